This design comes from an exercise in tuning for small area, a short achievable clock period and few clock cycles per item on the open sky130 flow, not from production work. RTL that was checked went through simulation tests only; none was proved equivalent to the original. Order is by start time. A run may have started before the one above it ended, and the first run may already hold edits. Some runs may be left out. An edit can pass the tests and still lose a function that they never use. Only the layout flow was run in runs 2 to 9, 22 and 25; the RTL was not checked for function there.

==> design/flow/design.v <==
module SQRT(
	CLK, RST,
	START,
	DATA_IN,
	DATA_OUT,
	DONE
);
input			CLK, RST;
input			START;
input [15:0]	DATA_IN;
output [15:0]	DATA_OUT;
output			DONE;
wire			SEL_REG_0;
wire [1:0]		SEL_REG_1;
wire [1:0]		SEL_REG_2;
wire [1:0]		SEL_REG_3;
wire [1:0]		SEL_ADD_0;
wire [1:0]		SEL_ADD_1;
wire			CTRL;
DATAPATH DATAPATH(
	CLK, RST,
	DATA_IN,
	SEL_REG_0,
	SEL_REG_1,
	SEL_REG_2,
	SEL_REG_3,
	SEL_ADD_0,
	SEL_ADD_1,
	CTRL,
	DATA_OUT
);
CONTROLLER CONTROLLER(
	CLK, RST,
	START,
	CTRL,
	DONE,
	SEL_REG_0,
	SEL_REG_1,
	SEL_REG_2,
	SEL_REG_3,
	SEL_ADD_0,
	SEL_ADD_1
);
endmodule
module DATAPATH(
	CLK, RST,  
	DATA_IN,   
	IN_SEL_REG_0,   
	IN_SEL_REG_1,   
	IN_SEL_REG_2,   
	IN_SEL_REG_3,   
	IN_SEL_ADD_0,  
	IN_SEL_ADD_1,  
	CTRL,  
	DATA_OUT   
);
input			CLK, RST;
input [15:0]	DATA_IN;
input			IN_SEL_REG_0;
input [1:0]		IN_SEL_REG_1;
input [1:0]		IN_SEL_REG_2;
input [1:0]		IN_SEL_REG_3;
input [1:0]		IN_SEL_ADD_0;
input [1:0]		IN_SEL_ADD_1;
output			CTRL;
output [15:0]	DATA_OUT;
reg [15:0]		REG_0, REG_1, REG_2, REG_3;
wire [15:0]		DATA_IN_MUL_0, DATA_IN_MUL_1, DATA_OUT_MUL;
wire [15:0]		DATA_IN_DIV_0, DATA_IN_DIV_1, DATA_OUT_DIV;
wire [15:0]		DATA_IN_ADD_0, DATA_IN_ADD_1, DATA_OUT_ADD;
wire [15:0]		DATA_IN_CMP_0, DATA_IN_CMP_1;
wire [15:0]		DATA_IN_SHIFT, DATA_OUT_SHIFT;
always @(posedge CLK or posedge RST)
begin
	if(RST) begin
		REG_0 <= 16'd0;
		REG_1 <= 16'd0;
		REG_2 <= 16'd0;
		REG_3 <= 16'd0;
	end else begin
		REG_0 <= MUX_2_TO_1(DATA_IN, REG_0, IN_SEL_REG_0);
		REG_1 <= MUX_4_TO_1(REG_1, DATA_OUT_ADD, DATA_OUT_DIV, DATA_OUT_SHIFT, IN_SEL_REG_1);
		REG_2 <= MUX_3_TO_1(REG_1, DATA_OUT_MUL, DATA_OUT_ADD, IN_SEL_REG_2);
		REG_3 <= MUX_3_TO_1(16'b0000000000000000, REG_3, DATA_OUT_ADD, IN_SEL_REG_3);
	end
end
assign DATA_IN_MUL_0 = 16'b0000000011100011;  
assign DATA_IN_MUL_1 = REG_0;
assign DATA_IN_DIV_0 = REG_0;
assign DATA_IN_DIV_1 = REG_1;
assign DATA_IN_ADD_0 = MUX_3_TO_1(16'b0000000000111000, 16'b0000000100000000, REG_2, IN_SEL_ADD_0);  
assign DATA_IN_ADD_1 = MUX_3_TO_1(REG_1, REG_2, REG_3, IN_SEL_ADD_1);
assign DATA_IN_CMP_0 = REG_3;
assign DATA_IN_CMP_1 = 16'b0000010100000000;  
assign DATA_IN_SHIFT = REG_2;
function [15:0] MUX_2_TO_1;
input [15:0]    IN_0;
input [15:0]    IN_1;
input           IN_SEL;
reg [15:0]      ANSWER;
begin
	if(IN_SEL==0)
		ANSWER = IN_0;
	else if(IN_SEL==1)
		ANSWER = IN_1;
	else
		ANSWER = 16'b0000000000000000;
	MUX_2_TO_1 = ANSWER;
end
endfunction
function [15:0] MUX_3_TO_1;
input [15:0]    IN_0;
input [15:0]    IN_1;
input [15:0]    IN_2;
input [1:0]     IN_SEL;
reg [15:0]      ANSWER;
begin
	if(IN_SEL==0)
		ANSWER = IN_0;
	else if(IN_SEL==1)
		ANSWER = IN_1;
	else if(IN_SEL==2)
		ANSWER = IN_2;
	else
		ANSWER = 16'b0000000000000000;
	MUX_3_TO_1 = ANSWER;
end
endfunction
function [15:0] MUX_4_TO_1;
input [15:0]    IN_0;
input [15:0]    IN_1;
input [15:0]    IN_2;
input [15:0]    IN_3;
input [1:0]     IN_SEL;
reg [15:0]      ANSWER;
begin
	if(IN_SEL==0)
		ANSWER = IN_0;
	else if(IN_SEL==1)
		ANSWER = IN_1;
	else if(IN_SEL==2)
		ANSWER = IN_2;
	else if(IN_SEL==3)
		ANSWER = IN_3;
	else
		ANSWER = 16'b0000000000000000;
	MUX_4_TO_1 = ANSWER;
end
endfunction
ADDER ADDER(DATA_IN_ADD_0, DATA_IN_ADD_1, DATA_OUT_ADD);
MULTIPLIER MULTIPLIER(DATA_IN_MUL_0, DATA_IN_MUL_1, DATA_OUT_MUL);
DIVIDER DIVIDER(DATA_IN_DIV_0, DATA_IN_DIV_1, DATA_OUT_DIV);
COMPARATOR COMPARATOR(DATA_IN_CMP_0, DATA_IN_CMP_1, CTRL);
SHIFTER SHIFTER(DATA_IN_SHIFT, DATA_OUT_SHIFT);
assign DATA_OUT = REG_1;
endmodule
module ADDER(A, B, Y);
	input [15:0] A;
	input [15:0] B;
	output [15:0] Y;
	assign Y = A + B;
endmodule
module MULTIPLIER(A, B, Y);
	input [15:0] A;
	input [15:0] B;
	output [15:0] Y;
	assign Y = {4'b0000, A[15:4]} * {4'b0000, B[15:4]};
endmodule
module DIVIDER(A, B, Y);
	input [15:0] A;
	input [15:0] B;
	wire [23:0] T1, T2;
	output [15:0] Y;
	assign Y = (B[15:8] == 8'd0) ? 16'hFFFF : A / {8'b00000000, B[15:8]};
endmodule
module COMPARATOR(A, B, Y);
	input [15:0] A;
	input [15:0] B;
	output Y;
	assign Y = A < B;
endmodule
module SHIFTER(A, Y);
	input [15:0] A;
	output [15:0] Y;
	assign Y = {1'b0, A[15:1]};
endmodule
module CONTROLLER(
	CLK, RST,
	START,
	CTRL,
	OUT_DONE,
	OUT_SEL_REG_0,
	OUT_SEL_REG_1,
	OUT_SEL_REG_2,
	OUT_SEL_REG_3,
	OUT_SEL_ADD_0,
	OUT_SEL_ADD_1
);
input			CLK, RST;
input			START;
input			CTRL;
output			OUT_DONE;
output			OUT_SEL_REG_0;
output [1:0]	OUT_SEL_REG_1;
output [1:0]	OUT_SEL_REG_2;
output [1:0]	OUT_SEL_REG_3;
output [1:0]	OUT_SEL_ADD_0;
output [1:0]	OUT_SEL_ADD_1;
reg		S0, S1, S2, S3, S4, S5, S6;
always @( posedge CLK or posedge RST ) begin
	if( RST )
		{S0, S1, S2, S3, S4, S5, S6} <= 7'b0000001;
	else begin
		if(S0) begin
			S0 <= 1'b0; S1 <= 1'b1;
		end else if(S1) begin
			S1 <= 1'b0; S2 <= 1'b1;
		end else if(S2) begin
			S2 <= 1'b0; S3 <= 1'b1;
		end else if(S3) begin
			S3 <= 1'b0; S4 <= 1'b1;
		end else if(S4) begin
			S4 <= 1'b0; S5 <= 1'b1;
		end else if(S5) begin
			S5 <= 1'b0;
			if(CTRL)
				S3 <= 1'b1;
			else
				S6 <= 1'b1;
		end else if(S6) begin
			if(START) begin
				S6 <= 1'b0; S1 <= 1'b1;
			end
		end else begin
			{S0, S1, S2, S3, S4, S5, S6} <= 7'b0000001;
		end
	end
end
assign OUT_DONE = S6;
assign OUT_SEL_REG_0 = GET_SEL_REG_0(S0, S1, S2, S3, S4, S5, S6) & ~(S6 & START);
assign OUT_SEL_REG_1 = GET_SEL_REG_1(S0, S1, S2, S3, S4, S5, S6);
assign OUT_SEL_REG_2 = GET_SEL_REG_2(S0, S1, S2, S3, S4, S5, S6);
assign OUT_SEL_REG_3 = GET_SEL_REG_3(S0, S1, S2, S3, S4, S5, S6);
assign OUT_SEL_ADD_0 = GET_SEL_ADD_0(S0, S1, S2, S3, S4, S5, S6);
assign OUT_SEL_ADD_1 = GET_SEL_ADD_1(S0, S1, S2, S3, S4, S5, S6);
function GET_SEL_REG_0;
	input	S0, S1, S2, S3, S4, S5, S6;
	reg		ANSWER;
	begin
		if(S0)
			ANSWER = 1'b0;
		else if(S1)
			ANSWER = 1'b1;
		else if(S2)
			ANSWER = 1'b1;
		else if(S3)
			ANSWER = 1'b1;
		else if(S4)
			ANSWER = 1'b1;
		else if(S5)
			ANSWER = 1'b1;
		else if(S6)
			ANSWER = 1'b1;
		else
			ANSWER = 1'b1;
		GET_SEL_REG_0 = ANSWER;
	end
endfunction
function [1:0] GET_SEL_REG_1;
	input		S0, S1, S2, S3, S4, S5, S6;
	reg [1:0]	ANSWER;
	begin
		if(S0)
			ANSWER = 2'b00;
		else if(S1)
			ANSWER = 2'b00;
		else if(S2)
			ANSWER = 2'b01;
		else if(S3)
			ANSWER = 2'b10;
		else if(S4)
			ANSWER = 2'b00;
		else if(S5)
			ANSWER = 2'b11;
		else if(S6)
			ANSWER = 2'b00;
		else
			ANSWER = 2'b00;
		GET_SEL_REG_1 = ANSWER;
	end
endfunction
function [1:0] GET_SEL_REG_2;
	input		S0, S1, S2, S3, S4, S5, S6;
	reg [1:0]	ANSWER;
	begin
		if(S0)
			ANSWER = 2'b00;
		else if(S1)
			ANSWER = 2'b01;
		else if(S2)
			ANSWER = 2'b00;
		else if(S3)
			ANSWER = 2'b00;
		else if(S4)
			ANSWER = 2'b10;
		else if(S5)
			ANSWER = 2'b00;
		else if(S6)
			ANSWER = 2'b00;
		else
			ANSWER = 2'b00;
		GET_SEL_REG_2 = ANSWER;
	end
endfunction
function [1:0] GET_SEL_REG_3;
	input		S0, S1, S2, S3, S4, S5, S6;
	reg [1:0]	ANSWER;
	begin
		if(S0)
			ANSWER = 2'b00;
		else if(S1)
			ANSWER = 2'b00;
		else if(S2)
			ANSWER = 2'b00;
		else if(S3)
			ANSWER = 2'b10;
		else if(S4)
			ANSWER = 2'b01;
		else if(S5)
			ANSWER = 2'b01;
		else if(S6)
			ANSWER = 2'b00;
		else
			ANSWER = 2'b00;
		GET_SEL_REG_3 = ANSWER;
	end
endfunction
function [1:0] GET_SEL_ADD_0;
	input		S0, S1, S2, S3, S4, S5, S6;
	reg [1:0]	ANSWER;
	begin
		if(S0)
			ANSWER = 2'b00;
		else if(S1)
			ANSWER = 2'b00;
		else if(S2)
			ANSWER = 2'b00;
		else if(S3)
			ANSWER = 2'b01;
		else if(S4)
			ANSWER = 2'b10;
		else if(S5)
			ANSWER = 2'b00;
		else if(S6)
			ANSWER = 2'b00;
		else
			ANSWER = 2'b00;
		GET_SEL_ADD_0 = ANSWER;
	end
endfunction
function [1:0] GET_SEL_ADD_1;
	input		S0, S1, S2, S3, S4, S5, S6;
	reg [1:0]	ANSWER;
	begin
		if(S0)
			ANSWER = 2'b00;
		else if(S1)
			ANSWER = 2'b00;
		else if(S2)
			ANSWER = 2'b01;
		else if(S3)
			ANSWER = 2'b10;
		else if(S4)
			ANSWER = 2'b00;
		else if(S5)
			ANSWER = 2'b00;
		else if(S6)
			ANSWER = 2'b00;
		else
			ANSWER = 2'b00;
		GET_SEL_ADD_1 = ANSWER;
	end
endfunction
endmodule
==> design/flow/run.sh <==
#!/bin/bash
# synth_recipe.tcl (not shown) runs the flow's synth.tcl, then flattens the netlist and writes it again
# the make line also repeats each setting of config.mk as NAME=value (left out here)
make -C /OpenROAD-flow-scripts/flow DESIGN_CONFIG=/design/flow/config.mk WORK_HOME=/design/flow/orfs CLKGATE_MAP_FILE= SYNTH_SCRIPT=/design/flow/synth_recipe.tcl finish
==> design/flow/config.mk <==
export PLATFORM = sky130hd
export DESIGN_NAME = SQRT
export DESIGN_NICKNAME = SQRT
export VERILOG_FILES = /design/flow/design.v
export SDC_FILE = /design/flow/constraint.sdc
export NUM_CORES = 4
export LEC_CHECK = 0
export CAP_MARGIN = 20
export CORE_MARGIN = 2
export CORE_UTILIZATION = 40
export SLEW_MARGIN = 20
==> design/flow/constraint.sdc <==
create_clock -name core_clock -period 34.0 [get_ports {CLK}]
set_input_delay 6.8000 -clock core_clock [delete_from_list [all_inputs] [get_ports {CLK}]]
set_output_delay 6.8000 -clock core_clock [all_outputs]
set_load 0.01 [all_outputs]
==> results.sh, run 1 <==
export IMPL_antenna_violating_nets_post_route=0
export IMPL_crit_arrival_ns=31.94
export IMPL_register_area_share_after_synthesis_pct=16.09
export IMPL_synthXorXnorAreaFrac_pct=5.755
export IMPL_critPathKind="flip-flop to flip-flop"
export IMPL_final_layout_size_suffix_gt1_share_pct=11.18
export IMPL_slowest_delay_ns=0.59
export IMPL_final_max_slew_violation_count=0
export IMPL_dr_first_iter_drc_count=731
export IMPL_stdcell_area_um2=12100
export IMPL_worst_slew_margin_rel_pct=33.50
export IMPL_finalHoldViolCount=0
export IMPL_core_area_um2=26880
export IMPL_reg2reg_slack_ns=2.31
export IMPL_hold_path_end="DATAPATH.REG_3[1]$_DFFE_PP0P_"
export IMPL_hold_depth=2
export IMPL_hold_start="DATAPATH.REG_3[1]$_DFFE_PP0P_"
export IMPL_area_fraction_of_the_dominant_cell_type_after_synthesis_pct=16.89
export IMPL_status="finished clean"
export IMPL_clk_insertion_delay_late_ns=0.35
export IMPL_post_synthesis_instance_area_um2=10890
export IMPL_layout_cells_most_common_list="ha_1 (147), nor2_1 (108), nand2_1 (98)"
export IMPL_max_cap_violations=0
export IMPL_ys_warnings_count=2
export IMPL_clk_root_buffer_cell="clkbuf_16"
export IMPL_grt_pass1_vias=9809
export IMPL_num_nets_final=1543
export IMPL_yosys_mux_area_fraction_pct=6.307
export IMPL_timing_critical_path_to_type="flip-flop"
export IMPL_fp_dieArea_um2=28560
export IMPL_post_place_instance_area_um2=11580
export IMPL_wl_mm=32.47
export IMPL_critical_path_slowest_cell="or4_4"
export IMPL_drc=0
export IMPL_grt_start_max_net_pins=61
export IMPL_worst_ep_required_time_ns=34.25
export IMPL_synth_largest_area_cell="ha_1"
export IMPL_drtPass1Iterations=5
export IMPL_cts_tree="done"
export IMPL_ios=36
export IMPL_fin_worst_skew_ns=0.009616
export IMPL_antenna_violations_before_repair=0
export IMPL_critical_path_peak_fanout=14
export IMPL_cts_reportedPaths_clkPinSlew_ns=0.06
export IMPL_synth_adder_area_share_pct=19.28
export IMPL_clock_sinks=70
export IMPL_maxClockFrequency_mhz=31.55
export IMPL_layout_commonest_cell="ha_1"
export IMPL_post_synthesis_compound_gate_area_fraction_pct=29.02
export IMPL_synthToLayoutAreaGrowth_pct=11.07
export IMPL_main_combinational_cell_family_by_area_after_synthesis="compound AO/OA/AOI/OAI gates"
export IMPL_port_buffers=35
export IMPL_synthFlopType="dfrtp_1"
export IMPL_report_final_setup_viol=0
export IMPL_timing_critical_path_from_type="flip-flop"
export IMPL_n_antenna_cell=0
export IMPL_via_count=10370
export IMPL_synthSimpleGateAreaFrac_pct=19.66
export IMPL_avgSynthCellArea_um2=8.134
export IMPL_yosys_cell_types_count=109
export IMPL_timing_rr_start="DATAPATH.REG_0[0]$_DFFE_PP0P_"
export IMPL_async_reset_ff_share_pct=100.0
export IMPL_route_detailed_wl_per_inst_um=18.99
export IMPL_die_width_um=169.0
export IMPL_num_rows=60
export IMPL_start_util_pct=40.53
export IMPL_finalCritPeriodShare_pct=93.21
export IMPL_first_pass_grt_wire_length_mm=52.50
export IMPL_grt_ovfl_total=0
export IMPL_hold_path_class="flip-flop to flip-flop"
export IMPL_via_per_inst=6.062
export IMPL_layout_min_cycle_time_ns=31.69
export IMPL_ctsHtreeMaxLevel=3
export IMPL_worstMarginPinSlew_ns=0.9975
export IMPL_hpwl_mm=24.94
export IMPL_fp_dieH_um=169.0
export IMPL_post_cts_hold_buffer_count=0
export IMPL_numCtsBuffers=9
export IMPL_gp_congestion=0.9156
export IMPL_reg2regPathDepth=141
export IMPL_worstReg2RegEnd="DATAPATH.REG_1[0]$_DFFE_PP0P_"
export IMPL_cts_path_max_buffers=2
export IMPL_globalRouteTotalUtil_pct=22.71
export IMPL_critical_path_top_cell_by_count="o21a_1"
export IMPL_postSynthRegisterBits=70
export IMPL_synth_edff_count=0
export IMPL_synth_top_cells_by_area="ha_1 (17%), dfrtp_1 (16%), a21oi_1 (4.1%)"
export IMPL_synthesis_instances=1339
==> per-stage QoR <==
stage	hold WS, ns	std cells	setup WS (ns)	util [%]	setup TNS (ns)
floorplan	0.4213	1339	3.881	-	0
global placement	0.4713	1684	1.086	43.08	0
detailed placement	0.4804	1684	0.4352	43.08	0
CTS	0.4979	1700	0.3086	44.21	0
global route	0.5284	1710	-0.1263	45.01	-0.1263
finish	0.5015	1710	2.309	45.01	0
==> cells in the mapped netlist, drive strengths merged (5+ instances only) <==
| cell | instances |
|---|---|
| clkbuf | 34 |
| buf | 7 |
| o21a | 47 |
| a21boi | 13 |
| nand4 | 13 |
| fa | 13 |
| inv | 67 |
| nand2b | 20 |
| nor4 | 7 |
| nor3 | 54 |
| o31a | 5 |
| dfrtp | 69 |
| a222oi | 8 |
| nand2 | 101 |
| xor2 | 23 |
| a22oi | 24 |
| a22o | 14 |
| or2 | 11 |
| a21o | 24 |
| and2 | 11 |
| or4 | 7 |
| a211o | 5 |
| a21oi | 91 |
| a31oi | 10 |
| or3 | 13 |
| nand3 | 27 |
| o211ai | 18 |
| o31ai | 13 |
| o21ai | 88 |
| nor2 | 112 |
| nor2b | 14 |
| ha | 147 |
| mux2i | 15 |
| o22ai | 9 |
| xnor2 | 46 |
| mux2 | 45 |
| a211oi | 22 |
| o21bai | 15 |
| and3 | 15 |
==> timing repair <==
action	in CTS	in global routing
setup endpoints to repair	0	2
setup buffers	0	10
resized for setup	0	28
==> how the worst max path moves through the flow <==
stage | start | end | slack (ns) | depth (start not counted)
detailed placement | DATAPATH.REG_1[8]$_DFFE_PP0P_ | DATAPATH.REG_1[0]$_DFFE_PP0P_ | 0.44 | 142
finish | DATAPATH.REG_0[0]$_DFFE_PP0P_ | DATAPATH.REG_1[0]$_DFFE_PP0P_ | 2.31 | 141
floorplan | DATAPATH.REG_1[8]$_DFFE_PP0P_ | DATAPATH.REG_1[0]$_DFFE_PP0P_ | 3.88 | 149
global route | DATAPATH.REG_0[4]$_DFFE_PP0P_ | DATAPATH.REG_1[0]$_DFFE_PP0P_ | -0.13 | 143
global placement | DATAPATH.REG_1[8]$_DFFE_PP0P_ | DATAPATH.REG_1[0]$_DFFE_PP0P_ | 1.09 | 142
CTS | DATAPATH.REG_1[8]$_DFFE_PP0P_ | DATAPATH.REG_1[0]$_DFFE_PP0P_ | 0.31 | 142
==> sequential cells by signal, summed over array words and instances (netlist names) <==
signal and flops:
DATAPATH.REG_0 16, CONTROLLER.S3 1, DATAPATH.REG_1 16, CONTROLLER.S1 1, CONTROLLER.S5 1, DATAPATH.REG_3 16, CONTROLLER.S2 1, CONTROLLER.S4 1
DATAPATH.REG_2 16, CONTROLLER.S6 1
==> cells by family after synthesis <==
logic type / Yosys count
flip-flops: 70
adder cells (fa/ha/maj): 160
multiplexers: 60
XOR/XNOR: 70
AO/OA/AOI/OAI: 449
buffers and inverters: 108
AND/OR/NAND/NOR: 422
==> critical path: cells and delay by family (launching register included) <==
kind / cells / cell delay, ns
buffers and inverters: 5 / 0.57
and+or+nand+nor: 32 / 6.73
AOI/OAI and AO/OA: 85 / 18.49
muxes: 3 / 0.86
DFF: 1 / 0.42
adders and majority gates: 15 / 4.32
xor gates and xnor gates: 1 / 0.14
==> cell type report <==
type	count	area, um^2
multi-input combinational	1161	8841
tap	341	426.7
inverter	67	251.5
fill	2669	14780
timing repair buffer	55	513.0
clock inverter	7	80.08
sequential	70	1760
clock buffer	9	225.2
==> per-layer routing <==
layer	GRT usage, %	vias to the layer above	wire length (um)
met5	0	-	0
met2	35.46	294	14340
met3	2.899	45	1652
met4	6.689	0	748
met1	32.75	4947	15730
li1	-	5080	-
Testbench counts, summed over its fixed seeds: cycles 36,872, items 2,048.
Power of run 1 is not shown: default switching activity piles up to over one toggle a cycle in this logic, so the estimate is an artifact.
==> run 2, diff against run 1 <==
==> design/flow/design.v (replaced) <==
module SQRT(
	CLK, RST,
	START,
	DATA_IN,
	DATA_OUT,
	DONE
);
input			CLK, RST;
input			START;
input [15:0]	DATA_IN;
output [15:0]	DATA_OUT;
output			DONE;
reg			done_r;		 
reg			init_r;		 
reg [2:0]	iter;		 
reg [1:0]	cnt;		 
reg [15:0]	X;			 
reg [15:0]	G;			 
reg [11:0]	Q;			 
reg [7:0]	R;			 
wire [7:0]	gi    = G[15:8];
wire		first = (cnt == 2'd0);
wire		skip  = first & (|G[15:12]);
wire [1:0]	nib   = first ? {1'b0, skip} : cnt;
wire		last  = (nib == 2'd3);
reg [3:0]	xb;
always @(*) begin
	case (nib)
	2'd0: xb = X[15:12];
	2'd1: xb = X[11:8];
	2'd2: xb = X[7:4];
	default: xb = X[3:0];
	endcase
end
wire [7:0]	r0 = first ? (skip ? {4'b0000, X[15:12]} : 8'd0) : R;
function [8:0] DSTEP;
	input [7:0] r;
	input       b;
	input [7:0] d;
	reg   [9:0] t;
	begin
		t = {1'b0, r, b} - {2'b00, d};
		if (t[9])
			DSTEP = {1'b0, r[6:0], b};
		else
			DSTEP = {1'b1, t[7:0]};
	end
endfunction
wire [8:0]	s3 = DSTEP(r0,       xb[3], gi);
wire [8:0]	s2 = DSTEP(s3[7:0],  xb[2], gi);
wire [8:0]	s1 = DSTEP(s2[7:0],  xb[1], gi);
wire [8:0]	s0 = DSTEP(s1[7:0],  xb[0], gi);
wire [3:0]	qn = {s3[8], s2[8], s1[8], s0[8]};
wire [15:0]	sum = G + {Q, qn};
wire [15:0]	g0  = 16'h0038 + 16'd14 * {4'b0000, X[15:4]};
always @(posedge CLK or posedge RST) begin
	if (RST) begin
		done_r <= 1'b1;
		init_r <= 1'b0;
	end else if (done_r) begin
		if (START) begin
			done_r <= 1'b0;
			init_r <= 1'b1;
		end
	end else if (init_r) begin
		init_r <= 1'b0;
	end else if (last && iter == 3'd4) begin
		done_r <= 1'b1;
	end
end
always @(posedge CLK) begin
	if (done_r) begin
		if (START)
			X <= DATA_IN;
	end else if (init_r) begin
		G    <= g0;
		iter <= 3'd0;
		cnt  <= 2'd0;
	end else begin
		R   <= s0[7:0];
		Q   <= first ? {8'd0, qn} : {Q[7:0], qn};
		cnt <= nib + 2'd1;
		if (last) begin
			G    <= {1'b0, sum[15:1]};
			iter <= iter + 3'd1;
		end
	end
end
assign DONE     = done_r;
assign DATA_OUT = G;
endmodule
==> run 2 against run 1 <==
- still clean
- final cell count shrank 53%
- synthesized cell count shrank 57%
- maximum frequency grew to 2.6 times the previous value
- via count shrank 57%
- non-clock buffer count shrank 18
- die area shrank 48%
- first-iteration DRC count shrank 60%
- count of clock-buffer cells in the layout grew 3
- sequential share of layout area grew 13 points
- register-to-register slack gained 20 ns
- highest routed layer unchanged
==> results.sh, run 2 <==
export IMPL_reg2reg_slack_ns=21.95
export IMPL_timing_rr_start="G[13]$_DFFE_PP_"
export IMPL_num_rows=43
export IMPL_critical_path_top_cell_by_count="o21ai_0"
export IMPL_cts_reportedPaths_clkPinSlew_ns=0.06
export IMPL_via_per_inst=5.529
export IMPL_post_synth_top_count_cell="ha_1"
export IMPL_grt_ovfl_total=0
export IMPL_critical_path_peak_fanout=19
export IMPL_n_antenna_cell=0
export IMPL_layout_min_cycle_time_ns=12.05
export IMPL_setup_tns_final_ns=0
export IMPL_critical_path_slowest_cell="nor4_1"
export IMPL_synthesis_instances=578
export IMPL_worst_ep_required_time_ns=34.06
export IMPL_post_place_instance_area_um2=6152
export IMPL_stdcell_area_um2=6406
export IMPL_ys_warnings_count=1
export IMPL_final_layout_size_suffix_gt1_share_pct=7.246
export IMPL_dr_first_iter_drc_count=293
export IMPL_timing_critical_path_to_type="flip-flop"
export IMPL_finalCritPeriodShare_pct=35.44
export IMPL_post_place_cells=785
export IMPL_cts_path_max_buffers=2
export IMPL_globalRouteTotalUtil_pct=19.76
export IMPL_worst_slew_margin_rel_pct=36.57
export IMPL_clk_root_buffer_cell="clkbuf_16"
export IMPL_status="finished clean"
export IMPL_hold_path_class="flip-flop to flip-flop"
export IMPL_synthToLayoutAreaGrowth_pct=14.26
export IMPL_post_synthesis_instance_area_um2=5607
export IMPL_drtPass1Iterations=5
export IMPL_final_max_slew_violation_count=0
export IMPL_postSynthRegisterBits=59
export IMPL_nFillCells=1354
export IMPL_maxClockFrequency_mhz=82.98
export IMPL_wl_mm=13.82
export IMPL_clk_insertion_delay_late_ns=0.33
export IMPL_fin_worst_skew_ns=0.007950
export IMPL_core_area_um2=13770
export IMPL_synthFlopType="edfxtp_1"
export IMPL_crit_arrival_ns=12.11
export IMPL_drc=0
export IMPL_grt_pass1_vias=4462
export IMPL_synth_largest_area_cell="edfxtp_1"
export IMPL_die_width_um=122.4
export IMPL_layout_top_registers="G (16), X (16), Q (12)"
export IMPL_critPathKind="flip-flop to flip-flop"
export IMPL_hold_depth=1
export IMPL_antenna_violations_before_repair=0
export IMPL_hold_start="Q[5]$_SDFFCE_PN0P_"
export IMPL_timing_critical_path_from_type="flip-flop"
export IMPL_ctsHtreeMaxLevel=3
export IMPL_first_pass_grt_wire_length_mm=22.87
export IMPL_gp_congestion=0.8678
export IMPL_register_area_share_after_synthesis_pct=31.44
export IMPL_post_cts_hold_buffer_count=0
export IMPL_synth_top_cells_by_area="edfxtp_1 (31%), ha_1 (14%), fa_1 (6.1%)"
export IMPL_rsz0062_at_grt="no"
export IMPL_async_reset_ff_share_pct=3.390
export IMPL_layoutNonFillerInstCount=801
export IMPL_antenna_violating_nets_post_route=0
export IMPL_grt_start_max_net_pins=34
export IMPL_worstMarginPinSlew_ns=0.9428
export IMPL_worstReg2RegEnd="G[13]$_DFFE_PP_"
export IMPL_ios=36
export IMPL_cts_tree="done"
export IMPL_top_post_synthesis_cells_by_count="ha_1 (63), edfxtp_1 (57), nor2_1 (49)"
export IMPL_reg2regPathDepth=46
export IMPL_yosys_cell_types_count=67
export IMPL_layout_cells_most_common_list="ha_1 (63), edfxtp_1 (57), nor2_1 (48)"
export IMPL_route_met3_wl_um=601
export IMPL_start_util_pct=40.71
export IMPL_routedLengthMet1_mm=6.588
export IMPL_numCtsBuffers=9
export IMPL_ctsResizeCount=0
export IMPL_port_buffers=35
export IMPL_hpwl_mm=10.89
export IMPL_fp_dieArea_um2=14980
export IMPL_route_detailed_wl_per_inst_um=17.25
export IMPL_area_fraction_of_the_dominant_cell_type_after_synthesis_pct=30.53
export IMPL_hold_path_end="Q[9]$_SDFFCE_PN0P_"
export IMPL_dr_max_layer_used="met4"
export IMPL_via_count=4429
export IMPL_synth_edff_count=57
export IMPL_post_cts_setup_buffers=0
export IMPL_hold_ws_ns=0.5679
export IMPL_slowest_delay_ns=0.85
export IMPL_avgSynthCellArea_um2=9.700
export IMPL_report_final_setup_viol=0
export IMPL_max_cap_violations=0
export IMPL_fp_dieH_um=122.4
export IMPL_met2WireLength_mm=6.403
export IMPL_finalHoldViolCount=0
export IMPL_num_nets_final=715
export IMPL_clock_sinks=59
export IMPL_layout_commonest_cell="ha_1"
==> run 2: cell families after synthesis <==
kind of cell,Yosys count,share of synthesized area (%)
xor+xnor,50,7.811
buf+inv,53,3.883
flops,59,31.44
mux,19,3.838
simple gates,168,14.86
compound gates,149,18.03
fa+ha+maj,80,20.13
==> run 2: area by class of cell <==
type | count | area (um^2) | share of cell area (%)
clock buffer | 12 | 236.5 | 3.691
sequential | 59 | 1763 | 27.52
inverter | 43 | 161.4 | 2.520
clock inverter | 4 | 17.52 | 0.2734
multi-input combinational | 466 | 3637 | 56.78
timing repair buffer | 37 | 365.4 | 5.703
tap | 180 | 225.2 | 3.516
==> run 2: stage by stage <==
step	util (%)	setup slack (ns)
5_1_grt	46.51	20.97
6_report	46.51	21.95
3_5_place_dp	44.67	22.17
4_1_cts	46.51	22.11
3_3_place_gp	44.63	22.47
2_1_floorplan	-	24.12
==> run 2: critical path: cells and delay by family, from the launching register on <==
family | cells | cell delay [ns]
simple gates | 11 | 2.62
compound gates | 24 | 5.51
xor+xnor | 1 | 0.14
mux | 3 | 1.16
buf+inv | 2 | 0.24
fa+ha+maj | 5 | 1.63
flops | 1 | 0.46
==> run 2: how the worst max path moves through the flow <==
stage | endpoint | slack (ns) | depth (start not counted) | startpoint
floorplan | G[13]$_DFFE_PP_ | 24.12 | 49 | G[15]$_SDFFCE_PN0P_
global placement | G[13]$_DFFE_PP_ | 22.47 | 46 | G[13]$_DFFE_PP_
detailed placement | G[13]$_DFFE_PP_ | 22.17 | 46 | G[13]$_DFFE_PP_
CTS | G[13]$_DFFE_PP_ | 22.11 | 46 | G[13]$_DFFE_PP_
global route | G[11]$_DFFE_PP_ | 20.97 | 46 | G[13]$_DFFE_PP_
finish | G[13]$_DFFE_PP_ | 21.95 | 46 | G[13]$_DFFE_PP_
==> run 2: per-layer routing <==
layer,up-vias,track usage (%)
met5,-,0
met4,0,5.819
met3,20,3.346
met2,111,32.29
met1,2113,26.91
li1,2185,-
Power of run 2 is left out for the same reason.
==> run 3, diff against run 2 <==
==> design/flow/design.v (replaced) <==
module SQRT(
	CLK, RST,
	START,
	DATA_IN,
	DATA_OUT,
	DONE
);
input			CLK, RST;
input			START;
input [15:0]	DATA_IN;
output [15:0]	DATA_OUT;
output			DONE;
reg			done_r;		 
reg [2:0]	iter;		 
reg [15:0]	X;			 
reg [15:0]	G;			 
function [8:0] DSTEP;
	input [7:0] r;
	input       b;
	input [7:0] d;
	reg   [9:0] t;
	begin
		t = {1'b0, r, b} - {2'b00, d};
		if (t[9])
			DSTEP = {1'b0, r[6:0], b};
		else
			DSTEP = {1'b1, t[7:0]};
	end
endfunction
function [15:0] DIV;
	input [15:0] x;
	input [7:0]  d;
	reg   [7:0]  r;
	reg   [8:0]  s;
	integer      i;
	begin
		r = 8'd0;
		for (i = 15; i >= 0; i = i - 1) begin
			s = DSTEP(r, x[i], d);
			DIV[i] = s[8];
			r = s[7:0];
		end
	end
endfunction
wire [15:0]	quo  = DIV(X, G[15:8]);
wire [15:0]	sum  = G + quo;
wire [15:0]	g0   = 16'h0038 + 16'd14 * {4'b0000, DATA_IN[15:4]};
always @(posedge CLK or posedge RST) begin
	if (RST)
		done_r <= 1'b1;
	else if (done_r)
		done_r <= ~START;
	else if (iter == 3'd4)
		done_r <= 1'b1;
end
always @(posedge CLK) begin
	if (done_r) begin
		if (START) begin
			X    <= DATA_IN;
			G    <= g0;
			iter <= 3'd0;
		end
	end else begin
		G    <= {1'b0, sum[15:1]};
		iter <= iter + 3'd1;
	end
end
assign DONE     = done_r;
assign DATA_OUT = G;
endmodule
--- a/design/flow/config.mk
+++ b/design/flow/config.mk
@@ -5,6 +5,7 @@
 export SDC_FILE = /design/flow/constraint.sdc
 export NUM_CORES = 4
 export LEC_CHECK = 0
+export ABC_AREA = 1
 export CAP_MARGIN = 20
 export CORE_MARGIN = 2
 export CORE_UTILIZATION = 40
==> run 3 against run 2 <==
- non-clock buffer count increased by 6
- sequential share of layout area is 17 points lower
- critical path type unchanged
- worst setup slack worse by 18 ns
- first-iteration DRC count up 30%
- global-route usage shrank 0.68 points
- critical endpoint unchanged
- hold slack lost 0.0042 ns
- area after synthesis is 63% higher
- still clean on timing, DRC and antenna
- routed wire length rose by 61%
- clock skew hardly changed
==> results.sh, run 3 <==
export IMPL_start_util_pct=40.53
export IMPL_clk_root_buffer_cell="clkbuf_16"
export IMPL_final_max_slew_violation_count=0
export IMPL_postSynthRegisterBits=36
export IMPL_critical_path_depth=222
export IMPL_top_post_synthesis_cells_by_count="nand2_1 (332), inv_1 (224), ha_1 (152)"
export IMPL_synthToLayoutAreaGrowth_pct=9.725
export IMPL_register_area_share_after_synthesis_pct=11.70
export IMPL_crit_family="compound AO/OA/AOI/OAI gates"
export IMPL_synth_edff_count=34
export IMPL_critical_path_peak_fanout=17
export IMPL_core_area_um2=22500
export IMPL_critical_path_top_cell_by_count="nand2_1"
export IMPL_fin_worst_skew_ns=0.007767
export IMPL_timing_critical_path_from="G[10]$_DFFE_PP_"
export IMPL_maxClockFrequency_mhz=32.99
export IMPL_nFillCells=2317
export IMPL_register_area_um2=1067
export IMPL_hold_path_class="flip-flop to flip-flop"
export IMPL_worstMarginPinSlew_ns=0.9551
export IMPL_avgSynthCellArea_um2=6.921
export IMPL_cts_reportedPaths_clkPinSlew_ns=0.06
export IMPL_fp_dieH_um=155.0
export IMPL_setup_tns_final_ns=0
export IMPL_critPathKind="flip-flop to flip-flop"
export IMPL_worst_slew_margin_rel_pct=36.25
export IMPL_clk_insertion_delay_late_ns=0.29
export IMPL_clock_sinks=36
export IMPL_finalHoldViolCount=0
export IMPL_yosys_cell_types_count=46
export IMPL_ys_warnings_count=1
export IMPL_layout_min_cycle_time_ns=30.31
export IMPL_grt_ovfl_total=0
export IMPL_async_reset_ff_share_pct=2.778
export IMPL_wl_mm=22.25
export IMPL_post_place_cells=1636
export IMPL_antenna_violations_before_repair=0
export IMPL_n_antenna_cell=0
export IMPL_status="finished clean"
export IMPL_finish_utilization_pct=44.48
export IMPL_num_rows=55
export IMPL_grt_start_max_net_pins=23
export IMPL_reg2regPathDepth=222
export IMPL_finalCritPeriodShare_pct=89.14
export IMPL_synthesis_instances=1318
export IMPL_port_buffers=35
export IMPL_route_detailed_wl_per_inst_um=13.50
export IMPL_ctsHtreeMaxLevel=2
export IMPL_reg2reg_slack_ns=3.69
export IMPL_post_synthesis_instance_area_um2=9121
export IMPL_cts_path_max_buffers=2
export IMPL_num_nets_final=1560
export IMPL_synth_largest_area_cell="ha_1"
export IMPL_ios=36
export IMPL_drtPass1Iterations=5
export IMPL_layout_commonest_cell="nand2_1"
export IMPL_timing_critical_path_from_type="flip-flop"
export IMPL_footprint_of_the_multi_input_gates_um2=7156
export IMPL_timing_critical_path_to_type="flip-flop"
export IMPL_antenna_violating_nets_post_route=0
export IMPL_cts_tree="done"
export IMPL_via_per_inst=4.968
export IMPL_critical_path_slowest_cell="edfxtp_1"
export IMPL_synthFlopType="edfxtp_1"
export IMPL_worst_path_buffer_plus_inverter_count=25
export IMPL_slowest_delay_ns=0.54
export IMPL_via_count=8187
export IMPL_synth_top_cells_by_area="ha_1 (21%), nand2_1 (14%), edfxtp_1 (11%)"
export IMPL_grt_pass1_vias=7832
export IMPL_post_synth_top_count_cell="nand2_1"
export IMPL_layoutNonFillerInstCount=1648
export IMPL_final_layout_size_suffix_gt1_share_pct=6.897
export IMPL_drc=0
export IMPL_worstReg2RegEnd="G[13]$_DFFE_PP_"
export IMPL_gp_congestion=0.8432
export IMPL_timing_rr_start="G[10]$_DFFE_PP_"
export IMPL_fp_dieArea_um2=24030
export IMPL_globalRouteTotalUtil_pct=19.09
export IMPL_critPathCapture="G[13]$_DFFE_PP_"
export IMPL_layout_top_registers="G (16), X (16), iter (3)"
export IMPL_numCtsBuffers=5
export IMPL_max_cap_violations=0
export IMPL_dr_first_iter_drc_count=380
export IMPL_area_fraction_of_the_dominant_cell_type_after_synthesis_pct=20.85
export IMPL_hpwl_mm=17.88
export IMPL_die_width_um=155.0
export IMPL_layout_cells_most_common_list="nand2_1 (331), inv_1 (222), ha_1 (152)"
export IMPL_worst_ep_required_time_ns=34.01
export IMPL_crit_arrival_ns=30.32
export IMPL_report_final_setup_viol=0
export IMPL_hold_ws_ns=0.5637
export IMPL_first_pass_grt_wire_length_mm=38.00
## run 3: changes by cell type after synthesis, sizes merged, moves of 11 or more
cell    change
a21oi      +68
and2       -15
edfxtp     -23
ha         +89
inv       +188
mux2       -14
nand2     +322
nand3     +108
nor2       +11
o21ai      +41
o21bai     +12
xnor2      +19
xor2       +18
## run 3: final cells by class
class	count	area share (%)
Timing Repair Buffer	43	4.101
Tap cell	285	3.563
Multi-Input combinational cell	1047	71.50
Sequential cell	36	10.66
Inverter	229	8.764
Clock inverter	2	0.1250
Clock buffer	6	1.288
## run 3: worst min path at each step
stage	startpoint	end	slack [ns]	cells past startpoint
detailed placement	iter[2]$_SDFFCE_PP0P_	done_r$_DFF_PP1_	0.55	2
floorplan	iter[2]$_SDFFCE_PP0P_	done_r$_DFF_PP1_	0.50	2
CTS	iter[2]$_SDFFCE_PP0P_	done_r$_DFF_PP1_	0.57	2
finish	iter[2]$_SDFFCE_PP0P_	done_r$_DFF_PP1_	0.56	2
global placement	iter[2]$_SDFFCE_PP0P_	done_r$_DFF_PP1_	0.55	2
global route	iter[0]$_SDFFCE_PP0P_	iter[0]$_SDFFCE_PP0P_	0.63	1
## run 3: cells by family (layout without fill, tap and decap cells)
| group | after synthesis | after routing | share of synthesized area, % |
|---|---|---|---|
| compound gates | 222 | 222 | 14.14 |
| buf+inv | 237 | 280 | 10.08 |
| other cells | 1 | 3 | 0.04111 |
| xor+xnor | 87 | 87 | 8.354 |
| fa+ha+maj | 179 | 179 | 26.78 |
| simple gates | 556 | 556 | 28.90 |
| flops | 36 | 36 | 11.70 |
## run 3: worst min-delay path: stages (launching register included)
cell and delay, ns:
edfxtp_1 0.36, nand3_1 0.10, nand2_1 0.07
## run 3: stage by stage
| step | instance area [um^2] | setup slack [ns] |
|---|---|---|
| floorplan | 9129 | 5.904 |
| global placement | 9806 | 2.525 |
| detailed placement | 9806 | 1.786 |
| CTS | 9947 | 1.640 |
| global route | 10010 | -0.01571 |
| finish | 10010 | 3.691 |
## run 3: repair_timing
| action | in CTS | in global routing |
|---|---|---|
| setup buffers | 0 | 4 |
| setup endpoints to repair | 0 | 15 |
| hold buffers | 0 | 0 |
| gates resized for setup | 0 | 29 |
## run 3: per-layer routing
metal  vias to the layer above  routed length [um]  global-route usage [%]
met5                         -                   0                       0
met1                      3670               11660                   27.71
met3                        15                 550                   1.337
met2                       102                9789                   31.81
met4                         0                 250                   2.690
li1                       4400                   -                       -
Power of run 3 is left out for the same reason.
==> run 4, diff against run 3 <==
--- a/design/flow/config.mk
+++ b/design/flow/config.mk
@@ -5,7 +5,6 @@
 export SDC_FILE = /design/flow/constraint.sdc
 export NUM_CORES = 4
 export LEC_CHECK = 0
-export ABC_AREA = 1
 export CAP_MARGIN = 20
 export CORE_MARGIN = 2
 export CORE_UTILIZATION = 40
==> run 4 against run 3 <==
- global-route usage up 2.8 points
- via count up 9.1%
- critical path type unchanged
- critical path depth down 30
- cell area up 22%
- area after synthesis up 1.8%
- highest routed layer unchanged
==> results.sh, run 4 <==
export IMPL_cts_path_max_buffers=2
export IMPL_cts_reportedPaths_clkPinSlew_ns=0.06
export IMPL_post_synthesis_instance_area_um2=9283
export IMPL_synthXorXnorAreaFrac_pct=9.152
export IMPL_port_buffers=35
export IMPL_timing_critical_path_to_type="flip-flop"
export IMPL_async_reset_ff_share_pct=2.778
export IMPL_fp_dieArea_um2=24440
export IMPL_synthSimpleGateAreaFrac_pct=16.67
export IMPL_routedLengthMet1_mm=13.39
export IMPL_start_util_pct=40.88
export IMPL_postSynthRegisterBits=36
export IMPL_reg2reg_slack_ns=0.82
export IMPL_status="finished clean"
export IMPL_critical_path_top_cell_by_count="a21o_1"
export IMPL_gp_congestion=0.8890
export IMPL_antenna_violating_nets_post_route=0
export IMPL_globalRouteTotalUtil_pct=21.92
export IMPL_layout_cells_most_common_list="buf_4 (168), ha_1 (140), nand2_1 (98)"
export IMPL_crit_family="compound AO/OA/AOI/OAI gates"
export IMPL_synth_top_cells_by_area="ha_1 (20%), edfxtp_1 (11%), xnor2_1 (6.0%)"
export IMPL_met2WireLength_mm=12.11
export IMPL_synthFlopType="edfxtp_1"
export IMPL_clk_root_buffer_cell="clkbuf_16"
export IMPL_route_detailed_wl_per_inst_um=16.68
export IMPL_n_antenna_cell=0
export IMPL_maxClockFrequency_mhz=30.14
export IMPL_main_combinational_cell_family_by_area_after_synthesis="adder cells"
export IMPL_footprint_of_the_multi_input_gates_um2=8581
export IMPL_nFillCells=2125
export IMPL_final_max_slew_violation_count=0
export IMPL_dr_max_layer_used="met4"
export IMPL_drtPass1Iterations=5
export IMPL_die_width_um=156.3
export IMPL_via_per_inst=5.490
export IMPL_synth_edff_count=34
export IMPL_synth_adder_area_share_pct=26.31
export IMPL_register_area_share_after_synthesis_pct=11.50
export IMPL_layout_top_registers="G (16), X (16), iter (3)"
export IMPL_num_nets_final=1539
export IMPL_post_place_cells=1546
export IMPL_numCtsBuffers=5
export IMPL_fp_dieH_um=156.3
export IMPL_layout_min_cycle_time_ns=33.18
export IMPL_first_pass_grt_wire_length_mm=43.33
export IMPL_cts_tree="done"
export IMPL_timing_critical_path_from_type="flip-flop"
export IMPL_max_cap_violations=0
export IMPL_dr_first_iter_drc_count=498
export IMPL_final_layout_size_suffix_gt1_share_pct=27.50
export IMPL_slowest_delay_ns=0.57
export IMPL_critical_path_peak_fanout=9
export IMPL_hold_path_class="flip-flop to flip-flop"
export IMPL_finalCritPeriodShare_pct=97.58
export IMPL_clk_insertion_delay_late_ns=0.28
export IMPL_ys_warnings_count=1
export IMPL_yosys_mux_area_fraction_pct=6.942
export IMPL_layoutNonFillerInstCount=1627
export IMPL_ctsHtreeMaxLevel=2
export IMPL_yosys_cell_types_count=90
export IMPL_worst_slew_margin_rel_pct=34.91
export IMPL_top_post_synthesis_cells_by_count="ha_1 (152), nand2_1 (101), inv_1 (95)"
export IMPL_synthToLayoutAreaGrowth_pct=31.92
export IMPL_ios=36
export IMPL_clock_sinks=36
export IMPL_worst_path_buffer_plus_inverter_count=17
export IMPL_grt_pass1_vias=8492
export IMPL_report_final_setup_viol=0
export IMPL_wl_mm=27.14
export IMPL_finalHoldViolCount=0
export IMPL_register_area_um2=1067
export IMPL_rsz0062_at_grt="yes"
export IMPL_antenna_violations_before_repair=0
export IMPL_worst_ep_required_time_ns=34.01
export IMPL_post_place_instance_area_um2=11110
export IMPL_post_synthesis_compound_gate_area_fraction_pct=24.45
export IMPL_setup_tns_final_ns=0
export IMPL_grt_ovfl_total=0
export IMPL_core_area_um2=22710
export IMPL_critPathKind="flip-flop to flip-flop"
export IMPL_via_count=8932
export IMPL_critical_path_slowest_cell="or4_4"
export IMPL_synthesis_instances=1142
export IMPL_avgSynthCellArea_um2=8.128
export IMPL_num_rows=55
export IMPL_post_synth_top_count_cell="ha_1"
export IMPL_layout_commonest_cell="buf_4"
export IMPL_post_cts_hold_buffer_count=0
export IMPL_route_met3_wl_mm=1.052
export IMPL_hpwl_mm=21.13
export IMPL_stdcell_area_um2=12250
export IMPL_worstMarginPinSlew_ns=0.9763
export IMPL_crit_arrival_ns=33.18
export IMPL_drc=0
export IMPL_area_fraction_of_the_dominant_cell_type_after_synthesis_pct=20.49
export IMPL_grt_start_max_net_pins=37
export IMPL_synth_largest_area_cell="ha_1"
export IMPL_fin_worst_skew_ns=0.007357
-- run 4: cell families after synthesis --
logic type / count (synthesis)
compound gates: 334
simple gates: 317
flops: 36
other cells: 1
buf+inv: 118
mux: 60
xor+xnor: 97
fa+ha+maj: 179
-- run 4: through the flow --
step,util (%),worst slack [ns],hold slack (ns)
floorplan,-,-0.02204,0.5002
finish,53.92,0.8231,0.5372
global placement,48.93,0.1843,0.5355
global route,53.92,-0.9367,0.5573
CTS,50.57,0.00007816,0.5332
detailed placement,48.93,-0.5539,0.5194
-- run 4: layer usage --
metal | vias up | global-route usage, %
li1 | 4517 | -
met1 | 4169 | 31.33
met2 | 203 | 35.91
met3 | 43 | 1.662
met4 | 0 | 5.286
met5 | - | 0
-- run 4: final timing paths --
check | from | to | cells after the start
setup / recovery | G[8]$_DFFE_PP_ | G[13]$_DFFE_PP_ | 192
hold / removal | iter[2]$_SDFFCE_PP0P_ | done_r$_DFF_PP1_ | 2
setup reg to reg | G[8]$_DFFE_PP_ | G[13]$_DFFE_PP_ | 192
hold reg to reg | iter[2]$_SDFFCE_PP0P_ | done_r$_DFF_PP1_ | 2
max in group asynchronous | RST | done_r$_DFF_PP1_ | 2
min in group asynchronous | RST | done_r$_DFF_PP1_ | 2
-- run 4: area by class of cell --
type | count | share of cell area [%]
Clock inverter | 3 | 0.3474
Multi-Input combinational cell | 990 | 70.07
Clock buffer | 5 | 1.022
Tap cell | 285 | 2.912
Inverter | 100 | 3.239
Timing Repair Buffer | 208 | 13.69
Sequential cell | 36 | 8.716
-- run 4: tightest hold or removal path, cell delays in order, from the launching register on --
cell      delay, ns
edfxtp_1       0.36
nand3b_1       0.08
nand2_1        0.06
-- run 4: timing repair --
item                       in CTS  in global routing
pin swaps                       4                 74
setup endpoints to repair       3                 15
buffers inserted               23                 50
gates resized for setup         8                 86
Power of run 4 is left out for the same reason.
==> run 5, diff against run 4 <==
==> design/flow/design.v (replaced) <==
module SQRT(
	CLK, RST,
	START,
	DATA_IN,
	DATA_OUT,
	DONE
);
input			CLK, RST;
input			START;
input [15:0]	DATA_IN;
output [15:0]	DATA_OUT;
output			DONE;
reg			done_r;		 
reg			init_r;		 
reg [2:0]	iter;		 
reg [1:0]	cnt;		 
reg [15:0]	X;			 
reg [15:0]	G;			 
reg [11:0]	Q;			 
reg [7:0]	R;			 
wire [7:0]	gi    = G[15:8];
wire		first = (cnt == 2'd0);
wire		skip  = first & (|G[15:12]);
wire [1:0]	nib   = first ? {1'b0, skip} : cnt;
wire		last  = (nib == 2'd3);
reg [3:0]	xb;
always @(*) begin
	case (nib)
	2'd0: xb = X[15:12];
	2'd1: xb = X[11:8];
	2'd2: xb = X[7:4];
	default: xb = X[3:0];
	endcase
end
wire [7:0]	r0 = first ? (skip ? {4'b0000, X[15:12]} : 8'd0) : R;
function [8:0] DSTEP;
	input [7:0] r;
	input       b;
	input [7:0] d;
	reg   [9:0] t;
	begin
		t = {1'b0, r, b} - {2'b00, d};
		if (t[9])
			DSTEP = {1'b0, r[6:0], b};
		else
			DSTEP = {1'b1, t[7:0]};
	end
endfunction
wire [8:0]	s3 = DSTEP(r0,       xb[3], gi);
wire [8:0]	s2 = DSTEP(s3[7:0],  xb[2], gi);
wire [8:0]	s1 = DSTEP(s2[7:0],  xb[1], gi);
wire [8:0]	s0 = DSTEP(s1[7:0],  xb[0], gi);
wire [3:0]	qn = {s3[8], s2[8], s1[8], s0[8]};
wire [11:0]	hi0 = G[15:4] + Q;
wire [11:0]	hi1 = G[15:4] + Q + 12'd1;
wire [4:0]	lo  = {1'b0, G[3:0]} + {1'b0, qn};
wire [15:0]	sum = {lo[4] ? hi1 : hi0, lo[3:0]};
wire [15:0]	g0  = 16'h0038 + 16'd14 * {4'b0000, X[15:4]};
always @(posedge CLK or posedge RST) begin
	if (RST) begin
		done_r <= 1'b1;
		init_r <= 1'b0;
	end else if (done_r) begin
		if (START) begin
			done_r <= 1'b0;
			init_r <= 1'b1;
		end
	end else if (init_r) begin
		init_r <= 1'b0;
	end else if (last && iter == 3'd4) begin
		done_r <= 1'b1;
	end
end
always @(posedge CLK) begin
	if (done_r) begin
		if (START)
			X <= DATA_IN;
	end else if (init_r) begin
		G    <= g0;
		iter <= 3'd0;
		cnt  <= 2'd0;
	end else begin
		R   <= s0[7:0];
		Q   <= first ? {8'd0, qn} : {Q[7:0], qn};
		cnt <= nib + 2'd1;
		if (last) begin
			G    <= {1'b0, sum[15:1]};
			iter <= iter + 3'd1;
		end
	end
end
assign DONE     = done_r;
assign DATA_OUT = G;
endmodule
--- a/design/flow/config.mk
+++ b/design/flow/config.mk
@@ -5,6 +5,7 @@
 export SDC_FILE = /design/flow/constraint.sdc
 export NUM_CORES = 4
 export LEC_CHECK = 0
+export ABC_AREA = 1
 export CAP_MARGIN = 20
 export CORE_MARGIN = 2
 export CORE_UTILIZATION = 40
==> run 5 against run 4 <==
- die area down 37%
- routed wire length fell by 47%
- critical endpoint is now G[14]$_DFFE_PP_
- register-to-register slack improved by 23 ns
- maximum frequency grew to 3.3 times the previous value
- highest routed layer unchanged
==> results.sh, run 5 <==
export IMPL_clk_insertion_delay_late_ns=0.34
export IMPL_synthFlopType="edfxtp_1"
export IMPL_timing_critical_path_from="cnt[0]$_SDFFCE_PP0N_"
export IMPL_first_pass_grt_wire_length_mm=23.60
export IMPL_crit_arrival_ns=10.11
export IMPL_start_util_pct=41.17
export IMPL_status="finished clean"
export IMPL_grt_ovfl_total=0
export IMPL_die_width_um=124.0
export IMPL_route_detailed_wl_per_inst_um=15.22
export IMPL_synth_largest_area_cell="edfxtp_1"
export IMPL_reg2reg_slack_ns=23.98
export IMPL_hpwl_mm=11.45
export IMPL_rsz0062_at_grt="no"
export IMPL_post_cts_setup_buffers=0
export IMPL_clock_sinks=59
export IMPL_finalCritPeriodShare_pct=29.47
export IMPL_nFillCells=1343
export IMPL_reg2regPathDepth=57
export IMPL_worstReg2RegEnd="G[14]$_DFFE_PP_"
export IMPL_worstMarginPinSlew_ns=0.8302
export IMPL_wl_mm=14.43
export IMPL_timing_rr_start="cnt[0]$_SDFFCE_PP0N_"
export IMPL_layout_cells_most_common_list="nand2_1 (155), inv_1 (117), ha_1 (64)"
export IMPL_worst_path_buffer_plus_inverter_count=8
export IMPL_max_cap_violations=0
export IMPL_synthesis_instances=723
export IMPL_port_buffers=35
export IMPL_ios=36
export IMPL_globalRouteTotalUtil_pct=20.24
export IMPL_crit_family="compound AO/OA/AOI/OAI gates"
export IMPL_finalHoldViolCount=0
export IMPL_ctsHtreeMaxLevel=3
export IMPL_drc=0
export IMPL_final_max_slew_violation_count=0
export IMPL_fp_dieH_um=124.0
export IMPL_core_area_um2=13990
export IMPL_ctsResizeCount=0
export IMPL_drtPass1Iterations=6
export IMPL_async_reset_ff_share_pct=3.390
export IMPL_critical_path_peak_fanout=16
export IMPL_hold_start="iter[2]$_SDFFCE_PP0P_"
export IMPL_worst_slew_margin_rel_pct=44.66
export IMPL_hold_path_class="flip-flop to flip-flop"
export IMPL_postSynthRegisterBits=59
export IMPL_antenna_violating_nets_post_route=0
export IMPL_num_nets_final=864
export IMPL_layout_min_cycle_time_ns=10.02
export IMPL_layout_top_registers="G (16), X (16), Q (12)"
export IMPL_dr_first_iter_drc_count=367
export IMPL_area_fraction_of_the_dominant_cell_type_after_synthesis_pct=29.72
export IMPL_post_synthesis_instance_area_um2=5759
export IMPL_antenna_violations_before_repair=0
export IMPL_avgSynthCellArea_um2=7.966
export IMPL_synthToLayoutAreaGrowth_pct=15.29
export IMPL_via_per_inst=5.170
export IMPL_critPathKind="flip-flop to flip-flop"
export IMPL_final_layout_size_suffix_gt1_share_pct=6.380
export IMPL_critical_path_top_cell_by_count="nand2_1"
export IMPL_grt_pass1_vias=4790
export IMPL_num_rows=43
export IMPL_via_count=4901
export IMPL_cts_tree="done"
export IMPL_worst_ep_required_time_ns=34.09
export IMPL_fin_worst_skew_ns=0.009938
export IMPL_gp_congestion=0.9399
export IMPL_register_area_um2=1763
export IMPL_critical_path_slowest_cell="edfxtp_1"
export IMPL_post_cts_hold_buffer_count=0
export IMPL_slowest_delay_ns=0.46
export IMPL_hold_depth=2
export IMPL_synth_edff_count=57
export IMPL_register_area_share_after_synthesis_pct=30.61
export IMPL_n_antenna_cell=0
export IMPL_cts_path_max_buffers=2
export IMPL_fp_dieArea_um2=15370
export IMPL_footprint_of_the_multi_input_gates_um2=3501
export IMPL_grt_start_max_net_pins=25
export IMPL_hold_path_end="done_r$_DFF_PP1_"
export IMPL_report_final_setup_viol=0
export IMPL_setup_tns_final_ns=0
export IMPL_maxClockFrequency_mhz=99.81
export IMPL_ys_warnings_count=1
export IMPL_clk_root_buffer_cell="clkbuf_16"
export IMPL_yosys_cell_types_count=46
export IMPL_post_synth_top_count_cell="nand2_1"
export IMPL_synth_top_cells_by_area="edfxtp_1 (30%), ha_1 (14%), nand2_1 (10%)"
export IMPL_timing_critical_path_from_type="flip-flop"
export IMPL_timing_critical_path_to_type="flip-flop"
export IMPL_layout_commonest_cell="nand2_1"
export IMPL_numCtsBuffers=9
export IMPL_top_post_synthesis_cells_by_count="nand2_1 (155), inv_1 (117), ha_1 (64)"
export IMPL_cts_reportedPaths_clkPinSlew_ns=0.06
[run 5: cell count changes after synthesis, moves of 28 or more]
cell,delta
a21o_1,-34
a21oi_1,-40
xnor2_1,-52
mux2i_1,-30
nor2_1,-31
nor2b_1,-28
nand2_1,+54
ha_1,-88
[run 5: routing by layer]
metal / wire length, um / vias up / track usage (%)
met5: 0 / - / 0
li1: - / 2462 / -
met1: 6732 / 2270 / 26.89
met2: 6714 / 145 / 33.38
met3: 692 / 24 / 3.480
met4: 291 / 0 / 7.022
[run 5: metrics by stage]
step	util [%]	instances	instance area [um^2]	hold slack (ns)	setup WS, ns
after floorplan	-	723	5759	0.5223	25.83
after global placement	45.09	932	6307	0.5694	24.35
after detailed placement	45.09	932	6307	0.5730	24.09
after CTS	47.42	948	6633	0.5884	24.08
after global routing	47.47	948	6640	0.6015	23.07
final	47.47	948	6640	0.5814	23.98
[run 5: kinds of logic after synthesis]
logic type,Yosys count,synth area share [%]
and+or+nand+nor,273,20.29
AOI/OAI and AO/OA,134,13.43
buffers and inverters,131,8.799
adders and majority gates,82,20.16
DFF,59,30.61
xor gates and xnor gates,43,6.539
muxes,1,0.1738
[run 5: how the worst max path moves through the flow]
stage	to	slack (ns)	depth (start not counted)
after floorplan	G[14]$_DFFE_PP_	25.83	61
after global placement	G[14]$_DFFE_PP_	24.35	57
after detailed placement	G[14]$_DFFE_PP_	24.09	57
after CTS	G[14]$_DFFE_PP_	24.08	57
after global routing	G[14]$_DFFE_PP_	23.07	57
final	G[14]$_DFFE_PP_	23.98	57
[run 5: final cells by class]
class                           instances  area share [%]
Multi-Input combinational cell        533           52.72
Sequential cell                        59           26.55
Clock inverter                          7           1.507
Tap cell                              180           3.392
Timing Repair Buffer                   36           5.389
Inverter                              124           7.047
Clock buffer                            9           3.392
[run 5: worst min-delay path, cell delays in order, from the launching register on]
cell and delay (ns):
edfxtp_1 0.37, nand4_1 0.10, o21ai_0 0.08
Power of run 5 is left out for the same reason.
==> run 6, diff against run 5 <==
==> design/flow/design.v (replaced) <==
module SQRT(
	CLK, RST,
	START,
	DATA_IN,
	DATA_OUT,
	DONE
);
input			CLK, RST;
input			START;
input [15:0]	DATA_IN;
output [15:0]	DATA_OUT;
output			DONE;
reg			done_r;		 
reg [2:0]	iter;		 
reg			first;		 
reg [1:0]	nib;		 
reg [15:0]	X;			 
reg [15:0]	G;			 
reg [11:0]	Q;			 
reg [7:0]	R;			 
function [8:0] DSTEP;
	input [7:0] r;
	input       b;
	input [7:0] d;
	reg   [7:0] t, g, p, gn, pn;
	reg         q;
	integer     i, k;
	begin
		t = {r[6:0], b};
		for (i = 0; i < 8; i = i + 1) begin
			g[i] = ~t[i] & d[i];
			p[i] = ~(t[i] ^ d[i]);
		end
		for (k = 1; k < 8; k = k * 2) begin
			gn = g; pn = p;
			for (i = k; i < 8; i = i + 1) begin
				gn[i] = g[i] | (p[i] & g[i-k]);
				pn[i] = p[i] & p[i-k];
			end
			g = gn; p = pn;
		end
		q = r[7] | ~g[7];
		DSTEP[8] = q;
		DSTEP[0] = q ? (t[0] ^ d[0]) : t[0];
		for (i = 1; i < 8; i = i + 1)
			DSTEP[i] = q ? (t[i] ^ d[i] ^ g[i-1]) : t[i];
	end
endfunction
wire [7:0]	gi    = G[15:8];
wire		last  = (nib == 2'd3);
reg [3:0]	xb;
always @(*) begin
	case (nib)
	2'd0: xb = X[15:12];
	2'd1: xb = X[11:8];
	2'd2: xb = X[7:4];
	default: xb = X[3:0];
	endcase
end
wire [7:0]	r0 = first ? (nib[0] ? {4'b0000, X[15:12]} : 8'd0) : R;
wire [8:0]	s3 = DSTEP(r0,       xb[3], gi);
wire [8:0]	s2 = DSTEP(s3[7:0],  xb[2], gi);
wire [8:0]	s1 = DSTEP(s2[7:0],  xb[1], gi);
wire [8:0]	s0 = DSTEP(s1[7:0],  xb[0], gi);
wire [3:0]	qn = {s3[8], s2[8], s1[8], s0[8]};
wire [11:0]	hi0 = G[15:4] + Q;
wire [11:0]	hi1 = G[15:4] + Q + 12'd1;
wire [4:0]	lo  = {1'b0, G[3:0]} + {1'b0, qn};
wire [15:0]	sum = {lo[4] ? hi1 : hi0, lo[3:0]};
function SKIPS;
	input [11:0] h;		 
	input [3:0]  xt;	 
	begin
		SKIPS = (|h[11:9]) | (xt < h[8:5]);
	end
endfunction
wire		sk0 = SKIPS(hi0, X[15:12]);
wire		sk1 = SKIPS(hi1, X[15:12]);
wire		skn = lo[4] ? sk1 : sk0;
wire [15:0]	ea  = {DATA_IN[15:4], 4'b0000};
wire [15:0]	eb  = ~{3'b000, DATA_IN[15:4], 1'b0};
wire [15:0]	ek  = 16'h0038;
wire [15:0]	ex  = ea ^ eb ^ ek;
wire [15:0]	ec  = (ea & eb) | (ek & (ea ^ eb));
wire [15:0]	g0  = ex + {ec[14:0], 1'b1};
wire		take = done_r & START;
wire		sk_in = |DATA_IN[15:8] | (&DATA_IN[7:4]);
always @(posedge CLK or posedge RST) begin
	if (RST)
		done_r <= 1'b1;
	else if (done_r)
		done_r <= ~START;
	else if (last && iter == 3'd4)
		done_r <= 1'b1;
end
always @(posedge CLK) begin
	R   <= s0[7:0];
	Q   <= first ? {8'd0, qn} : {Q[7:0], qn};
end
always @(posedge CLK) begin
	if (take) begin
		X     <= DATA_IN;
		G     <= g0;
		iter  <= 3'd0;
		first <= 1'b1;
		nib   <= {1'b0, sk_in};
	end else if (!done_r) begin
		if (last) begin
			G     <= {1'b0, sum[15:1]};
			iter  <= iter + 3'd1;
			first <= 1'b1;
			nib   <= {1'b0, skn};
		end else begin
			first <= 1'b0;
			nib   <= nib + 2'd1;
		end
	end
end
assign DONE     = done_r;
assign DATA_OUT = G;
endmodule
==> run 6 against run 5 <==
- still clean on timing, DRC and antenna
- register-to-register slack improved by 0.24 ns
- area after synthesis increased by 1.3%
- hold slack got worse by 0.16 ns
- global-route usage decreased by 0.83 points
- via count increased by 5.8%
- sequential share of layout area decreased by 3.8 points
- first-iteration DRC count decreased by 7.4%
- non-clock buffer count unchanged
- maximum frequency increased by 2.5%
- clock skew about the same
- routed wire length increased by 2.2%
- critical path type unchanged
- critical endpoint is now nib[0]$_DFFE_PP_
==> results.sh, run 6 <==
export IMPL_ys_warnings_count=1
export IMPL_via_per_inst=5.018
export IMPL_hold_path_class="flip-flop to flip-flop"
export IMPL_hold_depth=2
export IMPL_worst_ep_required_time_ns=34.07
export IMPL_ctsResizeCount=0
export IMPL_final_max_slew_violation_count=0
export IMPL_num_rows=44
export IMPL_layout_cells_most_common_list="nand2_1 (210), inv_1 (122), ha_1 (83)"
export IMPL_avgSynthCellArea_um2=7.248
export IMPL_first_pass_grt_wire_length_mm=24.58
export IMPL_synth_edff_count=33
export IMPL_yosys_cell_types_count=47
export IMPL_postSynthRegisterBits=59
export IMPL_globalRouteTotalUtil_pct=19.41
export IMPL_rsz0062_at_grt="no"
export IMPL_core_area_um2=14370
export IMPL_crit_arrival_ns=9.84
export IMPL_critical_path_peak_fanout=18
export IMPL_drtPass1Iterations=5
export IMPL_register_area_share_after_synthesis_pct=26.01
export IMPL_fp_dieArea_um2=15570
export IMPL_critical_path_top_cell_by_count="nand2_1"
export IMPL_async_reset_ff_share_pct=1.695
export IMPL_cts_path_max_buffers=2
export IMPL_post_cts_hold_buffer_count=0
export IMPL_reg2reg_slack_ns=24.23
export IMPL_grt_ovfl_total=0
export IMPL_layout_top_registers="G (16), X (16), Q (12)"
export IMPL_top_post_synthesis_cells_by_count="nand2_1 (210), inv_1 (122), ha_1 (83)"
export IMPL_cts_tree="done"
export IMPL_clock_sinks=59
export IMPL_synthToLayoutAreaGrowth_pct=14.52
export IMPL_synthesis_instances=805
export IMPL_timing_critical_path_from_type="flip-flop"
export IMPL_synthFlopType="edfxtp_1"
export IMPL_dr_first_iter_drc_count=340
export IMPL_numCtsBuffers=9
export IMPL_critPathKind="flip-flop to flip-flop"
export IMPL_post_cts_setup_buffers=0
export IMPL_status="finished clean"
export IMPL_finalHoldViolCount=0
export IMPL_gp_congestion=0.8335
export IMPL_ctsHtreeMaxLevel=3
export IMPL_clk_insertion_delay_late_ns=0.33
export IMPL_report_final_setup_viol=0
export IMPL_layout_commonest_cell="nand2_1"
export IMPL_ios=36
export IMPL_layout_min_cycle_time_ns=9.775
export IMPL_drc=0
export IMPL_synth_largest_area_cell="ha_1"
export IMPL_finalCritPeriodShare_pct=28.75
export IMPL_fp_dieH_um=124.8
export IMPL_wl_mm=14.75
export IMPL_die_width_um=124.8
export IMPL_final_layout_size_suffix_gt1_share_pct=5.771
export IMPL_post_synth_top_count_cell="nand2_1"
export IMPL_timing_critical_path_to_type="flip-flop"
export IMPL_num_nets_final=952
export IMPL_max_cap_violations=0
export IMPL_area_fraction_of_the_dominant_cell_type_after_synthesis_pct=17.80
export IMPL_setup_tns_final_ns=0
export IMPL_fin_worst_skew_ns=0.009996
export IMPL_synth_top_cells_by_area="ha_1 (18%), edfxtp_1 (17%), nand2_1 (14%)"
export IMPL_slowest_delay_ns=0.53
export IMPL_cts_reportedPaths_clkPinSlew_ns=0.06
export IMPL_critical_path_slowest_cell="a31oi_1"
export IMPL_antenna_violating_nets_post_route=0
export IMPL_worstMarginPinSlew_ns=0.8431
export IMPL_antenna_violations_before_repair=0
export IMPL_maxClockFrequency_mhz=102.3
export IMPL_via_count=5184
export IMPL_hpwl_mm=11.96
export IMPL_route_detailed_wl_per_inst_um=14.27
export IMPL_port_buffers=35
export IMPL_grt_start_max_net_pins=22
export IMPL_clk_root_buffer_cell="clkbuf_16"
export IMPL_post_synthesis_instance_area_um2=5834
export IMPL_reg2regPathDepth=54
export IMPL_n_antenna_cell=0
export IMPL_worst_slew_margin_rel_pct=43.66
export IMPL_grt_pass1_vias=4917
export IMPL_start_util_pct=40.60
run 6: final cells by class:
cell class,count,area (um^2)
well taps,184,230.2
repair buffers,36,357.8
clock buffers,9,225.2
inverters,130,488.0
multi-input cells,608,3779
fillers,1441,7687
flip-flops and latches,59,1518
clock inverters,7,83.83
run 6: worst max-delay path: cells and delay by family, from the launching register on:
family                   cells  cell delay, ns
buffers and inverters        9            1.36
AO/OA/AOI/OAI               12            2.31
adder cells (fa/ha/maj)      7            2.49
AND/OR/NAND/NOR             26            2.91
flip-flops                   1            0.44
run 6: metal layers:
layer,global-route usage [%],part of all wire [%]
met2,32.47,46
met1,26.98,50
met3,2.534,3.3
met5,0,0
met4,3.767,0.80
run 6: worst paths after layout:
| check | from | endpoint |
|---|---|---|
| max reg2reg | nib[0]$_DFFE_PP_ | nib[0]$_DFFE_PP_ |
| max | nib[0]$_DFFE_PP_ | nib[0]$_DFFE_PP_ |
| min in group asynchronous | RST | done_r$_DFF_PP1_ |
| min reg2reg | Q[6]$_SDFF_PP0_ | Q[10]$_SDFF_PP0_ |
| min | Q[6]$_SDFF_PP0_ | Q[10]$_SDFF_PP0_ |
| max in group asynchronous | RST | done_r$_DFF_PP1_ |
run 6: kinds of logic after synthesis:
kind of cell               count (synthesis)  synth area share, %
and+or+nand+nor                          354                27.00
AOI/OAI and AO/OA                        135                13.38
xor gates and xnor gates                  29                4.353
DFF                                       59                26.01
buffers and inverters                    138                9.221
adders and majority gates                 89                19.86
muxes                                      1               0.1716
run 6: stage by stage:
| stage | hold WS, ns | setup slack, ns | cell area [um^2] | instances | util [%] |
|---|---|---|---|---|---|
| after floorplan | 0.4074 | 25.14 | 5834 | 805 | - |
| final | 0.4239 | 24.23 | 6681 | 1033 | 46.50 |
| after CTS | 0.4259 | 24.22 | 6681 | 1033 | 46.50 |
| after detailed placement | 0.4183 | 24.23 | 6372 | 1017 | 44.35 |
| after global placement | 0.4189 | 24.19 | 6372 | 1017 | 44.35 |
| after global routing | 0.4403 | 23.11 | 6681 | 1033 | 46.50 |
Power of run 6 is left out for the same reason.
==> run 7, diff against run 6 <==
--- a/design/flow/design.v
+++ b/design/flow/design.v
@@ -12,8 +12,7 @@
 output			DONE;
 reg			done_r;		 
 reg [2:0]	iter;		 
-reg			first;		 
-reg [1:0]	nib;		 
+reg [1:0]	cnt;		 
 reg [15:0]	X;			 
 reg [15:0]	G;			 
 reg [11:0]	Q;			 
@@ -47,6 +46,9 @@
 	end
 endfunction
 wire [7:0]	gi    = G[15:8];
+wire		first = (cnt == 2'd0);
+wire		skip  = first & ((|gi[7:4]) | (X[15:12] < gi[3:0]));
+wire [1:0]	nib   = first ? {1'b0, skip} : cnt;
 wire		last  = (nib == 2'd3);
 reg [3:0]	xb;
 always @(*) begin
@@ -57,7 +59,7 @@
 	default: xb = X[3:0];
 	endcase
 end
-wire [7:0]	r0 = first ? (nib[0] ? {4'b0000, X[15:12]} : 8'd0) : R;
+wire [7:0]	r0 = first ? (skip ? {4'b0000, X[15:12]} : 8'd0) : R;
 wire [8:0]	s3 = DSTEP(r0,       xb[3], gi);
 wire [8:0]	s2 = DSTEP(s3[7:0],  xb[2], gi);
 wire [8:0]	s1 = DSTEP(s2[7:0],  xb[1], gi);
@@ -67,16 +69,6 @@
 wire [11:0]	hi1 = G[15:4] + Q + 12'd1;
 wire [4:0]	lo  = {1'b0, G[3:0]} + {1'b0, qn};
 wire [15:0]	sum = {lo[4] ? hi1 : hi0, lo[3:0]};
-function SKIPS;
-	input [11:0] h;		 
-	input [3:0]  xt;	 
-	begin
-		SKIPS = (|h[11:9]) | (xt < h[8:5]);
-	end
-endfunction
-wire		sk0 = SKIPS(hi0, X[15:12]);
-wire		sk1 = SKIPS(hi1, X[15:12]);
-wire		skn = lo[4] ? sk1 : sk0;
 wire [15:0]	ea  = {DATA_IN[15:4], 4'b0000};
 wire [15:0]	eb  = ~{3'b000, DATA_IN[15:4], 1'b0};
 wire [15:0]	ek  = 16'h0038;
@@ -84,7 +76,6 @@
 wire [15:0]	ec  = (ea & eb) | (ek & (ea ^ eb));
 wire [15:0]	g0  = ex + {ec[14:0], 1'b1};
 wire		take = done_r & START;
-wire		sk_in = |DATA_IN[15:8] | (&DATA_IN[7:4]);
 always @(posedge CLK or posedge RST) begin
 	if (RST)
 		done_r <= 1'b1;
@@ -96,24 +87,16 @@
 always @(posedge CLK) begin
 	R   <= s0[7:0];
 	Q   <= first ? {8'd0, qn} : {Q[7:0], qn};
+	cnt <= (done_r | last) ? 2'd0 : nib + 2'd1;
 end
 always @(posedge CLK) begin
 	if (take) begin
-		X     <= DATA_IN;
-		G     <= g0;
-		iter  <= 3'd0;
-		first <= 1'b1;
-		nib   <= {1'b0, sk_in};
-	end else if (!done_r) begin
-		if (last) begin
-			G     <= {1'b0, sum[15:1]};
-			iter  <= iter + 3'd1;
-			first <= 1'b1;
-			nib   <= {1'b0, skn};
-		end else begin
-			first <= 1'b0;
-			nib   <= nib + 2'd1;
-		end
+		X    <= DATA_IN;
+		G    <= g0;
+		iter <= 3'd0;
+	end else if (!done_r && last) begin
+		G    <= {1'b0, sum[15:1]};
+		iter <= iter + 3'd1;
 	end
 end
 assign DONE     = done_r;
==> run 7 against run 6 <==
- still clean
- sequential cell count decreased by 1
- core utilization increased by 1.2 points
- routed wire length decreased by 4.5%
- sequential share of layout area increased by 0.75 points
- non-clock buffer count increased by 1
- final cell count decreased by 8.0%
- maximum frequency decreased by 5.3%
- area after synthesis decreased by 6.4%
- largest cell class unchanged
==> results.sh, run 7 <==
export IMPL_status="finished clean"
export IMPL_post_cts_setup_buffers=0
export IMPL_top_post_synthesis_cells_by_count="nand2_1 (169), inv_1 (121), ha_1 (74)"
export IMPL_synthFlopType="edfxtp_1"
export IMPL_fin_worst_skew_ns=0.006075
export IMPL_avgSynthCellArea_um2=7.514
export IMPL_via_count=4845
export IMPL_finalCritPeriodShare_pct=30.37
export IMPL_setup_tns_final_ns=0
export IMPL_num_rows=42
export IMPL_hpwl_mm=11.02
export IMPL_register_area_share_after_synthesis_pct=27.23
export IMPL_first_pass_grt_wire_length_mm=23.47
export IMPL_grt_start_max_net_pins=34
export IMPL_layoutNonFillerInstCount=950
export IMPL_synth_edff_count=32
export IMPL_register_area_um2=1488
export IMPL_slowest_delay_ns=0.71
export IMPL_final_max_slew_violation_count=0
export IMPL_start_util_pct=41.09
export IMPL_timing_critical_path_from_type="flip-flop"
export IMPL_synthToLayoutAreaGrowth_pct=16.08
export IMPL_layout_commonest_cell="nand2_1"
export IMPL_finalHoldViolCount=0
export IMPL_die_width_um=120.9
export IMPL_layout_top_registers="G (16), X (16), Q (12)"
export IMPL_hold_path_class="flip-flop to flip-flop"
export IMPL_yosys_cell_types_count=46
export IMPL_ctsResizeCount=0
export IMPL_antenna_violating_nets_post_route=0
export IMPL_wl_mm=14.08
export IMPL_globalRouteTotalUtil_pct=20.55
export IMPL_async_reset_ff_share_pct=1.724
export IMPL_core_area_um2=13300
export IMPL_synth_largest_area_cell="edfxtp_1"
export IMPL_post_place_cells=933
export IMPL_port_buffers=35
export IMPL_fp_dieH_um=120.9
export IMPL_postSynthRegisterBits=58
export IMPL_ys_warnings_count=1
export IMPL_ios=36
export IMPL_worst_slew_margin_rel_pct=48.90
export IMPL_drc=0
export IMPL_report_final_setup_viol=0
export IMPL_synthesis_instances=727
export IMPL_gp_congestion=0.9186
export IMPL_synth_top_cells_by_area="edfxtp_1 (18%), ha_1 (17%), nand2_1 (12%)"
export IMPL_timing_critical_path_to_type="flip-flop"
export IMPL_cts_path_max_buffers=2
export IMPL_critical_path_peak_fanout=14
export IMPL_clk_root_buffer_cell="clkbuf_16"
export IMPL_crit_arrival_ns=10.41
export IMPL_clk_insertion_delay_late_ns=0.33
export IMPL_via_per_inst=5.100
export IMPL_critPathKind="flip-flop to flip-flop"
export IMPL_ctsHtreeMaxLevel=3
export IMPL_final_layout_size_suffix_gt1_share_pct=7.364
export IMPL_critical_path_top_cell_by_count="nand2_1"
export IMPL_numCtsBuffers=9
export IMPL_post_cts_hold_buffer_count=0
export IMPL_footprint_of_the_multi_input_gates_um2=3445
export IMPL_max_cap_violations=0
export IMPL_critical_path_slowest_cell="edfxtp_1"
export IMPL_worstMarginPinSlew_ns=0.7647
export IMPL_fp_dieArea_um2=14610
export IMPL_clock_sinks=58
export IMPL_layout_min_cycle_time_ns=10.33
export IMPL_nFillCells=1329
export IMPL_cts_tree="done"
export IMPL_grt_pass1_vias=4896
export IMPL_area_fraction_of_the_dominant_cell_type_after_synthesis_pct=17.59
export IMPL_n_antenna_cell=0
export IMPL_post_synthesis_instance_area_um2=5463
export IMPL_layout_cells_most_common_list="nand2_1 (169), inv_1 (121), ha_1 (74)"
export IMPL_cts_reportedPaths_clkPinSlew_ns=0.06
export IMPL_rsz0062_at_grt="no"
export IMPL_route_detailed_wl_per_inst_um=14.82
export IMPL_grt_ovfl_total=0
export IMPL_worst_ep_required_time_ns=34.09
export IMPL_antenna_violations_before_repair=0
export IMPL_post_synth_top_count_cell="nand2_1"
export IMPL_dr_first_iter_drc_count=248
export IMPL_maxClockFrequency_mhz=96.83
export IMPL_drtPass1Iterations=5
export IMPL_num_nets_final=868
==> run 7: cell count changes after synthesis, moves of 9 or more <==
cell	before	now
o21ai_1	17	3
nand4_1	19	7
o21ai_0	32	47
ha_1	83	74
nor2_1	50	35
nand2_1	210	169
==> run 7: final cells by class <==
class | count | area share (%)
Multi-Input combinational cell | 535 | 54.32
Sequential cell | 58 | 23.46
Inverter | 128 | 7.577
Timing Repair Buffer | 37 | 6.077
Clock buffer | 10 | 3.946
Tap cell | 176 | 3.473
Clock inverter | 6 | 1.144
==> run 7: logic make-up after synthesis <==
| family | synth area share [%] |
|---|---|
| flops | 27.23 |
| mux | 0.3665 |
| buf+inv | 9.711 |
| xor+xnor | 5.772 |
| compound gates | 14.45 |
| fa+ha+maj | 19.15 |
| simple gates | 23.32 |
==> run 7: worst paths after layout <==
check,startpoint,slack [ns],to,cells after the start
worst max-delay path,G[9]$_DFFE_PP_,23.67,G[14]$_DFFE_PP_,62
worst min-delay path,Q[7]$_SDFF_PP0_,0.43,Q[11]$_SDFF_PP0_,2
worst max register to register,G[9]$_DFFE_PP_,23.67,G[14]$_DFFE_PP_,62
worst min register to register,Q[7]$_SDFF_PP0_,0.43,Q[11]$_SDFF_PP0_,2
max in group asynchronous,RST,27.21,done_r$_DFF_PP1_,2
min in group asynchronous,RST,6.77,done_r$_DFF_PP1_,2
==> run 7: routing by layer <==
layer	global-route usage, %	part of all wire [%]	routed length [um]
met1	26.40	47	6652
met2	34.83	47	6590
met3	3.242	3.3	464
met4	7.413	2.6	372
met5	0	0	0
==> run 7: critical path, delay by kind of cell (launching register included) <==
family	cells	cell delay [ns]
buf+inv	9	0.94
flops	1	0.71
mux	1	0.21
fa+ha+maj	7	2.55
compound gates	9	1.37
simple gates	36	4.30
==> run 7: metrics by stage <==
step                area [um^2]  utilization, %  hold slack [ns]  setup WS, ns
detailed placement         5991           45.06           0.4243         23.69
global placement           5991           45.06           0.4276         23.98
global route               6341           47.69           0.4488         22.65
finish                     6341           47.69           0.4312         23.67
floorplan                  5463               -           0.4127         24.91
CTS                        6314           47.49           0.4336         23.64
Power of run 7 is left out for the same reason.
==> run 8, diff against run 7 <==
--- a/design/flow/design.v
+++ b/design/flow/design.v
@@ -12,7 +12,8 @@
 output			DONE;
 reg			done_r;		 
 reg [2:0]	iter;		 
-reg [1:0]	cnt;		 
+reg			first;		 
+reg [1:0]	nib;		 
 reg [15:0]	X;			 
 reg [15:0]	G;			 
 reg [11:0]	Q;			 
@@ -46,9 +47,6 @@
 	end
 endfunction
 wire [7:0]	gi    = G[15:8];
-wire		first = (cnt == 2'd0);
-wire		skip  = first & ((|gi[7:4]) | (X[15:12] < gi[3:0]));
-wire [1:0]	nib   = first ? {1'b0, skip} : cnt;
 wire		last  = (nib == 2'd3);
 reg [3:0]	xb;
 always @(*) begin
@@ -59,7 +57,7 @@
 	default: xb = X[3:0];
 	endcase
 end
-wire [7:0]	r0 = first ? (skip ? {4'b0000, X[15:12]} : 8'd0) : R;
+wire [7:0]	r0 = first ? (nib[0] ? {4'b0000, X[15:12]} : 8'd0) : R;
 wire [8:0]	s3 = DSTEP(r0,       xb[3], gi);
 wire [8:0]	s2 = DSTEP(s3[7:0],  xb[2], gi);
 wire [8:0]	s1 = DSTEP(s2[7:0],  xb[1], gi);
@@ -69,6 +67,16 @@
 wire [11:0]	hi1 = G[15:4] + Q + 12'd1;
 wire [4:0]	lo  = {1'b0, G[3:0]} + {1'b0, qn};
 wire [15:0]	sum = {lo[4] ? hi1 : hi0, lo[3:0]};
+function SKIPS;
+	input [11:0] h;		 
+	input [3:0]  xt;	 
+	begin
+		SKIPS = (|h[11:9]) | (xt < h[8:5]);
+	end
+endfunction
+wire		sk0 = SKIPS(hi0, X[15:12]);
+wire		sk1 = SKIPS(hi1, X[15:12]);
+wire		skn = lo[4] ? sk1 : sk0;
 wire [15:0]	ea  = {DATA_IN[15:4], 4'b0000};
 wire [15:0]	eb  = ~{3'b000, DATA_IN[15:4], 1'b0};
 wire [15:0]	ek  = 16'h0038;
@@ -76,6 +84,7 @@
 wire [15:0]	ec  = (ea & eb) | (ek & (ea ^ eb));
 wire [15:0]	g0  = ex + {ec[14:0], 1'b1};
 wire		take = done_r & START;
+wire		sk_in = |DATA_IN[15:8] | (&DATA_IN[7:4]);
 always @(posedge CLK or posedge RST) begin
 	if (RST)
 		done_r <= 1'b1;
@@ -87,16 +96,24 @@
 always @(posedge CLK) begin
 	R   <= s0[7:0];
 	Q   <= first ? {8'd0, qn} : {Q[7:0], qn};
-	cnt <= (done_r | last) ? 2'd0 : nib + 2'd1;
 end
 always @(posedge CLK) begin
 	if (take) begin
-		X    <= DATA_IN;
-		G    <= g0;
-		iter <= 3'd0;
-	end else if (!done_r && last) begin
-		G    <= {1'b0, sum[15:1]};
-		iter <= iter + 3'd1;
+		X     <= DATA_IN;
+		G     <= g0;
+		iter  <= 3'd0;
+		first <= 1'b1;
+		nib   <= {1'b0, sk_in};
+	end else if (!done_r) begin
+		if (last) begin
+			G     <= {1'b0, sum[15:1]};
+			iter  <= iter + 3'd1;
+			first <= 1'b1;
+			nib   <= {1'b0, skn};
+		end else begin
+			first <= 1'b0;
+			nib   <= nib + 2'd1;
+		end
 	end
 end
 assign DONE     = done_r;
==> design/flow/flow/run.sh (new file) <==
#!/bin/bash
# Standard layout, with repair_timing aiming for 25 ns of setup slack
# (the clock period and constraints are the design's own).
set -euo pipefail
bash standard.sh SETUP_SLACK_MARGIN=25 finish > make_finish.log 2>&1
==> design/flow/standard.sh (new file) <==
#!/bin/bash
# synth_recipe.tcl (not shown) runs the flow's synth.tcl, then flattens the netlist and writes it again
# the make line also repeats each setting of config.mk as NAME=value (left out here)
make -C /OpenROAD-flow-scripts/flow DESIGN_CONFIG=/design/flow/config.mk WORK_HOME=/design/flow/orfs CLKGATE_MAP_FILE= SYNTH_SCRIPT=/design/flow/synth_recipe.tcl "${@:-finish}"
removed: design/flow/run.sh
==> run 8 against run 7 <==
- clock skew increased by 0.0018 ns
- non-clock buffer count increased by 15
- routed wire length increased by 7.0%
- first-iteration DRC count increased by 37%
- final cell count increased by 10%
- critical endpoint unchanged
- cell area increased by 9.2%
- synthesized cell count increased by 11%
- core utilization increased by 0.49 points
- count of clock-buffer cells in the layout decreased by 1
- sequential share of layout area decreased by 1.5 points
==> results.sh, run 8 <==
export IMPL_wl_mm=15.07
export IMPL_hold_ws_ns=0.4239
export IMPL_avgSynthCellArea_um2=7.248
export IMPL_async_reset_ff_share_pct=1.695
export IMPL_worst_slew_margin_rel_pct=44.44
export IMPL_layout_commonest_cell="nand2_1"
export IMPL_ios=36
export IMPL_dr_first_iter_drc_count=340
export IMPL_status="finished clean"
export IMPL_fp_dieArea_um2=15570
export IMPL_ys_warnings_count=1
export IMPL_worst_ep_required_time_ns=34.07
export IMPL_drc=0
export IMPL_cts_tree="done"
export IMPL_gp_congestion=0.8335
export IMPL_final_layout_size_suffix_gt1_share_pct=11.68
export IMPL_fp_dieH_um=124.8
export IMPL_top_post_synthesis_cells_by_count="nand2_1 (210), inv_1 (122), ha_1 (83)"
export IMPL_cts_path_max_buffers=2
export IMPL_yosys_cell_types_count=47
export IMPL_dp_slack_ns=24.23
export IMPL_post_cts_hold_buffer_count=0
export IMPL_timing_critical_path_from_type="input pin"
export IMPL_ctsHtreeMaxLevel=3
export IMPL_postSynthRegisterBits=59
export IMPL_n_antenna_cell=0
export IMPL_port_buffers=35
export IMPL_hold_depth=2
export IMPL_core_area_um2=14370
export IMPL_via_per_inst=5.106
export IMPL_numCtsBuffers=9
export IMPL_report_final_setup_viol=0
export IMPL_via_count=5356
export IMPL_synth_top_cells_by_area="ha_1 (18%), edfxtp_1 (17%), nand2_1 (14%)"
export IMPL_globalRouteTotalUtil_pct=19.47
export IMPL_fin_worst_skew_ns=0.007836
export IMPL_antenna_violating_nets_post_route=0
export IMPL_synthesis_instances=805
export IMPL_grt_start_max_net_pins=22
export IMPL_num_nets_final=968
export IMPL_synthFlopType="edfxtp_1"
export IMPL_finalHoldViolCount=0
export IMPL_timing_final_ws_setup_ns=25.14
export IMPL_synth_largest_area_cell="ha_1"
export IMPL_first_pass_grt_wire_length_mm=24.65
export IMPL_maxClockFrequency_mhz=112.9
export IMPL_clk_insertion_delay_late_ns=0.33
export IMPL_hold_path_class="flip-flop to flip-flop"
export IMPL_antenna_violations_before_repair=0
export IMPL_finalCritPeriodShare_pct=26.05
export IMPL_layout_cells_most_common_list="nand2_1 (209), inv_1 (117), ha_1 (79)"
export IMPL_critical_path_peak_fanout=4
export IMPL_register_area_share_after_synthesis_pct=26.01
export IMPL_timing_critical_path_to_type="flip-flop"
export IMPL_post_synthesis_instance_area_um2=5834
export IMPL_cts_reportedPaths_clkPinSlew_ns=0.05
export IMPL_drtPass1Iterations=4
export IMPL_post_synth_top_count_cell="nand2_1"
export IMPL_layout_top_registers="G (16), X (16), Q (12)"
export IMPL_clock_sinks=59
export IMPL_final_max_slew_violation_count=0
export IMPL_rsz0062_at_grt="yes"
export IMPL_num_rows=44
export IMPL_critPathKind="input pin to flip-flop"
export IMPL_reg2regPathDepth=53
export IMPL_die_width_um=124.8
export IMPL_area_fraction_of_the_dominant_cell_type_after_synthesis_pct=17.80
export IMPL_setup_tns_final_ns=0
export IMPL_grt_pass1_vias=4954
export IMPL_crit_arrival_ns=8.93
export IMPL_start_util_pct=40.60
export IMPL_synthToLayoutAreaGrowth_pct=18.68
export IMPL_grt_ovfl_total=0
export IMPL_clk_root_buffer_cell="clkbuf_16"
export IMPL_hpwl_mm=11.96
export IMPL_synth_edff_count=33
export IMPL_max_cap_violations=0
export IMPL_layout_min_cycle_time_ns=8.858
export IMPL_route_detailed_wl_per_inst_um=14.36
export IMPL_worstMarginPinSlew_ns=0.8314
[run 8: cell types whose count changed after synthesis, moves of 5 or more]
cell / delta
nand4_1: +12
xor2_1: -5
o21ai_0: -15
nand2_1: +41
o21ai_1: +14
ha_1: +9
o21ai_2: -6
o22ai_1: +6
nor2_1: +15
[run 8: cell families (layout without fill, tap and decap cells)]
family | Yosys count | in the layout | synth area share, %
simple gates | 354 | 354 | 27.00
mux | 1 | 1 | 0.1716
compound gates | 135 | 135 | 13.38
flops | 59 | 59 | 26.01
buf+inv | 138 | 198 | 9.221
xor+xnor | 29 | 29 | 4.353
fa+ha+maj | 89 | 89 | 19.86
[run 8: what timing repair did]
| item | CTS | global route |
|---|---|---|
| resized for setup | 22 | 45 |
| setup buffers | 0 | 16 |
| pin swaps | 0 | 18 |
| endpoints found under the setup margin | 14 | 15 |
[run 8: worst max-delay path, stage by stage]
cell and delay [ns]:
clkdlybuf4s50_1 0.56, inv_1 0.07, ha_1 0.27, ha_1 0.32, nand2_1 0.11, nand2_1 0.07
a21oi_2 0.19, o21ai_2 0.08, nand2_1 0.11, a21oi_2 0.07, nor2_1 0.08, nand2_1 0.06
nand3_1 0.07, nand2_1 0.06
[run 8: routing by layer]
layer	GRT usage (%)	up-vias	wire, um
li1	-	2811	-
met1	26.87	2431	7505
met2	32.47	99	6885
met3	2.706	15	460
met4	4.164	0	214
met5	0	-	0
[run 8: cell type report]
class                           count  area (um^2)
Clock buffer                        9        225.2
Clock inverter                      7        83.83
Fill cell                        1428         7445
Inverter                          130        509.2
Multi-Input combinational cell    608         3910
Sequential cell                    59         1518
Tap cell                          184        230.2
Timing Repair Buffer               52        447.9
[run 8: path summary, 6_finish.rpt]
path / from / endpoint / slack, ns
max in group asynchronous: RST / done_r$_DFF_PP1_ / 27.22
worst min register to register: Q[6]$_SDFF_PP0_ / Q[10]$_SDFF_PP0_ / 0.42
worst max register to register: nib[0]$_DFFE_PP_ / nib[0]$_DFFE_PP_ / 25.68
min in group asynchronous: RST / done_r$_DFF_PP1_ / 6.76
worst max-delay path: DATA_IN[11] / G[14]$_DFFE_PP_ / 25.14
worst min-delay path: Q[6]$_SDFF_PP0_ / Q[10]$_SDFF_PP0_ / 0.42
[run 8: metrics by stage]
stage / util (%) / cell area [um^2] / std cells
2_1_floorplan: - / 5834 / 805
3_3_place_gp: 44.35 / 6372 / 1017
3_5_place_dp: 44.35 / 6372 / 1017
4_1_cts: 46.66 / 6705 / 1033
5_1_grt: 48.19 / 6924 / 1049
6_report: 48.19 / 6924 / 1049
Power of run 8 is left out for the same reason.
==> run 9, diff against run 8 <==
==> design/flow/flow/run.sh (replaced) <==
#!/bin/bash
# Standard layout, with repair_timing aiming for 26 ns of setup slack
# (the clock period and constraints are the design's own).
set -euo pipefail
bash standard.sh SETUP_SLACK_MARGIN=26 finish > make_finish.log 2>&1
==> run 9 against run 8 <==
- critical path depth is 4 lower
- die area stayed put
- still clean on timing, DRC and antenna
- via count is 7.2% higher
- sequential share of layout area is 2.9 points lower
- synthesized cell count stayed put
- final cell count is 6.5% higher
- sequential cell count stayed put
- non-clock buffer count is 65 higher
- core utilization is 7.5 points higher
==> results.sh, run 9 <==
export IMPL_via_per_inst=5.138
export IMPL_drtPass1Iterations=5
export IMPL_postSynthRegisterBits=59
export IMPL_synth_largest_area_cell="ha_1"
export IMPL_ctsHtreeMaxLevel=3
export IMPL_synthesis_instances=805
export IMPL_cts_tree="done"
export IMPL_layout_commonest_cell="nand2_1"
export IMPL_antenna_violating_nets_post_route=0
export IMPL_num_rows=44
export IMPL_register_area_share_after_synthesis_pct=26.01
export IMPL_clk_root_buffer_cell="clkbuf_16"
export IMPL_numCtsBuffers=9
export IMPL_core_area_um2=14370
export IMPL_globalRouteTotalUtil_pct=20.89
export IMPL_ys_warnings_count=1
export IMPL_timing_critical_path_to_type="flip-flop"
export IMPL_setup_tns_final_ns=0
export IMPL_post_synth_top_count_cell="nand2_1"
export IMPL_cts_path_max_buffers=2
export IMPL_crit_arrival_ns=8.69
export IMPL_fp_dieArea_um2=15570
export IMPL_grt_pass1_vias=5295
export IMPL_post_place_instance_area_um2=6496
export IMPL_layout_top_registers="G (16), X (16), Q (12)"
export IMPL_n_antenna_cell=0
export IMPL_grt_start_max_net_pins=29
export IMPL_grt_ovfl_total=0
export IMPL_gp_congestion=0.8521
export IMPL_die_width_um=124.8
export IMPL_stdcell_area_um2=7998
export IMPL_top_post_synthesis_cells_by_count="nand2_1 (210), inv_1 (122), ha_1 (83)"
export IMPL_dr_first_iter_drc_count=349
export IMPL_finalHoldViolCount=0
export IMPL_worst_slew_margin_rel_pct=63.74
export IMPL_synthToLayoutAreaGrowth_pct=37.08
export IMPL_finalCritPeriodShare_pct=25.33
export IMPL_worst_ep_required_time_ns=34.08
export IMPL_synth_top_cells_by_area="ha_1 (18%), edfxtp_1 (17%), nand2_1 (14%)"
export IMPL_critical_path_peak_fanout=4
export IMPL_worstMarginPinSlew_ns=0.5421
export IMPL_critPathKind="input pin to flip-flop"
export IMPL_final_layout_size_suffix_gt1_share_pct=25.62
export IMPL_report_final_setup_viol=0
export IMPL_area_fraction_of_the_dominant_cell_type_after_synthesis_pct=17.80
export IMPL_rsz0062_at_grt="yes"
export IMPL_wl_mm=17.04
export IMPL_start_util_pct=40.60
export IMPL_hold_path_class="flip-flop to flip-flop"
export IMPL_via_count=5739
export IMPL_avgSynthCellArea_um2=7.248
export IMPL_fin_worst_skew_ns=0.008051
export IMPL_hpwl_mm=12.06
export IMPL_cts_reportedPaths_clkPinSlew_ns=0.05
export IMPL_clock_sinks=59
export IMPL_route_detailed_wl_per_inst_um=15.26
export IMPL_synthFlopType="edfxtp_1"
export IMPL_num_nets_final=1036
export IMPL_fp_dieH_um=124.8
export IMPL_drc=0
export IMPL_antenna_violations_before_repair=0
export IMPL_async_reset_ff_share_pct=1.695
export IMPL_port_buffers=35
export IMPL_final_max_slew_violation_count=0
export IMPL_first_pass_grt_wire_length_mm=26.28
export IMPL_layout_cells_most_common_list="nand2_1 (194), inv_1 (108), buf_4 (73)"
export IMPL_timing_critical_path_from_type="input pin"
export IMPL_synth_edff_count=33
export IMPL_yosys_cell_types_count=47
export IMPL_layout_min_cycle_time_ns=8.612
export IMPL_maxClockFrequency_mhz=116.1
export IMPL_status="finished clean"
export IMPL_post_synthesis_instance_area_um2=5834
export IMPL_clk_insertion_delay_late_ns=0.33
export IMPL_ios=36
export IMPL_max_cap_violations=0
==> run 9: per-stage QoR <==
stage	hold slack, ns	utilization, %	instances	setup slack [ns]
final	0.4224	55.66	1117	25.39
after global routing	0.4466	55.66	1117	25.22
after CTS	0.4241	50.95	1076	25.35
after detailed placement	0.4166	45.21	1017	24.28
after global placement	0.4157	45.21	1017	24.27
after floorplan	0.4074	-	805	25.28
==> run 9: worst max-delay path, cell delays in order <==
cell	delay, ns
clkdlybuf4s50_1	0.50
inv_1	0.07
ha_1	0.28
ha_1	0.33
a21oi_1	0.22
nor2_1	0.07
a211oi_2	0.19
nand3_1	0.12
nand2_1	0.07
nor2_1	0.05
==> run 9: metal layers <==
layer  GRT usage [%]  routed length (um)
met1           27.17                7734
met2           36.52                8173
met3           2.663                 693
met4           5.486                 439
met5               0                   0
==> run 9: what timing repair did <==
item | 4_1_cts | 5_1_grt
hold buffers | 0 | 0
pin swaps | 35 | 68
gates cloned | 1 | 2
setup buffers | 42 | 39
resized for setup | 114 | 90
endpoints found under the setup margin | 68 | 14
==> run 9: layout make-up <==
type,instances,area (um^2)
multi-input cells,610,4362
clock buffers,9,225.2
inverters,130,534.3
clock inverters,7,83.83
repair buffers,117,1037
flip-flops and latches,59,1520
repair inverters,1,5.005
fillers,1303,6371
well taps,184,230.2
==> run 9: cells by family after synthesis <==
group	after synthesis	share of synthesized area [%]
fa+ha+maj	89	19.86
xor+xnor	29	4.353
mux	1	0.1716
compound gates	135	13.38
buf+inv	138	9.221
flops	59	26.01
simple gates	354	27.00
==> run 9: final timing paths <==
| path | start | endpoint | slack, ns | cells after the start |
|---|---|---|---|---|
| max | DATA_IN[15] | G[15]$_SDFFCE_PN0P_ | 25.39 | 10 |
| min | Q[7]$_SDFF_PP0_ | Q[11]$_SDFF_PP0_ | 0.42 | 2 |
| max reg2reg | nib[0]$_DFFE_PP_ | G[12]$_DFFE_PP_ | 26.07 | 49 |
| min reg2reg | Q[7]$_SDFF_PP0_ | Q[11]$_SDFF_PP0_ | 0.42 | 2 |
| max in group asynchronous | RST | done_r$_DFF_PP1_ | 27.22 | 2 |
| min in group asynchronous | RST | done_r$_DFF_PP1_ | 6.76 | 2 |
Power of run 9 is left out for the same reason.
==> run 10, diff against run 9 <==
--- a/design/flow/design.v
+++ b/design/flow/design.v
@@ -16,7 +16,7 @@
 reg [1:0]	nib;		 
 reg [15:0]	X;			 
 reg [15:0]	G;			 
-reg [11:0]	Q;			 
+reg [11:0]	A;			 
 reg [7:0]	R;			 
 function [8:0] DSTEP;
 	input [7:0] r;
@@ -63,9 +63,19 @@
 wire [8:0]	s1 = DSTEP(s2[7:0],  xb[1], gi);
 wire [8:0]	s0 = DSTEP(s1[7:0],  xb[0], gi);
 wire [3:0]	qn = {s3[8], s2[8], s1[8], s0[8]};
-wire [11:0]	hi0 = G[15:4] + Q;
-wire [11:0]	hi1 = G[15:4] + Q + 12'd1;
-wire [4:0]	lo  = {1'b0, G[3:0]} + {1'b0, qn};
+reg [3:0]	gb;
+always @(*) begin
+	case (nib)
+	2'd0: gb = G[15:12];
+	2'd1: gb = G[11:8];
+	2'd2: gb = G[7:4];
+	default: gb = G[3:0];
+	endcase
+end
+wire [11:0]	ain = first ? {8'd0, nib[0] ? G[15:12] : 4'd0} : A;
+wire [11:0]	hi0 = ain;
+wire [11:0]	hi1 = ain + 12'd1;
+wire [4:0]	lo  = {1'b0, gb} + {1'b0, qn};
 wire [15:0]	sum = {lo[4] ? hi1 : hi0, lo[3:0]};
 function SKIPS;
 	input [11:0] h;		 
@@ -95,7 +105,7 @@
 end
 always @(posedge CLK) begin
 	R   <= s0[7:0];
-	Q   <= first ? {8'd0, qn} : {Q[7:0], qn};
+	A   <= sum[11:0];
 end
 always @(posedge CLK) begin
 	if (take) begin
==> design/flow/flow/run.sh (replaced) <==
#!/bin/bash
# Standard layout, with repair_timing aiming for 25.5 ns of setup slack
# (the clock period and constraints are the design's own).
set -euo pipefail
bash standard.sh SETUP_SLACK_MARGIN=25.5 finish > make_finish.log 2>&1
==> run 10 against run 9 <==
- critical path depth down 9
- register-to-register slack about the same
- critical endpoint is now DATA_OUT[15]
- synthesized cell count up 0.99%
- worst setup slack better by 0.097 ns
- die area down 0.87%
- sequential share of layout area up 1.8 points
- critical path type is now flip-flop to output pin
- sequential cell count unchanged
- final cell count down 4.4%
- via count down 4.1%
==> results.sh, run 10 <==
export IMPL_maxClockFrequency_mhz=117.4
export IMPL_layout_min_cycle_time_ns=8.515
export IMPL_post_synth_top_count_cell="nand2_1"
export IMPL_critPathCapture="DATA_OUT[15]"
export IMPL_status="finished clean"
export IMPL_layout_commonest_cell="nand2_1"
export IMPL_grt_ovfl_total=0
export IMPL_worst_path_buffer_plus_inverter_count=1
export IMPL_start_util_pct=41.33
export IMPL_drc=0
export IMPL_grt_start_max_net_pins=30
export IMPL_port_buffers=35
export IMPL_first_pass_grt_wire_length_mm=26.57
export IMPL_rsz0062_at_grt="yes"
export IMPL_cts_reportedPaths_clkPinSlew_ns=0.05
export IMPL_fp_dieArea_um2=15430
export IMPL_via_count=5505
export IMPL_core_area_um2=13990
export IMPL_ys_warnings_count=1
export IMPL_avgSynthCellArea_um2=7.112
export IMPL_clock_sinks=59
export IMPL_num_nets_final=980
export IMPL_crit_family="flip-flops"
export IMPL_ctsHtreeMaxLevel=3
export IMPL_wl_mm=17.10
export IMPL_timing_rr_start="first$_SDFFE_PP1N_"
export IMPL_hold_path_class="flip-flop to flip-flop"
export IMPL_finalHoldViolCount=0
export IMPL_register_area_share_after_synthesis_pct=26.25
export IMPL_finalCritPeriodShare_pct=25.05
export IMPL_synth_top_cells_by_area="edfxtp_1 (17%), ha_1 (16%), nand2_1 (15%)"
export IMPL_slowest_delay_ns=0.73
export IMPL_yosys_cell_types_count=46
export IMPL_timing_critical_path_to_type="output pin"
export IMPL_synthFlopType="edfxtp_1"
export IMPL_synthesis_instances=813
export IMPL_worstMarginPinSlew_ns=0.7450
export IMPL_timing_critical_path_from="G[15]$_SDFFCE_PN0P_"
export IMPL_worst_ep_required_time_ns=27.20
export IMPL_crit_arrival_ns=1.72
export IMPL_layout_top_registers="G (16), X (16), A (12)"
export IMPL_grt_pass1_vias=5165
export IMPL_hpwl_mm=12.65
export IMPL_reg2reg_slack_ns=26.08
export IMPL_worstReg2RegEnd="G[6]$_DFFE_PP_"
export IMPL_reg2regPathDepth=51
export IMPL_fin_worst_skew_ns=0.006180
export IMPL_clk_root_buffer_cell="clkbuf_16"
export IMPL_critical_path_slowest_cell="edfxtp_1"
export IMPL_timing_critical_path_from_type="flip-flop"
export IMPL_post_synthesis_instance_area_um2=5782
export IMPL_hold_ws_ns=0.4453
export IMPL_die_width_um=124.2
export IMPL_cts_tree="done"
export IMPL_globalRouteTotalUtil_pct=21.49
export IMPL_n_antenna_cell=0
export IMPL_top_post_synthesis_cells_by_count="nand2_1 (236), inv_1 (134), ha_1 (73)"
export IMPL_route_detailed_wl_per_inst_um=16.01
export IMPL_max_cap_violations=0
export IMPL_gp_congestion=0.9089
export IMPL_cp_cell_sequence="clkdlybuf4s50_1"
export IMPL_layoutNonFillerInstCount=1068
export IMPL_ios=36
export IMPL_antenna_violations_before_repair=0
export IMPL_synth_largest_area_cell="edfxtp_1"
export IMPL_dr_first_iter_drc_count=355
export IMPL_num_rows=43
export IMPL_numCtsBuffers=9
export IMPL_stdcell_area_um2=7313
export IMPL_nFillCells=1374
export IMPL_clk_insertion_delay_late_ns=0.33
export IMPL_fp_dieH_um=124.2
export IMPL_async_reset_ff_share_pct=1.695
export IMPL_final_max_slew_violation_count=0
export IMPL_hold_start="iter[2]$_SDFFE_PP0P_"
export IMPL_worst_slew_margin_rel_pct=50.21
export IMPL_setup_tns_final_ns=0
export IMPL_post_place_cells=1015
export IMPL_area_fraction_of_the_dominant_cell_type_after_synthesis_pct=17.14
export IMPL_report_final_setup_viol=0
export IMPL_antenna_violating_nets_post_route=0
export IMPL_final_layout_size_suffix_gt1_share_pct=19.03
export IMPL_post_place_instance_area_um2=6400
export IMPL_drtPass1Iterations=5
export IMPL_via_per_inst=5.154
export IMPL_cts_path_max_buffers=2
export IMPL_layout_cells_most_common_list="nand2_1 (229), inv_1 (123), nand3_1 (66)"
export IMPL_critical_path_depth=1
export IMPL_critical_path_peak_fanout=7
export IMPL_critPathKind="flip-flop to output pin"
export IMPL_synth_edff_count=33
export IMPL_synthToLayoutAreaGrowth_pct=26.49
export IMPL_postSynthRegisterBits=59
run 10: cell count changes after synthesis, moves of 5 or more:
cell	delta
nor2_1	-17
nand4_1	-8
o21ai_1	-13
o21ai_0	-9
a21oi_1	-6
nand3_1	+23
xor2_1	+5
ha_1	-10
nand2_1	+26
inv_1	+12
run 10: worst register-to-register path, delay by kind of cell (launching register included):
family          cells  cell delay (ns)
compound gates      8             1.28
xor+xnor            1             0.18
fa+ha+maj           6             1.93
buf+inv             8             0.96
flops               1             0.66
simple gates       28             2.65
run 10: metal layers:
layer / wire length (um) / vias to the layer above / GRT usage [%]
li1: - / 2794 / -
met4: 544 / 0 / 7.997
met3: 785 / 34 / 3.442
met1: 7575 / 2509 / 27.32
met5: 0 / - / 0
met2: 8194 / 168 / 36.68
run 10: worst min-delay path by stage:
| stage | end | slack, ns | cells past startpoint |
|---|---|---|---|
| floorplan | done_r$_DFF_PP1_ | 0.42 | 2 |
| global placement | iter[2]$_SDFFE_PP0P_ | 0.45 | 2 |
| detailed placement | done_r$_DFF_PP1_ | 0.44 | 2 |
| CTS | done_r$_DFF_PP1_ | 0.45 | 2 |
| global route | done_r$_DFF_PP1_ | 0.50 | 2 |
| finish | done_r$_DFF_PP1_ | 0.45 | 2 |
run 10: what timing repair did:
item	4_1_cts	5_1_grt
gates cloned	0	4
setup buffers	3	30
hold buffers	0	0
pin swaps	4	21
setup endpoints to repair	40	27
gates resized for setup	65	59
run 10: cell type report:
cell class	instances	area (um^2)	share of cell area, %
clock buffers	10	229.0	3.131
clock inverters	6	80.08	1.095
inverters	139	539.3	7.374
multi-input cells	604	4123	56.37
flip-flops and latches	59	1519	20.77
well taps	180	225.2	3.080
repair buffers	69	593.1	8.110
repair inverters	1	5.005	0.06843
run 10: cells by family (layout without fill, tap and decap cells):
group,Yosys count,after routing,share of synthesized area [%]
AO/OA/AOI/OAI,99,99,9.976
adder cells (fa/ha/maj),78,78,17.53
flip-flops,59,59,26.25
buffers and inverters,153,225,10.63
AND/OR/NAND/NOR,388,391,30.17
XOR/XNOR,36,36,5.453
run 10: per-stage QoR:
step | utilization (%) | setup slack (ns)
after floorplan | - | 25.48
after CTS | 48.73 | 25.50
after detailed placement | 45.75 | 24.60
after global routing | 52.28 | 25.42
final | 52.28 | 25.48
after global placement | 45.75 | 24.63
Testbench counts for the RTL of run 10, summed over its fixed seeds: cycles 32,821, items 2,048.
Power of run 10 is left out for the same reason.
==> run 11, diff against run 10 <==
==> design/flow/flow/run.sh (replaced) <==
#!/bin/bash
# Standard layout, with repair_timing aiming for 25 ns of setup slack
# (the clock period and constraints are the design's own).
set -euo pipefail
bash standard.sh SETUP_SLACK_MARGIN=25 finish > make_finish.log 2>&1
==> run 11 against run 10 <==
- final cell count shrank 1.6%
- synthesized cell count is the same
- clock skew shrank 0.0014 ns
- count of clock-buffer cells in the layout shrank 1
- maximum frequency shrank 3.4%
- critical path depth grew 10
- non-clock buffer count shrank 17
- largest cell class unchanged
- first-iteration DRC count grew 17%
- critical path type is now input pin to flip-flop
- still clean
- register-to-register slack lost 0.46 ns
- worst setup slack lost 0.30 ns
- die area is the same
==> results.sh, run 11 <==
export IMPL_status="finished clean"
export IMPL_synthToLayoutAreaGrowth_pct=19.00
export IMPL_ctsHtreeMaxLevel=3
export IMPL_fin_worst_skew_ns=0.004813
export IMPL_via_per_inst=5.163
export IMPL_ys_warnings_count=1
export IMPL_worstMarginPinSlew_ns=0.7495
export IMPL_grt_start_max_net_pins=30
export IMPL_numCtsBuffers=9
export IMPL_drc=0
export IMPL_drtPass1Iterations=5
export IMPL_main_combinational_cell_family_by_area_after_synthesis="simple AND/OR/NAND/NOR gates"
export IMPL_die_width_um=124.2
export IMPL_postSynthRegisterBits=59
export IMPL_critical_path_slowest_cell="clkdlybuf4s50_1"
export IMPL_yosys_cell_types_count=46
export IMPL_layout_top_registers="G (16), X (16), A (12)"
export IMPL_dr_first_iter_drc_count=414
export IMPL_maxClockFrequency_mhz=113.4
export IMPL_clk_insertion_delay_late_ns=0.33
export IMPL_layout_commonest_cell="nand2_1"
export IMPL_final_max_slew_violation_count=0
export IMPL_num_rows=43
export IMPL_n_antenna_cell=0
export IMPL_fp_dieArea_um2=15430
export IMPL_critical_path_peak_fanout=6
export IMPL_cts_path_max_buffers=2
export IMPL_rsz0062_at_grt="no"
export IMPL_layout_min_cycle_time_ns=8.816
export IMPL_globalRouteTotalUtil_pct=20.29
export IMPL_clk_root_buffer_cell="clkbuf_16"
export IMPL_async_reset_ff_share_pct=1.695
export IMPL_crit_arrival_ns=8.89
export IMPL_slowest_delay_ns=0.48
export IMPL_critPathKind="input pin to flip-flop"
export IMPL_top_post_synthesis_cells_by_count="nand2_1 (236), inv_1 (134), ha_1 (73)"
export IMPL_clock_sinks=59
export IMPL_worst_slew_margin_rel_pct=49.92
export IMPL_critical_path_top_cell_by_count="nand3_1"
export IMPL_fp_dieH_um=124.2
export IMPL_max_cap_violations=0
export IMPL_final_layout_size_suffix_gt1_share_pct=11.25
export IMPL_area_fraction_of_the_dominant_cell_type_after_synthesis_pct=17.14
export IMPL_synthesis_instances=813
export IMPL_cts_reportedPaths_clkPinSlew_ns=0.05
export IMPL_post_synth_top_count_cell="nand2_1"
export IMPL_port_buffers=35
export IMPL_grt_ovfl_total=0
export IMPL_synth_adder_area_share_pct=17.53
export IMPL_synthSimpleGateAreaFrac_pct=30.17
export IMPL_via_count=5426
export IMPL_synth_largest_area_cell="edfxtp_1"
export IMPL_worst_ep_required_time_ns=34.07
export IMPL_start_util_pct=41.33
export IMPL_avgSynthCellArea_um2=7.112
export IMPL_finalCritPeriodShare_pct=25.93
export IMPL_post_synthesis_instance_area_um2=5782
export IMPL_layout_cells_most_common_list="nand2_1 (233), inv_1 (132), nand3_1 (67)"
export IMPL_num_nets_final=963
export IMPL_timing_critical_path_from_type="input pin"
export IMPL_report_final_setup_viol=0
export IMPL_cts_tree="done"
export IMPL_first_pass_grt_wire_length_mm=25.23
export IMPL_reg2regPathDepth=49
export IMPL_gp_congestion=0.9063
export IMPL_grt_pass1_vias=5002
export IMPL_wl_mm=16.42
export IMPL_antenna_violating_nets_post_route=0
export IMPL_register_area_share_after_synthesis_pct=26.25
export IMPL_setup_tns_final_ns=0
export IMPL_core_area_um2=13990
export IMPL_post_synthesis_compound_gate_area_fraction_pct=9.976
export IMPL_cp_cell_sequence="clkdlybuf4s50_1 -> inv_1 -> ha_1 -> ha_2 -> nand2_1 -> a21oi_1 -> a211oi_2 -> nand3_1 -> or2_2 -> nand3_1 -> o21ai_0"
export IMPL_hold_path_class="flip-flop to flip-flop"
export IMPL_antenna_violations_before_repair=0
export IMPL_hold_depth=2
export IMPL_timing_critical_path_to_type="flip-flop"
export IMPL_ios=36
export IMPL_synthFlopType="edfxtp_1"
export IMPL_synth_edff_count=33
export IMPL_hpwl_mm=12.33
export IMPL_finalHoldViolCount=0
export IMPL_synth_top_cells_by_area="edfxtp_1 (17%), ha_1 (16%), nand2_1 (15%)"
export IMPL_route_detailed_wl_per_inst_um=15.62
export IMPL_synthXorXnorAreaFrac_pct=5.453
export IMPL_post_cts_hold_buffer_count=0
export IMPL_yosys_mux_area_fraction_pct=0
## run 11: final cells by class
class / count / area (um^2)
clock inverter: 7 / 76.32
timing repair buffer: 52 / 489.2
inverter: 139 / 535.5
multi-input combinational: 604 / 3806
timing repair inverter: 1 / 5.005
clock buffer: 9 / 225.2
fill: 1413 / 7108
sequential: 59 / 1518
tap: 180 / 225.2
## run 11: logic make-up after synthesis
| logic type | after synthesis |
|---|---|
| AOI/OAI and AO/OA | 99 |
| and+or+nand+nor | 388 |
| buffers and inverters | 153 |
| adders and majority gates | 78 |
| xor gates and xnor gates | 36 |
| DFF | 59 |
## run 11: final timing paths
path,from,to,slack [ns]
setup / recovery,DATA_IN[15],G[13]$_DFFE_PP_,25.18
hold / removal,iter[2]$_SDFFE_PP0P_,done_r$_DFF_PP1_,0.46
setup reg to reg,first$_SDFFE_PP1N_,nib[0]$_DFFE_PP_,25.62
hold reg to reg,iter[2]$_SDFFE_PP0P_,done_r$_DFF_PP1_,0.46
max in group asynchronous,RST,done_r$_DFF_PP1_,27.22
min in group asynchronous,RST,done_r$_DFF_PP1_,6.76
## run 11: worst max-delay path, delay by kind of cell
kind,cells,cell delay (ns)
adder cells (fa/ha/maj),2,0.58
AO/OA/AOI/OAI,3,0.32
AND/OR/NAND/NOR,4,0.63
buffers and inverters,2,0.54
## run 11: what timing repair did
item | in CTS | in global routing
buffers inserted | 1 | 16
endpoints found under the setup margin | 29 | 26
pin swaps | 1 | 4
gates resized for setup | 9 | 35
gates cloned | 0 | 4
## run 11: through the flow
| step | cells | area, um^2 | utilization (%) | hold WS, ns | setup slack, ns |
|---|---|---|---|---|---|
| floorplan | 813 | 5782 | - | 0.4184 | 25.28 |
| global placement | 1014 | 6267 | 44.80 | 0.4465 | 24.38 |
| detailed placement | 1014 | 6267 | 44.80 | 0.4454 | 24.37 |
| CTS | 1031 | 6584 | 47.07 | 0.4605 | 24.96 |
| global route | 1051 | 6880 | 49.19 | 0.4848 | 24.88 |
| finish | 1051 | 6880 | 49.19 | 0.4585 | 25.18 |
## run 11: layer usage
layer	vias to the layer above	part of all wire, %	global-route usage (%)
met5	-	0	0
li1	2759	-	-
met2	154	47	33.94
met4	0	3.7	9.253
met1	2470	44	26.33
met3	43	4.7	2.194
Power of run 11 is left out for the same reason.
==> run 12, diff against run 11 <==
==> design/flow/flow/run.sh (replaced) <==
#!/bin/bash
set -euo pipefail
bash standard.sh SETUP_SLACK_MARGIN=25 "BUFFER_PORTS_ARGS=-buffer_cell sky130_fd_sc_hd__buf_2" finish > make_finish.log 2>&1
==> run 12 against run 11 <==
- global-route usage up 0.15 points
- register-to-register slack better by 0.06 ns
- clock skew grew 0.0045 ns
- critical path depth increased by 4
- critical endpoint is now G[12]$_DFFE_PP_
==> results.sh, run 12 <==
export IMPL_max_cap_violations=0
export IMPL_register_area_um2=1518
export IMPL_fin_worst_skew_ns=0.009285
export IMPL_synthToLayoutAreaGrowth_pct=13.81
export IMPL_reg2reg_slack_ns=25.68
export IMPL_cts_reportedPaths_clkPinSlew_ns=0.05
export IMPL_area_fraction_of_the_dominant_cell_type_after_synthesis_pct=17.14
export IMPL_worst_ep_required_time_ns=34.06
export IMPL_route_detailed_wl_per_inst_um=15.13
export IMPL_via_count=5306
export IMPL_critical_path_slowest_cell="ha_1"
export IMPL_cts_tree="done"
export IMPL_gp_congestion=0.8676
export IMPL_timing_rr_start="nib[0]$_DFFE_PP_"
export IMPL_globalRouteTotalUtil_pct=20.44
export IMPL_clock_sinks=59
export IMPL_first_pass_grt_wire_length_mm=25.47
export IMPL_post_synthesis_compound_gate_area_fraction_pct=9.976
export IMPL_finalCritPeriodShare_pct=25.64
export IMPL_rsz0062_at_grt="no"
export IMPL_clk_root_buffer_cell="clkbuf_16"
export IMPL_postSynthRegisterBits=59
export IMPL_dr_first_iter_drc_count=394
export IMPL_post_synth_top_count_cell="nand2_1"
export IMPL_timing_critical_path_to_type="flip-flop"
export IMPL_layout_top_registers="G (16), X (16), A (12)"
export IMPL_synthFlopType="edfxtp_1"
export IMPL_worstMarginPinSlew_ns=0.8335
export IMPL_yosys_cell_types_count=46
export IMPL_setup_tns_final_ns=0
export IMPL_drc=0
export IMPL_critical_path_peak_fanout=5
export IMPL_ios=36
export IMPL_hold_path_class="flip-flop to flip-flop"
export IMPL_fp_dieH_um=124.2
export IMPL_synth_largest_area_cell="edfxtp_1"
export IMPL_post_synthesis_instance_area_um2=5782
export IMPL_slowest_delay_ns=0.36
export IMPL_grt_ovfl_total=0
export IMPL_fp_dieArea_um2=15430
export IMPL_final_layout_size_suffix_gt1_share_pct=13.03
export IMPL_status="finished clean"
export IMPL_grt_pass1_vias=4991
export IMPL_crit_arrival_ns=8.78
export IMPL_cts_path_max_buffers=2
export IMPL_grt_start_max_net_pins=30
export IMPL_top_post_synthesis_cells_by_count="nand2_1 (236), inv_1 (134), ha_1 (73)"
export IMPL_post_cts_hold_buffer_count=0
export IMPL_critical_path_top_cell_by_count="nand2_1"
export IMPL_synth_top_cells_by_area="edfxtp_1 (17%), ha_1 (16%), nand2_1 (15%)"
export IMPL_layout_min_cycle_time_ns=8.718
export IMPL_register_area_share_after_synthesis_pct=26.25
export IMPL_ys_warnings_count=1
export IMPL_reg2regPathDepth=58
export IMPL_finalHoldViolCount=0
export IMPL_start_util_pct=41.33
export IMPL_critPathKind="input pin to flip-flop"
export IMPL_die_width_um=124.2
export IMPL_num_nets_final=959
export IMPL_core_area_um2=13990
export IMPL_maxClockFrequency_mhz=114.7
export IMPL_report_final_setup_viol=0
export IMPL_synth_edff_count=33
export IMPL_footprint_of_the_multi_input_gates_um2=3740
export IMPL_cp_cell_sequence="buf_2 -> inv_1 -> ha_1 -> inv_1 -> ha_1 -> nand4_1 -> o21ai_1 -> nand3_1 -> nand2_1 -> nand2_1 -> nand2_1 -> a21o_1 -> nand2_1 -> nand2_1 -> o21ai_0"
export IMPL_antenna_violating_nets_post_route=0
export IMPL_nFillCells=1476
export IMPL_hpwl_mm=12.29
export IMPL_synthesis_instances=813
export IMPL_drtPass1Iterations=6
export IMPL_hold_path_end="done_r$_DFF_PP1_"
export IMPL_synthSimpleGateAreaFrac_pct=30.17
export IMPL_yosys_mux_area_fraction_pct=0
export IMPL_avgSynthCellArea_um2=7.112
export IMPL_n_antenna_cell=0
export IMPL_synth_adder_area_share_pct=17.53
export IMPL_clk_insertion_delay_late_ns=0.33
export IMPL_layout_cells_most_common_list="nand2_1 (235), inv_1 (132), ha_1 (69)"
export IMPL_worst_slew_margin_rel_pct=44.09
export IMPL_async_reset_ff_share_pct=1.695
export IMPL_hold_depth=2
export IMPL_wl_mm=15.84
export IMPL_port_buffers=35
export IMPL_ctsHtreeMaxLevel=3
export IMPL_via_per_inst=5.068
export IMPL_num_rows=43
export IMPL_main_combinational_cell_family_by_area_after_synthesis="simple AND/OR/NAND/NOR gates"
export IMPL_antenna_violations_before_repair=0
export IMPL_final_max_slew_violation_count=0
export IMPL_timing_critical_path_from_type="input pin"
export IMPL_hold_start="iter[2]$_SDFFE_PP0P_"
export IMPL_numCtsBuffers=9
export IMPL_synthXorXnorAreaFrac_pct=5.453
export IMPL_layout_commonest_cell="nand2_1"
export IMPL_worstReg2RegEnd="G[6]$_DFFE_PP_"
==> run 12: layer usage <==
layer,vias up,track usage (%),share of wire (%)
met5,-,0,0
met4,0,6.213,2.4
met3,32,2.883,5.0
met2,125,34.75,48
met1,2398,26.91,45
li1,2751,-,-
==> run 12: layout make-up <==
type | instances | share of cell area, %
multi-input combinational | 602 | 56.84
sequential | 59 | 23.07
inverter | 139 | 8.081
timing repair buffer | 50 | 4.373
clock buffer | 10 | 3.480
tap | 180 | 3.423
clock inverter | 6 | 0.6655
timing repair inverter | 1 | 0.07606
==> run 12: per-stage QoR <==
stage / hold slack, ns / instance area, um^2 / instances / util, % / setup slack [ns]
3_3_place_gp: 0.4450 / 6100 / 1015 / 43.60 / 24.84
4_1_cts: 0.4553 / 6379 / 1031 / 45.60 / 25.07
5_1_grt: 0.4715 / 6580 / 1047 / 47.04 / 25.01
6_report: 0.4488 / 6580 / 1047 / 47.04 / 25.28
3_5_place_dp: 0.4438 / 6100 / 1015 / 43.60 / 24.82
2_1_floorplan: 0.4184 / 5782 / 813 / - / 25.28
==> run 12: critical path, delay by kind of cell <==
| family | cells | cell delay [ns] |
|---|---|---|
| fa+ha+maj | 2 | 0.64 |
| simple gates | 7 | 0.58 |
| buf+inv | 3 | 0.25 |
| compound gates | 3 | 0.52 |
==> run 12: kinds of logic after synthesis <==
family / after synthesis
buffers and inverters: 153
XOR/XNOR: 36
AO/OA/AOI/OAI: 99
adder cells (fa/ha/maj): 78
AND/OR/NAND/NOR: 388
flip-flops: 59
==> run 12: worst max-delay path by stage <==
stage | depth (start not counted) | from | to
after floorplan | 14 | DATA_IN[5] | G[12]$_DFFE_PP_
after global placement | 15 | DATA_IN[5] | G[12]$_DFFE_PP_
after detailed placement | 15 | DATA_IN[5] | G[12]$_DFFE_PP_
after CTS | 58 | nib[0]$_DFFE_PP_ | G[7]$_DFFE_PP_
after global routing | 15 | DATA_IN[5] | G[12]$_DFFE_PP_
final | 15 | DATA_IN[5] | G[12]$_DFFE_PP_
==> run 12: timing repair <==
item	CTS	global route
pin swaps	0	3
gates cloned	0	2
setup endpoints to repair	6	21
setup buffers	0	14
resized for setup	2	18
Power of run 12 is left out for the same reason.
==> run 13, diff against run 12 <==
==> design/flow/flow/run.sh (replaced) <==
#!/bin/bash
set -euo pipefail
bash standard.sh SETUP_SLACK_MARGIN=25.5 "BUFFER_PORTS_ARGS=-buffer_cell sky130_fd_sc_hd__buf_2" finish > make_finish.log 2>&1
==> run 13 against run 12 <==
- cell area is 8.6% higher
- hold slack worse by 0.0044 ns
- sequential cell count stayed put
- core utilization is 4.1 points higher
- count of clock-buffer cells in the layout is 1 lower
- global-route usage is 0.30 points higher
- first-iteration DRC count is 8.4% higher
- critical path depth is 5 lower
- critical path type unchanged
- largest cell class unchanged
- highest routed layer unchanged
==> results.sh, run 13 <==
export IMPL_critical_path_slowest_cell="ha_1"
export IMPL_crit_family="adder cells"
export IMPL_cp_cell_sequence="clkbuf_4 -> ha_1 -> ha_4 -> nand2_1 -> a21oi_1 -> a211oi_2 -> nand3_2 -> or2_2 -> nand3_1 -> o21ai_1"
export IMPL_ios=36
export IMPL_post_synthesis_compound_gate_area_fraction_pct=9.976
export IMPL_drtPass1Iterations=5
export IMPL_synthXorXnorAreaFrac_pct=5.453
export IMPL_globalRouteTotalUtil_pct=20.74
export IMPL_synthFlopType="edfxtp_1"
export IMPL_cts_tree="done"
export IMPL_post_synthesis_instance_area_um2=5782
export IMPL_worst_ep_required_time_ns=34.07
export IMPL_synthSimpleGateAreaFrac_pct=30.17
export IMPL_timing_rr_start="nib[0]$_DFFE_PP_"
export IMPL_worst_path_buffer_plus_inverter_count=1
export IMPL_slowest_delay_ns=0.33
export IMPL_top_post_synthesis_cells_by_count="nand2_1 (236), inv_1 (134), ha_1 (73)"
export IMPL_finalCritPeriodShare_pct=24.76
export IMPL_cts_reportedPaths_clkPinSlew_ns=0.06
export IMPL_layout_min_cycle_time_ns=8.418
export IMPL_main_combinational_cell_family_by_area_after_synthesis="simple AND/OR/NAND/NOR gates"
export IMPL_antenna_violating_nets_post_route=0
export IMPL_wl_mm=16.66
export IMPL_met2WireLength_mm=8.150
export IMPL_async_reset_ff_share_pct=1.695
export IMPL_worstMarginPinSlew_ns=0.8069
export IMPL_ctsHtreeMaxLevel=3
export IMPL_critPathKind="input pin to flip-flop"
export IMPL_clk_root_buffer_cell="clkbuf_16"
export IMPL_post_synth_top_count_cell="nand2_1"
export IMPL_timing_critical_path_to_type="flip-flop"
export IMPL_routedLengthMet1_mm=7.303
export IMPL_route_met3_wl_um=800
export IMPL_rsz0062_at_grt="no"
export IMPL_final_layout_size_suffix_gt1_share_pct=20.25
export IMPL_via_per_inst=5.203
export IMPL_layout_commonest_cell="nand2_1"
export IMPL_antenna_violations_before_repair=0
export IMPL_area_fraction_of_the_dominant_cell_type_after_synthesis_pct=17.14
export IMPL_layout_top_registers="G (16), X (16), A (12)"
export IMPL_port_buffers=35
export IMPL_fp_dieH_um=124.2
export IMPL_finalHoldViolCount=0
export IMPL_yosys_cell_types_count=46
export IMPL_synth_adder_area_share_pct=17.53
export IMPL_num_rows=43
export IMPL_first_pass_grt_wire_length_mm=25.74
export IMPL_numCtsBuffers=9
export IMPL_clock_sinks=59
export IMPL_report_final_setup_viol=0
export IMPL_die_width_um=124.2
export IMPL_ys_warnings_count=1
export IMPL_crit_arrival_ns=8.49
export IMPL_core_area_um2=13990
export IMPL_route_detailed_wl_per_inst_um=15.66
export IMPL_postSynthRegisterBits=59
export IMPL_hold_start="iter[2]$_SDFFE_PP0P_"
export IMPL_drc=0
export IMPL_hpwl_mm=12.57
export IMPL_setup_tns_final_ns=0
export IMPL_stdcell_area_um2=7147
export IMPL_fin_worst_skew_ns=0.007255
export IMPL_critical_path_peak_fanout=4
export IMPL_status="finished clean"
export IMPL_finish_utilization_pct=51.09
export IMPL_cts_path_max_buffers=2
export IMPL_synth_largest_area_cell="edfxtp_1"
export IMPL_maxClockFrequency_mhz=118.8
export IMPL_fp_dieArea_um2=15430
export IMPL_synth_top_cells_by_area="edfxtp_1 (17%), ha_1 (16%), nand2_1 (15%)"
export IMPL_gp_congestion=0.8757
export IMPL_post_place_instance_area_um2=6225
export IMPL_timing_critical_path_from="DATA_IN[11]"
export IMPL_grt_ovfl_total=0
export IMPL_avgSynthCellArea_um2=7.112
export IMPL_register_area_share_after_synthesis_pct=26.25
export IMPL_synth_edff_count=33
export IMPL_n_antenna_cell=0
export IMPL_synthToLayoutAreaGrowth_pct=23.61
export IMPL_synthesis_instances=813
export IMPL_nFillCells=1422
export IMPL_start_util_pct=41.33
export IMPL_hold_path_class="flip-flop to flip-flop"
export IMPL_final_max_slew_violation_count=0
export IMPL_timing_critical_path_from_type="input pin"
export IMPL_grt_start_max_net_pins=30
export IMPL_clk_insertion_delay_late_ns=0.33
export IMPL_max_cap_violations=0
export IMPL_via_count=5536
export IMPL_dr_max_layer_used="met4"
export IMPL_num_nets_final=976
export IMPL_layout_cells_most_common_list="nand2_1 (230), inv_1 (128), nand3_1 (66)"
export IMPL_dr_first_iter_drc_count=427
export IMPL_post_cts_hold_buffer_count=0
export IMPL_grt_pass1_vias=5101
export IMPL_yosys_mux_area_fraction_pct=0
export IMPL_worst_slew_margin_rel_pct=46.08
run 13: cell counts after synthesis:
Identical to the previous run, type by type.
run 13: logic make-up (layout without fill, tap and decap cells):
| kind of cell | Yosys count | after routing |
|---|---|---|
| compound gates | 99 | 99 |
| flops | 59 | 59 |
| buf+inv | 153 | 222 |
| simple gates | 388 | 390 |
| xor+xnor | 36 | 36 |
| fa+ha+maj | 78 | 78 |
run 13: routing by layer:
metal | up-vias | track usage, %
li1 | 2784 | -
met1 | 2559 | 26.73
met2 | 163 | 36.55
met3 | 30 | 2.324
met4 | 0 | 6.015
met5 | - | 0
run 13: path summary, 6_finish.rpt:
path	slack, ns	cells past startpoint	end
hold reg to reg	0.44	2	done_r$_DFF_PP1_
setup reg to reg	25.95	58	nib[0]$_DFFE_PP_
hold / removal	0.44	2	done_r$_DFF_PP1_
min in group asynchronous	6.45	2	done_r$_DFF_PP1_
max in group asynchronous	27.53	2	done_r$_DFF_PP1_
setup / recovery	25.58	10	G[13]$_DFFE_PP_
run 13: stage by stage:
step / hold WS, ns / cells / setup WS (ns)
floorplan: 0.4184 / 813 / 25.48
global placement: 0.4391 / 1015 / 25.10
detailed placement: 0.4446 / 1015 / 24.84
CTS: 0.4489 / 1034 / 25.50
global route: 0.4965 / 1064 / 25.36
finish: 0.4444 / 1064 / 25.58
run 13: cell type report:
class | count | area, um^2 | area share (%)
Clock buffer | 9 | 225.2 | 3.151
Clock inverter | 7 | 98.84 | 1.383
Inverter | 139 | 538.0 | 7.528
Multi-Input combinational cell | 603 | 4100 | 57.37
Sequential cell | 59 | 1519 | 21.25
Tap cell | 180 | 225.2 | 3.151
Timing Repair Buffer | 67 | 440.4 | 6.162
run 13: worst register-to-register path: cells and delay by family, from the launching register on:
kind | cells | cell delay [ns]
AND/OR/NAND/NOR | 32 | 3.40
AO/OA/AOI/OAI | 5 | 0.55
flip-flops | 1 | 0.42
buffers and inverters | 13 | 1.17
adder cells (fa/ha/maj) | 8 | 2.28
run 13: timing repair:
action                     CTS  global route
setup endpoints to repair   21            27
buffers inserted             3            28
cloned                       0             2
pin swaps                    2            13
gates resized for setup     10            60
Power of run 13 is left out for the same reason.
==> run 14, diff against run 13 <==
==> design/flow/flow/run.sh (replaced) <==
#!/bin/bash
set -euo pipefail
bash standard.sh SETUP_SLACK_MARGIN=25 "BUFFER_PORTS_ARGS=-buffer_cell sky130_fd_sc_hd__buf_2" finish > make_finish.log 2>&1
--- a/design/flow/config.mk
+++ b/design/flow/config.mk
@@ -9,4 +9,6 @@
 export CAP_MARGIN = 20
 export CORE_MARGIN = 2
 export CORE_UTILIZATION = 40
+export CTS_BUF_LIST = sky130_fd_sc_hd__clkbuf_4 sky130_fd_sc_hd__clkbuf_8
+export CTS_CLUSTER_SIZE = 30
 export SLEW_MARGIN = 20
==> run 14 against run 13 <==
- sequential share of layout area grew 2.2 points
- final cell count shrank 1.6%
- non-clock buffer count shrank 17
- count of clock-buffer cells in the layout grew 1
- synthesized cell count is the same
- cell area shrank 9.3%
- clock skew grew 0.0072 ns
- critical path type unchanged
==> results.sh, run 14 <==
export IMPL_status="finished clean"
export IMPL_post_cts_hold_buffer_count=0
export IMPL_dp_slack_ns=24.82
export IMPL_setup_tns_final_ns=0
export IMPL_synthesis_instances=813
export IMPL_port_buffers=35
export IMPL_drtPass1Iterations=5
export IMPL_synthXorXnorAreaFrac_pct=5.453
export IMPL_grt_pass1_vias=4968
export IMPL_finalCritPeriodShare_pct=25.61
export IMPL_post_synthesis_instance_area_um2=5782
export IMPL_synthSimpleGateAreaFrac_pct=30.17
export IMPL_dr_first_iter_drc_count=446
export IMPL_maxClockFrequency_mhz=114.8
export IMPL_ctsHtreeMaxLevel=3
export IMPL_critPathKind="input pin to flip-flop"
export IMPL_synthToLayoutAreaGrowth_pct=12.12
export IMPL_hold_start="iter[2]$_SDFFE_PP0P_"
export IMPL_layoutNonFillerInstCount=1047
export IMPL_register_area_share_after_synthesis_pct=26.25
export IMPL_drc=0
export IMPL_timing_rr_start="nib[0]$_DFFE_PP_"
export IMPL_ys_warnings_count=1
export IMPL_antenna_violations_before_repair=0
export IMPL_antenna_violating_nets_post_route=0
export IMPL_final_layout_size_suffix_gt1_share_pct=13.15
export IMPL_max_cap_violations=0
export IMPL_die_width_um=124.2
export IMPL_grt_ovfl_total=0
export IMPL_globalRouteTotalUtil_pct=20.27
export IMPL_ios=36
export IMPL_via_per_inst=5.070
export IMPL_area_fraction_of_the_dominant_cell_type_after_synthesis_pct=17.14
export IMPL_worst_slew_margin_rel_pct=44.98
export IMPL_hpwl_mm=12.29
export IMPL_synth_adder_area_share_pct=17.53
export IMPL_synth_edff_count=33
export IMPL_yosys_mux_area_fraction_pct=0
export IMPL_synthFlopType="edfxtp_1"
export IMPL_worst_ep_required_time_ns=34.08
export IMPL_layout_top_registers="G (16), X (16), A (12)"
export IMPL_fin_worst_skew_ns=0.01446
export IMPL_num_nets_final=959
export IMPL_gp_congestion=0.8676
export IMPL_crit_arrival_ns=8.79
export IMPL_yosys_cell_types_count=46
export IMPL_fp_dieArea_um2=15430
export IMPL_timing_critical_path_from_type="input pin"
export IMPL_num_rows=43
export IMPL_synth_largest_area_cell="edfxtp_1"
export IMPL_async_reset_ff_share_pct=1.695
export IMPL_finalHoldViolCount=0
export IMPL_synth_top_cells_by_area="edfxtp_1 (17%), ha_1 (16%), nand2_1 (15%)"
export IMPL_timing_critical_path_to_type="flip-flop"
export IMPL_grt_start_max_net_pins=30
export IMPL_first_pass_grt_wire_length_mm=25.38
export IMPL_final_max_slew_violation_count=0
export IMPL_fp_dieH_um=124.2
export IMPL_worstMarginPinSlew_ns=0.8202
export IMPL_post_synthesis_compound_gate_area_fraction_pct=9.976
export IMPL_hold_path_class="flip-flop to flip-flop"
export IMPL_n_antenna_cell=0
export IMPL_via_count=5308
export IMPL_critical_path_peak_fanout=5
export IMPL_post_synth_top_count_cell="nand2_1"
export IMPL_start_util_pct=41.33
export IMPL_main_combinational_cell_family_by_area_after_synthesis="simple AND/OR/NAND/NOR gates"
export IMPL_timing_final_ws_setup_ns=25.29
export IMPL_core_area_um2=13990
export IMPL_layout_commonest_cell="nand2_1"
export IMPL_layout_min_cycle_time_ns=8.708
export IMPL_avgSynthCellArea_um2=7.112
export IMPL_report_final_setup_viol=0
export IMPL_clock_sinks=59
export IMPL_nFillCells=1481
export IMPL_numCtsBuffers=9
export IMPL_route_detailed_wl_per_inst_um=15.11
export IMPL_clk_root_buffer_cell="clkbuf_8"
export IMPL_cts_reportedPaths_clkPinSlew_ns=0.07
export IMPL_cts_tree="done"
export IMPL_timing_critical_path_from="DATA_IN[5]"
export IMPL_wl_mm=15.82
export IMPL_top_post_synthesis_cells_by_count="nand2_1 (236), inv_1 (134), ha_1 (73)"
export IMPL_clk_insertion_delay_late_ns=0.35
export IMPL_cts_path_max_buffers=2
export IMPL_layout_cells_most_common_list="nand2_1 (235), inv_1 (132), ha_1 (69)"
export IMPL_post_place_cells=1015
export IMPL_rsz0062_at_grt="no"
export IMPL_postSynthRegisterBits=59
==> run 14: cell types whose count changed in the layout (fill, tap and decap cells not counted), sizes merged <==
cell      change
bufinv        -2
clkinv        +2
clkinvlp      +3
clkbuf        -1
nand2         -1
buf          -15
inv           -3
==> run 14: final cells by class <==
cell class / instances / area [um^2] / share of cell area [%]
inverters: 139 / 531.8 / 8.203
clock buffers: 10 / 131.4 / 2.027
clock inverters: 6 / 43.79 / 0.6755
repair inverters: 1 / 5.005 / 0.07721
repair buffers: 50 / 287.8 / 4.439
multi-input cells: 602 / 3740 / 57.69
flip-flops and latches: 59 / 1518 / 23.41
well taps: 180 / 225.2 / 3.474
==> run 14: final timing paths <==
| check | end | cells past startpoint | slack, ns |
|---|---|---|---|
| setup / recovery | G[12]$_DFFE_PP_ | 15 | 25.29 |
| min in group asynchronous | done_r$_DFF_PP1_ | 2 | 6.43 |
| hold reg to reg | done_r$_DFF_PP1_ | 2 | 0.45 |
| hold / removal | done_r$_DFF_PP1_ | 2 | 0.45 |
| setup reg to reg | G[6]$_DFFE_PP_ | 59 | 25.67 |
| max in group asynchronous | done_r$_DFF_PP1_ | 2 | 27.55 |
==> run 14: kinds of logic (layout without fill, tap and decap cells) <==
kind of cell / after synthesis / count (layout)
flip-flops: 59 / 59
AND/OR/NAND/NOR: 388 / 389
adder cells (fa/ha/maj): 78 / 78
XOR/XNOR: 36 / 36
AO/OA/AOI/OAI: 99 / 99
buffers and inverters: 153 / 206
==> run 14: timing repair <==
action / 4_1_cts / 5_1_grt
gates resized for setup: 2 / 18
cloned: 0 / 2
endpoints found under the hold margin: 0 / 0
setup buffers: 0 / 14
endpoints found under the setup margin: 6 / 21
pin swaps: 0 / 3
==> run 14: routing by layer <==
layer / part of all wire [%] / track usage [%] / vias to the layer above
li1: - / - / 2745
met1: 46 / 26.86 / 2402
met2: 48 / 34.59 / 134
met3: 3.8 / 2.582 / 27
met4: 2.6 / 5.882 / 0
met5: 0 / 0 / -
==> run 14: metrics by stage <==
step	utilization [%]	instance area (um^2)	hold slack, ns
floorplan	-	5782	0.4184
global placement	43.60	6100	0.4450
detailed placement	43.60	6100	0.4438
CTS	44.90	6281	0.4582
global route	46.34	6482	0.4744
finish	46.34	6482	0.4512
==> run 14: critical path, cell delays in order <==
cell     delay, ns
buf_2         0.12
inv_1         0.09
ha_1          0.28
inv_1         0.04
ha_1          0.36
nand4_1       0.11
o21ai_1       0.29
nand3_1       0.11
nand2_1       0.11
nand2_1       0.06
nand2_1       0.09
a21o_1        0.14
nand2_1       0.05
nand2_1       0.05
o21ai_0       0.10
Power of run 14 is left out for the same reason.
==> run 15, diff against run 14 <==
--- a/design/flow/config.mk
+++ b/design/flow/config.mk
@@ -5,7 +5,7 @@
 export SDC_FILE = /design/flow/constraint.sdc
 export NUM_CORES = 4
 export LEC_CHECK = 0
-export ABC_AREA = 1
+export ABC_AREA = 0
 export CAP_MARGIN = 20
 export CORE_MARGIN = 2
 export CORE_UTILIZATION = 40
==> run 15 against run 14 <==
- maximum frequency decreased by 6.9%
- count of clock-buffer cells in the layout up 1
- synthesized cell count shrank 28%
- register-to-register slack got worse by 1.0 ns
- non-clock buffer count increased by 66
- core utilization increased by 7.7 points
- largest cell class unchanged
- first-iteration DRC count shrank 38%
- worst setup slack got worse by 0.65 ns
- via count fell by 7.3%
- hold slack improved by 0.018 ns
- highest routed layer unchanged
- cell area increased by 9.0%
==> results.sh, run 15 <==
export IMPL_synth_top_cells_by_area="edfxtp_1 (19%), ha_1 (17%), dfxtp_1 (9.4%)"
export IMPL_finalCritPeriodShare_pct=27.52
export IMPL_hpwl_mm=11.58
export IMPL_crit_arrival_ns=9.43
export IMPL_via_per_inst=5.572
export IMPL_route_detailed_wl_per_inst_um=18.48
export IMPL_cts_path_max_buffers=2
export IMPL_async_reset_ff_share_pct=1.695
export IMPL_ctsHtreeMaxLevel=3
export IMPL_critical_path_depth=52
export IMPL_fp_dieArea_um2=14190
export IMPL_synth_adder_area_share_pct=19.12
export IMPL_num_rows=42
export IMPL_rsz0062_at_grt="yes"
export IMPL_register_area_share_after_synthesis_pct=28.64
export IMPL_main_combinational_cell_family_by_area_after_synthesis="compound AO/OA/AOI/OAI gates"
export IMPL_synth_largest_area_cell="edfxtp_1"
export IMPL_report_final_setup_viol=0
export IMPL_fp_dieH_um=119.1
export IMPL_reg2reg_slack_ns=24.64
export IMPL_ios=36
export IMPL_yosys_cell_types_count=62
export IMPL_drtPass1Iterations=5
export IMPL_footprint_of_the_multi_input_gates_um2=4065
export IMPL_max_cap_violations=0
export IMPL_post_synthesis_instance_area_um2=5300
export IMPL_clk_insertion_delay_late_ns=0.35
export IMPL_yosys_mux_area_fraction_pct=3.824
export IMPL_cts_tree="done"
export IMPL_grt_ovfl_total=0
export IMPL_nFillCells=1143
export IMPL_drc=0
export IMPL_num_nets_final=799
export IMPL_hold_path_class="flip-flop to flip-flop"
export IMPL_timing_critical_path_from="nib[0]$_DFFE_PP_"
export IMPL_antenna_violations_before_repair=0
export IMPL_worst_path_buffer_plus_inverter_count=7
export IMPL_critPathKind="flip-flop to flip-flop"
export IMPL_final_max_slew_violation_count=0
export IMPL_first_pass_grt_wire_length_mm=25.71
export IMPL_layout_top_registers="G (16), X (16), A (12)"
export IMPL_antenna_violating_nets_post_route=0
export IMPL_clk_root_buffer_cell="clkbuf_8"
export IMPL_via_count=4920
export IMPL_synth_edff_count=33
export IMPL_grt_start_max_net_pins=31
export IMPL_finish_utilization_pct=54.01
export IMPL_critical_path_top_cell_by_count="fa_2"
export IMPL_area_fraction_of_the_dominant_cell_type_after_synthesis_pct=18.70
export IMPL_synthFlopType="edfxtp_1"
export IMPL_timing_rr_start="nib[0]$_DFFE_PP_"
export IMPL_post_synth_top_count_cell="ha_1"
export IMPL_timing_critical_path_from_type="flip-flop"
export IMPL_dr_first_iter_drc_count=277
export IMPL_fin_worst_skew_ns=0.01473
export IMPL_postSynthRegisterBits=59
export IMPL_critical_path_peak_fanout=17
export IMPL_top_post_synthesis_cells_by_count="ha_1 (73), nand2_1 (63), inv_1 (42)"
export IMPL_hold_start="iter[2]$_SDFFE_PP0P_"
export IMPL_layout_min_cycle_time_ns=9.358
export IMPL_n_antenna_cell=0
export IMPL_finalHoldViolCount=0
export IMPL_layout_cells_most_common_list="buf_4 (79), ha_1 (60), nand2_1 (57)"
export IMPL_gp_congestion=0.9293
export IMPL_grt_pass1_vias=5122
export IMPL_worst_ep_required_time_ns=34.07
export IMPL_synthToLayoutAreaGrowth_pct=33.33
export IMPL_ys_warnings_count=1
export IMPL_die_width_um=119.1
export IMPL_synthSimpleGateAreaFrac_pct=14.49
export IMPL_register_area_um2=1523
export IMPL_synthXorXnorAreaFrac_pct=7.602
export IMPL_clock_sinks=59
export IMPL_synthesis_instances=588
export IMPL_hold_ws_ns=0.4693
export IMPL_slowest_delay_ns=0.48
export IMPL_worst_slew_margin_rel_pct=41.55
export IMPL_cts_reportedPaths_clkPinSlew_ns=0.07
export IMPL_dp_slack_ns=23.58
export IMPL_post_synthesis_compound_gate_area_fraction_pct=21.58
export IMPL_port_buffers=35
export IMPL_layout_commonest_cell="buf_4"
export IMPL_status="finished clean"
export IMPL_avgSynthCellArea_um2=9.014
export IMPL_final_layout_size_suffix_gt1_share_pct=35.36
export IMPL_start_util_pct=40.50
export IMPL_setup_tns_final_ns=0
export IMPL_timing_critical_path_to_type="flip-flop"
export IMPL_core_area_um2=13090
export IMPL_critical_path_slowest_cell="edfxtp_1"
export IMPL_wl_mm=16.32
export IMPL_hold_depth=2
export IMPL_globalRouteTotalUtil_pct=23.22
export IMPL_crit_family="compound AO/OA/AOI/OAI gates"
export IMPL_reg2regPathDepth=52
export IMPL_maxClockFrequency_mhz=106.9
export IMPL_worstMarginPinSlew_ns=0.8747
export IMPL_timing_final_ws_setup_ns=24.64
export IMPL_numCtsBuffers=9
==> run 15: routing by layer <==
layer,up-vias,global-route usage (%),part of all wire (%)
li1,2372,-,-
met1,2339,27.07,41
met2,162,40.88,50
met3,47,2.969,4.1
met4,0,13.24,4.7
met5,-,0,0
==> run 15: through the flow <==
stage	cell area [um^2]	std cells
after floorplan	5479	588
after global placement	5786	785
after detailed placement	5786	785
after CTS	6838	870
after global routing	7067	883
final	7067	883
==> run 15: path summary, 6_finish.rpt <==
kind,to
max in group asynchronous,done_r$_DFF_PP1_
hold / removal,done_r$_DFF_PP1_
min in group asynchronous,done_r$_DFF_PP1_
hold reg to reg,done_r$_DFF_PP1_
setup / recovery,G[14]$_DFFE_PP_
setup reg to reg,G[14]$_DFFE_PP_
==> run 15: cells by family after synthesis <==
| logic type | count (synthesis) |
|---|---|
| and+or+nand+nor | 164 |
| AOI/OAI and AO/OA | 161 |
| DFF | 59 |
| xor gates and xnor gates | 46 |
| buffers and inverters | 61 |
| adders and majority gates | 78 |
| muxes | 19 |
==> run 15: final cells by class <==
type	count	share of cell area, %
Clock buffer	11	2.054
Sequential cell	59	21.55
Timing Repair Buffer	116	11.51
Inverter	47	2.815
Multi-Input combinational cell	469	57.52
Clock inverter	5	1.434
Tap cell	176	3.116
==> run 15: repair_timing <==
| action | 4_1_cts | 5_1_grt |
|---|---|---|
| pin swaps | 38 | 20 |
| buffers inserted | 68 | 12 |
| gates cloned | 1 | 0 |
| resized for setup | 57 | 23 |
| hold buffers | 0 | 0 |
| endpoints found under the setup margin | 28 | 29 |
==> run 15: tightest hold or removal path, cell delays in order, from the launching register on <==
cell and delay [ns]:
dfxtp_1 0.33, nand2_1 0.06, o21ai_0 0.07
Power of run 15 is left out for the same reason.
==> run 16, diff against run 15 <==
==> design/flow/flow/run.sh (replaced) <==
#!/bin/bash
set -euo pipefail
bash standard.sh SETUP_SLACK_MARGIN=24.5 "BUFFER_PORTS_ARGS=-buffer_cell sky130_fd_sc_hd__buf_2" finish > make_finish.log 2>&1
--- a/design/flow/config.mk
+++ b/design/flow/config.mk
@@ -5,7 +5,7 @@
 export SDC_FILE = /design/flow/constraint.sdc
 export NUM_CORES = 4
 export LEC_CHECK = 0
-export ABC_AREA = 0
+export ABC_AREA = 1
 export CAP_MARGIN = 20
 export CORE_MARGIN = 2
 export CORE_UTILIZATION = 40
==> run 16 against run 15 <==
- die area up 8.8%
- maximum frequency up 5.8%
- hold slack worse by 0.018 ns
- global-route usage down 3.0 points
- area after synthesis up 9.1%
- worst setup slack better by 0.52 ns
- synthesized cell count up 38%
- core utilization down 8.6 points
- critical path depth down 37
- clock skew up 0.00076 ns
- sequential share of layout area up 2.4 points
- critical endpoint is now G[12]$_DFFE_PP_
- highest routed layer unchanged
==> results.sh, run 16 <==
export IMPL_num_rows=43
export IMPL_wl_mm=15.56
export IMPL_gp_congestion=0.8676
export IMPL_core_area_um2=13990
export IMPL_reg2reg_slack_ns=25.33
export IMPL_die_width_um=124.2
export IMPL_area_fraction_of_the_dominant_cell_type_after_synthesis_pct=17.14
export IMPL_layout_cells_most_common_list="nand2_1 (235), inv_1 (133), ha_1 (71)"
export IMPL_synthToLayoutAreaGrowth_pct=9.738
export IMPL_report_final_setup_viol=0
export IMPL_async_reset_ff_share_pct=1.695
export IMPL_num_nets_final=949
export IMPL_crit_family="adder cells"
export IMPL_ctsHtreeMaxLevel=3
export IMPL_yosys_cell_types_count=46
export IMPL_status="finished clean"
export IMPL_worst_ep_required_time_ns=34.08
export IMPL_reg2regPathDepth=59
export IMPL_avgSynthCellArea_um2=7.112
export IMPL_post_synthesis_instance_area_um2=5782
export IMPL_hold_path_end="done_r$_DFF_PP1_"
export IMPL_nFillCells=1497
export IMPL_antenna_violating_nets_post_route=0
export IMPL_first_pass_grt_wire_length_mm=25.37
export IMPL_post_synth_top_count_cell="nand2_1"
export IMPL_clk_insertion_delay_late_ns=0.35
export IMPL_hold_ws_ns=0.4513
export IMPL_setup_tns_final_ns=0
export IMPL_critical_path_top_cell_by_count="nand2_1"
export IMPL_cts_path_max_buffers=2
export IMPL_crit_arrival_ns=8.92
export IMPL_footprint_of_the_multi_input_gates_um2=3667
export IMPL_via_count=5242
export IMPL_slowest_delay_ns=0.40
export IMPL_critical_path_peak_fanout=5
export IMPL_final_layout_size_suffix_gt1_share_pct=11.55
export IMPL_yosys_mux_area_fraction_pct=0
export IMPL_cts_reportedPaths_clkPinSlew_ns=0.07
export IMPL_numCtsBuffers=9
export IMPL_timing_rr_start="nib[0]$_DFFE_PP_"
export IMPL_hold_path_class="flip-flop to flip-flop"
export IMPL_register_area_um2=1518
export IMPL_synthXorXnorAreaFrac_pct=5.453
export IMPL_cp_cell_sequence="buf_2 -> inv_1 -> ha_1 -> inv_1 -> ha_1 -> nand4_1 -> o21ai_0 -> nand3_1 -> nand2_1 -> nand2_1 -> nand2_1 -> a21o_1 -> nand2_1 -> nand2_1 -> o21ai_0"
export IMPL_worstReg2RegEnd="G[7]$_DFFE_PP_"
export IMPL_worstMarginPinSlew_ns=0.8427
export IMPL_worst_slew_margin_rel_pct=43.47
export IMPL_hpwl_mm=12.29
export IMPL_finalHoldViolCount=0
export IMPL_top_post_synthesis_cells_by_count="nand2_1 (236), inv_1 (134), ha_1 (73)"
export IMPL_synth_edff_count=33
export IMPL_grt_start_max_net_pins=30
export IMPL_start_util_pct=41.33
export IMPL_synthesis_instances=813
export IMPL_clk_root_buffer_cell="clkbuf_8"
export IMPL_dr_first_iter_drc_count=348
export IMPL_critical_path_slowest_cell="o21ai_0"
export IMPL_drc=0
export IMPL_layout_commonest_cell="nand2_1"
export IMPL_final_max_slew_violation_count=0
export IMPL_via_per_inst=5.055
export IMPL_finalCritPeriodShare_pct=26.01
export IMPL_critPathKind="input pin to flip-flop"
export IMPL_hold_start="iter[2]$_SDFFE_PP0P_"
export IMPL_ios=36
export IMPL_synth_top_cells_by_area="edfxtp_1 (17%), ha_1 (16%), nand2_1 (15%)"
export IMPL_fp_dieArea_um2=15430
export IMPL_drtPass1Iterations=6
export IMPL_grt_ovfl_total=0
export IMPL_clock_sinks=59
export IMPL_maxClockFrequency_mhz=113.1
export IMPL_timing_critical_path_from_type="input pin"
export IMPL_n_antenna_cell=0
export IMPL_fp_dieH_um=124.2
export IMPL_main_combinational_cell_family_by_area_after_synthesis="simple AND/OR/NAND/NOR gates"
export IMPL_post_synthesis_compound_gate_area_fraction_pct=9.976
export IMPL_fin_worst_skew_ns=0.01549
export IMPL_ys_warnings_count=1
export IMPL_globalRouteTotalUtil_pct=20.26
export IMPL_rsz0062_at_grt="no"
export IMPL_layout_min_cycle_time_ns=8.842
export IMPL_synth_adder_area_share_pct=17.53
export IMPL_register_area_share_after_synthesis_pct=26.25
export IMPL_synthFlopType="edfxtp_1"
export IMPL_synth_largest_area_cell="edfxtp_1"
export IMPL_postSynthRegisterBits=59
export IMPL_worst_path_buffer_plus_inverter_count=3
export IMPL_port_buffers=35
export IMPL_max_cap_violations=0
export IMPL_route_detailed_wl_per_inst_um=15.00
export IMPL_timing_critical_path_to_type="flip-flop"
export IMPL_synthSimpleGateAreaFrac_pct=30.17
export IMPL_layout_top_registers="G (16), X (16), A (12)"
export IMPL_antenna_violations_before_repair=0
export IMPL_grt_pass1_vias=4961
export IMPL_hold_depth=2
export IMPL_cts_tree="done"
## run 16: cell types whose count changed after synthesis, moves of 8 or more
cell / before / now
o21a_1: 8 / 0
inv_1: 42 / 134
mux2_2: 10 / 0
xnor2_1: 29 / 14
a21o_1: 15 / 3
nand2b_1: 11 / 0
nand2_2: 0 / 9
o21ai_0: 37 / 23
nand3_1: 12 / 68
mux2i_1: 9 / 0
a211oi_1: 9 / 1
nand2_1: 63 / 236
nor2b_1: 12 / 0
## run 16: final cells by class
class / count / area share [%]
clock buffer: 10 / 2.071
multi-input combinational: 601 / 57.80
tap: 180 / 3.550
timing repair buffer: 42 / 3.589
clock inverter: 6 / 0.6902
sequential: 59 / 23.92
inverter: 139 / 8.381
## run 16: kinds of logic (layout without fill, tap and decap cells)
kind of cell	after synthesis	count (layout)
flip-flops	59	59
buffers and inverters	153	197
XOR/XNOR	36	36
adder cells (fa/ha/maj)	78	78
AO/OA/AOI/OAI	99	99
AND/OR/NAND/NOR	388	388
## run 16: worst min-delay path, delay by kind of cell, from the launching register on
kind	cells	cell delay, ns
flops	1	0.32
simple gates	2	0.13
## run 16: worst max-delay path by stage
stage / start / endpoint / depth (start not counted)
after floorplan: DATA_IN[5] / G[12]$_DFFE_PP_ / 14
after global placement: DATA_IN[5] / G[12]$_DFFE_PP_ / 15
after detailed placement: DATA_IN[5] / G[12]$_DFFE_PP_ / 15
after CTS: nib[0]$_DFFE_PP_ / G[7]$_DFFE_PP_ / 57
after global routing: nib[0]$_DFFE_PP_ / G[7]$_DFFE_PP_ / 59
final: DATA_IN[5] / G[12]$_DFFE_PP_ / 15
## run 16: through the flow
stage	cell area [um^2]	cells	utilization, %	setup slack (ns)
finish	6345	1037	45.36	25.16
CTS	6275	1031	44.86	24.80
global placement	6100	1015	43.60	24.84
floorplan	5782	813	-	25.28
global route	6345	1037	45.36	24.50
detailed placement	6100	1015	43.60	24.82
## run 16: routing by layer
| layer | up-vias | track usage, % | share of wire (%) |
|---|---|---|---|
| li1 | 2726 | - | - |
| met5 | - | 0 | 0 |
| met4 | 0 | 5.882 | 2.6 |
| met1 | 2376 | 26.78 | 46 |
| met3 | 27 | 2.582 | 4.4 |
| met2 | 113 | 34.65 | 47 |
## run 16: what timing repair did
| item | in CTS | in global routing |
|---|---|---|
| hold endpoints to repair | 0 | 0 |
| endpoints found under the setup margin | 0 | 20 |
| hold buffers | 0 | 0 |
| setup buffers | 0 | 6 |
| resized for setup | 0 | 8 |
Power of run 16 is left out for the same reason.
==> run 17, diff against run 16 <==
--- a/design/flow/design.v
+++ b/design/flow/design.v
@@ -11,6 +11,7 @@
 output [15:0]	DATA_OUT;
 output			DONE;
 reg			done_r;		 
+reg			init_r;		 
 reg [2:0]	iter;		 
 reg			first;		 
 reg [1:0]	nib;		 
@@ -22,28 +23,13 @@
 	input [7:0] r;
 	input       b;
 	input [7:0] d;
-	reg   [7:0] t, g, p, gn, pn;
-	reg         q;
-	integer     i, k;
+	reg   [9:0] t;
 	begin
-		t = {r[6:0], b};
-		for (i = 0; i < 8; i = i + 1) begin
-			g[i] = ~t[i] & d[i];
-			p[i] = ~(t[i] ^ d[i]);
-		end
-		for (k = 1; k < 8; k = k * 2) begin
-			gn = g; pn = p;
-			for (i = k; i < 8; i = i + 1) begin
-				gn[i] = g[i] | (p[i] & g[i-k]);
-				pn[i] = p[i] & p[i-k];
-			end
-			g = gn; p = pn;
-		end
-		q = r[7] | ~g[7];
-		DSTEP[8] = q;
-		DSTEP[0] = q ? (t[0] ^ d[0]) : t[0];
-		for (i = 1; i < 8; i = i + 1)
-			DSTEP[i] = q ? (t[i] ^ d[i] ^ g[i-1]) : t[i];
+		t = {1'b0, r, b} - {2'b00, d};
+		if (t[9])
+			DSTEP = {1'b0, r[6:0], b};
+		else
+			DSTEP = {1'b1, t[7:0]};
 	end
 endfunction
 wire [7:0]	gi    = G[15:8];
@@ -87,20 +73,36 @@
 wire		sk0 = SKIPS(hi0, X[15:12]);
 wire		sk1 = SKIPS(hi1, X[15:12]);
 wire		skn = lo[4] ? sk1 : sk0;
-wire [15:0]	ea  = {DATA_IN[15:4], 4'b0000};
-wire [15:0]	eb  = ~{3'b000, DATA_IN[15:4], 1'b0};
+wire [15:0]	ea  = {X[15:4], 4'b0000};
+wire [15:0]	eb  = ~{3'b000, X[15:4], 1'b0};
 wire [15:0]	ek  = 16'h0038;
 wire [15:0]	ex  = ea ^ eb ^ ek;
 wire [15:0]	ec  = (ea & eb) | (ek & (ea ^ eb));
-wire [15:0]	g0  = ex + {ec[14:0], 1'b1};
+wire [15:0]	ey  = {ec[14:0], 1'b1};
+reg  [15:0]	g0;
+reg  [16:0]	gc;
+integer		j;
+always @(*) begin
+	gc[0] = 1'b0;
+	for (j = 0; j < 16; j = j + 1) begin
+		g0[j]   = ex[j] ^ ey[j] ^ gc[j];
+		gc[j+1] = (ex[j] & ey[j]) | (gc[j] & (ex[j] ^ ey[j]));
+	end
+end
 wire		take = done_r & START;
-wire		sk_in = |DATA_IN[15:8] | (&DATA_IN[7:4]);
+wire		sk_in = |X[15:8] | (&X[7:4]);
+always @(posedge CLK or posedge RST) begin
+	if (RST)
+		init_r <= 1'b0;
+	else
+		init_r <= take;
+end
 always @(posedge CLK or posedge RST) begin
 	if (RST)
 		done_r <= 1'b1;
 	else if (done_r)
 		done_r <= ~START;
-	else if (last && iter == 3'd4)
+	else if (!init_r && last && iter == 3'd4)
 		done_r <= 1'b1;
 end
 always @(posedge CLK) begin
@@ -108,8 +110,9 @@
 	A   <= sum[11:0];
 end
 always @(posedge CLK) begin
-	if (take) begin
+	if (take)
 		X     <= DATA_IN;
+	if (init_r) begin
 		G     <= g0;
 		iter  <= 3'd0;
 		first <= 1'b1;
==> design/flow/flow/run.sh (replaced) <==
#!/bin/bash
set -euo pipefail
bash standard.sh SETUP_SLACK_MARGIN=25 "BUFFER_PORTS_ARGS=-buffer_cell sky130_fd_sc_hd__buf_2" finish > make_finish.log 2>&1
==> run 17 against run 16 <==
- still clean
- count of clock-buffer cells in the layout is 1 higher
- routed wire length shrank 7.6%
- register-to-register slack better by 0.33 ns
- critical path type is now flip-flop to flip-flop
- sequential cell count up 1
- global-route usage up 0.21 points
- sequential share of layout area rose by 2.1 points
- critical path depth rose by 31
- area after synthesis fell by 7.9%
- worst setup slack improved by 0.50 ns
- via count fell by 11%
==> results.sh, run 17 <==
export IMPL_top_post_synthesis_cells_by_count="nand2_1 (179), inv_1 (112), ha_1 (62)"
export IMPL_routedLengthMet1_mm=6.354
export IMPL_hpwl_mm=11.64
export IMPL_postSynthRegisterBits=60
export IMPL_antenna_violations_before_repair=0
export IMPL_synthToLayoutAreaGrowth_pct=11.16
export IMPL_critPathKind="flip-flop to flip-flop"
export IMPL_ios=36
export IMPL_fp_dieArea_um2=14250
export IMPL_cts_path_max_buffers=2
export IMPL_met2WireLength_mm=6.920
export IMPL_port_buffers=35
export IMPL_die_width_um=119.4
export IMPL_numCtsBuffers=9
export IMPL_via_per_inst=5.137
export IMPL_layout_top_registers="G (16), X (16), A (12)"
export IMPL_wl_mm=14.38
export IMPL_post_synth_top_count_cell="nand2_1"
export IMPL_synth_top_cells_by_area="edfxtp_1 (19%), ha_1 (15%), nand2_1 (13%)"
export IMPL_globalRouteTotalUtil_pct=20.47
export IMPL_ctsHtreeMaxLevel=3
export IMPL_num_nets_final=827
export IMPL_route_detailed_wl_per_inst_um=15.79
export IMPL_max_cap_violations=0
export IMPL_post_cts_hold_buffer_count=0
export IMPL_status="finished clean"
export IMPL_crit_family="adder cells"
export IMPL_via_count=4680
export IMPL_finalHoldViolCount=0
export IMPL_route_met3_wl_um=500
export IMPL_start_util_pct=40.53
export IMPL_clk_root_buffer_cell="clkbuf_8"
export IMPL_timing_critical_path_to_type="flip-flop"
export IMPL_dr_max_layer_used="met4"
export IMPL_async_reset_ff_share_pct=3.333
export IMPL_layout_cells_most_common_list="nand2_1 (178), inv_1 (111), ha_1 (62)"
export IMPL_clk_insertion_delay_late_ns=0.35
export IMPL_hold_path_class="flip-flop to flip-flop"
export IMPL_critical_path_top_cell_by_count="nand2_1"
export IMPL_synth_edff_count=33
export IMPL_report_final_setup_viol=0
export IMPL_critical_path_peak_fanout=13
export IMPL_worst_path_buffer_plus_inverter_count=4
export IMPL_n_antenna_cell=0
export IMPL_drc=0
export IMPL_synth_largest_area_cell="edfxtp_1"
export IMPL_antenna_violating_nets_post_route=0
export IMPL_worst_ep_required_time_ns=34.06
export IMPL_post_synthesis_instance_area_um2=5325
export IMPL_fp_dieH_um=119.4
export IMPL_fin_worst_skew_ns=0.01038
export IMPL_grt_ovfl_total=0
export IMPL_num_rows=42
export IMPL_rsz0062_at_grt="yes"
export IMPL_register_area_share_after_synthesis_pct=28.97
export IMPL_worstMarginPinSlew_ns=0.8893
export IMPL_first_pass_grt_wire_length_mm=22.75
export IMPL_maxClockFrequency_mhz=119.9
export IMPL_area_fraction_of_the_dominant_cell_type_after_synthesis_pct=18.61
export IMPL_timing_critical_path_from_type="flip-flop"
export IMPL_synthesis_instances=689
export IMPL_core_area_um2=13140
export IMPL_finalCritPeriodShare_pct=24.53
export IMPL_grt_pass1_vias=4591
export IMPL_critical_path_slowest_cell="edfxtp_1"
export IMPL_yosys_cell_types_count=45
export IMPL_layout_min_cycle_time_ns=8.341
export IMPL_cts_reportedPaths_clkPinSlew_ns=0.07
export IMPL_gp_congestion=0.9384
export IMPL_setup_tns_final_ns=0
export IMPL_clock_sinks=60
export IMPL_slowest_delay_ns=0.49
export IMPL_grt_start_max_net_pins=36
export IMPL_cts_tree="done"
export IMPL_final_max_slew_violation_count=0
export IMPL_synthFlopType="edfxtp_1"
export IMPL_ys_warnings_count=1
export IMPL_dr_first_iter_drc_count=324
export IMPL_crit_arrival_ns=8.40
export IMPL_worst_slew_margin_rel_pct=40.35
export IMPL_final_layout_size_suffix_gt1_share_pct=12.38
export IMPL_drtPass1Iterations=5
export IMPL_avgSynthCellArea_um2=7.729
export IMPL_layout_commonest_cell="nand2_1"
==> run 17: cell families (layout without fill, tap and decap cells) <==
| logic type | count (synthesis) | after routing | synth area share (%) |
|---|---|---|---|
| AO/OA/AOI/OAI | 100 | 100 | 10.67 |
| XOR/XNOR | 32 | 32 | 5.263 |
| adder cells (fa/ha/maj) | 78 | 78 | 20.58 |
| buffers and inverters | 130 | 176 | 9.492 |
| flip-flops | 60 | 60 | 28.97 |
| AND/OR/NAND/NOR | 289 | 289 | 25.02 |
==> run 17: area by class of cell <==
cell class	count	area, um^2
repair buffers	39	205.2
clock buffers	11	145.1
fillers	1330	7218
well taps	176	220.2
inverters	121	466.7
clock inverters	5	51.30
multi-input cells	499	3288
flip-flops and latches	60	1543
==> run 17: path summary, 6_finish.rpt <==
path / from / endpoint / slack (ns) / cells past startpoint
max: nib[0]$_DFFE_PP_ / G[9]$_DFFE_PP_ / 25.66 / 46
min: iter[2]$_SDFFE_PP0P_ / iter[2]$_SDFFE_PP0P_ / 0.47 / 2
max reg2reg: nib[0]$_DFFE_PP_ / G[9]$_DFFE_PP_ / 25.66 / 46
min reg2reg: iter[2]$_SDFFE_PP0P_ / iter[2]$_SDFFE_PP0P_ / 0.47 / 2
max in group asynchronous: RST / done_r$_DFF_PP1_ / 27.52 / 2
min in group asynchronous: RST / init_r$_DFF_PP0_ / 6.29 / 2
==> run 17: what timing repair did <==
item,CTS,global route
endpoints found under the setup margin,0,21
endpoints found under the hold margin,0,0
buffers inserted,0,4
resized for setup,0,5
==> run 17: metrics by stage <==
stage	cells	setup WS, ns	area [um^2]	hold WS [ns]	util [%]
final	911	25.66	5919	0.4705	45.06
after floorplan	689	26.45	5325	0.4351	-
after global routing	911	24.94	5919	0.4918	45.06
after global placement	891	25.31	5674	0.4434	43.19
after CTS	907	25.03	5871	0.4741	44.69
after detailed placement	891	25.08	5674	0.4639	43.19
==> run 17: metal layers <==
| metal | vias up | GRT usage (%) |
|---|---|---|
| li1 | 2335 | - |
| met1 | 2167 | 25.65 |
| met2 | 135 | 34.84 |
| met3 | 43 | 3.305 |
| met4 | 0 | 8.897 |
| met5 | - | 0 |
==> run 17: tightest hold or removal path, stage by stage, from the launching register on <==
cell	delay, ns
dfxtp_1	0.33
inv_1	0.05
a21oi_1	0.05
Testbench counts for the RTL of run 17, summed over its fixed seeds: cycles 34,869, items 2,048.
Power of run 17 is left out for the same reason.
==> run 18, diff against run 17 <==
==> design/flow/flow/run.sh (replaced) <==
#!/bin/bash
set -euo pipefail
bash standard.sh SETUP_SLACK_MARGIN=25.5 "BUFFER_PORTS_ARGS=-buffer_cell sky130_fd_sc_hd__buf_2" finish > make_finish.log 2>&1
--- a/design/flow/config.mk
+++ b/design/flow/config.mk
@@ -9,6 +9,5 @@
 export CAP_MARGIN = 20
 export CORE_MARGIN = 2
 export CORE_UTILIZATION = 40
-export CTS_BUF_LIST = sky130_fd_sc_hd__clkbuf_4 sky130_fd_sc_hd__clkbuf_8
-export CTS_CLUSTER_SIZE = 30
+export CTS_BUF_LIST = sky130_fd_sc_hd__clkbuf_4
 export SLEW_MARGIN = 20
==> run 18 against run 17 <==
- still clean
- cell area is 0.27% lower
- non-clock buffer count did not move
- count of clock-buffer cells in the layout decreased by 1
- final cell count increased by 0.11%
- critical path type is now flip-flop to output pin
==> results.sh, run 18 <==
export IMPL_status="finished clean"
export IMPL_final_layout_size_suffix_gt1_share_pct=13.45
export IMPL_hpwl_mm=11.64
export IMPL_clk_root_buffer_cell="clkbuf_4"
export IMPL_synthToLayoutAreaGrowth_pct=10.86
export IMPL_fp_dieArea_um2=14250
export IMPL_critical_path_peak_fanout=7
export IMPL_rsz0062_at_grt="no"
export IMPL_clock_sinks=60
export IMPL_avgSynthCellArea_um2=7.729
export IMPL_critPathKind="flip-flop to output pin"
export IMPL_port_buffers=35
export IMPL_register_area_um2=1544
export IMPL_wl_mm=14.46
export IMPL_worst_ep_required_time_ns=27.20
export IMPL_crit_family="flip-flops"
export IMPL_post_synthesis_instance_area_um2=5325
export IMPL_slowest_delay_ns=0.62
export IMPL_worstMarginPinSlew_ns=0.8891
export IMPL_globalRouteTotalUtil_pct=20.53
export IMPL_nFillCells=1333
export IMPL_timing_critical_path_to_type="output pin"
export IMPL_cts_tree="done"
export IMPL_antenna_violations_before_repair=0
export IMPL_cts_reportedPaths_clkPinSlew_ns=0.11
export IMPL_ios=36
export IMPL_timing_critical_path_from_type="flip-flop"
export IMPL_cts_path_max_buffers=2
export IMPL_synthesis_instances=689
export IMPL_synth_largest_area_cell="edfxtp_1"
export IMPL_ctsHtreeMaxLevel=3
export IMPL_finalHoldViolCount=0
export IMPL_via_count=4685
export IMPL_antenna_violating_nets_post_route=0
export IMPL_finalCritPeriodShare_pct=23.47
export IMPL_core_area_um2=13140
export IMPL_post_cts_hold_buffer_count=0
export IMPL_gp_congestion=0.9384
export IMPL_numCtsBuffers=9
export IMPL_clk_insertion_delay_late_ns=0.41
export IMPL_top_post_synthesis_cells_by_count="nand2_1 (179), inv_1 (112), ha_1 (62)"
export IMPL_hold_ws_ns=0.4770
export IMPL_fin_worst_skew_ns=0.02083
export IMPL_fp_dieH_um=119.4
export IMPL_drtPass1Iterations=5
export IMPL_setup_tns_final_ns=0
export IMPL_layout_min_cycle_time_ns=7.979
export IMPL_register_area_share_after_synthesis_pct=28.97
export IMPL_synth_edff_count=33
export IMPL_max_cap_violations=0
export IMPL_critical_path_slowest_cell="dfstp_2"
export IMPL_post_synth_top_count_cell="nand2_1"
export IMPL_synth_top_cells_by_area="edfxtp_1 (19%), ha_1 (15%), nand2_1 (13%)"
export IMPL_n_antenna_cell=0
export IMPL_maxClockFrequency_mhz=125.3
export IMPL_dr_first_iter_drc_count=334
export IMPL_synthFlopType="edfxtp_1"
export IMPL_grt_ovfl_total=0
export IMPL_drc=0
export IMPL_report_final_setup_viol=0
export IMPL_cp_cell_sequence="buf_2"
export IMPL_start_util_pct=40.53
export IMPL_route_detailed_wl_per_inst_um=15.85
export IMPL_async_reset_ff_share_pct=3.333
export IMPL_layout_cells_most_common_list="nand2_1 (178), inv_1 (111), ha_1 (59)"
export IMPL_grt_pass1_vias=4621
export IMPL_via_per_inst=5.137
export IMPL_ys_warnings_count=1
export IMPL_crit_arrival_ns=1.18
export IMPL_area_fraction_of_the_dominant_cell_type_after_synthesis_pct=18.61
export IMPL_hold_path_class="flip-flop to flip-flop"
export IMPL_layoutNonFillerInstCount=912
export IMPL_die_width_um=119.4
export IMPL_num_nets_final=828
export IMPL_footprint_of_the_multi_input_gates_um2=3332
export IMPL_num_rows=42
export IMPL_worst_path_buffer_plus_inverter_count=1
export IMPL_postSynthRegisterBits=60
export IMPL_grt_start_max_net_pins=36
export IMPL_layout_commonest_cell="nand2_1"
export IMPL_yosys_cell_types_count=45
export IMPL_first_pass_grt_wire_length_mm=22.87
export IMPL_worst_slew_margin_rel_pct=40.36
export IMPL_layout_top_registers="G (16), X (16), A (12)"
export IMPL_final_max_slew_violation_count=0
export IMPL_post_place_cells=891
run 18: cell families (layout without fill, tap and decap cells):
kind of cell	after synthesis	count (layout)	synth area share, %
AOI/OAI and AO/OA	100	100	10.67
DFF	60	60	28.97
xor gates and xnor gates	32	32	5.263
and+or+nand+nor	289	289	25.02
buffers and inverters	130	177	9.492
adders and majority gates	78	78	20.58
run 18: layout make-up:
class,instances,area share [%]
multi-input combinational,499,56.44
sequential,60,26.16
inverter,121,7.906
tap,176,3.730
timing repair buffer,39,3.476
clock buffer,10,1.272
clock inverter,6,0.9326
timing repair inverter,1,0.08478
run 18: repair_timing:
action | 4_1_cts | 5_1_grt
pin swaps | 1 | 2
buffers inserted | 3 | 1
hold endpoints to repair | 0 | 0
endpoints found under the setup margin | 16 | 21
resized for setup | 2 | 14
gates cloned | 0 | 1
run 18: worst paths after layout:
path / to / slack [ns] / startpoint / depth (start not counted)
worst max-delay path: DONE / 26.02 / done_r$_DFF_PP1_ / 1
worst min-delay path: iter[2]$_SDFFE_PP0P_ / 0.48 / iter[2]$_SDFFE_PP0P_ / 2
worst max register to register: G[7]$_DFFE_PP_ / 26.13 / nib[0]$_DFFE_PP_ / 45
worst min register to register: iter[2]$_SDFFE_PP0P_ / 0.48 / iter[2]$_SDFFE_PP0P_ / 2
max in group asynchronous: done_r$_DFF_PP1_ / 27.58 / RST / 2
min in group asynchronous: init_r$_DFF_PP0_ / 6.22 / RST / 2
run 18: per-stage QoR:
step	worst slack [ns]	utilization, %	cell area, um^2
global route	25.48	44.93	5903
detailed placement	25.08	43.19	5674
global placement	25.31	43.19	5674
finish	26.02	44.93	5903
floorplan	26.45	-	5325
CTS	25.58	44.43	5837
run 18: layer usage:
| layer | routed length (um) | global-route usage [%] |
|---|---|---|
| met4 | 609 | 9.118 |
| met5 | 0 | 0 |
| met2 | 7027 | 35.06 |
| met3 | 575 | 3.017 |
| met1 | 6243 | 25.74 |
Power of run 18 is left out for the same reason.
==> run 19, diff against run 18 <==
--- a/design/flow/config.mk
+++ b/design/flow/config.mk
@@ -8,6 +8,6 @@
 export ABC_AREA = 1
 export CAP_MARGIN = 20
 export CORE_MARGIN = 2
-export CORE_UTILIZATION = 40
+export CORE_UTILIZATION = 65
 export CTS_BUF_LIST = sky130_fd_sc_hd__clkbuf_4
 export SLEW_MARGIN = 20
==> run 19 against run 18 <==
- area after synthesis unchanged
- global-route usage increased by 12 points
- sequential share of layout area increased by 0.36 points
- first-iteration DRC count decreased by 12%
- clock skew decreased by 0.0020 ns
- synthesized cell count unchanged
- cell area decreased by 1.4%
- count of clock-buffer cells in the layout unchanged
- routed wire length decreased by 4.1%
- critical endpoint is now DATA_OUT[9]
==> results.sh, run 19 <==
export IMPL_crit_family="flip-flops"
export IMPL_slowest_delay_ns=0.60
export IMPL_synth_largest_area_cell="edfxtp_1"
export IMPL_cp_cell_sequence="buf_2"
export IMPL_timing_rr_start="nib[0]$_DFFE_PP_"
export IMPL_nFillCells=681
export IMPL_num_rows=33
export IMPL_worstReg2RegEnd="G[9]$_DFFE_PP_"
export IMPL_wl_mm=13.86
export IMPL_ys_warnings_count=1
export IMPL_reg2regPathDepth=48
export IMPL_worst_path_buffer_plus_inverter_count=1
export IMPL_timing_critical_path_from_type="flip-flop"
export IMPL_clk_insertion_delay_late_ns=0.43
export IMPL_avgSynthCellArea_um2=7.729
export IMPL_via_count=4804
export IMPL_fp_dieArea_um2=8932
export IMPL_numCtsBuffers=9
export IMPL_hpwl_mm=11.13
export IMPL_ios=36
export IMPL_cts_path_max_buffers=2
export IMPL_register_area_share_after_synthesis_pct=28.97
export IMPL_area_fraction_of_the_dominant_cell_type_after_synthesis_pct=18.61
export IMPL_cts_tree="done"
export IMPL_register_area_um2=1544
export IMPL_grt_ovfl_total=0
export IMPL_final_layout_size_suffix_gt1_share_pct=14.05
export IMPL_synthToLayoutAreaGrowth_pct=9.351
export IMPL_timing_critical_path_to_type="output pin"
export IMPL_worst_slew_margin_rel_pct=42.69
export IMPL_report_final_setup_viol=0
export IMPL_synth_edff_count=33
export IMPL_footprint_of_the_multi_input_gates_um2=3323
export IMPL_grt_pass1_vias=4522
export IMPL_drc=0
export IMPL_setup_tns_final_ns=0
export IMPL_ctsHtreeMaxLevel=3
export IMPL_hold_path_class="flip-flop to flip-flop"
export IMPL_num_nets_final=832
export IMPL_core_area_um2=8093
export IMPL_synth_top_cells_by_area="edfxtp_1 (19%), ha_1 (15%), nand2_1 (13%)"
export IMPL_fp_dieH_um=94.51
export IMPL_top_post_synthesis_cells_by_count="nand2_1 (179), inv_1 (112), ha_1 (62)"
export IMPL_yosys_cell_types_count=45
export IMPL_maxClockFrequency_mhz=124.5
export IMPL_layout_cells_most_common_list="nand2_1 (178), inv_1 (111), ha_1 (58)"
export IMPL_hold_path_end="iter[2]$_SDFFE_PP0P_"
export IMPL_postSynthRegisterBits=60
export IMPL_antenna_violating_nets_post_route=0
export IMPL_status="finished clean"
export IMPL_die_width_um=94.51
export IMPL_worstMarginPinSlew_ns=0.8544
export IMPL_critPathKind="flip-flop to output pin"
export IMPL_worst_ep_required_time_ns=27.20
export IMPL_finalHoldViolCount=0
export IMPL_finalCritPeriodShare_pct=23.62
export IMPL_start_util_pct=65.80
export IMPL_gp_congestion=1.028
export IMPL_synthesis_instances=689
export IMPL_clock_sinks=60
export IMPL_critical_path_peak_fanout=5
export IMPL_synthFlopType="edfxtp_1"
export IMPL_route_detailed_wl_per_inst_um=16.41
export IMPL_hold_start="iter[2]$_SDFFE_PP0P_"
export IMPL_fin_worst_skew_ns=0.01883
export IMPL_antenna_violations_before_repair=0
export IMPL_reg2reg_slack_ns=26.09
export IMPL_clk_root_buffer_cell="clkbuf_4"
export IMPL_max_cap_violations=0
export IMPL_cts_reportedPaths_clkPinSlew_ns=0.12
export IMPL_first_pass_grt_wire_length_mm=21.72
export IMPL_port_buffers=35
export IMPL_hold_depth=2
export IMPL_rsz0062_at_grt="no"
export IMPL_async_reset_ff_share_pct=3.333
export IMPL_final_max_slew_violation_count=0
export IMPL_n_antenna_cell=0
export IMPL_via_per_inst=5.685
export IMPL_grt_start_max_net_pins=36
export IMPL_crit_arrival_ns=1.23
export IMPL_post_synthesis_instance_area_um2=5325
export IMPL_dr_first_iter_drc_count=293
export IMPL_layout_commonest_cell="nand2_1"
export IMPL_globalRouteTotalUtil_pct=32.46
export IMPL_layout_min_cycle_time_ns=8.030
export IMPL_critical_path_slowest_cell="edfxtp_1"
export IMPL_drtPass1Iterations=6
export IMPL_layout_top_registers="G (16), X (16), A (12)"
export IMPL_post_synth_top_count_cell="nand2_1"
export IMPL_post_cts_hold_buffer_count=0
[run 19: cell counts after synthesis]
No cell type changed its count.
[run 19: final cells by class]
type | count | share of cell area, %
clock buffer | 10 | 1.289
inverter | 121 | 8.015
multi-input combinational | 499 | 57.07
tap | 105 | 2.256
clock inverter | 6 | 0.6876
timing repair buffer | 44 | 4.168
sequential | 60 | 26.51
[run 19: worst max-delay path by stage]
stage	startpoint	end	cells past startpoint
2_1_floorplan	START	X[0]$_DFFE_PP_	2
3_3_place_gp	nib[0]$_DFFE_PP_	G[9]$_DFFE_PP_	44
3_5_place_dp	nib[0]$_DFFE_PP_	G[9]$_DFFE_PP_	45
4_1_cts	nib[0]$_DFFE_PP_	G[9]$_DFFE_PP_	44
5_1_grt	nib[0]$_DFFE_PP_	nib[0]$_DFFE_PP_	49
6_report	G[9]$_DFFE_PP_	DATA_OUT[9]	1
[run 19: repair_timing]
| item | CTS | global route |
|---|---|---|
| gates resized for setup | 1 | 14 |
| gates cloned | 0 | 0 |
| buffers inserted | 1 | 8 |
| pin swaps | 1 | 0 |
| endpoints found under the setup margin | 12 | 21 |
[run 19: per-layer routing]
| metal | track usage (%) | up-vias | wire length [um] |
|---|---|---|---|
| met5 | 0 | - | 0 |
| met4 | 13.29 | 0 | 540 |
| met3 | 6.145 | 45 | 973 |
| met2 | 58.27 | 196 | 7004 |
| met1 | 38.07 | 2212 | 5346 |
| li1 | - | 2351 | - |
[run 19: logic make-up (layout without fill, tap and decap cells)]
group                      count (synthesis)  after routing  synth area share [%]
xor gates and xnor gates                  32             32                 5.263
buffers and inverters                    130            181                 9.492
and+or+nand+nor                          289            289                 25.02
DFF                                       60             60                 28.97
adders and majority gates                 78             78                 20.58
AOI/OAI and AO/OA                        100            100                 10.67
[run 19: per-stage QoR]
stage | instance area (um^2) | setup slack (ns) | util (%) | instances | hold slack, ns
floorplan | 5325 | 26.45 | - | 689 | 0.4351
global placement | 5585 | 25.52 | 69.02 | 820 | 0.4433
detailed placement | 5585 | 25.23 | 69.02 | 820 | 0.4530
CTS | 5712 | 25.60 | 70.58 | 837 | 0.4698
global route | 5823 | 25.49 | 71.95 | 845 | 0.5079
finish | 5823 | 25.97 | 71.95 | 845 | 0.4707
Power of run 19 is left out for the same reason.
==> run 20, diff against run 19 <==
--- a/design/flow/config.mk
+++ b/design/flow/config.mk
@@ -8,6 +8,7 @@
 export ABC_AREA = 1
 export CAP_MARGIN = 20
 export CORE_MARGIN = 2
-export CORE_UTILIZATION = 65
+export CORE_UTILIZATION = 40
 export CTS_BUF_LIST = sky130_fd_sc_hd__clkbuf_4
+export GPL_TIMING_DRIVEN = 1
 export SLEW_MARGIN = 20
==> run 20 against run 19 <==
- still clean on timing, DRC and antenna
- worst setup slack gained 0.051 ns
- final cell count up 7.9%
- die area is 60% higher
- routed wire length grew 4.3%
- clock skew up 0.0020 ns
- count of clock-buffer cells in the layout did not move
- maximum frequency is 0.64% higher
- critical path type unchanged
==> results.sh, run 20 <==
export IMPL_synthesis_instances=689
export IMPL_top_post_synthesis_cells_by_count="nand2_1 (179), inv_1 (112), ha_1 (62)"
export IMPL_post_synthesis_compound_gate_area_fraction_pct=10.67
export IMPL_port_buffers=35
export IMPL_clk_root_buffer_cell="clkbuf_4"
export IMPL_critical_path_peak_fanout=7
export IMPL_via_count=4685
export IMPL_post_synth_top_count_cell="nand2_1"
export IMPL_footprint_of_the_multi_input_gates_um2=3332
export IMPL_stdcell_area_um2=5903
export IMPL_clock_sinks=60
export IMPL_drc=0
export IMPL_fin_worst_skew_ns=0.02083
export IMPL_worst_path_buffer_plus_inverter_count=1
export IMPL_cts_tree="done"
export IMPL_slowest_delay_ns=0.62
export IMPL_worstMarginPinSlew_ns=0.8891
export IMPL_layoutNonFillerInstCount=912
export IMPL_drtPass1Iterations=5
export IMPL_start_util_pct=40.53
export IMPL_synthXorXnorAreaFrac_pct=5.263
export IMPL_register_area_um2=1544
export IMPL_wl_mm=14.46
export IMPL_synthFlopType="edfxtp_1"
export IMPL_async_reset_ff_share_pct=3.333
export IMPL_synth_top_cells_by_area="edfxtp_1 (19%), ha_1 (15%), nand2_1 (13%)"
export IMPL_finalCritPeriodShare_pct=23.47
export IMPL_hold_path_class="flip-flop to flip-flop"
export IMPL_post_place_cells=891
export IMPL_ios=36
export IMPL_yosys_cell_types_count=45
export IMPL_yosys_mux_area_fraction_pct=0
export IMPL_antenna_violations_before_repair=0
export IMPL_n_antenna_cell=0
export IMPL_synth_largest_area_cell="edfxtp_1"
export IMPL_first_pass_grt_wire_length_mm=22.87
export IMPL_grt_pass1_vias=4621
export IMPL_layout_top_registers="G (16), X (16), A (12)"
export IMPL_clk_insertion_delay_late_ns=0.41
export IMPL_finalHoldViolCount=0
export IMPL_num_nets_final=828
export IMPL_num_rows=42
export IMPL_avgSynthCellArea_um2=7.729
export IMPL_nFillCells=1333
export IMPL_crit_arrival_ns=1.18
export IMPL_rsz0062_at_grt="no"
export IMPL_globalRouteTotalUtil_pct=20.53
export IMPL_synth_edff_count=33
export IMPL_crit_family="flip-flops"
export IMPL_maxClockFrequency_mhz=125.3
export IMPL_timing_final_ws_setup_ns=26.02
export IMPL_postSynthRegisterBits=60
export IMPL_synthToLayoutAreaGrowth_pct=10.86
export IMPL_worst_slew_margin_rel_pct=40.36
export IMPL_synth_adder_area_share_pct=20.58
export IMPL_synthSimpleGateAreaFrac_pct=25.02
export IMPL_ctsHtreeMaxLevel=3
export IMPL_cts_path_max_buffers=2
export IMPL_fp_dieH_um=119.4
export IMPL_dp_slack_ns=25.08
export IMPL_numCtsBuffers=9
export IMPL_die_width_um=119.4
export IMPL_via_per_inst=5.137
export IMPL_core_area_um2=13140
export IMPL_status="finished clean"
export IMPL_post_cts_hold_buffer_count=0
export IMPL_critical_path_slowest_cell="dfstp_2"
export IMPL_grt_start_max_net_pins=36
export IMPL_layout_min_cycle_time_ns=7.979
export IMPL_final_layout_size_suffix_gt1_share_pct=13.45
export IMPL_fp_dieArea_um2=14250
export IMPL_cp_cell_sequence="buf_2"
export IMPL_main_combinational_cell_family_by_area_after_synthesis="simple AND/OR/NAND/NOR gates"
export IMPL_layout_commonest_cell="nand2_1"
export IMPL_ys_warnings_count=1
export IMPL_antenna_violating_nets_post_route=0
export IMPL_cts_reportedPaths_clkPinSlew_ns=0.11
export IMPL_gp_congestion=0.9384
export IMPL_max_cap_violations=0
export IMPL_post_place_instance_area_um2=5674
export IMPL_post_synthesis_instance_area_um2=5325
export IMPL_register_area_share_after_synthesis_pct=28.97
export IMPL_dr_first_iter_drc_count=334
export IMPL_layout_cells_most_common_list="nand2_1 (178), inv_1 (111), ha_1 (59)"
export IMPL_report_final_setup_viol=0
export IMPL_final_max_slew_violation_count=0
export IMPL_critPathKind="flip-flop to output pin"
export IMPL_grt_ovfl_total=0
export IMPL_worst_ep_required_time_ns=27.20
export IMPL_hpwl_mm=11.64
export IMPL_timing_critical_path_to_type="output pin"
export IMPL_area_fraction_of_the_dominant_cell_type_after_synthesis_pct=18.61
export IMPL_route_detailed_wl_per_inst_um=15.85
export IMPL_timing_critical_path_from_type="flip-flop"
export IMPL_setup_tns_final_ns=0
==> run 20: kinds of logic (layout without fill, tap and decap cells) <==
group	count (synthesis)	count (layout)
DFF	60	60
adders and majority gates	78	78
and+or+nand+nor	289	289
AOI/OAI and AO/OA	100	100
xor gates and xnor gates	32	32
buffers and inverters	130	177
==> run 20: final timing paths <==
kind,slack [ns],cells past startpoint,startpoint,end
max,26.02,1,done_r$_DFF_PP1_,DONE
min reg2reg,0.48,2,iter[2]$_SDFFE_PP0P_,iter[2]$_SDFFE_PP0P_
min in group asynchronous,6.22,2,RST,init_r$_DFF_PP0_
max reg2reg,26.13,45,nib[0]$_DFFE_PP_,G[7]$_DFFE_PP_
min,0.48,2,iter[2]$_SDFFE_PP0P_,iter[2]$_SDFFE_PP0P_
max in group asynchronous,27.58,2,RST,done_r$_DFF_PP1_
==> run 20: what timing repair did <==
action,in CTS,in global routing
pin swaps,1,2
setup endpoints to repair,16,21
cloned,0,1
setup buffers,3,1
gates resized for setup,2,14
==> run 20: layout make-up <==
cell class	count	share of cell area (%)
timing repair buffer	39	3.476
tap	176	3.730
multi-input combinational	499	56.44
sequential	60	26.16
clock inverter	6	0.9326
clock buffer	10	1.272
inverter	121	7.906
timing repair inverter	1	0.08478
==> run 20: through the flow <==
stage / util, % / hold slack, ns
after global routing: 44.93 / 0.4982
after global placement: 43.19 / 0.4434
after floorplan: - / 0.4351
after CTS: 44.43 / 0.4804
final: 44.93 / 0.4770
after detailed placement: 43.19 / 0.4639
==> run 20: per-layer routing <==
layer  vias up  wire length (um)  GRT usage, %
li1       2338                 -             -
met1      2159              6243         25.74
met2       143              7027         35.06
met3        45               575         3.017
met4         0               609         9.118
met5         -                 0             0
Power of run 20 is left out for the same reason.
==> run 21, diff against run 20 <==
==> design/flow/flow/run.sh (replaced) <==
#!/bin/bash
set -euo pipefail
bash standard.sh SETUP_SLACK_MARGIN=25.75 "BUFFER_PORTS_ARGS=-buffer_cell sky130_fd_sc_hd__buf_2" finish > make_finish.log 2>&1
--- a/design/flow/config.mk
+++ b/design/flow/config.mk
@@ -10,5 +10,4 @@
 export CORE_MARGIN = 2
 export CORE_UTILIZATION = 40
 export CTS_BUF_LIST = sky130_fd_sc_hd__clkbuf_4
-export GPL_TIMING_DRIVEN = 1
 export SLEW_MARGIN = 20
==> run 21 against run 20 <==
- via count rose by 2.4%
- cell area grew 3.4%
- global-route usage stayed put
- maximum frequency is 0.13% lower
- die area unchanged
==> results.sh, run 21 <==
export IMPL_nFillCells=1324
export IMPL_drc=0
export IMPL_rsz0062_at_grt="no"
export IMPL_synth_largest_area_cell="edfxtp_1"
export IMPL_hold_path_class="flip-flop to flip-flop"
export IMPL_critPathKind="flip-flop to output pin"
export IMPL_cts_path_max_buffers=2
export IMPL_port_buffers=35
export IMPL_cts_tree="done"
export IMPL_layout_min_cycle_time_ns=7.989
export IMPL_hpwl_mm=11.64
export IMPL_cts_reportedPaths_clkPinSlew_ns=0.11
export IMPL_layout_commonest_cell="nand2_1"
export IMPL_footprint_of_the_multi_input_gates_um2=3412
export IMPL_top_post_synthesis_cells_by_count="nand2_1 (179), inv_1 (112), ha_1 (62)"
export IMPL_worst_ep_required_time_ns=27.20
export IMPL_grt_pass1_vias=4621
export IMPL_antenna_violating_nets_post_route=0
export IMPL_dr_first_iter_drc_count=409
export IMPL_maxClockFrequency_mhz=125.2
export IMPL_postSynthRegisterBits=60
export IMPL_synthesis_instances=689
export IMPL_fin_worst_skew_ns=0.01591
export IMPL_synthSimpleGateAreaFrac_pct=25.02
export IMPL_setup_tns_final_ns=0
export IMPL_post_synthesis_compound_gate_area_fraction_pct=10.67
export IMPL_slowest_delay_ns=0.63
export IMPL_worst_slew_margin_rel_pct=40.53
export IMPL_synthXorXnorAreaFrac_pct=5.263
export IMPL_drtPass1Iterations=7
export IMPL_critical_path_slowest_cell="dfstp_2"
export IMPL_clk_root_buffer_cell="clkbuf_4"
export IMPL_wl_mm=14.82
export IMPL_area_fraction_of_the_dominant_cell_type_after_synthesis_pct=18.61
export IMPL_timing_critical_path_from_type="flip-flop"
export IMPL_timing_critical_path_to_type="output pin"
export IMPL_via_per_inst=5.165
export IMPL_route_detailed_wl_per_inst_um=15.95
export IMPL_worstMarginPinSlew_ns=0.8865
export IMPL_die_width_um=119.4
export IMPL_fp_dieArea_um2=14250
export IMPL_num_nets_final=845
export IMPL_start_util_pct=40.53
export IMPL_ys_warnings_count=1
export IMPL_post_cts_hold_buffer_count=0
export IMPL_layout_cells_most_common_list="nand2_1 (178), inv_1 (110), ha_1 (55)"
export IMPL_n_antenna_cell=0
export IMPL_avgSynthCellArea_um2=7.729
export IMPL_globalRouteTotalUtil_pct=20.53
export IMPL_final_max_slew_violation_count=0
export IMPL_finalHoldViolCount=0
export IMPL_synthToLayoutAreaGrowth_pct=14.61
export IMPL_ctsHtreeMaxLevel=3
export IMPL_layout_top_registers="G (16), X (16), A (12)"
export IMPL_clock_sinks=60
export IMPL_via_count=4798
export IMPL_final_layout_size_suffix_gt1_share_pct=16.20
export IMPL_first_pass_grt_wire_length_mm=22.87
export IMPL_antenna_violations_before_repair=0
export IMPL_num_rows=42
export IMPL_critical_path_peak_fanout=7
export IMPL_gp_congestion=0.9384
export IMPL_fp_dieH_um=119.4
export IMPL_status="finished clean"
export IMPL_yosys_cell_types_count=45
export IMPL_crit_family="flip-flops"
export IMPL_synth_top_cells_by_area="edfxtp_1 (19%), ha_1 (15%), nand2_1 (13%)"
export IMPL_numCtsBuffers=9
export IMPL_worst_path_buffer_plus_inverter_count=1
export IMPL_max_cap_violations=0
export IMPL_core_area_um2=13140
export IMPL_ios=36
export IMPL_grt_ovfl_total=0
export IMPL_synthFlopType="edfxtp_1"
export IMPL_post_synth_top_count_cell="nand2_1"
export IMPL_synth_adder_area_share_pct=20.58
export IMPL_main_combinational_cell_family_by_area_after_synthesis="simple AND/OR/NAND/NOR gates"
export IMPL_crit_arrival_ns=1.19
export IMPL_grt_start_max_net_pins=36
export IMPL_cp_cell_sequence="buf_2"
export IMPL_post_synthesis_instance_area_um2=5325
export IMPL_synth_edff_count=33
export IMPL_yosys_mux_area_fraction_pct=0
export IMPL_async_reset_ff_share_pct=3.333
export IMPL_register_area_um2=1544
export IMPL_finalCritPeriodShare_pct=23.50
export IMPL_report_final_setup_viol=0
export IMPL_clk_insertion_delay_late_ns=0.41
export IMPL_register_area_share_after_synthesis_pct=28.97
[run 21: cell counts after synthesis]
No cell type changed its count.
[run 21: repair_timing]
action                                  CTS  global route
resized for setup                         3            23
endpoints found under the setup margin   21            22
gates cloned                              0             2
setup buffers                             3            17
pin swaps                                 1             6
[run 21: through the flow]
step	cells	utilization [%]	setup WS (ns)	hold WS, ns	cell area (um^2)
detailed placement	891	43.19	25.08	0.4639	5674
floorplan	689	-	26.45	0.4351	5325
CTS	910	44.45	25.76	0.4804	5839
global route	929	46.46	25.76	0.4982	6103
finish	929	46.46	26.01	0.4764	6103
global placement	891	43.19	25.31	0.4434	5674
[run 21: path summary, 6_finish.rpt]
check | slack (ns) | depth (start not counted) | start | to
worst max-delay path | 26.01 | 1 | done_r$_DFF_PP1_ | DONE
worst min-delay path | 0.48 | 2 | iter[2]$_SDFFE_PP0P_ | iter[2]$_SDFFE_PP0P_
worst max register to register | 26.23 | 47 | nib[0]$_DFFE_PP_ | G[8]$_DFFE_PP_
worst min register to register | 0.48 | 2 | iter[2]$_SDFFE_PP0P_ | iter[2]$_SDFFE_PP0P_
max in group asynchronous | 27.59 | 2 | RST | done_r$_DFF_PP1_
min in group asynchronous | 6.22 | 2 | RST | init_r$_DFF_PP0_
[run 21: final cells by class]
cell class / instances / share of cell area, %
Tap cell: 176 / 3.608
Clock buffer: 10 / 1.230
Timing Repair Buffer: 55 / 5.330
Clock inverter: 6 / 0.9020
Multi-Input combinational cell: 500 / 55.90
Sequential cell: 60 / 25.30
Timing Repair inverter: 1 / 0.08200
Inverter: 121 / 7.647
[run 21: logic make-up after synthesis]
| kind of cell | after synthesis |
|---|---|
| simple gates | 289 |
| xor+xnor | 32 |
| fa+ha+maj | 78 |
| flops | 60 |
| compound gates | 100 |
| buf+inv | 130 |
[run 21: worst reg2reg max path, delay by kind of cell (launching register included)]
family	cells	cell delay [ns]
DFF	1	0.39
adders and majority gates	8	2.00
xor gates and xnor gates	1	0.13
AOI/OAI and AO/OA	11	1.78
and+or+nand+nor	19	2.13
buffers and inverters	8	1.07
[run 21: metal layers]
layer / part of all wire, % / global-route usage (%) / wire length, um / up-vias
met2: 49 / 35.06 / 7233 / 141
met3: 3.7 / 3.017 / 543 / 45
li1: - / - / - / 2378
met1: 44 / 25.74 / 6446 / 2234
met4: 4.0 / 9.118 / 595 / 0
met5: 0 / 0 / 0 / -
Power of run 21 is left out for the same reason.
==> run 22, diff against run 21 <==
--- a/design/flow/design.v
+++ b/design/flow/design.v
@@ -23,13 +23,28 @@
 	input [7:0] r;
 	input       b;
 	input [7:0] d;
-	reg   [9:0] t;
+	reg   [7:0] t, g, p, gn, pn;
+	reg         q;
+	integer     i, k;
 	begin
-		t = {1'b0, r, b} - {2'b00, d};
-		if (t[9])
-			DSTEP = {1'b0, r[6:0], b};
-		else
-			DSTEP = {1'b1, t[7:0]};
+		t = {r[6:0], b};
+		for (i = 0; i < 8; i = i + 1) begin
+			g[i] = ~t[i] & d[i];
+			p[i] = ~(t[i] ^ d[i]);
+		end
+		for (k = 1; k < 8; k = k * 2) begin
+			gn = g; pn = p;
+			for (i = k; i < 8; i = i + 1) begin
+				gn[i] = g[i] | (p[i] & g[i-k]);
+				pn[i] = p[i] & p[i-k];
+			end
+			g = gn; p = pn;
+		end
+		q = r[7] | ~g[7];
+		DSTEP[8] = q;
+		DSTEP[0] = q ? (t[0] ^ d[0]) : t[0];
+		for (i = 1; i < 8; i = i + 1)
+			DSTEP[i] = q ? (t[i] ^ d[i] ^ g[i-1]) : t[i];
 	end
 endfunction
 wire [7:0]	gi    = G[15:8];
==> design/flow/flow/run.sh (replaced) <==
#!/bin/bash
set -euo pipefail
bash standard.sh SETUP_SLACK_MARGIN=25.5 "BUFFER_PORTS_ARGS=-buffer_cell sky130_fd_sc_hd__buf_2" finish > make_finish.log 2>&1
==> run 22 against run 21 <==
- register-to-register slack got worse by 0.27 ns
- non-clock buffer count increased by 4
- worst setup slack got worse by 0.23 ns
- area after synthesis increased by 6.2%
- global-route usage increased by 0.54 points
- first-iteration DRC count up 20%
- hold slack better by 0.0036 ns
- via count rose by 6.5%
- count of clock-buffer cells in the layout shrank 1
- clock skew decreased by 0.0066 ns
- routed wire length grew 4.4%
- critical path depth is the same
- largest cell class unchanged
- highest routed layer unchanged
==> results.sh, run 22 <==
export IMPL_status="finished clean"
export IMPL_grt_ovfl_total=0
export IMPL_via_count=5111
export IMPL_critical_path_peak_fanout=6
export IMPL_post_place_instance_area_um2=5978
export IMPL_route_detailed_wl_per_inst_um=15.37
export IMPL_synthFlopType="edfxtp_1"
export IMPL_synth_top_cells_by_area="edfxtp_1 (18%), nand2_1 (14%), ha_1 (14%)"
export IMPL_critPathKind="flip-flop to output pin"
export IMPL_slowest_delay_ns=0.76
export IMPL_top_post_synthesis_cells_by_count="nand2_1 (207), inv_1 (142), ha_1 (62)"
export IMPL_ios=36
export IMPL_timing_critical_path_from_type="flip-flop"
export IMPL_post_cts_hold_buffer_count=0
export IMPL_die_width_um=122.9
export IMPL_port_buffers=35
export IMPL_hpwl_mm=11.55
export IMPL_layoutNonFillerInstCount=1006
export IMPL_via_per_inst=5.081
export IMPL_num_rows=43
export IMPL_antenna_violating_nets_post_route=0
export IMPL_final_max_slew_violation_count=0
export IMPL_finalCritPeriodShare_pct=24.17
export IMPL_stdcell_area_um2=6575
export IMPL_fp_dieH_um=122.9
export IMPL_cts_path_max_buffers=2
export IMPL_setup_tns_final_ns=0
export IMPL_crit_family="flip-flops"
export IMPL_grt_start_max_net_pins=36
export IMPL_clk_root_buffer_cell="clkbuf_4"
export IMPL_synth_edff_count=33
export IMPL_drc=0
export IMPL_clk_insertion_delay_late_ns=0.41
export IMPL_crit_arrival_ns=1.42
export IMPL_cts_reportedPaths_clkPinSlew_ns=0.11
export IMPL_fin_worst_skew_ns=0.009321
export IMPL_max_cap_violations=0
export IMPL_dr_first_iter_drc_count=491
export IMPL_antenna_violations_before_repair=0
export IMPL_num_nets_final=918
export IMPL_critical_path_slowest_cell="edfxtp_1"
export IMPL_wl_mm=15.46
export IMPL_cts_tree="done"
export IMPL_worstMarginPinSlew_ns=0.9608
export IMPL_finalHoldViolCount=0
export IMPL_clock_sinks=60
export IMPL_start_util_pct=40.89
export IMPL_drtPass1Iterations=5
export IMPL_worst_ep_required_time_ns=27.20
export IMPL_worst_slew_margin_rel_pct=35.55
export IMPL_postSynthRegisterBits=60
export IMPL_core_area_um2=13830
export IMPL_post_synthesis_instance_area_um2=5654
export IMPL_yosys_cell_types_count=49
export IMPL_numCtsBuffers=9
export IMPL_synthesis_instances=759
export IMPL_cp_cell_sequence="buf_2"
export IMPL_globalRouteTotalUtil_pct=21.07
export IMPL_final_layout_size_suffix_gt1_share_pct=19.25
export IMPL_rsz0062_at_grt="no"
export IMPL_grt_pass1_vias=4851
export IMPL_gp_congestion=0.8851
export IMPL_layout_cells_most_common_list="nand2_1 (204), inv_1 (137), nand3_1 (53)"
export IMPL_n_antenna_cell=0
export IMPL_fp_dieArea_um2=15100
export IMPL_hold_path_class="flip-flop to flip-flop"
export IMPL_hold_ws_ns=0.4799
export IMPL_layout_commonest_cell="nand2_1"
export IMPL_maxClockFrequency_mhz=121.7
export IMPL_avgSynthCellArea_um2=7.450
export IMPL_worst_path_buffer_plus_inverter_count=1
export IMPL_post_synth_top_count_cell="nand2_1"
export IMPL_area_fraction_of_the_dominant_cell_type_after_synthesis_pct=17.53
export IMPL_synth_largest_area_cell="edfxtp_1"
export IMPL_post_place_cells=964
export IMPL_report_final_setup_viol=0
export IMPL_ys_warnings_count=1
export IMPL_register_area_share_after_synthesis_pct=27.28
export IMPL_async_reset_ff_share_pct=3.333
export IMPL_layout_min_cycle_time_ns=8.218
export IMPL_ctsHtreeMaxLevel=3
export IMPL_synthToLayoutAreaGrowth_pct=16.29
export IMPL_timing_critical_path_to_type="output pin"
export IMPL_layout_top_registers="G (16), X (16), A (12)"
export IMPL_first_pass_grt_wire_length_mm=24.36
[run 22: layout make-up]
cell class / instances / area [um^2]
Clock inverter: 7 / 66.31
Tap cell: 180 / 225.2
Clock buffer: 9 / 67.56
Sequential cell: 60 / 1544
Inverter: 147 / 566.8
Timing Repair Buffer: 59 / 355.3
Fill cell: 1380 / 7252
Multi-Input combinational cell: 544 / 3750
[run 22: cells by family (layout without fill, tap and decap cells)]
kind of cell    Yosys count  after routing  share of synthesized area (%)
buf+inv                 157            222                          11.24
flops                    60             60                          27.28
simple gates            351            352                          29.06
compound gates           86             87                          8.719
xor+xnor                 27             27                          4.315
fa+ha+maj                78             78                          19.38
[run 22: final timing paths]
path,start,endpoint,slack [ns],cells after the start
min in group asynchronous,RST,init_r$_DFF_PP0_,6.21,2
max,G[11]$_DFFE_PP_,DATA_OUT[11],25.78,1
max reg2reg,nib[0]$_DFFE_PP_,G[13]$_DFFE_PP_,25.96,59
min,iter[2]$_SDFFE_PP0P_,iter[2]$_SDFFE_PP0P_,0.48,2
max in group asynchronous,RST,done_r$_DFF_PP1_,27.59,2
min reg2reg,iter[2]$_SDFFE_PP0P_,iter[2]$_SDFFE_PP0P_,0.48,2
[run 22: what timing repair did]
action,in CTS,in global routing
setup buffers,6,18
gates resized for setup,9,45
gates cloned,1,1
pin swaps,2,13
endpoints found under the setup margin,22,26
[run 22: worst reg2reg max path: cells and delay by family, from the launching register on]
family,cells,cell delay [ns]
adder cells (fa/ha/maj),8,2.14
flip-flops,1,0.51
AND/OR/NAND/NOR,30,3.04
AO/OA/AOI/OAI,8,0.94
buffers and inverters,13,1.17
[run 22: through the flow]
step	util (%)	worst slack [ns]
CTS	44.88	25.53
floorplan	-	25.85
detailed placement	43.24	24.79
global placement	43.24	25.03
global route	47.55	25.42
finish	47.55	25.78
[run 22: metal layers]
| layer | track usage, % | wire length [um] | vias to the layer above |
|---|---|---|---|
| met5 | 0 | 0 | - |
| met4 | 7.112 | 391 | 0 |
| met3 | 2.860 | 826 | 27 |
| met2 | 33.39 | 6937 | 147 |
| met1 | 29.58 | 7308 | 2362 |
| li1 | - | - | 2575 |
Power of run 22 is left out for the same reason.
==> run 23, diff against run 22 <==
--- a/design/flow/design.v
+++ b/design/flow/design.v
@@ -23,28 +23,13 @@
 	input [7:0] r;
 	input       b;
 	input [7:0] d;
-	reg   [7:0] t, g, p, gn, pn;
-	reg         q;
-	integer     i, k;
+	reg   [9:0] t;
 	begin
-		t = {r[6:0], b};
-		for (i = 0; i < 8; i = i + 1) begin
-			g[i] = ~t[i] & d[i];
-			p[i] = ~(t[i] ^ d[i]);
-		end
-		for (k = 1; k < 8; k = k * 2) begin
-			gn = g; pn = p;
-			for (i = k; i < 8; i = i + 1) begin
-				gn[i] = g[i] | (p[i] & g[i-k]);
-				pn[i] = p[i] & p[i-k];
-			end
-			g = gn; p = pn;
-		end
-		q = r[7] | ~g[7];
-		DSTEP[8] = q;
-		DSTEP[0] = q ? (t[0] ^ d[0]) : t[0];
-		for (i = 1; i < 8; i = i + 1)
-			DSTEP[i] = q ? (t[i] ^ d[i] ^ g[i-1]) : t[i];
+		t = {1'b0, r, b} - {2'b00, d};
+		if (t[9])
+			DSTEP = {1'b0, r[6:0], b};
+		else
+			DSTEP = {1'b1, t[7:0]};
 	end
 endfunction
 wire [7:0]	gi    = G[15:8];
==> design/flow/flow/run.sh (replaced) <==
#!/bin/bash
set -euo pipefail
bash standard.sh SETUP_SLACK_MARGIN=25.25 "BUFFER_PORTS_ARGS=-buffer_cell sky130_fd_sc_hd__buf_2" finish > make_finish.log 2>&1
==> run 23 against run 22 <==
- count of clock-buffer cells in the layout increased by 1
- global-route usage decreased by 0.56 points
- via count decreased by 8.1%
- critical path depth increased by 44
- register-to-register slack about the same
- critical endpoint is now G[9]$_DFFE_PP_
- highest routed layer unchanged
==> results.sh, run 23 <==
export IMPL_status="finished clean"
export IMPL_critPathKind="flip-flop to flip-flop"
export IMPL_worstMarginPinSlew_ns=0.8880
export IMPL_worst_path_buffer_plus_inverter_count=4
export IMPL_met1_usage_pct=25.62
export IMPL_num_nets_final=828
export IMPL_layout_commonest_cell="nand2_1"
export IMPL_layout_cells_most_common_list="nand2_1 (178), inv_1 (111), ha_1 (59)"
export IMPL_numCtsBuffers=9
export IMPL_synth_top_cells_by_area="edfxtp_1 (19%), ha_1 (15%), nand2_1 (13%)"
export IMPL_critical_path_peak_fanout=13
export IMPL_core_area_um2=13140
export IMPL_ios=36
export IMPL_synth_edff_count=33
export IMPL_worst_ep_required_time_ns=34.13
export IMPL_reg2regPathDepth=45
export IMPL_cts_tree="done"
export IMPL_yosys_cell_types_count=45
export IMPL_global_route_usage_met3_pct=3.017
export IMPL_timing_critical_path_from="nib[0]$_DFFE_PP_"
export IMPL_hold_depth=2
export IMPL_globalRouteTotalUtil_pct=20.51
export IMPL_wl_mm=14.39
export IMPL_avgSynthCellArea_um2=7.729
export IMPL_die_width_um=119.4
export IMPL_post_synthesis_instance_area_um2=5325
export IMPL_critical_path_depth=45
export IMPL_antenna_violations_before_repair=0
export IMPL_finalCritPeriodShare_pct=23.67
export IMPL_via_per_inst=5.150
export IMPL_footprint_of_the_multi_input_gates_um2=3308
export IMPL_dr_first_iter_drc_count=386
export IMPL_hold_path_class="flip-flop to flip-flop"
export IMPL_grt_pass1_vias=4617
export IMPL_n_antenna_cell=0
export IMPL_ys_warnings_count=1
export IMPL_hold_start="iter[2]$_SDFFE_PP0P_"
export IMPL_report_final_setup_viol=0
export IMPL_clk_root_buffer_cell="clkbuf_4"
export IMPL_area_fraction_of_the_dominant_cell_type_after_synthesis_pct=18.61
export IMPL_first_pass_grt_wire_length_mm=22.85
export IMPL_timing_critical_path_to_type="flip-flop"
export IMPL_async_reset_ff_share_pct=3.333
export IMPL_grt_ovfl_total=0
export IMPL_fp_dieH_um=119.4
export IMPL_gp_congestion=0.9384
export IMPL_synth_largest_area_cell="edfxtp_1"
export IMPL_timing_rr_start="nib[0]$_DFFE_PP_"
export IMPL_timing_critical_path_from_type="flip-flop"
export IMPL_max_cap_violations=0
export IMPL_slowest_delay_ns=0.46
export IMPL_via_count=4697
export IMPL_clock_sinks=60
export IMPL_grt_start_max_net_pins=36
export IMPL_fin_worst_skew_ns=0.01616
export IMPL_top_post_synthesis_cells_by_count="nand2_1 (179), inv_1 (112), ha_1 (62)"
export IMPL_synthToLayoutAreaGrowth_pct=10.46
export IMPL_clk_insertion_delay_late_ns=0.41
export IMPL_synthesis_instances=689
export IMPL_nFillCells=1336
export IMPL_ctsHtreeMaxLevel=3
export IMPL_layout_min_cycle_time_ns=8.049
export IMPL_worst_slew_margin_rel_pct=40.44
export IMPL_num_rows=42
export IMPL_post_cts_hold_buffer_count=0
export IMPL_maxClockFrequency_mhz=124.2
export IMPL_final_layout_size_suffix_gt1_share_pct=13.04
export IMPL_cts_reportedPaths_clkPinSlew_ns=0.11
export IMPL_post_synth_top_count_cell="nand2_1"
export IMPL_fp_dieArea_um2=14250
export IMPL_finalHoldViolCount=0
export IMPL_critical_path_top_cell_by_count="nand2_1"
export IMPL_crit_family="adder cells"
export IMPL_cts_path_max_buffers=2
export IMPL_layout_top_registers="G (16), X (16), A (12)"
export IMPL_drtPass1Iterations=5
export IMPL_global_route_usage_met2_pct=35.13
export IMPL_rsz0062_at_grt="no"
export IMPL_final_max_slew_violation_count=0
export IMPL_route_detailed_wl_per_inst_um=15.78
export IMPL_register_area_um2=1544
export IMPL_register_area_share_after_synthesis_pct=28.97
export IMPL_critical_path_slowest_cell="edfxtp_1"
export IMPL_global_route_peak_usage_layer="met2"
export IMPL_postSynthRegisterBits=60
export IMPL_start_util_pct=40.53
export IMPL_antenna_violating_nets_post_route=0
export IMPL_synthFlopType="edfxtp_1"
export IMPL_crit_arrival_ns=8.17
export IMPL_drc=0
export IMPL_setup_tns_final_ns=0
export IMPL_port_buffers=35
export IMPL_hpwl_mm=11.64
run 23: metrics by stage:
stage                     setup slack (ns)  cell area, um^2  std cells  hold slack [ns]  util [%]
after floorplan                      26.45             5325        689           0.4351         -
after global placement               25.31             5674        891           0.4434     43.19
after detailed placement             25.08             5674        891           0.4639     43.19
after CTS                            25.35             5816        908           0.4804     44.27
after global routing                 25.26             5882        912           0.4982     44.77
final                                25.95             5882        912           0.4762     44.77
run 23: cell type report:
type | count | area share (%)
Clock buffer | 10 | 1.276
Inverter | 121 | 7.934
Sequential cell | 60 | 26.25
Multi-Input combinational cell | 499 | 56.24
Timing Repair Buffer | 40 | 3.616
Tap cell | 176 | 3.744
Clock inverter | 6 | 0.9360
run 23: metal layers:
layer  vias to the layer above  part of all wire [%]
met2                       135                    49
li1                       2336                     -
met5                         -                     0
met3                        41                   3.6
met1                      2185                    44
met4                         0                   4.1
run 23: final timing paths:
path | endpoint | slack, ns
worst max-delay path | G[9]$_DFFE_PP_ | 25.95
worst min-delay path | iter[2]$_SDFFE_PP0P_ | 0.48
worst max register to register | G[9]$_DFFE_PP_ | 25.95
worst min register to register | iter[2]$_SDFFE_PP0P_ | 0.48
max in group asynchronous | done_r$_DFF_PP1_ | 27.59
min in group asynchronous | init_r$_DFF_PP0_ | 6.22
run 23: what timing repair did:
item | in CTS | in global routing
resized for setup | 1 | 10
pin swaps | 1 | 0
buffers inserted | 1 | 4
cloned | 0 | 0
endpoints found under the setup margin | 9 | 21
run 23: cells by family after synthesis:
family | count (synthesis) | share of synthesized area, %
flops | 60 | 28.97
compound gates | 100 | 10.67
buf+inv | 130 | 9.492
simple gates | 289 | 25.02
xor+xnor | 32 | 5.263
fa+ha+maj | 78 | 20.58
run 23: tightest hold or removal path, stage by stage (launching register included):
cell and delay [ns]:
dfxtp_1 0.34, inv_1 0.05, a21oi_1 0.05
Testbench counts for the RTL of run 23, summed over its fixed seeds: cycles 34,869, items 2,048.
Power of run 23 is left out for the same reason.
==> run 24, diff against run 23 <==
==> design/flow/flow/run.sh (replaced) <==
#!/bin/bash
set -euo pipefail
bash standard.sh SETUP_SLACK_MARGIN=25.4 "BUFFER_PORTS_ARGS=-buffer_cell sky130_fd_sc_hd__buf_2" finish > make_finish.log 2>&1
==> run 24 against run 23 <==
- cell area grew 0.15%
- count of clock-buffer cells in the layout stayed put
- still clean on timing, DRC and antenna
- critical path type unchanged
- largest cell class unchanged
- highest routed layer unchanged
- core utilization up 0.067 points
==> results.sh, run 24 <==
export IMPL_synth_top_cells_by_area="edfxtp_1 (19%), ha_1 (15%), nand2_1 (13%)"
export IMPL_numCtsBuffers=9
export IMPL_clock_sinks=60
export IMPL_async_reset_ff_share_pct=3.333
export IMPL_grt_start_max_net_pins=36
export IMPL_register_area_share_after_synthesis_pct=28.97
export IMPL_num_nets_final=827
export IMPL_start_util_pct=40.53
export IMPL_clk_root_buffer_cell="clkbuf_4"
export IMPL_antenna_violations_before_repair=0
export IMPL_crit_arrival_ns=8.14
export IMPL_timing_critical_path_from="nib[0]$_DFFE_PP_"
export IMPL_globalRouteTotalUtil_pct=20.51
export IMPL_first_pass_grt_wire_length_mm=22.85
export IMPL_footprint_of_the_multi_input_gates_um2=3324
export IMPL_final_max_slew_violation_count=0
export IMPL_ys_warnings_count=1
export IMPL_status="finished clean"
export IMPL_post_synth_top_count_cell="nand2_1"
export IMPL_post_place_instance_area_um2=5674
export IMPL_final_layout_size_suffix_gt1_share_pct=13.20
export IMPL_cts_reportedPaths_clkPinSlew_ns=0.11
export IMPL_gp_congestion=0.9384
export IMPL_worstMarginPinSlew_ns=0.8852
export IMPL_via_count=4703
export IMPL_grt_pass1_vias=4619
export IMPL_register_area_um2=1544
export IMPL_critPathKind="flip-flop to flip-flop"
export IMPL_clk_insertion_delay_late_ns=0.40
export IMPL_synthToLayoutAreaGrowth_pct=10.62
export IMPL_post_synthesis_instance_area_um2=5325
export IMPL_n_antenna_cell=0
export IMPL_post_cts_hold_buffer_count=0
export IMPL_num_rows=42
export IMPL_hold_start="iter[2]$_SDFFE_PP0P_"
export IMPL_layout_commonest_cell="nand2_1"
export IMPL_finalHoldViolCount=0
export IMPL_fin_worst_skew_ns=0.01570
export IMPL_report_final_setup_viol=0
export IMPL_die_width_um=119.4
export IMPL_ios=36
export IMPL_drc=0
export IMPL_worst_ep_required_time_ns=34.12
export IMPL_yosys_cell_types_count=45
export IMPL_cts_path_max_buffers=2
export IMPL_avgSynthCellArea_um2=7.729
export IMPL_dr_first_iter_drc_count=345
export IMPL_critical_path_slowest_cell="edfxtp_1"
export IMPL_finalCritPeriodShare_pct=23.57
export IMPL_via_per_inst=5.162
export IMPL_fp_dieArea_um2=14250
export IMPL_route_detailed_wl_per_inst_um=15.89
export IMPL_hpwl_mm=11.64
export IMPL_wl_mm=14.48
export IMPL_critical_path_top_cell_by_count="nand2_1"
export IMPL_timing_rr_start="nib[0]$_DFFE_PP_"
export IMPL_fp_dieH_um=119.4
export IMPL_stdcell_area_um2=5891
export IMPL_max_cap_violations=0
export IMPL_synth_edff_count=33
export IMPL_layout_min_cycle_time_ns=8.013
export IMPL_timing_critical_path_to_type="flip-flop"
export IMPL_hold_path_class="flip-flop to flip-flop"
export IMPL_port_buffers=35
export IMPL_drtPass1Iterations=5
export IMPL_antenna_violating_nets_post_route=0
export IMPL_ctsHtreeMaxLevel=3
export IMPL_maxClockFrequency_mhz=124.8
export IMPL_layout_cells_most_common_list="nand2_1 (178), inv_1 (111), ha_1 (59)"
export IMPL_setup_tns_final_ns=0
export IMPL_reg2reg_slack_ns=25.99
export IMPL_nFillCells=1333
export IMPL_slowest_delay_ns=0.45
export IMPL_synthesis_instances=689
export IMPL_layout_top_registers="G (16), X (16), A (12)"
export IMPL_area_fraction_of_the_dominant_cell_type_after_synthesis_pct=18.61
export IMPL_grt_ovfl_total=0
export IMPL_critical_path_peak_fanout=13
export IMPL_worst_slew_margin_rel_pct=40.62
export IMPL_top_post_synthesis_cells_by_count="nand2_1 (179), inv_1 (112), ha_1 (62)"
export IMPL_synthFlopType="edfxtp_1"
export IMPL_postSynthRegisterBits=60
export IMPL_synth_largest_area_cell="edfxtp_1"
export IMPL_timing_critical_path_from_type="flip-flop"
export IMPL_rsz0062_at_grt="no"
export IMPL_cts_tree="done"
export IMPL_core_area_um2=13140
run 24: path summary, 6_finish.rpt:
kind,depth (start not counted),endpoint
hold reg to reg,2,iter[2]$_SDFFE_PP0P_
hold / removal,2,iter[2]$_SDFFE_PP0P_
min in group asynchronous,2,init_r$_DFF_PP0_
max in group asynchronous,2,done_r$_DFF_PP1_
setup / recovery,45,G[9]$_DFFE_PP_
setup reg to reg,45,G[9]$_DFFE_PP_
run 24: logic make-up after synthesis:
kind of cell,count (synthesis),share of synthesized area [%]
simple gates,289,25.02
flops,60,28.97
compound gates,100,10.67
fa+ha+maj,78,20.58
buf+inv,130,9.492
xor+xnor,32,5.263
run 24: metal layers:
| layer | vias up | GRT usage [%] | share of wire [%] |
|---|---|---|---|
| li1 | 2337 | - | - |
| met3 | 44 | 3.017 | 3.5 |
| met5 | - | 0 | 0 |
| met1 | 2182 | 25.62 | 44 |
| met4 | 0 | 9.118 | 4.0 |
| met2 | 140 | 35.13 | 49 |
run 24: area by class of cell:
class / instances / area share, %
sequential: 60 / 26.21
timing repair buffer: 39 / 3.483
multi-input combinational: 499 / 56.44
tap: 176 / 3.738
clock buffer: 10 / 1.274
clock inverter: 6 / 0.9346
inverter: 121 / 7.923
run 24: stage by stage:
step | util [%] | instances | hold slack, ns | setup WS [ns]
2_1_floorplan | - | 689 | 0.4351 | 26.45
5_1_grt | 44.84 | 911 | 0.4982 | 25.41
6_report | 44.84 | 911 | 0.4763 | 25.99
3_3_place_gp | 43.19 | 891 | 0.4434 | 25.31
4_1_cts | 44.31 | 908 | 0.4804 | 25.42
3_5_place_dp | 43.19 | 891 | 0.4639 | 25.08
run 24: critical path, delay by kind of cell, from the launching register on:
| kind | cells | cell delay, ns |
|---|---|---|
| xor+xnor | 1 | 0.12 |
| fa+ha+maj | 8 | 2.50 |
| compound gates | 11 | 1.75 |
| flops | 1 | 0.45 |
| simple gates | 21 | 2.37 |
| buf+inv | 4 | 0.56 |
run 24: timing repair:
item                                   in CTS  in global routing
endpoints found under the hold margin       0                  0
buffers inserted                            1                  3
pin swaps                                   1                  1
setup endpoints to repair                  15                 21
resized for setup                           2                 13
Power of run 24 is left out for the same reason.
==> run 25, diff against run 24 <==
--- a/design/flow/design.v
+++ b/design/flow/design.v
@@ -59,10 +59,8 @@
 	endcase
 end
 wire [11:0]	ain = first ? {8'd0, nib[0] ? G[15:12] : 4'd0} : A;
-wire [11:0]	hi0 = ain;
-wire [11:0]	hi1 = ain + 12'd1;
 wire [4:0]	lo  = {1'b0, gb} + {1'b0, qn};
-wire [15:0]	sum = {lo[4] ? hi1 : hi0, lo[3:0]};
+wire [15:0]	sum = {ain + {11'd0, lo[4]}, lo[3:0]};
 function SKIPS;
 	input [11:0] h;		 
 	input [3:0]  xt;	 
@@ -70,9 +68,7 @@
 		SKIPS = (|h[11:9]) | (xt < h[8:5]);
 	end
 endfunction
-wire		sk0 = SKIPS(hi0, X[15:12]);
-wire		sk1 = SKIPS(hi1, X[15:12]);
-wire		skn = lo[4] ? sk1 : sk0;
+wire		skn = SKIPS(sum[15:4], X[15:12]);
 wire [15:0]	ea  = {X[15:4], 4'b0000};
 wire [15:0]	eb  = ~{3'b000, X[15:4], 1'b0};
 wire [15:0]	ek  = 16'h0038;
==> design/flow/flow/run.sh (replaced) <==
#!/bin/bash
set -euo pipefail
bash standard.sh SETUP_SLACK_MARGIN=25.5 "BUFFER_PORTS_ARGS=-buffer_cell sky130_fd_sc_hd__buf_2" finish > make_finish.log 2>&1
==> run 25 against run 24 <==
- worst setup slack got worse by 0.062 ns
- routed wire length down 4.0%
- hold slack got worse by 0.0036 ns
- synthesized cell count down 5.4%
- final cell count down 2.7%
- critical path depth rose by 7
- register-to-register slack got worse by 0.06 ns
- first-iteration DRC count increased by 6.1%
- global-route usage grew 0.24 points
- via count shrank 2.2%
==> results.sh, run 25 <==
export IMPL_synth_top_cells_by_area="edfxtp_1 (19%), ha_1 (15%), nand2_1 (12%)"
export IMPL_hold_path_end="iter[2]$_SDFFE_PP0P_"
export IMPL_timing_final_ws_setup_ns=25.92
export IMPL_post_synth_top_count_cell="nand2_1"
export IMPL_critical_path_peak_fanout=8
export IMPL_fin_worst_skew_ns=0.01294
export IMPL_worst_slew_margin_rel_pct=45.33
export IMPL_critical_path_top_cell_by_count="nand2_1"
export IMPL_dp_slack_ns=24.64
export IMPL_register_area_share_after_synthesis_pct=30.18
export IMPL_finish_utilization_pct=47.46
export IMPL_fp_dieH_um=117.1
export IMPL_hold_path_class="flip-flop to flip-flop"
export IMPL_drc=0
export IMPL_yosys_cell_types_count=43
export IMPL_post_cts_hold_buffer_count=0
export IMPL_max_cap_violations=0
export IMPL_die_width_um=117.1
export IMPL_globalRouteTotalUtil_pct=20.75
export IMPL_reg2regPathDepth=52
export IMPL_crit_arrival_ns=8.26
export IMPL_avgSynthCellArea_um2=7.841
export IMPL_gp_congestion=0.9246
export IMPL_ctsHtreeMaxLevel=3
export IMPL_clock_sinks=60
export IMPL_antenna_violations_before_repair=0
export IMPL_clk_root_buffer_cell="clkbuf_4"
export IMPL_rsz0062_at_grt="no"
export IMPL_layout_cells_most_common_list="nand2_1 (166), inv_1 (105), nand3_1 (47), ha_1 (47), buf_2 (35)"
export IMPL_start_util_pct=40.68
export IMPL_nFillCells=1214
export IMPL_report_final_setup_viol=0
export IMPL_synthFlopType="edfxtp_1"
export IMPL_async_reset_ff_share_pct=3.333
export IMPL_fp_dieArea_um2=13700
export IMPL_worst_ep_required_time_ns=34.18
export IMPL_synthesis_instances=652
export IMPL_antenna_violating_nets_post_route=0
export IMPL_timing_critical_path_from="nib[0]$_DFFE_PP_"
export IMPL_postSynthRegisterBits=60
export IMPL_area_fraction_of_the_dominant_cell_type_after_synthesis_pct=19.38
export IMPL_hold_start="iter[2]$_SDFFE_PP0P_"
export IMPL_layout_commonest_cell="nand2_1"
export IMPL_finalCritPeriodShare_pct=23.75
export IMPL_num_nets_final=804
export IMPL_wl_mm=13.90
export IMPL_clk_insertion_delay_late_ns=0.42
export IMPL_grt_pass1_vias=4372
export IMPL_route_detailed_wl_per_inst_um=15.69
export IMPL_post_synthesis_instance_area_um2=5112
export IMPL_status="finished clean"
export IMPL_top_post_synthesis_cells_by_count="nand2_1 (169), inv_1 (110), ha_1 (60)"
export IMPL_dr_first_iter_drc_count=366
export IMPL_cts_tree="done"
export IMPL_final_layout_size_suffix_gt1_share_pct=18.91
export IMPL_via_count=4598
export IMPL_synth_edff_count=33
export IMPL_grt_ovfl_total=0
export IMPL_slowest_delay_ns=0.54
export IMPL_hpwl_mm=10.71
export IMPL_cts_path_max_buffers=2
export IMPL_port_buffers=35
export IMPL_num_rows=41
export IMPL_timing_critical_path_to_type="flip-flop"
export IMPL_finalHoldViolCount=0
export IMPL_maxClockFrequency_mhz=123.8
export IMPL_first_pass_grt_wire_length_mm=21.38
export IMPL_critical_path_slowest_cell="edfxtp_1"
export IMPL_synth_largest_area_cell="edfxtp_1"
export IMPL_ios=36
export IMPL_via_per_inst=5.190
export IMPL_timing_rr_start="nib[0]$_DFFE_PP_"
export IMPL_cts_reportedPaths_clkPinSlew_ns=0.11
export IMPL_setup_tns_final_ns=0
export IMPL_critPathKind="flip-flop to flip-flop"
export IMPL_layout_top_registers="G (16), X (16), A (12)"
export IMPL_reg2reg_slack_ns=25.92
export IMPL_layout_min_cycle_time_ns=8.075
export IMPL_final_max_slew_violation_count=0
export IMPL_synthToLayoutAreaGrowth_pct=16.67
export IMPL_numCtsBuffers=9
export IMPL_ys_warnings_count=1
export IMPL_drtPass1Iterations=5
export IMPL_worstReg2RegEnd="nib[0]$_DFFE_PP_"
export IMPL_grt_start_max_net_pins=32
export IMPL_timing_critical_path_from_type="flip-flop"
export IMPL_hold_depth=2
export IMPL_core_area_um2=12570
export IMPL_worstMarginPinSlew_ns=0.8192
export IMPL_n_antenna_cell=0
-- run 25: changes by cell type in the layout (fill, tap and decap cells not counted), moves of 5 or more --
| cell | previous run | this run |
|---|---|---|
| ha_1 | 59 | 47 |
| buf_4 | 4 | 18 |
| o21ai_2 | 1 | 6 |
| inv_1 | 111 | 105 |
| nand2_1 | 178 | 166 |
| ha_4 | 0 | 9 |
-- run 25: worst max path at each step --
stage	to	slack, ns
after detailed placement	nib[0]$_DFFE_PP_	24.64
final	nib[0]$_DFFE_PP_	25.92
after global placement	nib[0]$_DFFE_PP_	24.81
after CTS	nib[0]$_DFFE_PP_	25.52
after floorplan	nib[0]$_DFFE_PP_	25.98
after global routing	nib[0]$_DFFE_PP_	25.42
-- run 25: layout make-up --
class | count | area [um^2] | area share [%]
clock inverters | 7 | 67.56 | 1.133
repair buffers | 53 | 310.3 | 5.202
flip-flops and latches | 60 | 1545 | 25.91
inverters | 113 | 430.4 | 7.216
clock buffers | 9 | 67.56 | 1.133
well taps | 172 | 215.2 | 3.608
multi-input cells | 472 | 3328 | 55.80
-- run 25: worst max-delay path, delay by kind of cell, from the launching register on --
family                   cells  cell delay [ns]
AND/OR/NAND/NOR             28             2.44
adder cells (fa/ha/maj)      9             2.38
AO/OA/AOI/OAI               11             1.85
buffers and inverters        4             0.62
flip-flops                   1             0.54
-- run 25: routing by layer --
metal  up-vias  track usage, %  wire length, um
met5         -               0                0
met1      2181           24.94             5845
met3        30           4.480              607
li1       2238               -                -
met2       149           36.65             7062
met4         0           7.451              382
-- run 25: repair_timing --
| item | CTS | global route |
|---|---|---|
| buffers inserted | 9 | 9 |
| endpoints found under the setup margin | 17 | 13 |
| pin swaps | 7 | 15 |
| resized for setup | 15 | 40 |
-- run 25: per-stage QoR --
step | instances | hold slack [ns] | instance area [um^2]
5_1_grt | 886 | 0.4938 | 5964
2_1_floorplan | 652 | 0.4351 | 5112
3_3_place_gp | 852 | 0.4523 | 5472
4_1_cts | 877 | 0.4749 | 5728
6_report | 886 | 0.4727 | 5964
3_5_place_dp | 852 | 0.4586 | 5472
-- run 25: cells by family (layout without fill, tap and decap cells) --
family                   count (synthesis)  after routing  share of synthesized area [%]
AO/OA/AOI/OAI                           90             90                          10.33
multiplexers                             1              1                         0.1958
adder cells (fa/ha/maj)                 76             76                          20.95
AND/OR/NAND/NOR                        277            277                          24.60
flip-flops                              60             60                          30.18
XOR/XNOR                                28             28                          4.797
buffers and inverters                  120            182                          8.957
Power of run 25 is left out for the same reason.

separate check: timing with driven ports:
How much do the figures lean on ideal ports? The routed layouts below were timed once more, with nothing changed but the port constraints.
Step 1: set_driving_cell puts a clkbuf_16 on CLK and a buf_2 on each other input, an assumption about the parent block.
Step 2 adds t to the input delays and takes it off the output delays; t is the mean of the earliest and latest rising clock arrival at the registers after step 1. Input paths then give back, and output paths get back, about the clock's delay inside the block.
Three values: no drivers, after step 1, after step 2; two values: the first two.
run | t (ns) | setup WS [ns] | worst hold slack (ns) | slew at the worst register clock pin (ns) | worst slew at a driven data input, ns
run 1 | 0.384 | 2.309 / 2.309 / 2.309 | 0.501 / 0.501 / 0.501 | 0.06 / 0.06 | 0.04
run 2 | 0.364 | 21.949 / 21.949 / 21.949 | 0.568 / 0.568 / 0.568 | 0.06 / 0.06 | 0.03
run 3 | 0.312 | 3.691 / 3.691 / 3.691 | 0.564 / 0.564 / 0.564 | 0.06 / 0.06 | 0.04
run 4 | 0.312 | 0.823 / 0.823 / 0.823 | 0.537 / 0.537 / 0.537 | 0.06 / 0.06 | 0.03
run 5 | 0.368 | 23.981 / 23.981 / 23.981 | 0.581 / 0.581 / 0.581 | 0.06 / 0.06 | 0.04
run 6 | 0.361 | 24.225 / 24.225 / 24.179 | 0.424 / 0.424 / 0.424 | 0.06 / 0.06 | 0.04
run 7 | 0.364 | 23.673 / 23.673 / 23.673 | 0.431 / 0.431 / 0.431 | 0.06 / 0.06 | 0.04
run 8 | 0.363 | 25.142 / 25.157 / 24.794 | 0.424 / 0.424 / 0.424 | 0.06 / 0.06 | 0.04
run 9 | 0.366 | 25.388 / 25.367 / 25.001 | 0.422 / 0.422 / 0.422 | 0.06 / 0.06 | 0.06
run 10 | 0.363 | 25.485 / 25.448 / 25.261 | 0.445 / 0.445 / 0.445 | 0.05 / 0.05 | 0.03
run 11 | 0.363 | 25.184 / 25.196 / 24.833 | 0.458 / 0.458 / 0.458 | 0.06 / 0.06 | 0.03
run 12 | 0.363 | 25.282 / 25.294 / 24.931 | 0.449 / 0.449 / 0.449 | 0.06 / 0.06 | 0.03
run 13 | 0.368 | 25.582 / 25.601 / 25.233 | 0.444 / 0.444 / 0.444 | 0.06 / 0.06 | 0.04
run 14 | 0.372 | 25.292 / 25.298 / 24.925 | 0.451 / 0.451 / 0.451 | 0.08 / 0.08 | 0.03
run 15 | 0.371 | 24.642 / 24.642 / 24.628 | 0.469 / 0.469 / 0.469 | 0.07 / 0.07 | 0.04
run 16 | 0.369 | 25.158 / 25.164 / 24.795 | 0.451 / 0.451 / 0.451 | 0.08 / 0.08 | 0.03
run 17 | 0.373 | 25.659 / 25.659 / 25.659 | 0.470 / 0.470 / 0.470 | 0.07 / 0.07 | 0.04
run 18 | 0.422 | 26.021 / 25.994 / 26.125 | 0.477 / 0.477 / 0.477 | 0.11 / 0.11 | 0.04
run 19 | 0.456 | 25.970 / 25.939 / 26.095 | 0.471 / 0.471 / 0.471 | 0.12 / 0.12 | 0.04
run 20 | 0.422 | 26.021 / 25.994 / 26.125 | 0.477 / 0.477 / 0.477 | 0.11 / 0.11 | 0.04
run 21 | 0.425 | 26.011 / 25.984 / 26.214 | 0.476 / 0.476 / 0.476 | 0.11 / 0.11 | 0.04
run 22 | 0.433 | 25.782 / 25.755 / 25.965 | 0.480 / 0.480 / 0.480 | 0.11 / 0.11 | 0.03
run 23 | 0.425 | 25.951 / 25.951 / 25.951 | 0.476 / 0.476 / 0.476 | 0.11 / 0.11 | 0.04
run 24 | 0.424 | 25.987 / 25.987 / 25.987 | 0.476 / 0.476 / 0.476 | 0.11 / 0.11 | 0.04
run 25 | 0.443 | 25.925 / 25.925 / 25.925 | 0.473 / 0.473 / 0.473 | 0.11 / 0.11 | 0.03
After both steps every run listed still meets setup and hold. The setup slack of run 9, which loses most, moves by -0.021 ns with the drivers and by -0.387 ns with both steps.
